From an optimization exercise on the open Yosys and OpenROAD flow, aimed at small area; shortcuts taken in it are not production practice.
The RTL was checked by simulation tests, not by an equivalence proof against the original design.
The runs stand in the order in which they began. Some may have run side by side, so a run need not build on the results above it, and the first need not be the original design.
The series may have gaps, and a smaller design here may also do less where the tests do not look.
The flow treats the clock pin as an ideal source, which a real chip does not have.
No activity file was given, so power comes from the tool's default toggle rates.

==> design/flow/config.mk <==
export PLATFORM = sky130hd
export DESIGN_NAME = top_level
export DESIGN_NICKNAME = top_level
export VERILOG_FILES = /design/flow/design.v
export SDC_FILE = /design/flow/constraint.sdc
export NUM_CORES = 4
export LEC_CHECK = 0
export CAP_MARGIN = 20
export CORE_MARGIN = 2
export CORE_UTILIZATION = 40
export SLEW_MARGIN = 20
==> design/flow/run.sh <==
#!/bin/bash
# synth_recipe.tcl (not shown) runs the flow's synth.tcl, then flattens the netlist and writes it again
# the make line also repeats each setting of config.mk as NAME=value (left out here)
make -C /OpenROAD-flow-scripts/flow DESIGN_CONFIG=/design/flow/config.mk WORK_HOME=/design/flow/orfs CLKGATE_MAP_FILE= SYNTH_SCRIPT=/design/flow/synth_recipe.tcl finish
==> design/flow/design.v <==
`timescale 1ns / 10ps
module flex_counter #(
    parameter SIZE = 4
) (
    input logic clk,
    input logic n_rst,
    input logic clear,
    input logic count_enable,
    input logic [SIZE-1:0]rollover_val,
    output logic [SIZE-1:0]count_out,
    output logic rollover_flag
);
    logic [SIZE-1:0]curr_count;
    logic [SIZE-1:0]next_count;
    logic next_rollover_flag;
    always_ff @( posedge clk or negedge n_rst ) begin
        if(!n_rst) begin
            curr_count <= 0;
            rollover_flag <= 0;
        end else begin
            curr_count <= next_count;
            rollover_flag <= next_rollover_flag;
        end
    end
    always_comb begin
        next_count = curr_count;
        if(clear) begin
            next_count = 0;
        end else if(count_enable) begin
            if(curr_count >= rollover_val) begin
                next_count = 1;
            end else begin
                next_count = curr_count+1;
            end
        end
        next_rollover_flag = (next_count == rollover_val);
    end
    assign count_out = curr_count;
endmodule
`timescale 1ns / 10ps
module flex_sr #(
    parameter SIZE = 8,
    parameter MSB_FIRST = 0
) (
    input logic clk,
    input logic n_rst,
    input logic shift_enable,
    input logic load_enable,
    input logic serial_in,
    input logic [SIZE-1:0]parallel_in,
    output logic serial_out,
    output logic [SIZE-1:0]parallel_out
);
    logic [SIZE-1:0]sr_temp;
    logic [SIZE-1:0]sr_next;
    always_ff @(posedge clk, negedge n_rst) begin
        if(!n_rst) begin
            sr_temp <= {SIZE{1'b1}};
        end else begin
            sr_temp <= sr_next;
        end
    end
    always_comb begin
        if(load_enable) begin
            sr_next = parallel_in;
        end else if(shift_enable) begin
            if(MSB_FIRST) begin
                sr_next = {sr_temp[SIZE-2:0], serial_in};
            end else if(!MSB_FIRST) begin
                sr_next = {serial_in, sr_temp[SIZE-1:1]};
            end
        end else begin
            sr_next = sr_temp;
        end
    end
    assign serial_out = MSB_FIRST ? sr_temp[SIZE-1] : sr_temp[0];
    assign parallel_out = sr_temp;
endmodule
`timescale 1ns / 10ps
module bit_pd_counter (
    input clk, n_rst,
    input logic enable,
    input logic clear,
    output logic flag,
    output logic [3:0] count_out
);
  logic [1:0] cycle_ctr, next_cycle_ctr;
  logic [3:0] period_cnt, next_period_cnt;
  logic curr_flag, next_flag;
  logic [3:0] max_cnt;
  always @(posedge clk, negedge n_rst) begin
    if (!n_rst) begin
      cycle_ctr  <= 2'd0;
      period_cnt <= 4'd0;
      curr_flag     <= 1'b0;
    end
    else begin
      cycle_ctr  <= next_cycle_ctr;
      period_cnt <= next_period_cnt;
      curr_flag <= next_flag;
    end
  end
  always_comb begin
    next_cycle_ctr = cycle_ctr;
    next_period_cnt = period_cnt;
    max_cnt = (cycle_ctr == 2) ? 4'd8 : 4'd7;
    if(clear) begin
        next_cycle_ctr = 0;
        next_period_cnt = 0;
    end else if(enable) begin
        if(period_cnt == max_cnt) begin
            next_period_cnt = 4'h0;
            if(cycle_ctr == 2) begin
                next_cycle_ctr = 2'h0;
            end else begin
                next_cycle_ctr = cycle_ctr + 1;
            end
        end else begin
            next_period_cnt = period_cnt + 1;
        end
    end
    next_flag = (next_period_cnt == max_cnt);
  end
  assign count_out = period_cnt;
  assign flag = curr_flag;
endmodule
`timescale 1ns / 10ps
module encoder #(
) (
    input clk, n_rst,
    input logic serial_in,
    input logic shift_strobe,
    input logic send_eop,
    input logic [4:0]curr_state,
    output logic dp_out,
    output logic dm_out
);
    logic d_out, next_d, d_inv, next_d_inv;
    always_ff @(posedge clk, negedge n_rst) begin
        if(!n_rst) begin
            d_out <= 1'b1;
            d_inv <= 1'b0;
        end else begin
            d_out <= next_d;
            d_inv <= next_d_inv;
        end
    end
    always_comb begin
        next_d = d_out;
        next_d_inv = d_inv;
        if (shift_strobe && (curr_state==5'h9 || curr_state==5'd10 || curr_state==5'd11)) begin
            next_d = 1'b0;
            next_d_inv = 1'b0;
        end else if(shift_strobe) begin
            next_d = serial_in ? d_out : ~d_out;
            next_d_inv = ~next_d;
        end
    end
    assign dp_out = d_out;
    assign dm_out = d_inv;
endmodule
`timescale 1ns / 10ps
module tx_timer (
    input clk, n_rst,
    input logic timer_en, timer_clr,
    output logic byte_done,
    output logic bit_done,
    output logic shift_strobe,
    output logic [3:0] pd_count, bit_count
);
    logic flag1, flag2;
    logic [3:0]count1, count2;
    bit_pd_counter bit_pd(
        .clk(clk), 
        .n_rst(n_rst),
        .enable(timer_en),
        .clear(timer_clr),
        .flag(flag1),
        .count_out(count1)
    );
    flex_counter #(
        .SIZE(4)
    ) bit_counter(
        .clk(clk),
        .n_rst(n_rst),
        .clear(timer_clr),
        .count_enable(flag1),
        .rollover_val(4'h8),
        .rollover_flag(flag2),
        .count_out(count2)
    );
    assign byte_done = (count1==4'h6) ? flag2 : 1'b0;
    assign shift_strobe = flag1;
    assign bit_done = flag1;
    assign pd_count = count1;
    assign bit_count = count2;
endmodule
`timescale 1ns / 10ps
module txcu #(
) (
    input clk, n_rst,
    input logic [7:0] tx_packet_data,
    input logic [6:0] buffer_occupancy,
    input logic [2:0] tx_packet,
    input logic byte_done,  bit_done,
    input logic [3:0]pd_count, bit_count,
    output logic [7:0] data_to_send,
    output logic timer_en, timer_clr,
    output logic load_en,
    output logic send_eop,
    output logic tx_transfer_active,
    output logic get_tx_packet_data,
    output logic tx_error,
    output logic [4:0]curr_state
);
typedef enum logic [4:0] {IDLE, EIDLE, LOAD_SYNC, SEND_SYNC, LOAD_PID, SEND_PID, FETCH_TX_DATA, LOAD_TX_DATA, SEND_TX_DATA, WAIT_EOP, SEND_EOP1, SEND_EOP2, END_TX, LOAD_CRC1, SEND_CRC1, LOAD_CRC2, SEND_CRC2} state_t;
typedef enum logic [2:0] {OUT, IN, DATA0, DATA1, ACK, NAK, STALL} tx_packet_type;
state_t state, next_state;
localparam [7:0]SYNC_DATA = 8'b00000001;
localparam [7:0]DATA0_PID = 8'b11000011;
localparam [7:0]DATA1_PID = 8'b01001011;
localparam [7:0]ACK_PID = 8'b11010010;
localparam [7:0]NAK_PID = 8'b01011010;
localparam [7:0]STALL_PID = 8'b00011110;
always_ff @(posedge clk, negedge n_rst) begin : state_logic
    if(!n_rst) begin
        state <= IDLE;
        tx_transfer_active <= 0;
    end else begin
        state <= next_state;
        tx_transfer_active <= (next_state!=IDLE && next_state!=EIDLE && next_state!=END_TX);
    end
end
always_comb begin : next_state_logic
    next_state = state;
    case (state)
        IDLE: begin
            if((tx_packet == DATA0 || tx_packet == DATA1) && buffer_occupancy == 7'h0) begin
                next_state = EIDLE;
            end else if(((tx_packet == DATA0 || tx_packet == DATA1) && buffer_occupancy != 7'h0) || tx_packet == ACK || tx_packet == NAK || tx_packet == STALL)begin
                next_state = LOAD_SYNC;
            end else begin
                next_state = IDLE;
            end
        end
        LOAD_SYNC: next_state = SEND_SYNC;
        SEND_SYNC: next_state = byte_done ? LOAD_PID : SEND_SYNC;
        LOAD_PID: next_state = SEND_PID;
        SEND_PID: begin
            if(pd_count==4'h4 && bit_count==4'h8) begin
                next_state = (tx_packet==DATA0 || tx_packet==DATA1) ? FETCH_TX_DATA : SEND_PID;
            end else if (byte_done) begin
                next_state = WAIT_EOP;
            end else begin
                next_state = SEND_PID;
            end
        end
        FETCH_TX_DATA: next_state = LOAD_TX_DATA;
        LOAD_TX_DATA: next_state = SEND_TX_DATA;
        SEND_TX_DATA: begin
            if(buffer_occupancy != 0) begin
                next_state = (pd_count==4'h4 && bit_count==4'h8) ? FETCH_TX_DATA : SEND_TX_DATA;
            end else begin
                next_state = (pd_count==4'h5 && bit_count==4'h8) ? LOAD_CRC1 : SEND_TX_DATA;
            end
        end
        LOAD_CRC1: next_state = SEND_CRC1;
        SEND_CRC1: next_state = (pd_count==4'h5 && bit_count==4'h8) ? LOAD_CRC2 : SEND_CRC1;
        LOAD_CRC2: next_state = SEND_CRC2;
        SEND_CRC2: next_state = byte_done ? WAIT_EOP : SEND_CRC2;
        WAIT_EOP: next_state = bit_done ? SEND_EOP1 : WAIT_EOP;
        SEND_EOP1: next_state = bit_done ? SEND_EOP2 : SEND_EOP1;
        SEND_EOP2: next_state = bit_done ? END_TX : SEND_EOP2;
        END_TX: next_state = tx_packet==3'h7 ? IDLE : END_TX;
        EIDLE: begin
            if((tx_packet == DATA0 || tx_packet == DATA1) && buffer_occupancy == 7'h0) begin
                next_state = EIDLE;
            end else if (((tx_packet == DATA0 || tx_packet == DATA1) && buffer_occupancy != 7'h0) || tx_packet == ACK || tx_packet == NAK || tx_packet == STALL) begin
                next_state = LOAD_SYNC;
            end else begin
                next_state = EIDLE;
            end
        end
        default: next_state = state;
    endcase
end
always_comb begin : output_block
    data_to_send = 8'h1;
    timer_en = 0;
    timer_clr = 0;
    load_en = 0;
    send_eop = 0;
    case(state)
        IDLE: begin
            data_to_send = 8'h1;
            timer_en = 0;
            load_en = 0;
            send_eop = 0;
            timer_clr = 1'b1;
        end
        LOAD_SYNC: begin
            data_to_send = SYNC_DATA;
            timer_en = 1'b1;
            timer_clr = 1'b0;
            load_en = 1'b1;
        end
        SEND_SYNC: begin
            load_en = 1'b0;
            timer_en = 1'b1;
        end
        LOAD_PID: begin
            load_en = 1'b1;
            timer_en = 1'b1;
            case(tx_packet)
                DATA0: data_to_send = DATA0_PID;
                DATA1: data_to_send = DATA1_PID;
                ACK: data_to_send = ACK_PID;
                NAK: data_to_send = NAK_PID;
                STALL: data_to_send = STALL_PID;
                default: data_to_send = 8'b11111111;
            endcase
        end
        SEND_PID:  begin
            load_en = 1'b0;
            timer_en = 1'b1;
            case(tx_packet)
                DATA0: data_to_send = DATA0_PID;
                ACK: data_to_send = ACK_PID;
                NAK: data_to_send = NAK_PID;
                STALL: data_to_send = STALL_PID;
                default: data_to_send = 8'b11111111;
            endcase
        end
        FETCH_TX_DATA:  begin
            timer_en = 1'b1;
        end
        LOAD_TX_DATA:  begin
            load_en = 1'b1;
            data_to_send = tx_packet_data;
            timer_en = 1'b1;
        end
        SEND_TX_DATA:  begin
            load_en = 1'b0;
            data_to_send = tx_packet_data;
            timer_en = 1'b1;
        end
        LOAD_CRC1:  begin
            load_en = 1'b1;
            data_to_send = 8'h55;
            timer_en = 1'b1;
        end
        SEND_CRC1:  begin
            load_en = 1'b0;
            data_to_send = 8'h55;
            timer_en = 1'b1;
        end
        LOAD_CRC2:  begin
            load_en = 1'b1;
            data_to_send = 8'h55;
            timer_en = 1'b1;
        end
        SEND_CRC2:  begin
            load_en = 1'b0;
            data_to_send = 8'h55;
            timer_en = 1'b1;
        end
        WAIT_EOP:  begin
            load_en = 1'b0;
            send_eop = 1'b0;
            timer_en = 1'b1;
        end
        SEND_EOP1:  begin
            load_en = 1'b0;
            send_eop = 1'b1;
            timer_en = 1'b1;
        end
        SEND_EOP2:  begin
            load_en = 1'b0;
            send_eop = 1'b1;
            timer_en = 1'b1;
        end
        END_TX: begin
            data_to_send = 8'h1;
            timer_en = 0;
            load_en = 0;
            send_eop = 0;
            timer_clr = 1'b1;
        end
        EIDLE:  begin
            data_to_send = 8'h1;
            timer_en = 0;
            load_en = 0;
            send_eop = 0;
        end
        default: begin
            data_to_send = 8'hFF;
            timer_en = 0;
            load_en = 0;
            send_eop = 0;
            timer_clr = 0;
        end
    endcase
end
assign curr_state = state;
assign get_tx_packet_data = state==FETCH_TX_DATA;
assign tx_error = state==EIDLE;
endmodule
`timescale 1ns / 10ps
module usb_tx (
    input clk, n_rst,
    input logic [7:0] tx_packet_data,
    input logic [6:0] buffer_occupancy,
    input logic [2:0] tx_packet,
    output logic dp_out, dm_out,
    output logic tx_transfer_active, tx_error, get_tx_packet_data
);
    logic byte_done, timer_en, timer_clr, load_en, send_eop, shift_strobe, sr_to_stuffer, bit_done; 
    logic [7:0]data_to_send;
    logic [4:0]curr_state;
    logic [3:0]pd_count, bit_count;
    txcu fsm_ctrl(
        .clk(clk),
        .n_rst(n_rst),
        .tx_packet_data(tx_packet_data),
        .buffer_occupancy(buffer_occupancy),
        .tx_packet(tx_packet),
        .byte_done(byte_done),
        .bit_done(bit_done),
        .pd_count(pd_count),
        .bit_count(bit_count),
        .data_to_send(data_to_send),
        .timer_en(timer_en), 
        .timer_clr(timer_clr),
        .load_en(load_en),
        .send_eop(send_eop),
        .tx_transfer_active(tx_transfer_active),
        .get_tx_packet_data(get_tx_packet_data),
        .tx_error(tx_error),
        .curr_state(curr_state)
    );
    tx_timer timer(
        .clk(clk), 
        .n_rst(n_rst),
        .timer_en(timer_en), 
        .timer_clr(timer_clr),
        .byte_done(byte_done),
        .bit_done(bit_done),
        .shift_strobe(shift_strobe),
        .pd_count(pd_count),
        .bit_count(bit_count)
    );
    flex_sr #(
        .SIZE(8),
        .MSB_FIRST(0)
    ) pts_register (
        .clk(clk),
        .n_rst(n_rst),
        .shift_enable(shift_strobe),
        .load_enable(load_en),
        .serial_in(1'b1),
        .parallel_in(data_to_send),
        .serial_out(sr_to_stuffer),
        .parallel_out()
    );
    encoder encoder_module(
        .clk(clk), 
        .n_rst(n_rst),
        .serial_in(sr_to_stuffer),
        .shift_strobe(shift_strobe),
        .curr_state(curr_state),
        .send_eop(send_eop),
        .dp_out(dp_out),
        .dm_out(dm_out)
    );
endmodule
`timescale 1ns / 10ps
module bit_pd_counter_rx (
    input clk, n_rst,
    input logic enable,
    input logic clear, restart,
    output logic flag,
    output logic [3:0] count_out
);
  logic [1:0] cycle_ctr, next_cycle_ctr;
  logic [3:0] period_cnt, next_period_cnt;
  logic curr_flag, next_flag;
  logic [3:0] max_cnt;
  always @(posedge clk, negedge n_rst) begin
    if (!n_rst) begin
      cycle_ctr  <= 2'd0;
      period_cnt <= 4'd0;
      curr_flag     <= 1'b0;
    end else if (restart) begin
      cycle_ctr  <= 2'd0;
      period_cnt <= 4'd0;
      curr_flag     <= 1'b0;
    end
    else begin
      cycle_ctr  <= next_cycle_ctr;
      period_cnt <= next_period_cnt;
      curr_flag <= next_flag;
    end
  end
  always_comb begin
    next_cycle_ctr = cycle_ctr;
    next_period_cnt = period_cnt;
    max_cnt = (cycle_ctr == 2) ? 4'd8 : 4'd7;
    if(clear) begin
        next_cycle_ctr = 0;
        next_period_cnt = 0;
    end else if(enable) begin
        if(period_cnt == max_cnt) begin
            next_period_cnt = 4'h0;
            if(cycle_ctr == 2) begin
                next_cycle_ctr = 2'h0;
            end else begin
                next_cycle_ctr = cycle_ctr + 1;
            end
        end else begin
            next_period_cnt = period_cnt + 1;
        end
    end
    next_flag = (next_period_cnt == max_cnt);
  end
  assign count_out = period_cnt;
  assign flag = curr_flag;
endmodule
`timescale 1ns / 10ps
module decoder #(
) (
    input clk, n_rst,
    input logic dp_in, dm_in,
    input logic sample_en, restart,
    output logic d_orig, error, end_packet
);
    logic prev_dp, prev_dm, next_d_orig;
    always_ff @(posedge clk, negedge n_rst) begin
        if (!n_rst) begin
            prev_dp <= 1;
            prev_dm <= 0;
            d_orig <= 0;
        end else if (restart) begin
            prev_dp <= 1;
            prev_dm <= 0;
            d_orig <= 0;
        end else if (sample_en) begin
            prev_dp <= dp_in;
            prev_dm <= dm_in;
            d_orig <= next_d_orig;
        end
    end
    always_comb begin
        next_d_orig = d_orig;
        end_packet = 0;
        error = 0;
        if (sample_en) begin
        if (dp_in == !dm_in) begin
            next_d_orig = (dp_in == prev_dp) ? 1 : 0;
        end else if ((dp_in == dm_in) && (dp_in == 0)) begin
            if ((dp_in == prev_dp) && (dp_in == prev_dm)) 
                end_packet = 1;
            else if (prev_dp == prev_dm)
                error = 1;
        end
        end
    end
endmodule
`timescale 1ns / 10ps
module flex_counter_rx #(
    parameter SIZE = 4
) (
    input logic clk,
    input logic n_rst,
    input logic clear,
    input logic count_enable, restart,
    input logic [SIZE-1:0]rollover_val,
    output logic [SIZE-1:0]count_out,
    output logic rollover_flag
);
    logic [SIZE-1:0]curr_count;
    logic [SIZE-1:0]next_count;
    logic next_rollover_flag;
    always_ff @( posedge clk or negedge n_rst ) begin
        if(!n_rst) begin
            curr_count <= 0;
            rollover_flag <= 0;
        end else if (restart) begin
            curr_count <= 0;
            rollover_flag <= 0;
        end else begin
            curr_count <= next_count;
            rollover_flag <= next_rollover_flag;
        end
    end
    always_comb begin
        next_count = curr_count;
        if(clear) begin
            next_count = 0;
        end else if(count_enable) begin
            if(curr_count >= rollover_val) begin
                next_count = 1;
            end else begin
                next_count = curr_count+1;
            end
        end
        next_rollover_flag = (next_count == rollover_val);
    end
    assign count_out = curr_count;
endmodule
`timescale 1ns / 10ps
module flex_sr_rx #(
    parameter SIZE = 8,
    parameter MSB_FIRST = 0
) (
    input logic clk,
    input logic n_rst,
    input logic shift_enable,
    input logic load_enable,
    input logic serial_in, restart,
    input logic [SIZE-1:0]parallel_in,
    output logic serial_out,
    output logic [SIZE-1:0]parallel_out
);
    logic [SIZE-1:0]sr_temp;
    logic [SIZE-1:0]sr_next;
    always_ff @(posedge clk, negedge n_rst) begin
        if(!n_rst) begin
            sr_temp <= {SIZE{1'b0}};
        end else if (restart) begin
            sr_temp <= {SIZE{1'b0}};
        end else begin
            sr_temp <= sr_next;
        end
    end
    always_comb begin
        if(load_enable) begin
            sr_next = parallel_in;
        end else if(shift_enable) begin
            if(MSB_FIRST) begin
                sr_next = {sr_temp[SIZE-2:0], serial_in};
            end else if(!MSB_FIRST) begin
                sr_next = {serial_in, sr_temp[SIZE-1:1]};
            end
        end else begin
            sr_next = sr_temp;
        end
    end
    assign serial_out = MSB_FIRST ? sr_temp[SIZE-1] : sr_temp[0];
    assign parallel_out = sr_temp;
endmodule
`timescale 1ns / 10ps
module rx_cu #(
) (
    input clk, n_rst,
    input logic [7:0] byte_reg,
    input logic end_packet, error,
    input logic valid_byte,
    input logic shift_strobe,
    input logic [6:0] buffer_occupancy,
    output logic start_count, restart,
    output logic [7:0] rx_packet_data,
    output logic rx_transfer_active, rx_error, rx_store_packet_data,
    output logic rx_data_ready, flush,
    output logic [2:0] rx_packet
);
    typedef enum logic [4:0] { IDLE, PID, DATA, WAIT, TOKEN, ACK, ERROR, EOP, WAIT1, WAIT2, WAIT3, WAIT4, WAIT5,WAITB,EIDLE, WAITA, WAITC, WAITD, WAITE, WAITF } states;
    states state, next_state;
    logic prev_valid, nxt_valid, prev_prev_valid, nxt_prev_valid, prev_prev_prev_valid;
    logic [1:0] token_byte_cnt;
    logic err, n_err, prev_end_packet, next_rx_data_ready;
    logic [2:0] next_rx_packet;
    always_ff @(posedge clk, negedge n_rst) begin
        if (!n_rst) begin
            state <= IDLE;
            prev_valid <= '0;
            prev_prev_valid <= 0;
            prev_prev_prev_valid <= 0;
            prev_end_packet <= 0;
            rx_packet <= 3'd7;
            rx_data_ready <= 0;
            err <= 0;
        end else if (restart) begin
            state <=  IDLE;
            prev_valid <= '0;
            prev_prev_valid <= 0;
            prev_prev_prev_valid <= 0;
            prev_end_packet <= 0;
            rx_packet <= 3'd7;
            rx_data_ready <= 0;
            err <= n_err;
        end else begin
            state <= next_state;
            prev_valid <= nxt_valid;
            prev_prev_valid <= nxt_prev_valid;
            prev_prev_prev_valid <= prev_prev_valid;
            prev_end_packet <= end_packet;
            rx_packet <= next_rx_packet;
            rx_data_ready <= next_rx_data_ready;
            err <= n_err;
        end
    end
    always_comb begin: valid
        nxt_valid = prev_valid;
        nxt_prev_valid = prev_prev_valid;
        if (shift_strobe) begin
            nxt_valid = valid_byte;
            nxt_prev_valid = prev_valid;
        end 
        if (prev_prev_valid == 1)
            nxt_prev_valid = 0;
    end
    always_comb begin : next_state_logic
        next_state = state;
        case(state) 
            EIDLE: begin
                if (prev_prev_prev_valid) begin
                    if (byte_reg == 8'h01) 
                        next_state = PID;
                end else 
                    next_state = EIDLE;
            end
            IDLE: begin
                if (byte_reg == 8'hc0) begin
                    next_state = ERROR;
                end
                if (prev_prev_prev_valid) begin
                    if (byte_reg == 8'h01) begin
                        next_state = PID;
                    end
                end else 
                    next_state = IDLE;
            end
            PID: begin
                if (end_packet)
                    next_state = ERROR;
                else begin
                    if (prev_prev_valid) begin
                        if (byte_reg[3:0] == 4'd3 || byte_reg[3:0] == 4'd11) begin
                            next_state = DATA;
                        end else if (byte_reg[3:0] == 4'd1 || byte_reg[3:0] == 4'd2 || byte_reg[3:0] == 4'd4) begin
                            next_state = TOKEN;
                        end else begin
                            next_state = ERROR;
                        end
                    end else begin
                        next_state = PID;
                end
                end
            end
            TOKEN: begin
                if (end_packet)
                    next_state = EOP;
                else
                    next_state = TOKEN;
            end
            ACK: begin
                if (end_packet)
                    next_state = EOP;
                else
                    next_state = TOKEN;
            end
            DATA: begin
                if (!prev_end_packet) begin
                    if (prev_prev_valid) begin
                        if (buffer_occupancy == 7'd64) begin
                            next_state = ERROR;
                        end else begin
                            next_state = WAIT;
                        end
                    end else begin
                        next_state = DATA;
                    end
                end else begin
                    next_state = EOP;
                end
            end
            WAIT: begin
                if (prev_end_packet || end_packet) begin
                    next_state = EOP;
                end else if (buffer_occupancy == 7'd64) begin
                    next_state = WAITA;
                end else
                    next_state = DATA;
            end
            WAITA: begin
                    next_state = WAITB;
            end
            WAITB: begin
                next_state = WAITC;
            end
            WAITC: begin
                next_state = WAITD;
            end
            WAITD: begin
                next_state =WAITE;
            end
            WAITE: begin
                next_state = WAITF;
            end
            WAITF: begin
                if (!end_packet && buffer_occupancy == 7'd64) 
                    next_state = ERROR;
                else
                    next_state = WAIT;
            end
            EOP: begin
                next_state = WAIT1;
            end
            ERROR: begin
                next_state = WAIT1;
            end
            WAIT1: next_state = WAIT2;
            WAIT2: next_state = WAIT3;
            WAIT3: next_state = WAIT4;
            WAIT4: next_state = WAIT5;
            WAIT5: next_state = IDLE;
            default: begin
                next_state = IDLE;
            end
        endcase
    end
    always_comb begin : output_logic
        next_rx_packet = rx_packet;
        rx_packet_data = 0;
        rx_store_packet_data = 0;
        flush = 0;
        next_rx_data_ready = rx_data_ready;
        start_count = 0;
        rx_transfer_active = 0;
        rx_error = 0;
        restart = 0;
        n_err = err;
        case(state)
            EIDLE: begin
                if (prev_prev_prev_valid) begin
                    if (byte_reg == 8'h01) begin
                        start_count = 1;
                        n_err = 0;
                    end
                end
                else begin
                    start_count = 0;
                end
            end
            IDLE: begin
                n_err = 0;
                if (prev_prev_prev_valid) begin
                    if (byte_reg == 8'h01) begin
                        start_count = 1;
                    end
                end
                else begin
                    start_count = 0;
                end
            end
            PID: begin
                if (prev_prev_valid) begin
                    rx_transfer_active = 1;
                    case (byte_reg ) 
                        8'b11100001: next_rx_packet = 3'd0;
                        8'b11010011: next_rx_packet = 3'd1;
                        8'b11000011: next_rx_packet = 3'd2;
                        8'b01001011: next_rx_packet = 3'd3;
                        8'b11010010: next_rx_packet = 3'd4;
                        default: begin 
                            next_rx_packet = 3'd7;
                        end
                    endcase
                    if (byte_reg[3:0] == 4'd3 || byte_reg[3:0] == 4'd11) begin
                        flush = 1;
                    end else begin
                        flush = 0;
                    end
                end else begin
                    rx_transfer_active = 0;
                end
            end
            TOKEN: begin
                rx_transfer_active = 1;
            end
            DATA: begin
                flush = 0;
                rx_transfer_active = 1;
                if (!prev_end_packet) begin
                    if (prev_prev_valid) begin
                        if (buffer_occupancy < 7'd64) begin
                            rx_store_packet_data = 1;
                            rx_packet_data = byte_reg;
                        end
                    end
                end
            end
            WAIT: begin
                rx_transfer_active = 1;
                rx_store_packet_data = 0;
            end
            WAITA: begin
                rx_transfer_active = 1;
            end
            WAITB: begin
                rx_transfer_active = 1;
            end
            WAITC: begin
                rx_transfer_active = 1;
            end
            WAITD: begin
                rx_transfer_active = 1;
            end
            WAITE: begin
                rx_transfer_active = 1;
            end
            WAITF: begin
                rx_transfer_active = 1;
            end
            ERROR:  begin rx_error = 1;
                    n_err = 1;
                    rx_transfer_active = 0;
            end
            EOP: begin
                next_rx_data_ready = 1;
                rx_transfer_active = 0;
            end
            WAIT5: restart = 1;
            default: begin
            end
        endcase
    end
endmodule
`timescale 1ns / 10ps
module rx_timer #(
) (
    input clk, n_rst,
    input logic timer_en, timer_clr, restart,
    output logic byte_done, shift_strobe, bit_done,
    output logic [3:0] pd_count, bit_count
);
    logic flag1, flag2;
    logic [3:0] count1, count2;
    bit_pd_counter_rx pd (
        .clk(clk),
        .n_rst(n_rst),
        .restart(restart),
        .enable(timer_en),
        .clear(timer_clr),
        .flag(flag1),
        .count_out(count1)
    );
    flex_counter_rx count (
        .clk(clk),
        .n_rst(n_rst),
        .restart(restart),
        .clear(timer_clr),
        .count_enable(flag1),
        .rollover_val(4'h8),
        .rollover_flag(flag2),
        .count_out(count2)
    );
    assign shift_strobe = flag1;
    assign bit_done = flag1;
    assign byte_done = flag2;
    assign pd_count = count1;
    assign bit_count = count2;
endmodule
`timescale 1ns / 10ps
module usb_rx #(
) (
    input clk, n_rst,
    input logic dp_in, dm_in,
    input logic [6:0] buffer_occupancy,
    output logic flush,
    output logic rx_data_ready, rx_transfer_active, rx_error, rx_store_packet_data,
    output logic [7:0] rx_packet_data, 
    output logic [2:0] rx_packet
);
    logic d_orig, error, end_packet;
    logic [7:0] input_data, byte_reg;
    logic unused, serial_out;
    logic shift_enable;
    logic valid_byte, start_count;
    logic bit_done, unused3;
    logic [3:0] pd_count, bit_count, unused1, unused2;
    logic restart;
    decoder nrzi (
        .clk(clk),
        .n_rst(n_rst),
        .restart(restart),
        .dp_in(dp_in),
        .dm_in(dm_in),
        .sample_en(shift_enable),
        .d_orig(d_orig),
        .error(error),
        .end_packet(end_packet)
    );
    flex_sr_rx #(.MSB_FIRST(0)) bit_shift (
        .clk(clk),
        .n_rst(n_rst),
        .restart(restart),
        .shift_enable(shift_enable),
        .load_enable(1'b0),
        .serial_in(d_orig),
        .parallel_in(8'b0),
        .serial_out(serial_out),
        .parallel_out(input_data)
    );
    assign unused = serial_out;
    always_ff @(posedge clk, negedge n_rst) begin
        if (!n_rst)
            byte_reg <= 8'b0;
        else if (restart)
            byte_reg <= 8'b0;
        else    
            byte_reg <= input_data;
    end
    rx_cu rcu (
        .clk(clk),
        .n_rst(n_rst),
        .restart(restart),
        .byte_reg(byte_reg),
        .end_packet(end_packet),
        .error(error),
        .valid_byte(valid_byte),
        .shift_strobe(shift_enable),
        .buffer_occupancy(buffer_occupancy),
        .start_count(start_count),
        .rx_packet_data(rx_packet_data),
        .rx_transfer_active(rx_transfer_active),
        .rx_error(rx_error),
        .rx_store_packet_data(rx_store_packet_data),
        .rx_data_ready(rx_data_ready),
        .flush(flush),
        .rx_packet(rx_packet)
    );
    logic temp;
    assign temp = error || start_count;
    rx_timer timer (
        .clk(clk),
        .n_rst(n_rst),
        .restart(restart),
        .timer_en(1'b1),
        .timer_clr(temp),
        .bit_done(bit_done),
        .shift_strobe(shift_enable),
        .byte_done(valid_byte),
        .pd_count(pd_count),
        .bit_count(bit_count)
    );
    assign unused1 = pd_count;
    assign unused2 = bit_count;
    assign unused3 = bit_done;
endmodule
`timescale 1ns / 10ps
module data_buffer #(
) (
    input clk, n_rst,
    input logic flush, clear,
    input logic get_rx_data, get_tx_packet_data,
    input logic store_tx_data, store_rx_packet_data,
    input logic [7:0] tx_data, rx_packet_data,
    output logic [6:0] buffer_occupancy,
    output logic [7:0] tx_packet_data, rx_data
);
    logic [63:0][7:0] curr_reg;
    logic [63:0][7:0] next_reg;
    logic [5:0] curr_read_ptr, curr_write_ptr, next_read_ptr, next_write_ptr;
    logic [6:0]curr_occupancy, next_occupancy;
    logic [7:0] curr_tx_packet_data, next_tx_packet_data, curr_rx_data, next_rx_data;
    always_ff @(posedge clk, negedge n_rst) begin
        if(!n_rst) begin
            curr_reg <= '0;
            curr_write_ptr <= 6'h0;
            curr_read_ptr <= 6'h0;
            curr_occupancy <= 7'h0;
            curr_tx_packet_data <= 8'd0;
            curr_rx_data <= 8'd0;
        end else begin
            curr_reg <= next_reg;
            curr_write_ptr <= next_write_ptr;
            curr_read_ptr <= next_read_ptr;
            curr_occupancy <= next_occupancy;
            curr_tx_packet_data <= next_tx_packet_data;
            curr_rx_data <= next_rx_data;
        end
    end
    always_comb begin : _WRITE
        next_reg = curr_reg;
        next_write_ptr = curr_write_ptr;
        if(clear || flush) begin
            next_write_ptr = 6'h0;
        end else if(curr_occupancy < 7'd64) begin
            if(store_tx_data) begin
                next_reg[curr_write_ptr] = tx_data;
                next_write_ptr = curr_write_ptr == 6'd63 ? 6'd0 : curr_write_ptr + 1;
            end else if(store_rx_packet_data) begin
                next_reg[curr_write_ptr] = rx_packet_data;
                next_write_ptr = curr_write_ptr == 6'd63 ? 6'd0 : curr_write_ptr + 1;
            end
        end
    end
    always_comb begin : _OCCUPANCY
        next_occupancy = curr_occupancy;
        if (clear || flush) begin
            next_occupancy = 7'd0;
        end else begin
            if ((store_tx_data||store_rx_packet_data) && !(get_tx_packet_data||get_rx_data)) begin
                next_occupancy = (curr_occupancy<7'd64) ? curr_occupancy+7'd1 : 7'd64;
            end else if ((get_tx_packet_data||get_rx_data) && !(store_tx_data||store_rx_packet_data)) begin
                next_occupancy = (curr_occupancy>0) ? curr_occupancy-7'd1 : 7'd0;
            end
        end
    end
    always_comb begin : _READ
        next_tx_packet_data = curr_tx_packet_data;
        next_rx_data = curr_rx_data;
        next_read_ptr = curr_read_ptr;
        if(clear || flush) begin
            next_read_ptr = 6'd0;
        end else if(get_tx_packet_data) begin
            next_tx_packet_data = curr_reg[curr_read_ptr];
            next_read_ptr = curr_read_ptr == 6'd63 ? 6'd0 : curr_read_ptr + 1;
        end else if(get_rx_data) begin
            next_rx_data = curr_reg[curr_read_ptr];
            next_read_ptr = curr_read_ptr == 6'd63 ? 6'd0 : curr_read_ptr + 1;
        end
    end
    assign tx_packet_data = curr_tx_packet_data;
    assign rx_data = curr_rx_data;
    assign buffer_occupancy = curr_occupancy;
endmodule
`timescale 1ns / 10ps
module hready_controller (
    input logic clk, 
    input logic n_rst,
    output logic hready,
    output logic hresp,
    output logic [3:0] regadd,
    output logic write_tx,
    output logic store_tx_data,
    output logic get_rx_data,
    input logic hwrite,
    input logic [3:0] haddr,
    input logic [1:0] hsize,
    input logic hsel,
    input logic [3:0] curr_addr,
    input logic [1:0] htrans
);
    typedef enum logic [5:0] {
        IDLE, EIDLE1, EIDLE2, WRITE0_DATA, WRITE1_DATA, WRITE1_MEM, WRITE1_NEXTTX, WRITE1_TX,
        WRITE2_DATA, WRITE2_MEM, WRITE2_NEXTTX1, WRITE2_NEXTTX2, WRITE2_TX,
        WRITE4_DATA, WRITE4_MEM, WRITE4_NEXTTX1, WRITE4_NEXTTX2, WRITE4_NEXTTX3, WRITE4_NEXTTX4, WRITE4_TX,
        READ0_DATA, READ1_DATA, READ1_NEXTMEM, READ1_MEM, READ1_HRDATA, 
        READ2_DATA, READ2_NEXTMEM1, READ2_NEXTMEM2, READ2_MEM, READ2_HRDATA,
        READ4_DATA, READ4_NEXTMEM1, READ4_NEXTMEM2, READ4_NEXTMEM3, READ4_NEXTMEM4, READ4_MEM, READ4_HRDATA
    } state_t;
    logic next_hready, next_hresp, next_get_rx_data, next_store_tx_data;
    state_t state, next_state;
    always_ff @( posedge clk, negedge n_rst ) begin : hready_state
        if(!n_rst) begin
            state <= IDLE;
            hready <= 1'b1;
            hresp <= 1'b0;
            get_rx_data <= 1'b0;
            store_tx_data <= 1'b0;
        end else begin
            state <= hsel ? next_state : IDLE;
            get_rx_data <= hsel ? next_get_rx_data : 1'b0;
            store_tx_data <= hsel ? next_store_tx_data : 1'b0;
            hready <= hsel ? next_hready : 1'b1;
            hresp <= hsel ? next_hresp : 1'b0;
        end        
    end
    always_comb begin : state_logic
        next_state = state;
        regadd = 4'h9;
        next_hready = 1'b0;
        next_hresp = 1'b0;
        next_store_tx_data = 1'b0;
        next_get_rx_data = 1'b0;
        write_tx = 1'b0;
        case (state)
            IDLE: begin
                next_hready = 1'b1;
                if((haddr == 4'd9 | haddr == 4'd10 | haddr == 4'd11 | haddr == 4'd14 | haddr == 4'd15) | 
                    (hwrite & ~(haddr == 4'b0 | haddr == 4'b1 | haddr == 4'd2 | haddr == 4'd3 | haddr == 4'd12 | haddr == 4'd13)) | 
                    (hwrite & haddr == 4'hC & hsize == 2'b10)) begin
                        next_state = EIDLE1;
                        next_hresp = 1'b1;
                        next_hready = 1'b0;
                end
                else if(!hwrite && haddr > 4'h3) begin 
                    next_state = IDLE;
                    next_hready = 1'b1;
                end
                else if(!hwrite && hsize == 2'b0 && haddr < 4'h4) begin
                    next_state = READ1_DATA;
                    next_get_rx_data = 1'b1;
                    next_hready = 1'b0;
                end
                else if(!hwrite && hsize == 2'b1 && (haddr == 4'b0 || haddr == 4'h2)) begin
                    next_state = READ2_DATA;
                    next_get_rx_data = 1'b1;
                    next_hready = 1'b0;
                end
                else if(!hwrite && hsize == 2'b10 && haddr == 4'b0) begin
                    next_state = READ4_DATA;
                    next_get_rx_data = 1'b1;
                    next_hready = 1'b0;
                end
                else if(hwrite && haddr > 4'h3) begin
                    next_state = WRITE0_DATA;
                    next_hready = 1'b0;
                end
                else if(hwrite && hsize == 2'b0 && haddr < 4'h4) begin
                    next_state = WRITE1_DATA;
                    next_hready = 1'b0;
                end
                else if(hwrite && hsize == 2'b1 && (haddr == 4'b0 || haddr == 4'h2)) begin
                    next_state = WRITE2_DATA;
                    next_hready = 1'b0;
                end
                else if(hwrite && hsize == 2'b10 && haddr == 4'b0) begin
                    next_state = WRITE4_DATA;
                    next_hready = 1'b0;
                end
                if(!hsel || htrans == 2'b0) begin
                    next_hready = 1'b1;
                    next_state = IDLE;
                    next_get_rx_data = 1'b0;
                    next_store_tx_data = 1'b0;
                    next_hresp = 1'b0;
                end
            end
            EIDLE1: begin
                next_hresp = 1'b1;
                next_hready = 1'b1;
                next_state = EIDLE2;
            end
            EIDLE2: begin
                next_hready = 1'b1;
                next_hresp = 1'b0;
                next_state = IDLE;
            end
            READ0_DATA: begin
                next_hready = 1'b1;
                next_state = IDLE;
            end
            READ1_DATA: begin
                next_get_rx_data = 1'b0;
                next_state = READ1_NEXTMEM;
            end
            READ1_NEXTMEM: begin
                regadd = curr_addr;
                next_state = READ1_MEM;
            end
            READ1_MEM: begin
                next_state = READ1_HRDATA;
            end
            READ1_HRDATA: begin 
                next_hready = 1'b1;
                next_state = IDLE;
            end
            READ2_DATA: begin
                next_get_rx_data = 1'b1;
                next_state = READ2_NEXTMEM1;
            end
            READ2_NEXTMEM1: begin
                next_get_rx_data = 1'b0;
                regadd = curr_addr;
                next_state = READ2_NEXTMEM2;
            end
            READ2_NEXTMEM2: begin
                regadd = curr_addr+4'b1;
                next_state = READ2_MEM;
            end
            READ2_MEM: next_state = READ2_HRDATA;
            READ2_HRDATA: begin 
                next_hready = 1'b1;
                next_state = IDLE;
            end
            READ4_DATA: begin
                next_get_rx_data = 1'b1;
                next_state = READ4_NEXTMEM1;
            end
            READ4_NEXTMEM1: begin
                next_get_rx_data = 1'b1;
                next_state = READ4_NEXTMEM2;
                regadd = curr_addr;
            end
            READ4_NEXTMEM2: begin
                next_get_rx_data = 1'b1;
                next_state = READ4_NEXTMEM3;
                regadd = curr_addr + 4'b1;
            end
            READ4_NEXTMEM3: begin
                next_get_rx_data = 1'b0;
                next_state = READ4_NEXTMEM4;
                regadd = curr_addr + 4'b10;
            end
            READ4_NEXTMEM4: begin
                regadd = curr_addr + 4'b11;
                next_state = READ4_MEM;
            end
            READ4_MEM: next_state = READ4_HRDATA;
            READ4_HRDATA: begin 
                next_hready = 1'b1;
                next_state = IDLE;
            end
            WRITE0_DATA: begin 
                next_hready = 1'b1;
                next_state = IDLE;
            end
            WRITE1_DATA: begin
                next_state = WRITE1_MEM;
            end
            WRITE1_MEM: next_state = WRITE1_NEXTTX;
            WRITE1_NEXTTX: begin
                regadd = curr_addr;
                write_tx = 1'b1;
                next_state = WRITE1_TX;
                next_store_tx_data = 1'b1;
            end
            WRITE1_TX: begin
                next_store_tx_data = 1'b0;
                next_hready = 1'b1;
                next_state = IDLE;
            end
            WRITE2_DATA: next_state = WRITE2_MEM;
            WRITE2_MEM: next_state = WRITE2_NEXTTX1;
            WRITE2_NEXTTX1: begin
                regadd = curr_addr;
                write_tx = 1'b1;
                next_state = WRITE2_NEXTTX2;
                next_store_tx_data = 1'b1;
            end
            WRITE2_NEXTTX2: begin
                regadd = curr_addr + 4'b1;
                next_state = WRITE2_TX;
                write_tx = 1'b1;
                next_store_tx_data = 1'b1;
            end
            WRITE2_TX: begin
                next_store_tx_data = 1'b0;
                next_state = IDLE;
                next_hready = 1'b1;
            end
            WRITE4_DATA: next_state = WRITE4_MEM;
            WRITE4_MEM: next_state = WRITE4_NEXTTX1;
            WRITE4_NEXTTX1: begin
                regadd = curr_addr;
                write_tx = 1'b1;
                next_state = WRITE4_NEXTTX2;
                next_store_tx_data = 1'b1;
            end
            WRITE4_NEXTTX2: begin
                regadd = curr_addr + 4'b1;
                write_tx = 1'b1;
                next_store_tx_data = 1'b1;
                next_state = WRITE4_NEXTTX3;
            end
            WRITE4_NEXTTX3: begin
                regadd = curr_addr + 4'h2;
                write_tx = 1'b1;
                next_store_tx_data = 1'b1;
                next_state = WRITE4_NEXTTX4;
            end
            WRITE4_NEXTTX4: begin
                regadd = curr_addr + 4'h3;
                write_tx = 1'b1;
                next_store_tx_data = 1'b1;
                next_state = WRITE4_TX;
            end
            WRITE4_TX: begin
                next_store_tx_data = 1'b0;
                next_hready = 1'b1;
                next_state = IDLE;
            end
            default: next_state = IDLE;
        endcase
    end
endmodule
`timescale 1ns / 10ps
module ahb_subordinate_lite (
    input logic clk,
    input logic n_rst,
    input logic hsel,
    input logic [3:0] haddr,
    input logic [1:0] hsize,
    input logic [1:0] htrans,
    input logic hwrite,
    input logic [31:0] hwdata,
    output logic [31:0] hrdata,
    output logic hresp,
    output logic hready,
    input logic [2:0] rx_packet,
    input logic rx_data_ready,
    input logic rx_transfer_active,
    input logic rx_error,
    output logic d_mode,
    input logic [6:0] buffer_occupancy,
    input logic [7:0] rx_data,
    output logic get_rx_data,
    output logic store_tx_data,
    output logic [7:0] tx_data,
    output logic clear,
    output logic [2:0] tx_packet,
    input logic tx_transfer_active,
    input logic tx_error,
    input logic [2:0] hburst
    );
    logic [3:0] txreg;
    /*verilator lint_off UNUSEDSIGNAL*/
    logic [15:0][7:0] mem,next_mem;
    logic write_tx;
    /*verilator lint_on UNUSEDSIGNAL*/
    logic [3:0] prev_addr, curr_addr;
    logic [1:0] prev_size, curr_size;
    hready_controller hrcu(.clk(clk), .n_rst(n_rst), .hready(hready), .hresp(hresp), 
                            .regadd(txreg), .write_tx(write_tx), .store_tx_data(store_tx_data), .hsel(hsel), .htrans(htrans),
                            .get_rx_data(get_rx_data), .hwrite(hwrite), .haddr(haddr), .curr_addr(prev_addr), .hsize(hsize));
    logic [31:0] next_hrdata;
    logic [7:0] next_tx_data;
    logic prev_hwrite, prev_write, curr_write;
    logic [3:0] prev_write_addr, write_addr;
    logic [1:0] prev_write_size, write_size;
    logic prev_tx_active, prev_get_rx_data;
    assign d_mode = tx_transfer_active;
    assign clear = mem[13][0];
    always_comb begin
        case (mem[12])
            8'd1: tx_packet = 3'd2;
            8'd2: tx_packet = 3'd3;
            8'd3: tx_packet = 3'd4;
            8'd4: tx_packet = 3'd5;
            8'd5: tx_packet = 3'd6; 
            default: tx_packet = 3'd7;
        endcase
        next_tx_data = 8'b0;
        curr_addr = prev_addr;
        curr_size = prev_size;
        curr_write = prev_write;
        if(txreg < 4'h4) next_tx_data = mem[txreg][7:0];
        if(hsel && hready) begin
            curr_addr = haddr;
            curr_size = hsize;
            curr_write = hwrite;
        end
    end
    always_ff @( posedge clk, negedge n_rst ) begin : ready_stuff
        if(!n_rst) begin
            prev_addr <= 4'h9;
            prev_size <= 2'b0;
            prev_write <= 1'b0;
        end else begin
            prev_write <= curr_write;
            prev_addr <= curr_addr;
            prev_size <= curr_size;
        end
    end
    always_comb begin : read_logic
        next_hrdata = hrdata;
        if(hsel) begin
            next_hrdata = 32'b0;
            if(hready) begin
                if(!hwrite && !(hresp)) begin  
                    next_hrdata[31:0] = 32'b0;
                    if(hsize == 2'b0) begin
                        next_hrdata[haddr[1:0]*8 +: 8] = mem[haddr];
                    end
                    if(hsize == 2'b1) begin
                        next_hrdata[haddr[1:0]*8 +: 16] = {mem[haddr+4'b1], mem[haddr]};
                    end
                    if(hsize == 2'b10 && haddr <= 4'd12) begin
                        next_hrdata[31:0] = {mem[haddr+4'b11], mem[haddr+4'b10], mem[haddr+4'b1], mem[haddr]};
                    end
                end
            end
            if(~hready) begin
                if(!prev_write && !hresp) begin
                    if(prev_size == 2'b0) begin
                        next_hrdata[prev_addr[1:0]*8 +: 8] = mem[prev_addr];
                    end
                    if(prev_size == 2'b1) begin
                        next_hrdata[prev_addr[1:0]*8 +: 16] = {mem[prev_addr+4'b1], mem[prev_addr]};
                    end
                    if(prev_size == 2'b10 && prev_addr <= 4'd12) begin
                        next_hrdata[31:0] = {mem[prev_addr+4'b11], mem[prev_addr+4'b10], mem[prev_addr+4'b1], mem[prev_addr]};
                    end
                end
            end
        end
    end
    always_comb begin : write_logic
        next_mem = mem;
        if((tx_transfer_active == 1'b0 && prev_tx_active == 1'b1) || tx_error == 1'b1) next_mem[12] = 8'b0;
        if(hsel) begin
            if(prev_hwrite && (prev_write_addr < 4'd4 || prev_write_addr == 4'd12 || prev_write_addr == 4'd13)) begin
                if(prev_write_size == 2'b0) begin
                    next_mem[prev_write_addr] = hwdata[prev_write_addr[1:0]*8 +: 8];
                end
                if(prev_write_size == 2'b1) begin
                    next_mem[prev_write_addr] = hwdata[prev_write_addr[1:0]*8 +: 8];
                    next_mem[prev_write_addr+4'b1] = hwdata[prev_write_addr[1:0]*8+8 +: 8];
                end
                if(prev_write_size == 2'b10) begin
                    next_mem[prev_write_addr] = hwdata[7:0];
                    next_mem[prev_write_addr+4'b1] = hwdata[15:8];
                    next_mem[prev_write_addr+4'b10] = hwdata[23:16];
                    next_mem[prev_write_addr+4'b11] = hwdata[31:24];
                end
                if(prev_write_addr == 4'd13 || (prev_write_addr == 4'd12 && prev_write_size!=0)) begin
                end
            end
        end
        write_addr = 4'h9;
        write_size = 2'b0;
        if(hsel && htrans != 0 && hwrite) begin
            write_addr = haddr;
            write_size = hsize;
        end
        else if(hsel && htrans != 0 && hwrite == 1'b0) begin
            write_addr = 4'hF;
        end
        if(prev_get_rx_data) begin
            next_mem[txreg] = rx_data;
        end
        if(mem[13][0] == 1'b1) begin
            next_mem[13] = 8'b0;
        end
    end
    always_ff @(posedge clk, negedge n_rst) begin : write_ff
        if(!n_rst) begin
            prev_write_addr <= 4'b0;
            prev_hwrite <= 1'b0;
            prev_write_size <= 2'b0;
            prev_tx_active <= 1'b0;
            prev_get_rx_data <= 1'b0;
        end
        else begin
            prev_tx_active <= tx_transfer_active;
            prev_get_rx_data <= get_rx_data;
            prev_write_addr <= (hready == 1'b0) ? prev_write_addr : write_addr;
            prev_write_size <= (hready == 1'b0) ? prev_write_size : write_size;
            prev_hwrite <= (hready == 1'b0) ? prev_hwrite : hwrite;
        end
    end
    always_ff @( posedge clk, negedge n_rst ) begin : registers_ff
        if(!n_rst) begin
            mem <= '0;
            hrdata <= 32'b0;
            tx_data <= 8'b0;
        end
        else begin
            hrdata <= next_hrdata;
            tx_data <= next_tx_data;
            mem[0] <= next_mem[0];
            mem[1] <= next_mem[1];
            mem[2] <= next_mem[2];
            mem[3] <= next_mem[3];
            mem[4][0] <= rx_data_ready;
            mem[4][1] <= rx_packet == 3'b1;  
            mem[4][2] <= rx_packet == 3'b0;  
            mem[4][3] <= rx_packet == 3'd4;  
            mem[4][4] <= rx_packet == 3'd2;  
            mem[4][5] <= rx_packet == 3'd3;  
            mem[4][7:6] <= 2'b0;
            mem[5] <= {6'b0, tx_transfer_active, rx_transfer_active};
            mem[6] <= {7'b0, rx_error};
            mem[7] <= {7'b0, tx_error};
            mem[8] <= {1'b0, buffer_occupancy};
            mem[9] <= 8'b0;  
            mem[10] <= 8'b0;  
            mem[11] <= 8'b0;  
            mem[12] <= next_mem[12];  
            mem[13] <= next_mem[13];  
            mem[14] <= 8'b0;  
            mem[15] <= 8'b0;  
        end
    end
endmodule
`timescale 1ns / 10ps
module top_level #(
) (
    input logic clk,
    input logic n_rst,
    input logic hsel,
    input logic [3:0] haddr,
    input logic [1:0] hsize,
    input logic [1:0] htrans,
    input logic hwrite,
    input logic [31:0] hwdata,
    output logic [31:0] hrdata,
    output logic hresp,
    output logic hready,
    input logic dp_in,
    input logic dm_in,
    output logic d_mode,
    output logic dp_out,
    output logic dm_out
);
    logic [6:0] occupancy;
    logic rx_transfer_active, rx_data_ready, rx_error;
    logic [2:0] rx_packet, tx_packet;
    logic flush;
    logic [7:0] rx_data, tx_data;
    logic get_rx_data, store_tx_data;
    logic clear;
    logic [7:0] tx_packet_data, rx_packet_data;
    logic store_rx_packet_data, get_tx_packet_data;
    logic tx_transfer_active, tx_error;
    ahb_subordinate_lite ahb(
        .clk(clk),
        .n_rst(n_rst),
        .hsel(hsel),
        .haddr(haddr),
        .hsize(hsize),
        .htrans(htrans),
        .hwrite(hwrite),
        .hwdata(hwdata),
        .hrdata(hrdata),
        .hready(hready),
        .hresp(hresp),
        .rx_packet(rx_packet),
        .rx_data_ready(rx_data_ready),
        .rx_transfer_active(rx_transfer_active),
        .rx_error(rx_error),
        .d_mode(d_mode),
        .buffer_occupancy(occupancy),
        .rx_data(rx_data),
        .get_rx_data(get_rx_data),
        .store_tx_data(store_tx_data),
        .tx_data(tx_data),
        .clear(clear),
        .tx_packet(tx_packet),
        .tx_transfer_active(tx_transfer_active),
        .tx_error(tx_error),
        .hburst(3'b000)
    );
    data_buffer buffer(
        .clk(clk),
        .n_rst(n_rst),
        .flush(flush),
        .clear(clear),
        .get_rx_data(get_rx_data),
        .get_tx_packet_data(get_tx_packet_data),
        .store_tx_data(store_tx_data),
        .store_rx_packet_data(store_rx_packet_data),
        .tx_data(tx_data),
        .rx_packet_data(rx_packet_data),
        .buffer_occupancy(occupancy),
        .tx_packet_data(tx_packet_data),
        .rx_data(rx_data)
    );
    usb_tx transmitter(
        .clk(clk),
        .n_rst(n_rst),
        .tx_packet_data(tx_packet_data),
        .buffer_occupancy(occupancy),
        .tx_packet(tx_packet),
        .dp_out(dp_out),
        .dm_out(dm_out),
        .tx_transfer_active(tx_transfer_active),
        .tx_error(tx_error),
        .get_tx_packet_data(get_tx_packet_data)
    );
    usb_rx rx (
        .clk(clk),
        .n_rst(n_rst),
        .dp_in(dp_in),
        .dm_in(dm_in),
        .buffer_occupancy(occupancy),
        .flush(flush),
        .rx_data_ready(rx_data_ready),
        .rx_error(rx_error),
        .rx_store_packet_data(store_rx_packet_data),
        .rx_packet(rx_packet),
        .rx_packet_data(rx_packet_data),
        .rx_transfer_active(rx_transfer_active)
    );
endmodule
==> design/flow/constraint.sdc <==
create_clock -name core_clock -period 10.0 [get_ports {clk}]
set_input_delay 2.0000 -clock core_clock [delete_from_list [all_inputs] [get_ports {clk}]]
set_output_delay 2.0000 -clock core_clock [all_outputs]
set_load 0.01 [all_outputs]
==> results.txt, run 1 <==
outcome complete, no violations; Final setup viols 0; Final HPWL DP 118 mm; Worst-Skew Late Latency 0.68 ns; CP max-delay cell dfrtp_1; register area share after synthesis 40.3%; CTS Buf Count 83; vias in the first global route 39600; leakage power figure 20.7 nW; initial drt markers 4810; gp weighted congestion 1.01; critical setup path kind register to register; Register Area 0.0188 mm^2; first-pass GRT wire length 258 mm; max cap viols 0; H-tree depth 3; Most common cell on crit path inv_1; # diodes 0; most frequent cells in the layout nand2_1 (766), dfrtp_1 (729), o21ai_0 (637); final worst path period share 51.3%; Remaining DRCs 0; flop2flop setup slack 4.87 ns; Peak supply drop 146 uV; site row count 125; Layout Nets 5001; GRT Residual Overflow 0; share of cells above drive strength 1 14.4%; XOR/XNOR Fraction of Synth Area 0.683%; r2r endpoint ahb.mem[30]$_DFF_PN0_; Synth Area in Adders 1.17%; Final ANT Viol Nets 0; Hold Path Stages 0; multiplexer share of the synthesized area 15.7%; Port Buffers 82; per-cell routed wire length 26.0 um; Hold Slack 0.416 ns; Min-Delay Path Class register to register; Avg Inst Size Synth 9.15 um^2; Critical Path End Type register; initial antenna violation count 3; Synth Register Bits 749; RSZ-0062 raised after global routing no; Post-Synth Simple-Gate Area 17.0%; HP Start rx.rcu.rx_data_ready$_DFFE_PN0P_; Area contributors post-synth dfrtp_1 (39%), mux4_2 (8.4%), o21ai_0 (6.9%); met1 GRT Util 37.9%; Tmin final 5.13 ns; largest net degree at the start of global routing 172; Crit. Startpoint ahb.hrcu.state[1]$_DFFE_PN0P_; PwrDens 201 mW/mm^2; Fin. Hold Viols 0; multi-input logic area 0.0258 mm^2; total number of vias 41100; number of primary I/O pins 83; GRT Overall Usage 27.9%; Worst Tran Pin Value 1.12 ns; main combinational cell family by area after synthesis compound AO/OA/AOI/OAI gates; total wire length 169 mm; Max Fclk 0.195 GHz; Slew HR 23.7%; CP Max Fanout 26; Root Driver clkbuf_16; ys flop type dfrtp_1; crit-path max cell delay 0.83 ns; busiest grt layer met2; setup_tns 0 ns; Startpoint Class register; Slew Limit Fails 0; number of synthesized flops with an enable pin 0; clock tree buffer depth 3; Worst-path clk slew 0.06 ns; max FFs per register 512; FF-to-FF Start ahb.hrcu.state[1]$_DFFE_PN0P_; Cells after Synth 5082; met3 usage 4.38%; worst clock skew 0.0324 ns; CP arrival 5.71 ns; post-synthesis cell area 0.0465 mm^2; core outline area 0.116 mm^2; most common cell after layout, fill and taps aside nand2_1; CTS hold repair buffers 0; Post-CTS Setup Bufs 0; Min-Delay Endpoint ahb.mem[32]$_DFF_PN0_; Die Y 345 um; syn_nets 5171; via/cell ratio 6.31; CTS resizes 0; initial core utilization 40.2%; post-synth top area cell dfrtp_1; P&R area growth vs syn 9.88%; Compound-Gate Fraction of Synth Area 20.8%; # fillers 11300; yosys warns 14; GR met2 Demand/Resource 43.9%; die width 345 um; router iterations before antenna repair 8; area of the die 0.119 mm^2; Synth top area share 39.4%; Critical Path RT 10.59 ns; clk sink count 749; Synth cell types 103; critical path, cell by cell inv_1, nor2_1, and3_1, inv_1, fa_1, o221ai_1, buf_4, clkinv_1, ha_1, or3_1, a211oi_1, and2_1, mux2_2, o21ai_0; fin util 44.2%; Async SR Flop Fraction 100%; TritonCTS clock tree done; path depth of the worst reg2reg path 14
## worst max path at each step
stage                                            end  slack (ns)  cells after the start
after floorplan           ahb.hrdata[25]$_DFFE_PN0P_        5.59                     11
after global placement    ahb.hrdata[14]$_DFFE_PN0P_        4.45                     10
after detailed placement  ahb.hrdata[14]$_DFFE_PN0P_        4.37                     10
after CTS                      ahb.mem[30]$_DFF_PN0_        5.00                     14
after global routing           ahb.mem[19]$_DFF_PN0_        4.49                     14
final                          ahb.mem[30]$_DFF_PN0_        4.87                     14
## where the power goes
| part | total, mW | switching, mW | internal, mW |
|---|---|---|---|
| registers | 3.86 | 0.607 | 3.26 |
| logic | 3.21 | 2.03 | 1.18 |
| clock network | 3.20 | 1.33 | 1.87 |
| total | 10.3 | 3.97 | 6.31 |
## Yosys cell counts (12+ instances only)
cell,instances
nor2_1,338
buf_2,65
inv_1,72
nand2b_1,24
and2_1,58
and3_1,33
xnor2_1,18
a22o_1,32
o221ai_1,34
o21a_1,15
nand2_1,766
nor3b_1,13
nor2b_1,46
nor3_1,85
a311oi_1,16
nand4_1,39
clkbuf_1,311
a221oi_1,33
mux2_2,198
or2_2,22
nor4_1,15
ha_1,42
dfrtp_1,733
a221o_1,15
a21o_1,18
o211ai_1,30
a211oi_1,49
mux2i_1,115
a22oi_1,79
nand2_2,16
or3_1,28
dfstp_2,16
mux4_2,174
a32oi_1,24
nand3_1,131
a211o_1,12
a21oi_1,274
o21ai_0,639
o22ai_1,97
a31oi_1,76
buf_1,39
## layer usage
layer  routed length, um  share of wire [%]  vias up
met5                   0                  0        -
met4                9080                5.4        0
met3               12500                7.4      453
met2               77300                 46     1863
met1               70400                 42    20400
li1                    -                  -    18400
## final cells by class
class,count,share of cell area [%]
inverter,78,0.573
sequential,749,36.7
tap,1524,3.73
clock inverter,27,0.815
clock buffer,127,4.76
multi-input combinational,3831,50.5
timing repair buffer,169,2.92
## critical path, delay by kind of cell (launching register included)
family / cells / cell delay [ns]
compound gates: 3 / 0.74
simple gates: 4 / 1.42
mux: 1 / 0.38
flops: 1 / 0.83
fa+ha+maj: 2 / 0.84
buf+inv: 4 / 0.83
## cells by family (layout without fill, tap and decap cells)
family                   Yosys count  after routing
XOR/XNOR                          32             32
AO/OA/AOI/OAI                   1567           1567
adder cells (fa/ha/maj)           43             43
flip-flops                       749            749
AND/OR/NAND/NOR                 1702           1702
multiplexers                     487            487
buffers and inverters            502            401
## metrics by stage
step | setup slack, ns | cells | cell area [um^2] | power [mW]
after floorplan | 5.59 | 5082 | 46500 | 5.80
after global placement | 4.45 | 6349 | 48200 | 6.98
after detailed placement | 4.37 | 6349 | 48200 | 6.99
after CTS | 5.00 | 6503 | 51100 | 10.2
after global routing | 4.49 | 6505 | 51100 | 10.7
final | 4.87 | 6505 | 51100 | 10.3
==> run 2: changes to the inputs <==
==> design/flow/design.v (replaced) <==
`timescale 1ns / 10ps
`timescale 1ns / 10ps
`timescale 1ns / 10ps
`timescale 1ns / 10ps
`timescale 1ns / 10ps
`timescale 1ns / 10ps
`timescale 1ns / 10ps
module usb_tx (
    input clk, n_rst,
    input logic [7:0] tx_packet_data,
    input logic [6:0] buffer_occupancy,
    input logic [7:0] tx_req,
    output logic dp_out, dm_out,
    output logic tx_transfer_active, tx_error, get_tx_packet_data,
    output logic tx_req_clr
);
    typedef enum logic [4:0] {
        IDLE = 5'd0, EIDLE = 5'd1, END1 = 5'd2, END_TX = 5'd3,
        WAIT_EOP = 5'd8, SEND_EOP1 = 5'd9, SEND_EOP2 = 5'd10,
        LOAD_SYNC = 5'd16, SEND_SYNC = 5'd17, LOAD_PID = 5'd18, SEND_PID = 5'd19,
        FETCH_TX_DATA = 5'd20, LOAD_TX_DATA = 5'd21, SEND_TX_DATA = 5'd22,
        LOAD_CRC1 = 5'd24, SEND_CRC1 = 5'd25, LOAD_CRC2 = 5'd26, SEND_CRC2 = 5'd27
    } state_t;
    state_t state, next_state;
    logic [3:0] pd, bc;
    logic [1:0] cyc;
    logic [7:0] sr;
    logic d_out, d_inv;
    logic is_data, is_hand, is_none, occ0;
    assign is_data = tx_req == 8'd1 || tx_req == 8'd2;
    assign is_hand = tx_req == 8'd3 || tx_req == 8'd4 || tx_req == 8'd5;
    assign is_none = !is_data && !is_hand;
    assign occ0 = buffer_occupancy == 7'd0;
    logic active, eop, strobe, bc8, byte_done;
    assign active = state[4] | state[3];
    assign eop = state[4:3] == 2'b01;
    assign strobe = pd == ((cyc == 2'd2) ? 4'd8 : 4'd7);
    assign bc8 = bc == 4'd8;
    assign byte_done = bc8 && pd == 4'd6;
    always_comb begin
        next_state = state;
        case (state)
            IDLE, EIDLE: begin
                if (is_data && occ0) next_state = EIDLE;
                else if (!is_none) next_state = LOAD_SYNC;
            end
            LOAD_SYNC: next_state = SEND_SYNC;
            SEND_SYNC: if (byte_done) next_state = LOAD_PID;
            LOAD_PID: next_state = SEND_PID;
            SEND_PID: begin
                if (bc8 && pd == 4'd4) begin
                    if (is_data) next_state = FETCH_TX_DATA;
                end else if (byte_done) next_state = WAIT_EOP;
            end
            FETCH_TX_DATA: next_state = LOAD_TX_DATA;
            LOAD_TX_DATA: next_state = SEND_TX_DATA;
            SEND_TX_DATA: begin
                if (!occ0) begin
                    if (bc8 && pd == 4'd4) next_state = FETCH_TX_DATA;
                end else if (bc8 && pd == 4'd5) next_state = LOAD_CRC1;
            end
            LOAD_CRC1: next_state = SEND_CRC1;
            SEND_CRC1: if (bc8 && pd == 4'd5) next_state = LOAD_CRC2;
            LOAD_CRC2: next_state = SEND_CRC2;
            SEND_CRC2: if (byte_done) next_state = WAIT_EOP;
            WAIT_EOP: if (strobe) next_state = SEND_EOP1;
            SEND_EOP1: if (strobe) next_state = SEND_EOP2;
            SEND_EOP2: if (strobe) next_state = END1;
            END1, END_TX: next_state = is_none ? IDLE : END_TX;
            default: next_state = state;
        endcase
    end
    logic load;
    logic [7:0] ld;
    assign load = state == LOAD_SYNC || state == LOAD_PID || state == LOAD_TX_DATA ||
                  state == LOAD_CRC1 || state == LOAD_CRC2;
    always_comb begin
        case (state)
            LOAD_SYNC: ld = 8'h01;
            LOAD_PID: begin
                case (tx_req)
                    8'd1: ld = 8'b11000011;
                    8'd2: ld = 8'b01001011;
                    8'd3: ld = 8'b11010010;
                    8'd4: ld = 8'b01011010;
                    8'd5: ld = 8'b00011110;
                    default: ld = 8'hff;
                endcase
            end
            LOAD_TX_DATA: ld = tx_packet_data;
            default: ld = 8'h55;
        endcase
    end
    always_ff @(posedge clk, negedge n_rst) begin
        if (!n_rst) begin
            state <= IDLE;
            pd <= '0;
            cyc <= '0;
            bc <= '0;
            sr <= 8'hff;
            d_out <= 1'b1;
            d_inv <= 1'b0;
        end else begin
            state <= next_state;
            if (!active) begin
                pd <= '0;
                cyc <= '0;
                bc <= '0;
            end else begin
                if (strobe) begin
                    pd <= '0;
                    cyc <= (cyc == 2'd2) ? 2'd0 : cyc + 2'd1;
                    bc <= bc8 ? 4'd1 : bc + 4'd1;
                end else pd <= pd + 4'd1;
            end
            if (load) sr <= ld;
            else if (strobe) sr <= {1'b1, sr[7:1]};
            if (strobe) begin
                if (eop) begin
                    d_out <= 1'b0;
                    d_inv <= 1'b0;
                end else begin
                    d_out <= sr[0] ? d_out : ~d_out;
                    d_inv <= sr[0] ? ~d_out : d_out;
                end
            end
        end
    end
    assign dp_out = d_out;
    assign dm_out = d_inv;
    assign tx_transfer_active = active;
    assign tx_error = state == EIDLE;
    assign get_tx_packet_data = state == FETCH_TX_DATA;
    assign tx_req_clr = state == END1 || state == EIDLE;
endmodule
`timescale 1ns / 10ps
`timescale 1ns / 10ps
`timescale 1ns / 10ps
`timescale 1ns / 10ps
`timescale 1ns / 10ps
`timescale 1ns / 10ps
`timescale 1ns / 10ps
module usb_rx #(
) (
    input clk, n_rst,
    input logic dp_in, dm_in,
    input logic [6:0] buffer_occupancy,
    output logic flush,
    output logic rx_data_ready, rx_transfer_active, rx_error, rx_store_packet_data,
    output logic [7:0] rx_packet_data,
    output logic [2:0] rx_packet
);
    typedef enum logic [4:0] {
        IDLE = 5'd0, PID = 5'd1, ERROR = 5'd2, EOP = 5'd3,
        WAIT1 = 5'd4, WAIT2 = 5'd5, WAIT3 = 5'd6, WAIT4 = 5'd7, WAIT5 = 5'd8,
        TOKEN = 5'd16, DATA = 5'd17, WAIT = 5'd18,
        WAITA = 5'd19, WAITB = 5'd20, WAITC = 5'd21, WAITD = 5'd22, WAITE = 5'd23, WAITF = 5'd24
    } state_t;
    state_t state, next_state;
    logic prev_dp, prev_dm, d_orig;
    logic [3:0] pd, bc;
    logic [1:0] cyc;
    logic [7:0] sr, byte_reg;
    logic pv, ppv, pppv, pep;
    logic [2:0] next_rx_packet;
    logic restart, strobe, se0, end_packet, error, start_count, tclr, full;
    assign restart = state == WAIT5;
    assign strobe = pd == ((cyc == 2'd2) ? 4'd8 : 4'd7);
    assign se0 = !dp_in && !dm_in;
    assign end_packet = strobe && se0 && !prev_dp && !prev_dm;
    assign error = strobe && se0 && prev_dp && prev_dm;
    assign start_count = state == IDLE && pppv && byte_reg == 8'h01;
    assign tclr = error || start_count;
    assign full = buffer_occupancy == 7'd64;
    always_comb begin
        next_state = state;
        case (state)
            IDLE: if (pppv) begin
                if (byte_reg == 8'h01) next_state = PID;
                else if (byte_reg == 8'hc0) next_state = ERROR;
            end
            PID: begin
                if (end_packet) next_state = ERROR;
                else if (ppv) begin
                    if (byte_reg[2:0] == 3'd3) next_state = DATA;
                    else if (byte_reg[3:0] == 4'd1 || byte_reg[3:0] == 4'd2 || byte_reg[3:0] == 4'd4)
                        next_state = TOKEN;
                    else next_state = ERROR;
                end
            end
            TOKEN: if (end_packet) next_state = EOP;
            DATA: begin
                if (pep) next_state = EOP;
                else if (ppv) next_state = full ? ERROR : WAIT;
            end
            WAIT: begin
                if (pep || end_packet) next_state = EOP;
                else if (full) next_state = WAITA;
                else next_state = DATA;
            end
            WAITA: next_state = WAITB;
            WAITB: next_state = WAITC;
            WAITC: next_state = WAITD;
            WAITD: next_state = WAITE;
            WAITE: next_state = WAITF;
            WAITF: next_state = (!end_packet && full) ? ERROR : WAIT;
            EOP, ERROR: next_state = WAIT1;
            WAIT1: next_state = WAIT2;
            WAIT2: next_state = WAIT3;
            WAIT3: next_state = WAIT4;
            WAIT4: next_state = WAIT5;
            default: next_state = IDLE;
        endcase
    end
    always_comb begin
        case (byte_reg)
            8'b11100001: next_rx_packet = 3'd0;
            8'b11010011: next_rx_packet = 3'd1;
            8'b11000011: next_rx_packet = 3'd2;
            8'b01001011: next_rx_packet = 3'd3;
            8'b11010010: next_rx_packet = 3'd4;
            default: next_rx_packet = 3'd7;
        endcase
    end
    always_ff @(posedge clk, negedge n_rst) begin
        if (!n_rst) begin
            state <= IDLE;
            prev_dp <= 1'b1;
            prev_dm <= 1'b0;
            d_orig <= 1'b0;
            pd <= '0;
            cyc <= '0;
            bc <= '0;
            sr <= '0;
            byte_reg <= '0;
            pv <= 1'b0;
            ppv <= 1'b0;
            pppv <= 1'b0;
            pep <= 1'b0;
            rx_packet <= 3'd7;
            rx_data_ready <= 1'b0;
        end else if (restart) begin
            state <= IDLE;
            prev_dp <= 1'b1;
            prev_dm <= 1'b0;
            d_orig <= 1'b0;
            pd <= '0;
            cyc <= '0;
            bc <= '0;
            sr <= '0;
            byte_reg <= '0;
            pv <= 1'b0;
            ppv <= 1'b0;
            pppv <= 1'b0;
            pep <= 1'b0;
            rx_packet <= 3'd7;
            rx_data_ready <= 1'b0;
        end else begin
            state <= next_state;
            if (strobe) begin
                prev_dp <= dp_in;
                prev_dm <= dm_in;
                if (dp_in != dm_in) d_orig <= dp_in == prev_dp;
                sr <= {d_orig, sr[7:1]};
            end
            if (tclr) begin
                pd <= '0;
                cyc <= '0;
                bc <= '0;
            end else if (strobe) begin
                pd <= '0;
                cyc <= (cyc == 2'd2) ? 2'd0 : cyc + 2'd1;
                bc <= (bc == 4'd8) ? 4'd1 : bc + 4'd1;
            end else pd <= pd + 4'd1;
            byte_reg <= sr;
            if (strobe) pv <= bc == 4'd8;
            ppv <= !ppv && strobe && pv;
            pppv <= ppv;
            pep <= end_packet;
            if (state == PID && ppv) rx_packet <= next_rx_packet;
            if (state == EOP) rx_data_ready <= 1'b1;
        end
    end
    assign flush = state == PID && ppv && byte_reg[2:0] == 3'd3;
    assign rx_transfer_active = state[4] || (state == PID && ppv);
    assign rx_error = state == ERROR;
    assign rx_store_packet_data = state == DATA && !pep && ppv && !full;
    assign rx_packet_data = byte_reg;
endmodule
`timescale 1ns / 10ps
module data_buffer #(
) (
    input clk, n_rst,
    input logic flush, clear,
    input logic get_rx_data, get_tx_packet_data,
    input logic store_tx_data, store_rx_packet_data,
    input logic [7:0] tx_data, rx_packet_data,
    output logic [6:0] buffer_occupancy,
    output logic [7:0] tx_packet_data, rx_data
);
    logic [7:0] mem [0:63];
    logic [5:0] wptr, rptr;
    logic [6:0] occ, hwm;
    logic [7:0] txd, rxd;
    logic clr, st, gt, wen;
    logic [7:0] wdata, rdata;
    assign clr = clear | flush;
    assign st = store_tx_data | store_rx_packet_data;
    assign gt = get_tx_packet_data | get_rx_data;
    assign wen = !clr && !occ[6] && st;
    assign wdata = store_tx_data ? tx_data : rx_packet_data;
    assign rdata = (hwm > {1'b0, rptr}) ? mem[rptr] : 8'h00;
    always_ff @(posedge clk) begin
        if (wen) mem[wptr] <= wdata;
    end
    always_ff @(posedge clk, negedge n_rst) begin
        if (!n_rst) begin
            wptr <= '0;
            rptr <= '0;
            occ <= '0;
            hwm <= '0;
            txd <= '0;
            rxd <= '0;
        end else begin
            if (wen && {1'b0, wptr} == hwm) hwm <= hwm + 7'd1;
            if (clr) wptr <= '0;
            else if (wen) wptr <= wptr + 6'd1;
            if (clr) rptr <= '0;
            else if (gt) rptr <= rptr + 6'd1;
            if (clr) occ <= '0;
            else if (st && !gt && !occ[6]) occ <= occ + 7'd1;
            else if (gt && !st && occ != 7'd0) occ <= occ - 7'd1;
            if (!clr && get_tx_packet_data) txd <= rdata;
            if (!clr && !get_tx_packet_data && get_rx_data) rxd <= rdata;
        end
    end
    assign tx_packet_data = txd;
    assign rx_data = rxd;
    assign buffer_occupancy = occ;
endmodule
`timescale 1ns / 10ps
`timescale 1ns / 10ps
module ahb_subordinate_lite (
    input logic clk,
    input logic n_rst,
    input logic hsel,
    input logic [3:0] haddr,
    input logic [1:0] hsize,
    input logic [1:0] htrans,
    input logic hwrite,
    input logic [31:0] hwdata,
    output logic [31:0] hrdata,
    output logic hresp,
    output logic hready,
    input logic [2:0] rx_packet,
    input logic rx_data_ready,
    input logic rx_transfer_active,
    input logic rx_error,
    input logic [6:0] buffer_occupancy,
    input logic [7:0] rx_data,
    output logic get_rx_data,
    output logic store_tx_data,
    output logic [7:0] tx_data,
    output logic clear,
    output logic [7:0] tx_req,
    input logic tx_transfer_active,
    input logic tx_error,
    input logic tx_req_clr
);
    localparam logic [2:0] M_IDLE = 3'b000, M_ERR2 = 3'b001, M_ERR1 = 3'b011,
                           M_W0 = 3'b100, M_SEQ = 3'b110;
    logic [2:0] mode, next_mode;
    logic [2:0] step;
    logic rd;
    logic [3:0] paddr;
    logic [1:0] psize;
    logic wv;
    logic [7:0] win [0:3];
    logic [7:0] r12, r13;
    logic [2:0] rxp_d;
    logic rdy_d, rxa_d, txa_d, rxe_d, txe_d;
    logic [6:0] occ_d;
    assign hready = !mode[2] && !mode[1];
    assign hresp = mode[0];
    logic seq, err, last;
    assign seq = (mode == M_SEQ);
    always_comb begin
        case (psize)
            2'd0: last = (step == 3'd3);
            2'd1: last = (step == 3'd4);
            default: last = (step == 3'd6);
        endcase
    end
    assign err = haddr == 4'd9 || haddr == 4'd10 || haddr == 4'd11 || haddr == 4'd14 || haddr == 4'd15 ||
                 (hwrite && haddr[3:2] != 2'b00 && haddr != 4'd12 && haddr != 4'd13) ||
                 (hwrite && haddr == 4'd12 && hsize == 2'd2);
    always_comb begin
        next_mode = mode;
        if (!hsel) next_mode = M_IDLE;
        else begin
            case (mode)
                M_IDLE: if (htrans != 2'b00) begin
                    if (err) next_mode = M_ERR1;
                    else if (haddr[3:2] != 2'b00) next_mode = hwrite ? M_W0 : M_IDLE;
                    else next_mode = M_SEQ;
                end
                M_ERR1: next_mode = M_ERR2;
                M_SEQ: if (last) next_mode = M_IDLE;
                default: next_mode = M_IDLE;
            endcase
        end
    end
    always_ff @(posedge clk, negedge n_rst) begin
        if (!n_rst) mode <= M_IDLE;
        else mode <= next_mode;
    end
    always_ff @(posedge clk) begin
        step <= seq ? step + 3'd1 : 3'd0;
        if (hready) rd <= !hwrite;
    end
    logic [2:0] s1, s3;
    assign s1 = step - 3'd1;
    assign s3 = step - 3'd3;
    logic pop;
    logic [1:0] pop_idx, tx_idx;
    always_comb begin
        case (psize)
            2'd0: begin get_rx_data = step == 3'd0; pop = step == 3'd1; end
            2'd1: begin get_rx_data = step[2:1] == 2'b00; pop = s1[2:1] == 2'b00; end
            default: begin get_rx_data = !step[2]; pop = !s1[2]; end
        endcase
        get_rx_data = get_rx_data && seq && rd;
        pop = pop && seq && rd && step != 3'd0;
        store_tx_data = seq && !rd && (step >= 3'd3);
    end
    assign pop_idx = paddr[1:0] + s1[1:0];
    assign tx_idx = paddr[1:0] + s3[1:0];
    assign tx_data = win[tx_idx];
    function automatic logic lanesel(input logic [1:0] a, input logic [1:0] sz, input logic [1:0] k);
        lanesel = sz[1] || (sz[0] ? a[1] == k[1] : a == k);
    endfunction
    always_ff @(posedge clk, negedge n_rst) begin
        if (!n_rst) begin
            paddr <= 4'h9;
            psize <= 2'b0;
            wv <= 1'b0;
        end else begin
            if (hsel && hready) begin
                paddr <= haddr;
                psize <= hsize;
            end
            if (hready) wv <= hsel && htrans != 2'b00 && hwrite &&
                              (haddr[3:2] == 2'b00 || haddr == 4'd12 || haddr == 4'd13);
        end
    end
    logic bw_win, bw_reg;
    assign bw_win = hsel && wv && !paddr[3];
    assign bw_reg = hsel && wv && paddr[3];
    always_ff @(posedge clk, negedge n_rst) begin
        if (!n_rst) begin
            win[0] <= '0; win[1] <= '0; win[2] <= '0; win[3] <= '0;
            r12 <= '0;
            r13 <= '0;
            rxp_d <= 3'd7;
            rdy_d <= 1'b0; rxa_d <= 1'b0; txa_d <= 1'b0; rxe_d <= 1'b0; txe_d <= 1'b0;
            occ_d <= '0;
        end else begin
            for (int k = 0; k < 4; k++) begin
                if (pop && pop_idx == k[1:0]) win[k] <= rx_data;
                else if (bw_win && lanesel(paddr[1:0], psize, k[1:0])) win[k] <= hwdata[8*k +: 8];
            end
            if (bw_reg && lanesel(paddr[1:0], psize, 2'd0)) r12 <= hwdata[7:0];
            else if (tx_req_clr) r12 <= 8'd0;
            if (r13[0]) r13 <= 8'd0;
            else if (bw_reg && lanesel(paddr[1:0], psize, 2'd1)) r13 <= hwdata[15:8];
            rxp_d <= rx_packet;
            rdy_d <= rx_data_ready;
            rxa_d <= rx_transfer_active;
            txa_d <= tx_transfer_active;
            rxe_d <= rx_error;
            txe_d <= tx_error;
            occ_d <= buffer_occupancy;
        end
    end
    assign clear = r13[0];
    assign tx_req = r12;
    logic [3:0] ra;
    logic [1:0] rs;
    logic [31:0] rv;
    logic [7:0] st4;
    assign ra = hready ? haddr : paddr;
    assign rs = hready ? hsize : psize;
    assign st4 = {2'b00, rxp_d == 3'd3, rxp_d == 3'd2, rxp_d == 3'd4, rxp_d == 3'd0, rxp_d == 3'd1, rdy_d};
    always_comb begin
        for (int k = 0; k < 4; k++) begin
            logic [7:0] b;
            case (ra[3:2])
                2'd0: b = win[k];
                2'd1: b = (k == 0) ? st4 : (k == 1) ? {6'b0, txa_d, rxa_d} :
                          (k == 2) ? {7'b0, rxe_d} : {7'b0, txe_d};
                2'd2: b = (k == 0) ? {1'b0, occ_d} : 8'h00;
                default: b = (k == 0) ? r12 : (k == 1) ? r13 : 8'h00;
            endcase
            rv[8*k +: 8] = (lanesel(ra[1:0], rs, k[1:0]) && !hresp) ? b : 8'h00;
        end
    end
    always_ff @(posedge clk) begin
        if (hsel) hrdata <= rv;
    end
endmodule
`timescale 1ns / 10ps
module top_level #(
) (
    input logic clk,
    input logic n_rst,
    input logic hsel,
    input logic [3:0] haddr,
    input logic [1:0] hsize,
    input logic [1:0] htrans,
    input logic hwrite,
    input logic [31:0] hwdata,
    output logic [31:0] hrdata,
    output logic hresp,
    output logic hready,
    input logic dp_in,
    input logic dm_in,
    output logic d_mode,
    output logic dp_out,
    output logic dm_out
);
    logic [6:0] occupancy;
    logic rx_transfer_active, rx_data_ready, rx_error;
    logic [2:0] rx_packet;
    logic [7:0] tx_req;
    logic tx_req_clr;
    logic flush;
    logic [7:0] rx_data, tx_data;
    logic get_rx_data, store_tx_data;
    logic clear;
    logic [7:0] tx_packet_data, rx_packet_data;
    logic store_rx_packet_data, get_tx_packet_data;
    logic tx_transfer_active, tx_error;
    assign d_mode = tx_transfer_active;
    ahb_subordinate_lite ahb(
        .clk(clk),
        .n_rst(n_rst),
        .hsel(hsel),
        .haddr(haddr),
        .hsize(hsize),
        .htrans(htrans),
        .hwrite(hwrite),
        .hwdata(hwdata),
        .hrdata(hrdata),
        .hready(hready),
        .hresp(hresp),
        .rx_packet(rx_packet),
        .rx_data_ready(rx_data_ready),
        .rx_transfer_active(rx_transfer_active),
        .rx_error(rx_error),
        .buffer_occupancy(occupancy),
        .rx_data(rx_data),
        .get_rx_data(get_rx_data),
        .store_tx_data(store_tx_data),
        .tx_data(tx_data),
        .clear(clear),
        .tx_req(tx_req),
        .tx_transfer_active(tx_transfer_active),
        .tx_error(tx_error),
        .tx_req_clr(tx_req_clr)
    );
    data_buffer buffer(
        .clk(clk),
        .n_rst(n_rst),
        .flush(flush),
        .clear(clear),
        .get_rx_data(get_rx_data),
        .get_tx_packet_data(get_tx_packet_data),
        .store_tx_data(store_tx_data),
        .store_rx_packet_data(store_rx_packet_data),
        .tx_data(tx_data),
        .rx_packet_data(rx_packet_data),
        .buffer_occupancy(occupancy),
        .tx_packet_data(tx_packet_data),
        .rx_data(rx_data)
    );
    usb_tx transmitter(
        .clk(clk),
        .n_rst(n_rst),
        .tx_packet_data(tx_packet_data),
        .buffer_occupancy(occupancy),
        .tx_req(tx_req),
        .dp_out(dp_out),
        .dm_out(dm_out),
        .tx_transfer_active(tx_transfer_active),
        .tx_error(tx_error),
        .get_tx_packet_data(get_tx_packet_data),
        .tx_req_clr(tx_req_clr)
    );
    usb_rx rx (
        .clk(clk),
        .n_rst(n_rst),
        .dp_in(dp_in),
        .dm_in(dm_in),
        .buffer_occupancy(occupancy),
        .flush(flush),
        .rx_data_ready(rx_data_ready),
        .rx_error(rx_error),
        .rx_store_packet_data(store_rx_packet_data),
        .rx_packet(rx_packet),
        .rx_packet_data(rx_packet_data),
        .rx_transfer_active(rx_transfer_active)
    );
endmodule
==> run 2 against run 1 <==
  * Combinational power shrank 52%
  * First-iteration DRC count shrank 63%
  * Final area shrank 30%
  * Sequential power grew 3%
  * Non-clock buffer count shrank 63
  * Hold slack lost 0.046 ns
  * Routed wire length shrank 53%
  * Die area shrank 32%
  * Clock power shrank 14%
  * Area after synthesis shrank 32%
  * Largest power group unchanged
==> results.txt, run 2 <==
outcome complete, no violations; Slew HR 23.8%; initial core utilization 40.1%; Synth Register Bits 730; number of synthesized flops with an enable pin 545; max FFs per register 512; Max Fclk 0.226 GHz; RSZ-0062 raised after global routing no; CP Max Fanout 18; TritonCTS clock tree done; Avg Inst Size Synth 14.8 um^2; Min-Delay Endpoint ahb.rxp_d[0]$_DFF_PN1_; critical path, cell by cell nor2_1, inv_1, clkdlybuf4s50_1; core outline area 0.0786 mm^2; fin util 45.5%; syn_nets 2219; Final setup viols 0; Post-CTS Setup Bufs 0; FF-to-FF Start buffer.rptr[1]$_DFFE_PN0P_; ys flop type edfxtp_1; Peak supply drop 161 uV; GRT Overall Usage 19.2%; CTS Buf Count 76; clock tree buffer depth 3; path depth of the worst reg2reg path 8; area of the die 0.0812 mm^2; register area share after synthesis 66.5%; number of primary I/O pins 83; total number of vias 18900; Critical Path End Type output port; critical setup path kind register to output port; Routed met2 length 37.9 mm; via/cell ratio 5.67; CP max-delay cell dfrtp_1; initial drt markers 1797; leakage power figure 12.6 nW; max cap viols 0; CTS hold repair buffers 0; gp weighted congestion 0.851; total wire length 78.7 mm; Area contributors post-synth edfxtp_1 (52%), dfrtp_1 (13%), mux4_2 (7.3%); vias in the first global route 18500; Die Y 285 um; Tmin final 4.42 ns; HP Start rx.rx_packet[0]$_DFFE_PN1P_; clk sink count 730; die width 285 um; first-pass GRT wire length 118 mm; Hold Path Stages 0; most frequent cells in the layout edfxtp_1 (545), nor2_1 (223), dfrtp_1 (161); r2r endpoint buffer.txd[5]$_DFFE_PN0P_; site row count 103; post-synth top area cell edfxtp_1; share of cells above drive strength 1 13.6%; Worst Tran Pin Value 1.14 ns; Async SR Flop Fraction 24.9%; largest net degree at the start of global routing 108; Slew Limit Fails 0; met3 wire len 4.88 mm; final worst path period share 44.2%; Fin. Hold Viols 0; GRT Residual Overflow 0; Max Used Layer met5; worst clock skew 0.0207 ns; H-tree depth 3; Synth cell types 84; Final HPWL DP 50.4 mm; initial antenna violation count 1; met1 WL 33.9 mm; count leader, synth edfxtp_1; Min-Delay Path Class register to register; crit-path max cell delay 0.57 ns; setup_tns 0 ns; CTS resizes 0; yosys warns 5; Cells after Synth 2139; Final ANT Viol Nets 0; PwrDens 231 mW/mm^2; Layout Nets 2298; router iterations before antenna repair 6; CP arrival 2.42 ns; Worst-path clk slew 0.06 ns; Startpoint Class register; Root Driver clkbuf_16; per-cell routed wire length 23.7 um; flop2flop setup slack 5.65 ns; Remaining DRCs 0; Critical Path RT 8.00 ns; # diodes 0; post-synthesis cell area 0.0316 mm^2; P&R area growth vs syn 13.4%; Worst-Skew Late Latency 0.64 ns; Synth top area share 51.9%; most common cell after layout, fill and taps aside edfxtp_1; Port Buffers 82; Commonest cells post-synth edfxtp_1 (545), nor2_1 (223), dfrtp_1 (164)
## run 2: cell types whose count changed after synthesis, sizes merged, moves of 66 or more
| cell | before | now |
|---|---|---|
| a21oi | 274 | 112 |
| dfrtp | 733 | 164 |
| edfxtp | 0 | 545 |
| o21ai | 647 | 62 |
| nand2 | 783 | 127 |
| mux2 | 198 | 28 |
| clkbuf | 314 | 54 |
| nand3 | 132 | 26 |
| a31oi | 76 | 10 |
| nor2 | 343 | 223 |
| mux4 | 174 | 103 |
| o22ai | 97 | 11 |
## run 2: cells by family (layout without fill, tap and decap cells)
family / Yosys count / count (layout) / share of synthesized area [%]
multiplexers: 276 / 276 / 13.0
buffers and inverters: 142 / 280 / 2.07
AND/OR/NAND/NOR: 570 / 570 / 8.82
adder cells (fa/ha/maj): 34 / 34 / 1.37
flip-flops: 730 / 730 / 66.5
XOR/XNOR: 37 / 37 / 1.03
AO/OA/AOI/OAI: 350 / 350 / 7.21
## run 2: layout make-up
cell class                 count  area (um^2)
tap                         1050         1310
sequential                   730        21000
clock buffer                 106         2110
inverter                      37          139
multi-input combinational   1267         9920
clock inverter                31          303
fill                        6865        42800
timing repair buffer         106         1000
## run 2: how the worst max path moves through the flow
stage,from,end,slack [ns],cells past startpoint
5_1_grt,transmitter.state[3]$_DFFE_PN0P_,d_mode,5.41,3
3_3_place_gp,haddr[2],ahb.hrdata[0]$_SDFFCE_PN0P_,5.59,4
4_1_cts,transmitter.state[3]$_DFFE_PN0P_,d_mode,5.52,3
2_1_floorplan,haddr[3],ahb.hrdata[2]$_SDFFCE_PN0P_,6.41,4
6_report,transmitter.state[3]$_DFFE_PN0P_,d_mode,5.58,3
3_5_place_dp,haddr[2],ahb.hrdata[0]$_SDFFCE_PN0P_,5.53,4
## run 2: per-layer routing
layer	vias to the layer above	GRT usage, %
li1	8335	-
met3	139	3.31
met4	2	6.02
met5	-	0
met2	676	31.3
met1	9701	26.3
## run 2: where the power goes
group,leakage (nW),switching (mW),internal (mW)
logic,4.07,0.897,0.636
clock network,1.17,1.20,1.57
registers,7.40,0.311,3.68
## run 2: per-stage QoR
step           hold slack (ns)  power [mW]  cell area (um^2)  std cells  setup WS, ns
2_1_floorplan            0.354        5.01             31600       2139          6.41
3_3_place_gp             0.362        5.52             33400       3189          5.59
3_5_place_dp             0.363        5.58             33400       3189          5.53
4_1_cts                  0.371        8.33             35800       3326          5.52
5_1_grt                  0.374        8.63             35800       3327          5.41
6_report                 0.370        8.28             35800       3327          5.58
## run 2: critical path: cells and delay by family (launching register included)
family | cells | cell delay, ns
DFF | 1 | 0.57
and+or+nand+nor | 1 | 0.44
buffers and inverters | 2 | 0.78
==> run 3: changes to the inputs <==
--- a/design/flow/config.mk
+++ b/design/flow/config.mk
@@ -7,5 +7,7 @@
 export LEC_CHECK = 0
 export CAP_MARGIN = 20
 export CORE_MARGIN = 2
-export CORE_UTILIZATION = 40
+export CORE_UTILIZATION = 60
+export CTS_BUF_LIST = sky130_fd_sc_hd__clkbuf_4
+export CTS_CLUSTER_SIZE = 30
 export SLEW_MARGIN = 20
==> run 3 against run 2 <==
  * Utilization increased by 22 points
  * Sequential share of layout area increased by 0.76 points
  * Clock-buffer cell count increased by 168
  * Die area decreased by 33%
  * Hold slack got worse by 0.0033 ns
  * First-iteration DRC count increased by 14%
  * Largest power group unchanged
  * Flip-flop and latch count unchanged
  * Clock skew increased by 0.037 ns
  * Global-route usage increased by 9.8 points
  * Final area decreased by 1.3%
  * Routed wire length decreased by 3.2%
==> results.txt, run 3 <==
Startpoint Class register; router iterations before antenna repair 5; Critical Path RT 8.00 ns; Synth cell types 84; Worst Tran Pin Value 1.15 ns; Hold Slack 0.366 ns; Port Buffers 82; Final HPWL DP 48.1 mm; most common cell after layout, fill and taps aside edfxtp_1; initial antenna violation count 1; main combinational cell family by area after synthesis multiplexers; core outline area 0.0522 mm^2; CP max-delay cell dfrtp_1; die width 233 um; Psw 2.39 mW; multiplexer share of the synthesized area 13.0%; Tmin final 4.84 ns; Die Y 233 um; Fin. Hold Viols 0; clk sink count 730; GRT Residual Overflow 0; site row count 84; TritonCTS clock tree done; Worst-path clk slew 0.06 ns; critical path, cell by cell nor2_1, inv_1, clkdlybuf4s50_1; PwrDens 227 mW/mm^2; vias in the first global route 19500; Root Driver clkbuf_4; Synth Register Bits 730; CP Max Fanout 18; per-cell routed wire length 24.1 um; yosys warns 5; delay-heaviest family, CP buffers and inverters; initial drt markers 2040; Commonest cells post-synth edfxtp_1 (545), nor2_1 (223), dfrtp_1 (164); share of cells above drive strength 1 20.0%; largest net degree at the start of global routing 69; max FFs per register 512; Synth top area share 51.9%; CTS resizes 0; Layout Nets 2407; gp weighted congestion 0.876; Cells after Synth 2139; Clock Power Share 31.7%; Max Fclk 0.206 GHz; Final setup viols 0; Post-CTS Setup Bufs 0; GRT Overall Usage 29.0%; setup_tns 0 ns; count leader, synth edfxtp_1; Tot Pwr 8.03 mW; total number of vias 19300; Cell Int Power 5.64 mW; syn_nets 2219; Min-Delay Path Class register to register; number of primary I/O pins 83; via/cell ratio 6.11; total wire length 76.2 mm; Comb power frac 19.1%; Post-Synth Simple-Gate Area 8.82%; met1 GRT Util 39.1%; CTS hold repair buffers 0; critical setup path kind register to output port; ys flop type edfxtp_1; CTS Buf Count 186; register area share after synthesis 66.5%; outcome complete, no violations; GR met2 Demand/Resource 45.9%; clock tree buffer depth 3; Compound-Gate Fraction of Synth Area 7.21%; # fillers 3762; Slew Limit Fails 0; Peak supply drop 142 uV; post-synth top area cell edfxtp_1; most frequent cells in the layout edfxtp_1 (545), clkbuf_4 (274), nor2_1 (223); busiest grt layer met2; max cap viols 0; area of the die 0.0545 mm^2; first-pass GRT wire length 116 mm; Avg Inst Size Synth 14.8 um^2; Async SR Flop Fraction 24.9%; initial core utilization 60.4%; critical path buffer and inverter count 2; RSZ-0062 raised after global routing no; H-tree depth 4; Final ANT Viol Nets 0; Critical Path End Type output port; post-synthesis cell area 0.0316 mm^2; Slew HR 23.5%; Sw Ratio 29.7%; XOR/XNOR Fraction of Synth Area 1.03%; fin util 67.7%; P&R area growth vs syn 12.0%; Area contributors post-synth edfxtp_1 (52%), dfrtp_1 (13%), mux4_2 (7.3%); number of synthesized flops with an enable pin 545; Worst-Skew Late Latency 1.02 ns; Remaining DRCs 0; CP arrival 2.84 ns; Seq pwr share 49.2%; crit-path max cell delay 0.58 ns; leakage power figure 12.9 nW; worst clock skew 0.0575 ns; final worst path period share 48.4%; Synth Area in Adders 1.37%; met3 usage 6.80%
-- run 3: cell counts after synthesis --
No cell type changed its count.
-- run 3: area by class of cell --
| cell class | count | area (um^2) | share of cell area, % |
|---|---|---|---|
| Tap cell | 688 | 861 | 2.44 |
| Sequential cell | 730 | 21000 | 59.5 |
| Antenna cell | 2 | 5.00 | 0.0142 |
| Clock buffer | 274 | 2060 | 5.82 |
| Timing Repair Buffer | 105 | 995 | 2.81 |
| Clock inverter | 59 | 347 | 0.981 |
| Multi-Input combinational cell | 1267 | 9920 | 28.1 |
| Inverter | 37 | 139 | 0.393 |
-- run 3: metrics by stage --
step | worst slack (ns) | cells | instance area (um^2)
2_1_floorplan | 6.41 | 2139 | 31600
5_1_grt | 4.90 | 3162 | 35300
6_report | 5.16 | 3162 | 35300
3_5_place_dp | 5.20 | 2826 | 32900
4_1_cts | 5.03 | 3159 | 35300
3_3_place_gp | 5.30 | 2826 | 32900
-- run 3: path summary, 6_finish.rpt --
path / slack [ns] / from / cells past startpoint / end
max: 5.16 / transmitter.state[3]$_DFFE_PN0P_ / 3 / d_mode
min in group asynchronous: 0.99 / n_rst / 1 / transmitter.bc[3]$_DFFE_PN0P_
min: 0.37 / rx.rx_packet[0]$_DFFE_PN1P_ / 0 / ahb.rxp_d[0]$_DFF_PN1_
max reg2reg: 5.89 / buffer.rptr[1]$_DFFE_PN0P_ / 8 / buffer.rxd[1]$_DFFE_PN0P_
max in group asynchronous: 7.69 / n_rst / 2 / buffer.rptr[0]$_DFFE_PN0P_
min reg2reg: 0.37 / rx.rx_packet[0]$_DFFE_PN1P_ / 0 / ahb.rxp_d[0]$_DFF_PN1_
-- run 3: cells by family (layout without fill, tap and decap cells) --
family,count (synthesis),count (layout)
flops,730,730
buf+inv,142,475
mux,276,276
fa+ha+maj,34,34
other cells,0,2
xor+xnor,37,37
simple gates,570,570
compound gates,350,350
-- run 3: metal layers --
layer | part of all wire, % | up-vias
li1 | - | 8686
met1 | 40 | 9626
met2 | 48 | 836
met3 | 8.1 | 163
met4 | 3.4 | 0
met5 | 0 | -
-- run 3: power groups by stage --
stage                     logic, mW  registers (mW)  clock network [mW]
after CTS                      1.53            3.95                2.60
final                          1.53            3.95                2.55
after detailed placement       1.52            4.01                   0
after floorplan                1.14            3.87                   0
after global placement         1.48            4.01                   0
after global routing           1.68            3.99                2.76
==> run 4: changes to the inputs <==
--- a/design/flow/design.v
+++ b/design/flow/design.v
@@ -34,7 +34,7 @@
     logic active, eop, strobe, bc8, byte_done;
     assign active = state[4] | state[3];
     assign eop = state[4:3] == 2'b01;
-    assign strobe = pd == ((cyc == 2'd2) ? 4'd8 : 4'd7);
+    assign strobe = active && pd == ((cyc == 2'd2) ? 4'd8 : 4'd7);
     assign bc8 = bc == 4'd8;
     assign byte_done = bc8 && pd == 4'd6;
     always_comb begin
@@ -94,14 +94,22 @@
     always_ff @(posedge clk, negedge n_rst) begin
         if (!n_rst) begin
             state <= IDLE;
-            pd <= '0;
-            cyc <= '0;
-            bc <= '0;
-            sr <= 8'hff;
             d_out <= 1'b1;
             d_inv <= 1'b0;
         end else begin
             state <= next_state;
+            if (strobe) begin
+                if (eop) begin
+                    d_out <= 1'b0;
+                    d_inv <= 1'b0;
+                end else begin
+                    d_out <= sr[0] ? d_out : ~d_out;
+                    d_inv <= sr[0] ? ~d_out : d_out;
+                end
+            end
+        end
+    end
+    always_ff @(posedge clk) begin
             if (!active) begin
                 pd <= '0;
                 cyc <= '0;
@@ -115,16 +123,6 @@
             end
             if (load) sr <= ld;
             else if (strobe) sr <= {1'b1, sr[7:1]};
-            if (strobe) begin
-                if (eop) begin
-                    d_out <= 1'b0;
-                    d_inv <= 1'b0;
-                end else begin
-                    d_out <= sr[0] ? d_out : ~d_out;
-                    d_inv <= sr[0] ? ~d_out : d_out;
-                end
-            end
-        end
     end
     assign dp_out = d_out;
     assign dm_out = d_inv;
@@ -160,7 +158,8 @@
     logic prev_dp, prev_dm, d_orig;
     logic [3:0] pd, bc;
     logic [1:0] cyc;
-    logic [7:0] sr, byte_reg;
+    logic [8:0] sr;
+    logic [7:0] cur_byte, prev_byte;
     logic pv, ppv, pppv, pep;
     logic [2:0] next_rx_packet;
     logic restart, strobe, se0, end_packet, error, start_count, tclr, full;
@@ -169,21 +168,23 @@
     assign se0 = !dp_in && !dm_in;
     assign end_packet = strobe && se0 && !prev_dp && !prev_dm;
     assign error = strobe && se0 && prev_dp && prev_dm;
-    assign start_count = state == IDLE && pppv && byte_reg == 8'h01;
+    assign cur_byte = sr[8:1];
+    assign prev_byte = sr[7:0];
+    assign start_count = state == IDLE && pppv && cur_byte == 8'h01;
     assign tclr = error || start_count;
     assign full = buffer_occupancy == 7'd64;
     always_comb begin
         next_state = state;
         case (state)
             IDLE: if (pppv) begin
-                if (byte_reg == 8'h01) next_state = PID;
-                else if (byte_reg == 8'hc0) next_state = ERROR;
+                if (cur_byte == 8'h01) next_state = PID;
+                else if (cur_byte == 8'hc0) next_state = ERROR;
             end
             PID: begin
                 if (end_packet) next_state = ERROR;
                 else if (ppv) begin
-                    if (byte_reg[2:0] == 3'd3) next_state = DATA;
-                    else if (byte_reg[3:0] == 4'd1 || byte_reg[3:0] == 4'd2 || byte_reg[3:0] == 4'd4)
+                    if (prev_byte[2:0] == 3'd3) next_state = DATA;
+                    else if (prev_byte[3:0] == 4'd1 || prev_byte[3:0] == 4'd2 || prev_byte[3:0] == 4'd4)
                         next_state = TOKEN;
                     else next_state = ERROR;
                 end
@@ -213,7 +214,7 @@
         endcase
     end
     always_comb begin
-        case (byte_reg)
+        case (prev_byte)
             8'b11100001: next_rx_packet = 3'd0;
             8'b11010011: next_rx_packet = 3'd1;
             8'b11000011: next_rx_packet = 3'd2;
@@ -232,7 +233,6 @@
             cyc <= '0;
             bc <= '0;
             sr <= '0;
-            byte_reg <= '0;
             pv <= 1'b0;
             ppv <= 1'b0;
             pppv <= 1'b0;
@@ -248,7 +248,6 @@
             cyc <= '0;
             bc <= '0;
             sr <= '0;
-            byte_reg <= '0;
             pv <= 1'b0;
             ppv <= 1'b0;
             pppv <= 1'b0;
@@ -261,7 +260,7 @@
                 prev_dp <= dp_in;
                 prev_dm <= dm_in;
                 if (dp_in != dm_in) d_orig <= dp_in == prev_dp;
-                sr <= {d_orig, sr[7:1]};
+                sr <= {d_orig, sr[8:1]};
             end
             if (tclr) begin
                 pd <= '0;
@@ -272,7 +271,6 @@
                 cyc <= (cyc == 2'd2) ? 2'd0 : cyc + 2'd1;
                 bc <= (bc == 4'd8) ? 4'd1 : bc + 4'd1;
             end else pd <= pd + 4'd1;
-            byte_reg <= sr;
             if (strobe) pv <= bc == 4'd8;
             ppv <= !ppv && strobe && pv;
             pppv <= ppv;
@@ -281,11 +279,11 @@
             if (state == EOP) rx_data_ready <= 1'b1;
         end
     end
-    assign flush = state == PID && ppv && byte_reg[2:0] == 3'd3;
+    assign flush = state == PID && ppv && prev_byte[2:0] == 3'd3;
     assign rx_transfer_active = state[4] || (state == PID && ppv);
     assign rx_error = state == ERROR;
     assign rx_store_packet_data = state == DATA && !pep && ppv && !full;
-    assign rx_packet_data = byte_reg;
+    assign rx_packet_data = prev_byte;
 endmodule
 `timescale 1ns / 10ps
 module data_buffer #(
@@ -309,7 +307,25 @@
     assign gt = get_tx_packet_data | get_rx_data;
     assign wen = !clr && !occ[6] && st;
     assign wdata = store_tx_data ? tx_data : rx_packet_data;
-    assign rdata = (hwm > {1'b0, rptr}) ? mem[rptr] : 8'h00;
+    logic valid;
+    logic [63:0] rsel;
+    assign valid = hwm > {1'b0, rptr};
+    always_comb begin
+        rsel = '0;
+        rsel[rptr] = valid;
+    end
+    genvar b, g;
+    generate
+        for (b = 0; b < 8; b++) begin : rbit
+            logic [21:0] t;
+            for (g = 0; g < 21; g++) begin : grp
+                rd_aoi3 u (.d({mem[3*g+2][b], mem[3*g+1][b], mem[3*g][b]}),
+                           .s(rsel[3*g+2:3*g]), .y(t[g]));
+            end
+            assign t[21] = !(mem[63][b] && rsel[63]);
+            assign rdata[b] = !(&t);
+        end
+    endgenerate
     always_ff @(posedge clk) begin
         if (wen) mem[wptr] <= wdata;
     end
@@ -338,6 +354,13 @@
     assign rx_data = rxd;
     assign buffer_occupancy = occ;
 endmodule
+module rd_aoi3 (
+    input logic [2:0] d,
+    input logic [2:0] s,
+    output logic y
+);
+    assign y = !((d[0] && s[0]) || (d[1] && s[1]) || (d[2] && s[2]));
+endmodule
 `timescale 1ns / 10ps
 `timescale 1ns / 10ps
 module ahb_subordinate_lite (
@@ -415,6 +438,10 @@
         else mode <= next_mode;
     end
     always_ff @(posedge clk) begin
+        if (hsel && hready) begin
+            paddr <= haddr;
+            psize <= hsize;
+        end
         step <= seq ? step + 3'd1 : 3'd0;
         if (hready) rd <= !hwrite;
     end
@@ -441,14 +468,8 @@
     endfunction
     always_ff @(posedge clk, negedge n_rst) begin
         if (!n_rst) begin
-            paddr <= 4'h9;
-            psize <= 2'b0;
             wv <= 1'b0;
         end else begin
-            if (hsel && hready) begin
-                paddr <= haddr;
-                psize <= hsize;
-            end
             if (hready) wv <= hsel && htrans != 2'b00 && hwrite &&
                               (haddr[3:2] == 2'b00 || haddr == 4'd12 || haddr == 4'd13);
         end
==> design/flow/flow/run.sh (new file) <==
#!/bin/bash
# Standard layout with two changes: port buffers use the smallest buffer cell,
# and clock tree synthesis uses small clock buffers without dummy loads.
set -euo pipefail
bash standard.sh \
  "BUFFER_PORTS_ARGS=-buffer_cell sky130_fd_sc_hd__buf_1" \
  "CTS_ARGS=-sink_clustering_enable -repair_clock_nets -dont_use_dummy_load -buf_list sky130_fd_sc_hd__clkbuf_8 -sink_clustering_size 20 -sink_clustering_max_diameter 50" \
  finish > orfs_make.log 2>&1
==> design/flow/standard.sh (new file) <==
#!/bin/bash
# synth_recipe.tcl (not shown) runs the flow's synth.tcl, then flattens the netlist and writes it again
# the make line also repeats each setting of config.mk as NAME=value (left out here)
make -C /OpenROAD-flow-scripts/flow DESIGN_CONFIG=/design/flow/config.mk WORK_HOME=/design/flow/orfs CLKGATE_MAP_FILE= SYNTH_SCRIPT=/design/flow/synth_recipe.tcl "${@:-finish}"
--- a/design/flow/config.mk
+++ b/design/flow/config.mk
@@ -8,6 +8,6 @@
 export CAP_MARGIN = 20
 export CORE_MARGIN = 2
 export CORE_UTILIZATION = 60
-export CTS_BUF_LIST = sky130_fd_sc_hd__clkbuf_4
-export CTS_CLUSTER_SIZE = 30
 export SLEW_MARGIN = 20
+export SYNTH_HIERARCHICAL = 1
+export SYNTH_MINIMUM_KEEP_SIZE = 0
removed: design/flow/run.sh
==> run 4 against run 3 <==
  * Highest routed layer unchanged
  * Register-to-register slack worse by 0.57 ns
  * Critical endpoint is now buffer.rxd[4]$_DFFE_PN0P_
  * Combinational power down 19%
  * Area after synthesis down 4.7%
  * Still clean on timing, DRC and antenna
==> results.txt, run 4 <==
Synth Area in Adders 1.43%; largest net degree at the start of global routing 78; max FFs per register 512; count leader, synth edfxtp_1; post-synth top area cell edfxtp_1; Critical Path End Type register; Compound-Gate Fraction of Synth Area 11.6%; critical setup path kind register to register; GRT Overall Usage 30.8%; fin worst setup slack 5.32 ns; Remaining DRCs 0; multiplexer share of the synthesized area 2.61%; leakage power figure 11.3 nW; CP Max Fanout 31; CTS resizes 0; register area share after synthesis 69.3%; via/cell ratio 6.77; Psw 1.99 mW; share of cells above drive strength 1 9.09%; router iterations before antenna repair 14; gp weighted congestion 1.06; total wire length 80.0 mm; Worst Tran Pin Value 1.19 ns; DP Cell Count 2834; vias in the first global route 18800; Async SR Flop Fraction 20.9%; initial core utilization 60.3%; fin util 64.2%; initial drt markers 2892; Sw Ratio 30.8%; Port Buffers 82; clk sink count 723; Synth Register Bits 723; CTS hold repair buffers 0; yosys warns 11; H-tree depth 2; Slew HR 20.0%; TritonCTS clock tree done; Register Area 0.0208 mm^2; Root Driver clkbuf_8; clock tree buffer depth 3; Clock Power Share 22.2%; max cap viols 0; # diodes 0; Fin. Hold Viols 0; initial antenna violation count 0; number of primary I/O pins 83; Synth top area share 55.8%; Peak supply drop 158 uV; Comb power frac 19.1%; RSZ-0062 raised after global routing no; site row count 82; Die Y 228 um; PwrDens 202 mW/mm^2; GRT Residual Overflow 0; outcome complete, no violations; Post-Synth Simple-Gate Area 11.8%; Post-CTS Setup Bufs 0; Cell Int Power 4.48 mW; final worst path period share 46.8%; multi-input logic area 0.00877 mm^2; core outline area 0.0499 mm^2; XOR/XNOR Fraction of Synth Area 1.22%; most frequent cells in the layout edfxtp_1 (559), nor2_1 (212), a222oi_1 (169); Startpoint Class register; # fillers 3801; syn_nets 2199; CTS Buf Count 60; pre-CTS WS 5.45 ns; Layout Nets 2303; ys flop type edfxtp_1; Worst-path clk slew 0.09 ns; Synth cell types 104; Slew Limit Fails 0; area of the die 0.0519 mm^2; worst clock skew 0.0970 ns; setup_tns 0 ns; first-pass GRT wire length 121 mm; per-cell routed wire length 27.6 um; Final setup viols 0; die width 228 um; total number of vias 19600; number of synthesized flops with an enable pin 559; Min-Delay Path Class register to register; most common cell after layout, fill and taps aside edfxtp_1; Cells after Synth 2120; main combinational cell family by area after synthesis simple AND/OR/NAND/NOR gates; post-synthesis cell area 0.0301 mm^2; Tmin final 4.68 ns; Area contributors post-synth edfxtp_1 (56%), dfrtp_1 (12%), a222oi_1 (5.6%); CP arrival 5.30 ns; Final ANT Viol Nets 0; Max Fclk 0.214 GHz; Commonest cells post-synth edfxtp_1 (559), nor2_1 (212), a222oi_1 (169); Final HPWL DP 54.2 mm; Layout Cells excl Fill 2894; P&R area growth vs syn 6.43%; Critical Path RT 10.62 ns; Avg Inst Size Synth 14.2 um^2; Seq pwr share 58.7%; Worst-Skew Late Latency 0.75 ns
==> run 4: changes by cell type after synthesis, sizes merged, moves of 28 or more <==
cell	delta
a222oi	+169
mux2i	-107
mux4	-94
nand4	+42
nor4	+38
nor3	+33
nand2	+28
==> run 4: through the flow <==
step	hold WS (ns)	total power, mW	instance area, um^2
floorplan	0.352	4.61	30100
global placement	0.361	5.02	31000
detailed placement	0.358	5.08	31100
CTS	0.370	6.47	32000
global route	0.377	6.74	32000
finish	0.368	6.48	32000
==> run 4: worst paths after layout <==
check,startpoint,end,slack (ns),cells after the start
setup / recovery,buffer.rptr[4]$_DFFE_PN0P_,buffer.rxd[4]$_DFFE_PN0P_,5.32,14
hold / removal,rx.rx_packet[2]$_DFFE_PN1P_,ahb.rxp_d[2]$_DFF_PN1_,0.37,0
setup reg to reg,buffer.rptr[4]$_DFFE_PN0P_,buffer.rxd[4]$_DFFE_PN0P_,5.32,14
hold reg to reg,rx.rx_packet[2]$_DFFE_PN1P_,ahb.rxp_d[2]$_DFF_PN1_,0.37,0
max in group asynchronous,n_rst,transmitter.state[1]$_DFFE_PN0P_,6.69,3
min in group asynchronous,n_rst,ahb.win[3][7]$_DFFE_PN0P_,1.17,1
==> run 4: per-layer routing <==
layer / global-route usage, % / up-vias / wire length (um)
li1: - / 8643 / -
met1: 44.6 / 9679 / 32200
met2: 48.4 / 1118 / 37200
met3: 4.48 / 163 / 7580
met4: 11.1 / 0 / 2920
met5: 0 / - / 0
==> run 4: kinds of logic (layout without fill, tap and decap cells) <==
| logic type | Yosys count | count (layout) |
|---|---|---|
| buf+inv | 120 | 222 |
| compound gates | 445 | 445 |
| xor+xnor | 42 | 42 |
| fa+ha+maj | 34 | 34 |
| simple gates | 691 | 691 |
| flops | 723 | 723 |
| mux | 65 | 65 |
==> run 4: area by class of cell <==
cell class / count / area share, %
multi-input cells: 1277 / 27.4
flip-flops and latches: 723 / 65.1
repair buffers: 115 / 1.74
clock buffers: 60 / 2.58
inverters: 47 / 0.559
well taps: 672 / 2.63
==> run 4: power groups by stage <==
stage | clock (mW) | combinational, mW | sequential, mW
final | 1.43 | 1.24 | 3.80
after floorplan | 0 | 0.866 | 3.75
after global placement | 0 | 1.16 | 3.86
after global routing | 1.56 | 1.35 | 3.83
after detailed placement | 0 | 1.21 | 3.87
after CTS | 1.45 | 1.22 | 3.80
==> run 4: worst max-delay path, cell delays in order, from the launching register on <==
cell      delay (ns)
dfrtp_1         0.46
clkinv_1        0.30
ha_1            0.40
a21o_1          0.17
a211oi_1        0.24
a21oi_1         0.28
nand3_1         0.17
buf_4           0.46
nor3_1          0.30
a222oi_1        0.59
nand4_1         0.18
nor4_1          0.62
nand2_1         0.17
nor2_1          0.15
a21oi_1         0.09
==> run 4: modules after synthesis (local to each module, per instance), excerpt <==
module                cells  copies in the design
data_buffer            1056                     1
ahb_subordinate_lite    446                     1
usb_rx                  247                     1
usb_tx                  203                     1
rd_aoi3                   1                   168
==> run 5: changes to the inputs <==
==> design/flow/flow/run.sh (replaced) <==
#!/bin/bash
# Standard layout with two changes: port buffers use the smallest buffer cell,
# and clock tree synthesis uses small clock buffers without dummy loads.
set -euo pipefail
bash standard.sh \
  "BUFFER_PORTS_ARGS=-buffer_cell sky130_fd_sc_hd__buf_1" \
  "CTS_ARGS=-sink_clustering_enable -repair_clock_nets -dont_use_dummy_load -buf_list sky130_fd_sc_hd__clkbuf_4 -sink_clustering_size 10 -sink_clustering_max_diameter 40" \
  finish > orfs_make.log 2>&1
==> run 5 against run 4 <==
  * Non-clock buffer count unchanged
  * Clock-buffer cell count grew 41
  * Register-to-register slack better by 0.04 ns
  * Die area stayed put
  * Via count up 0.79%
  * First-iteration DRC count grew 6.1%
  * Setup slack better by 0.037 ns
  * Utilization is 0.11 points lower
  * Synthesized cell count did not move
  * Routed wire length up 0.25%
  * Final cell count increased by 1.6%
  * Hold slack got worse by 0.0048 ns
  * Critical path type unchanged
==> results.txt, run 5 <==
Startpoint Class register; Placed Area 0.0311 mm^2; fin area 0.0320 mm^2; Slew Limit Fails 0; area of the die 0.0519 mm^2; CP arrival 5.45 ns; Layout Cells excl Fill 2939; worst clock skew 0.137 ns; Die Y 228 um; Commonest cells post-synth edfxtp_1 (559), nor2_1 (212), a222oi_1 (169); leakage power figure 11.3 nW; GRT Overall Usage 31.0%; fin worst setup slack 5.36 ns; syn_nets 2199; Cells after Synth 2120; Synth cell types 104; critical setup path kind register to register; total wire length 80.2 mm; Synth Register Bits 723; count leader, synth edfxtp_1; Final ANT Viol Nets 0; initial drt markers 3069; vias in the first global route 19000; crit-path max cell delay 0.99 ns; P&R area growth vs syn 6.26%; Worst-Skew Late Latency 0.93 ns; outcome complete, no violations; CP max-delay cell nor3_1; Max Fclk 0.216 GHz; number of synthesized flops with an enable pin 559; Avg Inst Size Synth 14.2 um^2; max FFs per register 512; final worst path period share 46.4%; Port Buffers 82; clock tree buffer depth 3; register area share after synthesis 69.3%; Tmin final 4.64 ns; Remaining DRCs 0; first-pass GRT wire length 121 mm; Worst-path clk slew 0.11 ns; initial core utilization 60.3%; CTS Buf Count 101; core outline area 0.0499 mm^2; Synth top area share 55.8%; ys flop type edfxtp_1; DP Cell Count 2834; share of cells above drive strength 1 10.8%; Worst Tran Pin Value 1.17 ns; max cap viols 0; setup_tns 0 ns; CP Max Fanout 31; total number of vias 19800; most frequent cells in the layout edfxtp_1 (559), nor2_1 (212), a222oi_1 (169); Critical Path RT 10.81 ns; most common cell after layout, fill and taps aside edfxtp_1; largest net degree at the start of global routing 78; yosys warns 11; Peak supply drop 127 uV; Area contributors post-synth edfxtp_1 (56%), dfrtp_1 (12%), a222oi_1 (5.6%); Slew HR 21.2%; Async SR Flop Fraction 20.9%; RSZ-0062 raised after global routing no; Layout Nets 2344; Min-Delay Path Class register to register; PwrDens 200 mW/mm^2; Final setup viols 0; per-cell routed wire length 27.3 um; TritonCTS clock tree done; clk sink count 723; site row count 82; H-tree depth 3; Fin. Hold Viols 0; GRT Residual Overflow 0; via/cell ratio 6.72; post-synthesis cell area 0.0301 mm^2; pre-CTS WS 5.45 ns; number of primary I/O pins 83; CTS hold repair buffers 0; Post-CTS Setup Bufs 0; router iterations before antenna repair 14; Root Driver clkbuf_4; # fillers 3841; CTS resizes 0; initial antenna violation count 1; Critical Path End Type register; critical path, cell by cell clkinv_1, ha_1, nand4b_1, a21o_1, a21oi_1, nand2_1, buf_4, nor3_1, a222oi_1, nand3_1, nor2_1, nand2_1, nor2_1, a21oi_1; Final HPWL DP 54.2 mm; gp weighted congestion 1.06; post-synth top area cell edfxtp_1; die width 228 um
-- run 5: changes by cell type in the layout (fill, tap and decap cells not counted) --
| cell | change |
|---|---|
| clkbuf_4 | +101 |
| clkbuf_8 | -60 |
| diode_2 | +4 |
| nor3_1 | -1 |
| nor3_2 | +1 |
-- run 5: worst paths after layout --
path,startpoint,depth (start not counted),to,slack [ns]
min in group asynchronous,n_rst,1,ahb.mode[2]$_DFFE_PN0P_,1.02
worst max-delay path,buffer.rptr[4]$_DFFE_PN0P_,14,buffer.rxd[3]$_DFFE_PN0P_,5.36
worst min register to register,rx.rx_packet[0]$_DFFE_PN1P_,0,ahb.rxp_d[0]$_DFF_PN1_,0.36
worst min-delay path,rx.rx_packet[0]$_DFFE_PN1P_,0,ahb.rxp_d[0]$_DFF_PN1_,0.36
max in group asynchronous,n_rst,3,rx.bc[1]$_DFFE_PN0P_,6.88
worst max register to register,buffer.rptr[4]$_DFFE_PN0P_,14,buffer.rxd[3]$_DFFE_PN0P_,5.36
-- run 5: layout make-up --
cell class | count | area [um^2] | share of cell area [%]
diodes | 4 | 10.0 | 0.0313
clock buffers | 101 | 758 | 2.37
inverters | 47 | 179 | 0.560
multi-input cells | 1277 | 8770 | 27.5
flip-flops and latches | 723 | 20800 | 65.2
well taps | 672 | 841 | 2.63
repair buffers | 115 | 556 | 1.74
-- run 5: power by group --
group / switching, mW / total, mW / internal, mW / leakage, nW
Clock: 0.902 / 1.36 / 0.461 / 0.465
Combinational: 0.832 / 1.24 / 0.406 / 3.27
Sequential: 0.260 / 3.80 / 3.54 / 7.57
Total: 1.99 / 6.41 / 4.41 / 11.3
-- run 5: per-layer routing --
| layer | up-vias | GRT usage, % | routed length [um] |
|---|---|---|---|
| met4 | 0 | 9.58 | 2710 |
| met3 | 189 | 5.66 | 7260 |
| met2 | 1059 | 48.8 | 37800 |
| li1 | 8762 | - | - |
| met1 | 9748 | 44.4 | 32400 |
| met5 | - | 0 | 0 |
-- run 5: per-module statistics from Yosys (local to each module, per instance), a selection --
module / cells / area, um^2 / times used / flops+latches
rd_aoi3: 1 / 10.0 / 168 / 0
data_buffer: 1056 / 19300 / 1 / 554
usb_rx: 247 / 2130 / 1 / 35
ahb_subordinate_lite: 446 / 5190 / 1 / 109
usb_tx: 203 / 1730 / 1 / 25
-- run 5: stage by stage --
| stage | utilization (%) | hold slack, ns | power (mW) |
|---|---|---|---|
| final | 64.1 | 0.363 | 6.41 |
| after global routing | 64.1 | 0.373 | 6.69 |
| after CTS | 64.0 | 0.367 | 6.41 |
| after detailed placement | 62.5 | 0.358 | 5.08 |
| after global placement | 62.2 | 0.361 | 5.02 |
| after floorplan | - | 0.352 | 4.61 |
-- run 5: kinds of logic after synthesis --
family,Yosys count,share of synthesized area [%]
AO/OA/AOI/OAI,445,11.6
AND/OR/NAND/NOR,691,11.8
adder cells (fa/ha/maj),34,1.43
flip-flops,723,69.3
buffers and inverters,120,2.04
multiplexers,65,2.61
XOR/XNOR,42,1.22
-- run 5: worst max-delay path, delay by kind of cell (launching register included) --
kind | cells | cell delay [ns]
flops | 1 | 0.48
simple gates | 7 | 1.76
compound gates | 4 | 1.33
buf+inv | 2 | 0.63
fa+ha+maj | 1 | 0.41
==> run 6: changes to the inputs <==
==> design/flow/design.v (replaced) <==
`timescale 1ns / 10ps
`timescale 1ns / 10ps
`timescale 1ns / 10ps
`timescale 1ns / 10ps
`timescale 1ns / 10ps
`timescale 1ns / 10ps
`timescale 1ns / 10ps
`timescale 1ns / 10ps
`timescale 1ns / 10ps
`timescale 1ns / 10ps
`timescale 1ns / 10ps
`timescale 1ns / 10ps
`timescale 1ns / 10ps
`timescale 1ns / 10ps
`timescale 1ns / 10ps
`timescale 1ns / 10ps
`timescale 1ns / 10ps
`timescale 1ns / 10ps
module top_level #(
) (
    input logic clk,
    input logic n_rst,
    input logic hsel,
    input logic [3:0] haddr,
    input logic [1:0] hsize,
    input logic [1:0] htrans,
    input logic hwrite,
    input logic [31:0] hwdata,
    output logic [31:0] hrdata,
    output logic hresp,
    output logic hready,
    input logic dp_in,
    input logic dm_in,
    output logic d_mode,
    output logic dp_out,
    output logic dm_out
);
    logic get_rx_data, store_tx_data, clear;
    logic [7:0] tx_data;
    logic [7:0] tx_req;
    logic tx_active, tx_error, tx_req_clr, get_tx_data;
    logic [6:0] occ;
    logic [7:0] txd, rxd;
    logic flush, rx_ready, rx_active, rx_error, store_rx_data;
    logic [7:0] rx_byte;
    logic [2:0] rx_packet;
    localparam logic [2:0] M_IDLE = 3'b000, M_ERR2 = 3'b001, M_ERR1 = 3'b011,
                           M_W0 = 3'b100, M_SEQ = 3'b110;
    logic [2:0] mode, next_mode;
    logic [2:0] step;
    logic rd;
    logic [3:0] paddr;
    logic [1:0] psize;
    logic wv;
    logic [7:0] win [0:3];
    logic [7:0] r12, r13;
    logic [2:0] rxp_d;
    logic rdy_d, rxa_d, txa_d, rxe_d, txe_d;
    logic [6:0] occ_d;
    function automatic logic lanesel(input logic [1:0] a, input logic [1:0] sz, input logic [1:0] k);
        lanesel = sz[1] || (sz[0] ? a[1] == k[1] : a == k);
    endfunction
    assign hready = !mode[2] && !mode[1];
    assign hresp = mode[0];
    logic seq, err, last;
    assign seq = (mode == M_SEQ);
    always_comb begin
        case (psize)
            2'd0: last = (step == 3'd3);
            2'd1: last = (step == 3'd4);
            default: last = (step == 3'd6);
        endcase
    end
    assign err = haddr == 4'd9 || haddr == 4'd10 || haddr == 4'd11 || haddr == 4'd14 || haddr == 4'd15 ||
                 (hwrite && haddr[3:2] != 2'b00 && haddr != 4'd12 && haddr != 4'd13) ||
                 (hwrite && haddr == 4'd12 && hsize == 2'd2);
    always_comb begin
        next_mode = mode;
        if (!hsel) next_mode = M_IDLE;
        else begin
            case (mode)
                M_IDLE: if (htrans != 2'b00) begin
                    if (err) next_mode = M_ERR1;
                    else if (haddr[3:2] != 2'b00) next_mode = hwrite ? M_W0 : M_IDLE;
                    else next_mode = M_SEQ;
                end
                M_ERR1: next_mode = M_ERR2;
                M_SEQ: if (last) next_mode = M_IDLE;
                default: next_mode = M_IDLE;
            endcase
        end
    end
    always_ff @(posedge clk, negedge n_rst) begin
        if (!n_rst) mode <= M_IDLE;
        else mode <= next_mode;
    end
    always_ff @(posedge clk) begin
        if (hsel && hready) begin
            paddr <= haddr;
            psize <= hsize;
        end
        step <= seq ? step + 3'd1 : 3'd0;
        if (hready) rd <= !hwrite;
    end
    logic [2:0] s1, s3;
    assign s1 = step - 3'd1;
    assign s3 = step - 3'd3;
    logic pop;
    logic [1:0] pop_idx, tx_idx;
    always_comb begin
        case (psize)
            2'd0: begin get_rx_data = step == 3'd0; pop = step == 3'd1; end
            2'd1: begin get_rx_data = step[2:1] == 2'b00; pop = s1[2:1] == 2'b00; end
            default: begin get_rx_data = !step[2]; pop = !s1[2]; end
        endcase
        get_rx_data = get_rx_data && seq && rd;
        pop = pop && seq && rd && step != 3'd0;
        store_tx_data = seq && !rd && (step >= 3'd3);
    end
    assign pop_idx = paddr[1:0] + s1[1:0];
    assign tx_idx = paddr[1:0] + s3[1:0];
    assign tx_data = win[tx_idx];
    always_ff @(posedge clk, negedge n_rst) begin
        if (!n_rst) begin
            wv <= 1'b0;
        end else begin
            if (hready) wv <= hsel && htrans != 2'b00 && hwrite &&
                              (haddr[3:2] == 2'b00 || haddr == 4'd12 || haddr == 4'd13);
        end
    end
    logic bw_win, bw_reg;
    assign bw_win = hsel && wv && !paddr[3];
    assign bw_reg = hsel && wv && paddr[3];
    always_ff @(posedge clk, negedge n_rst) begin
        if (!n_rst) begin
            win[0] <= '0; win[1] <= '0; win[2] <= '0; win[3] <= '0;
            r12 <= '0;
            r13 <= '0;
            rxp_d <= 3'd7;
            rdy_d <= 1'b0; rxa_d <= 1'b0; txa_d <= 1'b0; rxe_d <= 1'b0; txe_d <= 1'b0;
            occ_d <= '0;
        end else begin
            for (int k = 0; k < 4; k++) begin
                if (pop && pop_idx == k[1:0]) win[k] <= rxd;
                else if (bw_win && lanesel(paddr[1:0], psize, k[1:0])) win[k] <= hwdata[8*k +: 8];
            end
            if (bw_reg && lanesel(paddr[1:0], psize, 2'd0)) r12 <= hwdata[7:0];
            else if (tx_req_clr) r12 <= 8'd0;
            if (r13[0]) r13 <= 8'd0;
            else if (bw_reg && lanesel(paddr[1:0], psize, 2'd1)) r13 <= hwdata[15:8];
            rxp_d <= rx_packet;
            rdy_d <= rx_ready;
            rxa_d <= rx_active;
            txa_d <= tx_active;
            rxe_d <= rx_error;
            txe_d <= tx_error;
            occ_d <= occ;
        end
    end
    assign clear = r13[0];
    assign tx_req = r12;
    logic [3:0] ra;
    logic [1:0] rs;
    logic [31:0] rv;
    logic [7:0] st4;
    assign ra = hready ? haddr : paddr;
    assign rs = hready ? hsize : psize;
    assign st4 = {2'b00, rxp_d == 3'd3, rxp_d == 3'd2, rxp_d == 3'd4, rxp_d == 3'd0, rxp_d == 3'd1, rdy_d};
    always_comb begin
        for (int k = 0; k < 4; k++) begin
            logic [7:0] b;
            case (ra[3:2])
                2'd0: b = win[k];
                2'd1: b = (k == 0) ? st4 : (k == 1) ? {6'b0, txa_d, rxa_d} :
                          (k == 2) ? {7'b0, rxe_d} : {7'b0, txe_d};
                2'd2: b = (k == 0) ? {1'b0, occ_d} : 8'h00;
                default: b = (k == 0) ? r12 : (k == 1) ? r13 : 8'h00;
            endcase
            rv[8*k +: 8] = (lanesel(ra[1:0], rs, k[1:0]) && !hresp) ? b : 8'h00;
        end
    end
    always_ff @(posedge clk) begin
        if (hsel) hrdata <= rv;
    end
    logic [7:0] mem [0:63];
    logic [5:0] wptr, rptr;
    logic [6:0] hwm;
    logic clr, st, gt, wen;
    logic [7:0] wdata, rdata;
    assign clr = clear | flush;
    assign st = store_tx_data | store_rx_data;
    assign gt = get_tx_data | get_rx_data;
    assign wen = !clr && !occ[6] && st;
    assign wdata = store_tx_data ? tx_data : rx_byte;
    logic valid;
    logic [63:0] rsel;
    assign valid = hwm > {1'b0, rptr};
    always_comb begin
        rsel = '0;
        rsel[rptr] = valid;
    end
    genvar gb, gg;
    generate
        for (gb = 0; gb < 8; gb++) begin : rbit
            logic [21:0] t;
            for (gg = 0; gg < 21; gg++) begin : grp
                rd_aoi3 u (.d({mem[3*gg+2][gb], mem[3*gg+1][gb], mem[3*gg][gb]}),
                           .s(rsel[3*gg+2:3*gg]), .y(t[gg]));
            end
            assign t[21] = !(mem[63][gb] && rsel[63]);
            assign rdata[gb] = !(&t);
        end
    endgenerate
    always_ff @(posedge clk) begin
        if (wen) mem[wptr] <= wdata;
    end
    always_ff @(posedge clk, negedge n_rst) begin
        if (!n_rst) begin
            wptr <= '0;
            rptr <= '0;
            occ <= '0;
            hwm <= '0;
            txd <= '0;
            rxd <= '0;
        end else begin
            if (wen && {1'b0, wptr} == hwm) hwm <= hwm + 7'd1;
            if (clr) wptr <= '0;
            else if (wen) wptr <= wptr + 6'd1;
            if (clr) rptr <= '0;
            else if (gt) rptr <= rptr + 6'd1;
            if (clr) occ <= '0;
            else if (st && !gt && !occ[6]) occ <= occ + 7'd1;
            else if (gt && !st && occ != 7'd0) occ <= occ - 7'd1;
            if (!clr && get_tx_data) txd <= rdata;
            if (!clr && !get_tx_data && get_rx_data) rxd <= rdata;
        end
    end
    localparam logic [4:0]
        T_IDLE = 5'd0, T_EIDLE = 5'd1, T_END1 = 5'd2, T_END = 5'd3,
        T_WAIT_EOP = 5'd8, T_EOP1 = 5'd9, T_EOP2 = 5'd10,
        T_LOAD_SYNC = 5'd16, T_SEND_SYNC = 5'd17, T_LOAD_PID = 5'd18, T_SEND_PID = 5'd19,
        T_FETCH = 5'd20, T_LOAD_DATA = 5'd21, T_SEND_DATA = 5'd22,
        T_LOAD_CRC1 = 5'd24, T_SEND_CRC1 = 5'd25, T_LOAD_CRC2 = 5'd26, T_SEND_CRC2 = 5'd27;
    logic [4:0] t_state, t_next;
    logic [3:0] t_pd, t_bc;
    logic [1:0] t_cyc;
    logic [7:0] t_sr;
    logic t_dout, t_dinv;
    logic t_is_data, t_is_none, t_occ0;
    assign t_is_data = tx_req == 8'd1 || tx_req == 8'd2;
    assign t_is_none = !(tx_req == 8'd1 || tx_req == 8'd2 || tx_req == 8'd3 ||
                         tx_req == 8'd4 || tx_req == 8'd5);
    assign t_occ0 = occ == 7'd0;
    logic t_eop, t_strobe, t_bc8, t_byte_done;
    assign tx_active = t_state[4] | t_state[3];
    assign t_eop = t_state[4:3] == 2'b01;
    assign t_strobe = tx_active && t_pd == ((t_cyc == 2'd2) ? 4'd8 : 4'd7);
    assign t_bc8 = t_bc == 4'd8;
    assign t_byte_done = t_bc8 && t_pd == 4'd6;
    always_comb begin
        t_next = t_state;
        case (t_state)
            T_IDLE, T_EIDLE: begin
                if (t_is_data && t_occ0) t_next = T_EIDLE;
                else if (!t_is_none) t_next = T_LOAD_SYNC;
            end
            T_LOAD_SYNC: t_next = T_SEND_SYNC;
            T_SEND_SYNC: if (t_byte_done) t_next = T_LOAD_PID;
            T_LOAD_PID: t_next = T_SEND_PID;
            T_SEND_PID: begin
                if (t_bc8 && t_pd == 4'd4) begin
                    if (t_is_data) t_next = T_FETCH;
                end else if (t_byte_done) t_next = T_WAIT_EOP;
            end
            T_FETCH: t_next = T_LOAD_DATA;
            T_LOAD_DATA: t_next = T_SEND_DATA;
            T_SEND_DATA: begin
                if (!t_occ0) begin
                    if (t_bc8 && t_pd == 4'd4) t_next = T_FETCH;
                end else if (t_bc8 && t_pd == 4'd5) t_next = T_LOAD_CRC1;
            end
            T_LOAD_CRC1: t_next = T_SEND_CRC1;
            T_SEND_CRC1: if (t_bc8 && t_pd == 4'd5) t_next = T_LOAD_CRC2;
            T_LOAD_CRC2: t_next = T_SEND_CRC2;
            T_SEND_CRC2: if (t_byte_done) t_next = T_WAIT_EOP;
            T_WAIT_EOP: if (t_strobe) t_next = T_EOP1;
            T_EOP1: if (t_strobe) t_next = T_EOP2;
            T_EOP2: if (t_strobe) t_next = T_END1;
            T_END1, T_END: t_next = t_is_none ? T_IDLE : T_END;
            default: t_next = t_state;
        endcase
    end
    logic t_load;
    logic [7:0] t_ld;
    assign t_load = t_state == T_LOAD_SYNC || t_state == T_LOAD_PID || t_state == T_LOAD_DATA ||
                    t_state == T_LOAD_CRC1 || t_state == T_LOAD_CRC2;
    always_comb begin
        case (t_state)
            T_LOAD_SYNC: t_ld = 8'h01;
            T_LOAD_PID: begin
                case (tx_req)
                    8'd1: t_ld = 8'b11000011;
                    8'd2: t_ld = 8'b01001011;
                    8'd3: t_ld = 8'b11010010;
                    8'd4: t_ld = 8'b01011010;
                    8'd5: t_ld = 8'b00011110;
                    default: t_ld = 8'hff;
                endcase
            end
            T_LOAD_DATA: t_ld = txd;
            default: t_ld = 8'h55;
        endcase
    end
    always_ff @(posedge clk, negedge n_rst) begin
        if (!n_rst) begin
            t_state <= T_IDLE;
            t_dout <= 1'b1;
            t_dinv <= 1'b0;
        end else begin
            t_state <= t_next;
            if (t_strobe) begin
                if (t_eop) begin
                    t_dout <= 1'b0;
                    t_dinv <= 1'b0;
                end else begin
                    t_dout <= t_sr[0] ? t_dout : ~t_dout;
                    t_dinv <= t_sr[0] ? ~t_dout : t_dout;
                end
            end
        end
    end
    always_ff @(posedge clk) begin
        if (!tx_active) begin
            t_pd <= '0;
            t_cyc <= '0;
            t_bc <= '0;
        end else if (t_strobe) begin
            t_pd <= '0;
            t_cyc <= (t_cyc == 2'd2) ? 2'd0 : t_cyc + 2'd1;
            t_bc <= t_bc8 ? 4'd1 : t_bc + 4'd1;
        end else t_pd <= t_pd + 4'd1;
        if (t_load) t_sr <= t_ld;
        else if (t_strobe) t_sr <= {1'b1, t_sr[7:1]};
    end
    assign dp_out = t_dout;
    assign dm_out = t_dinv;
    assign d_mode = tx_active;
    assign tx_error = t_state == T_EIDLE;
    assign get_tx_data = t_state == T_FETCH;
    assign tx_req_clr = t_state == T_END1 || t_state == T_EIDLE;
    localparam logic [4:0]
        R_IDLE = 5'd0, R_PID = 5'd1, R_ERROR = 5'd2, R_EOP = 5'd3,
        R_WAIT1 = 5'd4, R_WAIT2 = 5'd5, R_WAIT3 = 5'd6, R_WAIT4 = 5'd7, R_WAIT5 = 5'd8,
        R_TOKEN = 5'd16, R_DATA = 5'd17, R_WAIT = 5'd18,
        R_WAITA = 5'd19, R_WAITB = 5'd20, R_WAITC = 5'd21, R_WAITD = 5'd22, R_WAITE = 5'd23,
        R_WAITF = 5'd24;
    logic [4:0] r_state, r_next;
    logic r_prev_dp, r_prev_dm, r_d_orig;
    logic [3:0] r_pd, r_bc;
    logic [1:0] r_cyc;
    logic [8:0] r_sr;
    logic [7:0] r_cur, r_prev;
    logic r_pv, r_ppv, r_pppv, r_pep;
    logic [2:0] r_next_packet;
    logic r_restart, r_strobe, r_se0, r_end_packet, r_error_bit, r_start, r_tclr, r_full;
    assign r_cur = r_sr[8:1];
    assign r_prev = r_sr[7:0];
    assign r_restart = r_state == R_WAIT5;
    assign r_strobe = r_pd == ((r_cyc == 2'd2) ? 4'd8 : 4'd7);
    assign r_se0 = !dp_in && !dm_in;
    assign r_end_packet = r_strobe && r_se0 && !r_prev_dp && !r_prev_dm;
    assign r_error_bit = r_strobe && r_se0 && r_prev_dp && r_prev_dm;
    assign r_start = r_state == R_IDLE && r_pppv && r_cur == 8'h01;
    assign r_tclr = r_error_bit || r_start;
    assign r_full = occ == 7'd64;
    always_comb begin
        r_next = r_state;
        case (r_state)
            R_IDLE: if (r_pppv) begin
                if (r_cur == 8'h01) r_next = R_PID;
                else if (r_cur == 8'hc0) r_next = R_ERROR;
            end
            R_PID: begin
                if (r_end_packet) r_next = R_ERROR;
                else if (r_ppv) begin
                    if (r_prev[2:0] == 3'd3) r_next = R_DATA;
                    else if (r_prev[3:0] == 4'd1 || r_prev[3:0] == 4'd2 || r_prev[3:0] == 4'd4)
                        r_next = R_TOKEN;
                    else r_next = R_ERROR;
                end
            end
            R_TOKEN: if (r_end_packet) r_next = R_EOP;
            R_DATA: begin
                if (r_pep) r_next = R_EOP;
                else if (r_ppv) r_next = r_full ? R_ERROR : R_WAIT;
            end
            R_WAIT: begin
                if (r_pep || r_end_packet) r_next = R_EOP;
                else if (r_full) r_next = R_WAITA;
                else r_next = R_DATA;
            end
            R_WAITA: r_next = R_WAITB;
            R_WAITB: r_next = R_WAITC;
            R_WAITC: r_next = R_WAITD;
            R_WAITD: r_next = R_WAITE;
            R_WAITE: r_next = R_WAITF;
            R_WAITF: r_next = (!r_end_packet && r_full) ? R_ERROR : R_WAIT;
            R_EOP, R_ERROR: r_next = R_WAIT1;
            R_WAIT1: r_next = R_WAIT2;
            R_WAIT2: r_next = R_WAIT3;
            R_WAIT3: r_next = R_WAIT4;
            R_WAIT4: r_next = R_WAIT5;
            default: r_next = R_IDLE;
        endcase
    end
    always_comb begin
        case (r_prev)
            8'b11100001: r_next_packet = 3'd0;
            8'b11010011: r_next_packet = 3'd1;
            8'b11000011: r_next_packet = 3'd2;
            8'b01001011: r_next_packet = 3'd3;
            8'b11010010: r_next_packet = 3'd4;
            default: r_next_packet = 3'd7;
        endcase
    end
    always_ff @(posedge clk, negedge n_rst) begin
        if (!n_rst) begin
            r_state <= R_IDLE;
            r_prev_dp <= 1'b1;
            r_prev_dm <= 1'b0;
            r_d_orig <= 1'b0;
            r_pd <= '0;
            r_cyc <= '0;
            r_bc <= '0;
            r_sr <= '0;
            r_pv <= 1'b0;
            r_ppv <= 1'b0;
            r_pppv <= 1'b0;
            r_pep <= 1'b0;
            rx_packet <= 3'd7;
            rx_ready <= 1'b0;
        end else if (r_restart) begin
            r_state <= R_IDLE;
            r_prev_dp <= 1'b1;
            r_prev_dm <= 1'b0;
            r_d_orig <= 1'b0;
            r_pd <= '0;
            r_cyc <= '0;
            r_bc <= '0;
            r_sr <= '0;
            r_pv <= 1'b0;
            r_ppv <= 1'b0;
            r_pppv <= 1'b0;
            r_pep <= 1'b0;
            rx_packet <= 3'd7;
            rx_ready <= 1'b0;
        end else begin
            r_state <= r_next;
            if (r_strobe) begin
                r_prev_dp <= dp_in;
                r_prev_dm <= dm_in;
                if (dp_in != dm_in) r_d_orig <= dp_in == r_prev_dp;
                r_sr <= {r_d_orig, r_sr[8:1]};
            end
            if (r_tclr) begin
                r_pd <= '0;
                r_cyc <= '0;
                r_bc <= '0;
            end else if (r_strobe) begin
                r_pd <= '0;
                r_cyc <= (r_cyc == 2'd2) ? 2'd0 : r_cyc + 2'd1;
                r_bc <= (r_bc == 4'd8) ? 4'd1 : r_bc + 4'd1;
            end else r_pd <= r_pd + 4'd1;
            if (r_strobe) r_pv <= r_bc == 4'd8;
            r_ppv <= !r_ppv && r_strobe && r_pv;
            r_pppv <= r_ppv;
            r_pep <= r_end_packet;
            if (r_state == R_PID && r_ppv) rx_packet <= r_next_packet;
            if (r_state == R_EOP) rx_ready <= 1'b1;
        end
    end
    assign flush = r_state == R_PID && r_ppv && r_prev[2:0] == 3'd3;
    assign rx_active = r_state[4] || (r_state == R_PID && r_ppv);
    assign rx_error = r_state == R_ERROR;
    assign store_rx_data = r_state == R_DATA && !r_pep && r_ppv && !r_full;
    assign rx_byte = r_prev;
endmodule
module rd_aoi3 (
    input logic [2:0] d,
    input logic [2:0] s,
    output logic y
);
    assign y = !((d[0] && s[0]) || (d[1] && s[1]) || (d[2] && s[2]));
endmodule
==> design/flow/flow/run.sh (replaced) <==
#!/bin/bash
# The standard layout (standard.sh, unchanged synthesis) with three changes:
#  - port buffers use the smallest buffer cell (sky130_fd_sc_hd__buf_1);
#  - clock tree synthesis uses clkbuf_4 sink clusters and no dummy loads;
#  - after CTS, repair_timing -recover_power downsizes cells with spare slack.
# ORFS's full output goes to orfs_make.log in this folder.
set -euo pipefail
bash standard.sh \
  "BUFFER_PORTS_ARGS=-buffer_cell sky130_fd_sc_hd__buf_1" \
  "CTS_ARGS=-sink_clustering_enable -repair_clock_nets -dont_use_dummy_load -buf_list sky130_fd_sc_hd__clkbuf_4 -sink_clustering_size 10 -sink_clustering_max_diameter 40" \
  "POST_CTS_TCL=$PWD/flow/post_cts.tcl" \
  finish > orfs_make.log 2>&1
==> design/flow/flow/post_cts.tcl (new file) <==
# After clock tree synthesis: trade unused setup slack for smaller cells.
estimate_parasitics -placement
repair_timing -recover_power 100
==> run 6 against run 5 <==
  * Critical endpoint is now txd[3]$_DFFE_PN0P_
  * Setup slack lost 0.17 ns
  * Sequential share of layout area rose by 0.27 points
  * Die area down 1.1%
  * Hold slack about the same
  * Global-route usage about the same
==> results.txt, run 6 <==
syn_nets 2179; Tot Pwr 6.41 mW; Avg Inst Size Synth 14.2 um^2; Synth cell types 92; final worst path period share 48.1%; Slew Limit Fails 0; gp weighted congestion 0.976; Startpoint Class register; total number of vias 19500; share of cells above drive strength 1 8.96%; most frequent cells in the layout edfxtp_1 (559), nor2_1 (247), a222oi_1 (168); TritonCTS clock tree done; Cells after Synth 2099; area of the die 0.0513 mm^2; Async SR Flop Fraction 20.9%; post-synthesis cell area 0.0297 mm^2; initial drt markers 3064; Synth Register Bits 723; Worst Tran Pin Value 1.27 ns; Worst-Skew Late Latency 0.92 ns; first-pass GRT wire length 116 mm; Min-Delay Path Class register to register; leakage power figure 11.4 nW; Tmin final 4.81 ns; Synth top area share 56.5%; critical setup path kind register to register; Final HPWL DP 52.2 mm; router iterations before antenna repair 12; CP arrival 5.55 ns; vias in the first global route 18700; worst clock skew 0.120 ns; Area contributors post-synth edfxtp_1 (56%), dfrtp_1 (12%), a222oi_1 (5.7%); site row count 81; outcome complete, no violations; Max Fclk 0.208 GHz; max cap viols 0; Hold Slack 0.363 ns; number of synthesized flops with an enable pin 559; initial core utilization 60.7%; P&R area growth vs syn 7.03%; Final setup viols 0; Remaining DRCs 0; max FFs per register 512; # fillers 3683; Critical Path End Type register; per-cell routed wire length 26.8 um; RSZ-0062 raised after global routing no; PwrDens 201 mW/mm^2; via/cell ratio 6.66; count leader, synth edfxtp_1; register area share after synthesis 70.1%; setup_tns 0 ns; core outline area 0.0490 mm^2; multi-input logic area 0.00846 mm^2; largest net degree at the start of global routing 66; Critical Path RT 10.74 ns; number of primary I/O pins 83; initial antenna violation count 3; Peak supply drop 123 uV; clk sink count 723; Slew HR 14.8%; CP Max Fanout 13; post-synth top area cell edfxtp_1; ys flop type edfxtp_1; Port Buffers 82; Layout Nets 2336; GRT Residual Overflow 0; Final ANT Viol Nets 0; Die Y 227 um; GRT Overall Usage 30.9%; Register Area 0.0208 mm^2; most common cell after layout, fill and taps aside edfxtp_1; Fin. Hold Viols 0; Commonest cells post-synth edfxtp_1 (559), nor2_1 (240), a222oi_1 (168); yosys warns 8; die width 227 um; Worst-path clk slew 0.09 ns; total wire length 78.3 mm
## run 6: layout make-up
class / instances / share of cell area [%]
flip-flops and latches: 723 / 65.5
well taps: 664 / 2.61
diodes: 3 / 0.0236
inverters: 39 / 0.460
multi-input cells: 1268 / 26.6
clock buffers: 106 / 2.50
repair buffers: 118 / 2.34
## run 6: per-stage QoR
step           instance area, um^2  std cells  utilization (%)  setup slack (ns)
3_3_place_gp                 30800       2800             63.0              5.45
3_5_place_dp                 30800       2801             63.0              5.51
5_1_grt                      31800       2921             65.0              4.96
6_report                     31800       2921             65.0              5.19
2_1_floorplan                29700       2099                -              6.44
## run 6: logic make-up after synthesis
group           Yosys count  synth area share, %
compound gates          415                 11.0
xor+xnor                 41                 1.21
fa+ha+maj                35                 1.49
buf+inv                 108                 1.45
flops                   723                 70.1
mux                      82                 3.40
simple gates            695                 11.4
## run 6: report_power, final
| part | internal, mW | total, mW | switching [mW] |
|---|---|---|---|
| registers | 3.57 | 3.84 | 0.265 |
| logic | 0.422 | 1.16 | 0.738 |
| clock network | 0.482 | 1.41 | 0.927 |
## run 6: path summary, 6_finish.rpt
path	slack, ns	depth (start not counted)	from	endpoint
max	5.19	11	rptr[0]$_DFFE_PN0P_	txd[3]$_DFFE_PN0P_
min	0.36	0	rx_packet[2]$_DFFE_PN1P_	rxp_d[2]$_DFF_PN1_
max reg2reg	5.19	11	rptr[0]$_DFFE_PN0P_	txd[3]$_DFFE_PN0P_
min reg2reg	0.36	0	rx_packet[2]$_DFFE_PN1P_	rxp_d[2]$_DFF_PN1_
max in group asynchronous	7.06	5	n_rst	r13[1]$_DFFE_PN0P_
min in group asynchronous	0.91	1	n_rst	wv$_DFFE_PN0P_
## run 6: per-module statistics from Yosys (local to each module, per instance)
| module | flops+latches | times used | cells |
|---|---|---|---|
| rd_aoi3 | 0 | 168 | 1 |
| top_level | 723 | 1 | 1931 |
## run 6: per-layer routing
metal | share of wire, % | vias to the layer above | wire [um] | track usage (%)
met3 | 8.1 | 200 | 6330 | 6.13
li1 | - | 8628 | - | -
met2 | 47 | 990 | 37200 | 49.8
met1 | 40 | 9632 | 31500 | 41.8
met4 | 4.3 | 2 | 3350 | 12.3
met5 | 0.017 | - | 13 | 0
## run 6: critical path, cell delays in order (launching register included)
cell and delay, ns:
dfrtp_1 0.62, inv_1 0.17, ha_1 0.52, nand2b_1 0.37
or2_0 0.69, nor3_1 0.36, a222oi_1 0.52, nand4_1 0.33
nor4_1 0.66, nand2_1 0.15, nor2_1 0.13, a21oi_1 0.09
==> run 7: changes to the inputs <==
--- a/design/flow/flow/run.sh
+++ b/design/flow/flow/run.sh
@@ -7,6 +7,6 @@
 set -euo pipefail
 bash standard.sh \
   "BUFFER_PORTS_ARGS=-buffer_cell sky130_fd_sc_hd__buf_1" \
-  "CTS_ARGS=-sink_clustering_enable -repair_clock_nets -dont_use_dummy_load -buf_list sky130_fd_sc_hd__clkbuf_4 -sink_clustering_size 10 -sink_clustering_max_diameter 40" \
+  "CTS_ARGS=-sink_clustering_enable -repair_clock_nets -dont_use_dummy_load -buf_list sky130_fd_sc_hd__clkbuf_4 -sink_clustering_size 8 -sink_clustering_max_diameter 35" \
   "POST_CTS_TCL=$PWD/flow/post_cts.tcl" \
   finish > orfs_make.log 2>&1
--- a/design/flow/config.mk
+++ b/design/flow/config.mk
@@ -5,9 +5,9 @@
 export SDC_FILE = /design/flow/constraint.sdc
 export NUM_CORES = 4
 export LEC_CHECK = 0
-export CAP_MARGIN = 20
+export CAP_MARGIN = 10
 export CORE_MARGIN = 2
 export CORE_UTILIZATION = 60
-export SLEW_MARGIN = 20
+export SLEW_MARGIN = 10
 export SYNTH_HIERARCHICAL = 1
 export SYNTH_MINIMUM_KEEP_SIZE = 0
==> run 7 against run 6 <==
  * Still clean
  * Utilization is essentially flat
  * Total power rose by 2.0%
  * Register-to-register slack improved by 0.07 ns
  * Routed wire length down 0.29%
  * Setup slack better by 0.067 ns
  * Critical path type unchanged
  * Critical endpoint unchanged
  * Largest power group unchanged
==> results.txt, run 7 <==
Routed met2 length 36.8 mm; DP Cell Count 2800; worst clock skew 0.0917 ns; total wire length 78.1 mm; ys flop type edfxtp_1; CP max-delay cell or2_0; Synth cell types 92; critical path, cell by cell inv_1, ha_1, nand2b_1, or2_0, nor3_1, a222oi_1, nand4_1, nor4_1, nand2_1, nor2_1, a21oi_1; post-synth top area cell edfxtp_1; Async SR Flop Fraction 20.9%; initial drt markers 2671; HP Start rx_packet[2]$_DFFE_PN1P_; Tmin final 4.74 ns; count leader, synth edfxtp_1; met1 WL 31.4 mm; gp weighted congestion 0.976; Tot Pwr 6.54 mW; path depth of the worst reg2reg path 11; syn_nets 2179; Cell Int Power 4.59 mW; post-synthesis cell area 0.0297 mm^2; Slew HR 13.4%; crit-path max cell delay 0.68 ns; met3 wire len 6.37 mm; number of primary I/O pins 83; CP Max Fanout 13; Die Y 227 um; Cells after Synth 2099; final worst path period share 47.4%; die width 227 um; GRT Overall Usage 31.3%; fin util 65.0%; max FFs per register 512; Clock Power Share 23.9%; Avg Inst Size Synth 14.2 um^2; FF-to-FF Start rptr[0]$_DFFE_PN0P_; Layout Nets 2354; Seq pwr share 58.8%; most common cell after layout, fill and taps aside edfxtp_1; Layout Cells excl Fill 2947; initial core utilization 60.7%; Max Used Layer met5; PwrDens 205 mW/mm^2; Synth top area share 56.5%; via/cell ratio 6.66; number of synthesized flops with an enable pin 559; flop2flop setup slack 5.26 ns; P&R area growth vs syn 7.01%; most frequent cells in the layout edfxtp_1 (559), nor2_1 (247), a222oi_1 (168); Worst-path clk slew 0.08 ns; Final setup viols 0; Worst-Skew Late Latency 1.03 ns; initial antenna violation count 3; Hold Slack 0.364 ns; setup_tns 0 ns; Area contributors post-synth edfxtp_1 (56%), dfrtp_1 (12%), a222oi_1 (5.7%); CP arrival 5.61 ns; Critical Path RT 10.87 ns; max cap viols 0; Fin. Hold Viols 0; Min-Delay Path Class register to register; register area share after synthesis 70.1%; TritonCTS clock tree done; Critical Path End Type register; largest net degree at the start of global routing 66; router iterations before antenna repair 14; yosys warns 8; Hold Path Stages 0; Synth Register Bits 723; fin area 0.0318 mm^2; Placed Area 0.0308 mm^2; Slew Limit Fails 0; leakage power figure 11.4 nW; Peak supply drop 126 uV; site row count 81; critical setup path kind register to register; Startpoint Class register; fin worst setup slack 5.26 ns; GRT Residual Overflow 0; area of the die 0.0513 mm^2; share of cells above drive strength 1 9.42%; per-cell routed wire length 26.5 um; Final HPWL DP 52.1 mm; Worst Tran Pin Value 1.29 ns; Psw 1.95 mW; Final ANT Viol Nets 0; RSZ-0062 raised after global routing no; Comb power frac 17.2%; Min-Delay Endpoint rxp_d[2]$_DFF_PN1_; vias in the first global route 18900; Port Buffers 82; first-pass GRT wire length 117 mm; outcome complete, no violations; Commonest cells post-synth edfxtp_1 (559), nor2_1 (240), a222oi_1 (168); clk sink count 723; Sw Ratio 29.8%; core outline area 0.0490 mm^2; total number of vias 19600; pre-CTS WS 5.44 ns; Remaining DRCs 0; Max Fclk 0.211 GHz; r2r endpoint txd[3]$_DFFE_PN0P_
run 7: power groups by stage:
| stage | logic (mW) | registers [mW] | clock network, mW |
|---|---|---|---|
| after detailed placement | 1.12 | 3.91 | 0 |
| after global routing | 1.24 | 3.87 | 1.73 |
| final | 1.13 | 3.85 | 1.56 |
| after floorplan | 0.828 | 3.78 | 0 |
| after global placement | 1.10 | 3.90 | 0 |
run 7: worst max-delay path by stage:
| stage | startpoint | cells past startpoint | end |
|---|---|---|---|
| after floorplan | haddr[2] | 4 | hrdata[3]$_SDFFCE_PN0P_ |
| after global placement | rptr[0]$_DFFE_PN0P_ | 11 | txd[3]$_DFFE_PN0P_ |
| after detailed placement | rptr[0]$_DFFE_PN0P_ | 11 | txd[3]$_DFFE_PN0P_ |
| after global routing | rptr[0]$_DFFE_PN0P_ | 11 | rxd[3]$_DFFE_PN0P_ |
| final | rptr[0]$_DFFE_PN0P_ | 11 | txd[3]$_DFFE_PN0P_ |
run 7: per-layer routing:
metal / GRT usage [%] / vias to the layer above
met2: 49.6 / 1018
li1: - / 8694
met3: 6.98 / 209
met1: 41.8 / 9715
met4: 14.3 / 2
met5: 0 / -
run 7: area by class of cell:
cell class                      instances  area (um^2)
Antenna cell                           11         27.5
Clock buffer                          132          991
Fill cell                            3712        17100
Inverter                               39          146
Multi-Input combinational cell       1268         8420
Sequential cell                       723        20800
Tap cell                              664          831
Timing Repair Buffer                  110          563
run 7: cell families after synthesis:
family / count (synthesis) / share of synthesized area [%]
flops: 723 / 70.1
xor+xnor: 41 / 1.21
buf+inv: 108 / 1.45
mux: 82 / 3.40
fa+ha+maj: 35 / 1.49
simple gates: 695 / 11.4
compound gates: 415 / 11.0
run 7: critical path, delay by kind of cell (launching register included):
kind | cells | cell delay [ns]
compound gates | 2 | 0.64
fa+ha+maj | 1 | 0.54
buf+inv | 1 | 0.17
flops | 1 | 0.62
simple gates | 7 | 2.64
run 7: per-module statistics from Yosys (local to each module, per instance):
module     cell area [um^2]  flops+latches
rd_aoi3                10.0              0
top_level             28000            723
==> run 8: changes to the inputs <==
--- a/design/flow/flow/run.sh
+++ b/design/flow/flow/run.sh
@@ -7,6 +7,6 @@
 set -euo pipefail
 bash standard.sh \
   "BUFFER_PORTS_ARGS=-buffer_cell sky130_fd_sc_hd__buf_1" \
-  "CTS_ARGS=-sink_clustering_enable -repair_clock_nets -dont_use_dummy_load -buf_list sky130_fd_sc_hd__clkbuf_4 -sink_clustering_size 8 -sink_clustering_max_diameter 35" \
+  "CTS_ARGS=-sink_clustering_enable -repair_clock_nets -dont_use_dummy_load -buf_list sky130_fd_sc_hd__clkbuf_4 -sink_clustering_size 9 -sink_clustering_max_diameter 40" \
   "POST_CTS_TCL=$PWD/flow/post_cts.tcl" \
   finish > orfs_make.log 2>&1
--- a/design/flow/config.mk
+++ b/design/flow/config.mk
@@ -5,9 +5,9 @@
 export SDC_FILE = /design/flow/constraint.sdc
 export NUM_CORES = 4
 export LEC_CHECK = 0
-export CAP_MARGIN = 10
+export CAP_MARGIN = 0
 export CORE_MARGIN = 2
 export CORE_UTILIZATION = 60
-export SLEW_MARGIN = 10
+export SLEW_MARGIN = 0
 export SYNTH_HIERARCHICAL = 1
 export SYNTH_MINIMUM_KEEP_SIZE = 0
==> run 8 against run 7 <==
  * Still clean
  * Via count shrank 0.95%
  * Non-clock buffer count grew 5
  * Sequential share of layout area grew 0.28 points
  * Critical endpoint unchanged
==> results.txt, run 8 <==
Worst-path clk slew 0.10 ns; Synth top area share 56.5%; Async SR Flop Fraction 20.9%; RSZ-0062 raised after global routing no; via/cell ratio 6.67; total wire length 77.9 mm; main combinational cell family by area after synthesis simple AND/OR/NAND/NOR gates; Commonest cells post-synth edfxtp_1 (559), nor2_1 (240), a222oi_1 (168); largest net degree at the start of global routing 66; Worst Tran Pin Value 1.28 ns; Tmin final 4.90 ns; Die Y 227 um; per-cell routed wire length 26.7 um; area of the die 0.0513 mm^2; Area contributors post-synth edfxtp_1 (56%), dfrtp_1 (12%), a222oi_1 (5.7%); fin area 0.0317 mm^2; Critical Path RT 10.74 ns; site row count 81; Startpoint Class register; XOR/XNOR Fraction of Synth Area 1.21%; # fillers 3708; Max Fclk 0.204 GHz; number of primary I/O pins 83; GRT Overall Usage 31.0%; CP Max Fanout 13; share of cells above drive strength 1 8.61%; Synth Area in Adders 1.49%; Critical Path End Type register; max cap viols 0; max FFs per register 512; Final ANT Viol Nets 0; TritonCTS clock tree done; Port Buffers 82; Layout Cells excl Fill 2917; Final setup viols 0; initial drt markers 3109; initial antenna violation count 2; multi-input logic area 0.00842 mm^2; register area share after synthesis 70.1%; Remaining DRCs 0; die width 227 um; initial core utilization 60.7%; most common cell after layout, fill and taps aside edfxtp_1; clk sink count 723; gp weighted congestion 0.976; Peak supply drop 115 uV; ys flop type edfxtp_1; multiplexer share of the synthesized area 3.40%; Post-Synth Simple-Gate Area 11.4%; Slew Limit Fails 0; critical setup path kind register to register; Layout Nets 2334; fin worst setup slack 5.10 ns; pre-CTS WS 5.44 ns; Slew HR 14.3%; P&R area growth vs syn 6.54%; Min-Delay Path Class register to register; count leader, synth edfxtp_1; DP Cell Count 2800; total number of vias 19500; leakage power figure 11.3 nW; post-synthesis cell area 0.0297 mm^2; GRT Residual Overflow 0; most frequent cells in the layout edfxtp_1 (559), nor2_1 (247), a222oi_1 (168); Final HPWL DP 52.1 mm; outcome complete, no violations; core outline area 0.0490 mm^2; first-pass GRT wire length 117 mm; CP arrival 5.64 ns; Fin. Hold Viols 0; Avg Inst Size Synth 14.2 um^2; setup_tns 0 ns; number of synthesized flops with an enable pin 559; Synth Register Bits 723; final worst path period share 49.0%; Compound-Gate Fraction of Synth Area 11.0%; Register Area 0.0208 mm^2; syn_nets 2179; Placed Area 0.0308 mm^2; Synth cell types 92; Worst-Skew Late Latency 0.91 ns; yosys warns 8; router iterations before antenna repair 14; Cells after Synth 2099; PwrDens 202 mW/mm^2; post-synth top area cell edfxtp_1; worst clock skew 0.104 ns; vias in the first global route 18700
[run 8: cell counts after synthesis]
Identical to the previous run, type by type.
[run 8: worst max-delay path: stages, from the launching register on]
cell,delay (ns)
dfrtp_1,0.63
inv_1,0.17
ha_1,0.55
nand2b_1,0.39
or2_0,0.69
nor3_1,0.35
a222oi_1,0.58
nand4_1,0.33
nor4_1,0.67
nand2_1,0.16
nor2_1,0.13
a21oi_1,0.09
[run 8: area by class of cell]
cell class                      instances  share of cell area (%)
Clock buffer                          107                    2.54
Antenna cell                            1                 0.00790
Inverter                               39                   0.462
Multi-Input combinational cell       1268                    26.6
Sequential cell                       723                    65.8
Tap cell                              664                    2.62
Timing Repair Buffer                  115                    2.01
[run 8: kinds of logic (layout without fill, tap and decap cells)]
kind of cell / count (synthesis) / in the layout
buffers and inverters: 108 / 261
adder cells (fa/ha/maj): 35 / 35
AO/OA/AOI/OAI: 415 / 415
multiplexers: 82 / 82
other: 0 / 1
flip-flops: 723 / 723
AND/OR/NAND/NOR: 695 / 695
XOR/XNOR: 41 / 41
[run 8: per-layer routing]
metal	track usage (%)	part of all wire, %	routed length [um]
met5	0	0.014	11
met4	12.8	4.3	3370
met3	5.96	8.2	6350
met2	49.7	47	36700
met1	42.0	40	31400
[run 8: path summary, 6_finish.rpt]
check	from	endpoint	slack (ns)	depth (start not counted)
max	rptr[0]$_DFFE_PN0P_	txd[3]$_DFFE_PN0P_	5.10	11
min	rx_packet[1]$_DFFE_PN1P_	rxp_d[1]$_DFF_PN1_	0.37	0
max reg2reg	rptr[0]$_DFFE_PN0P_	txd[3]$_DFFE_PN0P_	5.10	11
min reg2reg	rx_packet[1]$_DFFE_PN1P_	rxp_d[1]$_DFF_PN1_	0.37	0
max in group asynchronous	n_rst	t_state[1]$_DFFE_PN0P_	6.46	3
min in group asynchronous	n_rst	r_bc[1]$_DFFE_PN0P_	1.18	1
[run 8: power by group]
part | leakage [nW] | switching, mW | internal [mW]
Sequential | 7.26 | 0.265 | 3.57
Combinational | 3.60 | 0.730 | 0.419
Clock | 0.492 | 0.929 | 0.487
Total | 11.3 | 1.92 | 4.48
[run 8: per-stage QoR]
| step | power, mW | utilization (%) | hold WS (ns) |
|---|---|---|---|
| finish | 6.40 | 64.7 | 0.373 |
| global route | 6.70 | 64.7 | 0.380 |
| detailed placement | 5.03 | 63.0 | 0.360 |
| global placement | 5.00 | 63.0 | 0.364 |
| floorplan | 4.61 | - | 0.352 |
[run 8: per-module statistics from Yosys (local to each module, per instance)]
module,times used,flip-flops and latches
top_level,1,723
rd_aoi3,168,0
==> run 9: changes to the inputs <==
--- a/design/flow/config.mk
+++ b/design/flow/config.mk
@@ -7,7 +7,7 @@
 export LEC_CHECK = 0
 export CAP_MARGIN = 0
 export CORE_MARGIN = 2
-export CORE_UTILIZATION = 60
+export CORE_UTILIZATION = 70
 export SLEW_MARGIN = 0
 export SYNTH_HIERARCHICAL = 1
 export SYNTH_MINIMUM_KEEP_SIZE = 0
==> run 9 against run 8 <==
  * Final area down 0.54%
  * Area after synthesis unchanged
  * Critical path type unchanged
  * Register-to-register slack got worse by 0.26 ns
  * Combinational power about the same
  * Largest power group unchanged
  * Largest cell class unchanged
  * Still clean on timing, DRC and antenna
==> results.txt, run 9 <==
outcome complete, no violations; PwrDens 201 mW/mm^2; Layout Nets 2330; post-synth top area cell edfxtp_1; TritonCTS clock tree done; via/cell ratio 7.06; critical setup path kind register to register; RSZ-0062 raised after global routing no; leakage power figure 11.3 nW; Sw Ratio 29.7%; Startpoint Class register; Hold Slack 0.376 ns; final worst path period share 51.6%; delay-heaviest family, CP simple AND/OR/NAND/NOR gates; fin util 75.1%; Final ANT Viol Nets 0; total wire length 74.2 mm; Remaining DRCs 0; syn_nets 2179; Worst Tran Pin Value 1.28 ns; Final HPWL DP 49.8 mm; number of synthesized flops with an enable pin 559; site row count 75; Cell Int Power 4.45 mW; Async SR Flop Fraction 20.9%; worst clock skew 0.131 ns; Max Fclk 0.194 GHz; Min-Delay Path Class register to register; Synth top area share 56.5%; Die Y 210 um; initial antenna violation count 2; Register Area 0.0208 mm^2; Commonest cells post-synth edfxtp_1 (559), nor2_1 (240), a222oi_1 (168); Port Buffers 82; vias in the first global route 19100; GRT Overall Usage 34.1%; Tmin final 5.16 ns; Seq pwr share 60.7%; core outline area 0.0419 mm^2; die width 210 um; Critical Path RT 10.76 ns; max cap viols 0; P&R area growth vs syn 5.97%; max FFs per register 512; number of primary I/O pins 83; Comb power frac 18.0%; Fin. Hold Viols 0; CP max-delay cell or2_0; share of cells above drive strength 1 8.54%; multi-input logic area 0.00842 mm^2; setup_tns 0 ns; Worst-path clk slew 0.10 ns; Area contributors post-synth edfxtp_1 (56%), dfrtp_1 (12%), a222oi_1 (5.7%); Clock Power Share 21.3%; ys flop type edfxtp_1; CP arrival 5.92 ns; router iterations before antenna repair 14; GRT Residual Overflow 0; per-cell routed wire length 26.6 um; gp weighted congestion 0.966; crit-path max cell delay 0.76 ns; # fillers 2722; Psw 1.88 mW; clk sink count 723; Slew Limit Fails 0; Synth Register Bits 723; yosys warns 8; Cells after Synth 2099; count leader, synth edfxtp_1; Critical Path End Type register; post-synthesis cell area 0.0297 mm^2; Worst-Skew Late Latency 0.92 ns; largest net degree at the start of global routing 65; critical path buffer and inverter count 1; initial core utilization 70.9%; CP Max Fanout 13; initial drt markers 2959; register area share after synthesis 70.1%; most frequent cells in the layout edfxtp_1 (559), nor2_1 (247), a222oi_1 (168); Final setup viols 0; total number of vias 19700; Synth cell types 92; Peak supply drop 138 uV; critical path, cell by cell inv_1, ha_1, nand2b_1, or2_0, nor2_1, a222oi_1, nand4_1, nor4_1, nand2_1, nor2_1, a21oi_1; Avg Inst Size Synth 14.2 um^2; first-pass GRT wire length 112 mm; Most common cell on crit path nor2_1; area of the die 0.0441 mm^2; Slew HR 13.9%; most common cell after layout, fill and taps aside edfxtp_1
==> run 9: changes by cell type in the layout (fill, tap and decap cells not counted), moves of 2 or more <==
| cell | delta |
|---|---|
| buf_4 | +2 |
| and2_1 | +3 |
| diode_2 | +4 |
| and2_0 | -3 |
| clkbuf_4 | -8 |
| nor4_1 | +2 |
| nor4_2 | -2 |
==> run 9: layout make-up <==
cell class,count,share of cell area (%)
well taps,539,2.14
diodes,5,0.0397
inverters,39,0.465
repair buffers,118,2.11
clock buffers,100,2.38
flip-flops and latches,723,66.1
multi-input cells,1268,26.7
==> run 9: metal layers <==
layer | vias to the layer above | GRT usage [%] | part of all wire, %
li1 | 8603 | - | -
met1 | 9607 | 45.3 | 38
met2 | 1298 | 55.8 | 48
met3 | 205 | 6.63 | 9.2
met4 | 0 | 15.0 | 4.8
met5 | - | 0 | 0
==> run 9: final timing paths <==
kind	from	slack, ns	to	cells past startpoint
worst max-delay path	rptr[0]$_DFFE_PN0P_	4.84	txd[7]$_DFFE_PN0P_	11
worst min-delay path	rx_packet[1]$_DFFE_PN1P_	0.38	rxp_d[1]$_DFF_PN1_	0
worst max register to register	rptr[0]$_DFFE_PN0P_	4.84	txd[7]$_DFFE_PN0P_	11
worst min register to register	rx_packet[1]$_DFFE_PN1P_	0.38	rxp_d[1]$_DFF_PN1_	0
max in group asynchronous	n_rst	6.49	t_state[1]$_DFFE_PN0P_	3
min in group asynchronous	n_rst	1.22	rx_ready$_DFFE_PN0P_	1
==> run 9: cells by family after synthesis <==
kind of cell	share of synthesized area (%)
flops	70.1
simple gates	11.4
compound gates	11.0
buf+inv	1.45
mux	3.40
xor+xnor	1.21
fa+ha+maj	1.49
==> run 9: Yosys stat by module (local to each module, per instance) <==
module	times used	cell area, um^2
top_level	1	28000
rd_aoi3	168	10.0
==> run 9: power groups by stage <==
stage | logic [mW] | clock network [mW] | registers, mW
global placement | 1.08 | 0 | 3.89
finish | 1.14 | 1.35 | 3.84
detailed placement | 1.11 | 0 | 3.90
floorplan | 0.828 | 0 | 3.78
global route | 1.25 | 1.49 | 3.87
==> run 9: metrics by stage <==
stage / worst slack [ns] / power (mW) / instances / instance area (um^2)
6_report: 4.84 / 6.33 / 2792 / 31500
3_5_place_dp: 5.15 / 5.01 / 2675 / 30600
2_1_floorplan: 6.44 / 4.61 / 2099 / 29700
5_1_grt: 4.79 / 6.61 / 2792 / 31500
3_3_place_gp: 5.31 / 4.97 / 2675 / 30600
==> run 10: changes to the inputs <==
==> design/flow/flow/run.sh (replaced) <==
#!/bin/bash
# The standard layout (standard.sh, unchanged synthesis) with three changes:
#  - port buffers use the smallest buffer cell (sky130_fd_sc_hd__buf_1);
#  - clock tree synthesis uses clkbuf_4 sink clusters and no dummy loads;
#  - after CTS and after global routing, repair_timing -recover_power
#    downsizes cells with spare slack (RECOVER_POWER in the global route step).
# ORFS's full output goes to orfs_make.log in this folder.
set -euo pipefail
bash standard.sh \
  "BUFFER_PORTS_ARGS=-buffer_cell sky130_fd_sc_hd__buf_1" \
  "CTS_ARGS=-sink_clustering_enable -repair_clock_nets -dont_use_dummy_load -buf_list sky130_fd_sc_hd__clkbuf_4 -sink_clustering_size 9 -sink_clustering_max_diameter 40" \
  "POST_CTS_TCL=$PWD/flow/post_cts.tcl" \
  "RECOVER_POWER=100" \
  finish > orfs_make.log 2>&1
--- a/design/flow/config.mk
+++ b/design/flow/config.mk
@@ -7,7 +7,7 @@
 export LEC_CHECK = 0
 export CAP_MARGIN = 0
 export CORE_MARGIN = 2
-export CORE_UTILIZATION = 70
+export CORE_UTILIZATION = 60
 export SLEW_MARGIN = 0
 export SYNTH_HIERARCHICAL = 1
 export SYNTH_MINIMUM_KEEP_SIZE = 0
==> run 10 against run 9 <==
  * Now fails the layout checks on max-capacitance violations, max-slew violations
  * Utilization decreased by 11 points
  * Clock power rose by 4%
  * Final cell count is 4.5% higher
  * Critical endpoint is now t_state[2]$_DFFE_PN0P_
  * Register-to-register slack lost 0.33 ns
  * Hold slack worse by 0.0026 ns
  * Via count decreased by 1.4%
  * Clock-buffer cell count rose by 7
  * Fmax fell by 13%
  * Routed wire length rose by 5.0%
  * Clock skew down 0.028 ns
  * Sequential power about the same
==> results.txt, run 10 <==
via/cell ratio 6.66; met1 WL 31.5 mm; area of the die 0.0513 mm^2; Final ANT Viol Nets 0; most common cell after layout, fill and taps aside edfxtp_1; Worst-path clk slew 0.09 ns; P&R area growth vs syn 5.96%; number of primary I/O pins 83; initial drt markers 2880; Worst-Skew Late Latency 0.92 ns; Critical Path RT 10.83 ns; most frequent cells in the layout edfxtp_1 (559), nor2_1 (248), a222oi_1 (168); Final HPWL DP 52.1 mm; Remaining DRCs 0; Tot Pwr 6.38 mW; GRT Residual Overflow 0; initial antenna violation count 2; final worst path period share 59.3%; worst clock skew 0.103 ns; Critical Path End Type asynchronous set/reset pin; clk sink count 723; max FFs per register 512; Avg Inst Size Synth 14.2 um^2; PwrDens 203 mW/mm^2; Die Y 227 um; HP Start rx_packet[1]$_DFFE_PN1P_; site row count 81; Final setup viols 0; Synth cell types 92; Layout Nets 2334; critical setup path kind input pin to asynchronous set/reset pin; Worst Tran Pin Value 3.43 ns; pre-CTS WS 5.44 ns; total number of vias 19400; syn_nets 2179; DP Cell Count 2800; Max Used Layer met5; Levels on crit path 3; Failed Checks max-capacitance violations, max-slew violations; Commonest cells post-synth edfxtp_1 (559), nor2_1 (240), a222oi_1 (168); post-synthesis cell area 0.0297 mm^2; Hold Slack 0.373 ns; max cap viols 13; largest net degree at the start of global routing 66; register area share after synthesis 70.1%; met3 wire len 6.24 mm; fin worst setup slack 4.07 ns; die width 227 um; critical path, cell by cell clkbuf_1, clkbuf_1, buf_4; FF-to-FF Start step[0]$_SDFF_PP0_; Synth top area share 56.5%; RSZ-0062 raised after global routing no; router iterations before antenna repair 9; core outline area 0.0490 mm^2; Cells after Synth 2099; post-synth top area cell edfxtp_1; gp weighted congestion 0.976; Most common cell on crit path clkbuf_1; Placed Area 0.0308 mm^2; Port Buffers 82; Synth Register Bits 723; Fin. Hold Viols 0; GRT Overall Usage 31.0%; setup_tns 0 ns; TritonCTS clock tree done; initial core utilization 60.7%; outcome failed layout checks; per-cell routed wire length 26.7 um; first-pass GRT wire length 117 mm; Tmin final 5.93 ns; # fillers 3742; Max Fclk 0.169 GHz; share of cells above drive strength 1 7.64%; Slew HR -129%; ys flop type edfxtp_1; path depth of the worst reg2reg path 8; Slew Limit Fails 546; leakage power figure 11.2 nW; number of synthesized flops with an enable pin 559; Startpoint Class input pin; vias in the first global route 18700; Async SR Flop Fraction 20.9%; delay-heaviest family, CP buffers and inverters; fin util 64.4%; r2r endpoint mem[44][5]$_DFFE_PP_; count leader, synth edfxtp_1; Routed met2 length 36.9 mm; crit-path max cell delay 2.48 ns; Area contributors post-synth edfxtp_1 (56%), dfrtp_1 (12%), a222oi_1 (5.7%); Peak supply drop 115 uV; fin area 0.0315 mm^2; Layout Cells excl Fill 2917; critical path buffer and inverter count 3; flop2flop setup slack 4.51 ns; total wire length 77.9 mm; Min-Delay Path Class register to register; CP arrival 6.76 ns; Hold Path Stages 0; Min-Delay Endpoint rxp_d[1]$_DFF_PN1_; CP Max Fanout 65; yosys warns 8; CP max-delay cell clkbuf_1
run 10: final cells by class:
class / count / area [um^2] / area share, %
inverters: 39 / 146 / 0.465
multi-input cells: 1268 / 8410 / 26.7
clock buffers: 107 / 803 / 2.55
flip-flops and latches: 723 / 20800 / 66.1
diodes: 1 / 2.50 / 0.00794
repair buffers: 115 / 478 / 1.52
well taps: 664 / 831 / 2.64
run 10: power breakdown:
group / switching, mW / internal [mW] / total [mW]
combinational: 0.725 / 0.390 / 1.11
sequential: 0.266 / 3.59 / 3.85
clock: 0.928 / 0.487 / 1.41
total: 1.92 / 4.46 / 6.38
run 10: logic make-up after synthesis:
logic type | Yosys count | synth area share, %
buf+inv | 108 | 1.45
xor+xnor | 41 | 1.21
mux | 82 | 3.40
compound gates | 415 | 11.0
simple gates | 695 | 11.4
fa+ha+maj | 35 | 1.49
flops | 723 | 70.1
run 10: Yosys stat by module (local to each module, per instance):
module / cell area, um^2 / flops+latches / times used / cells inside
rd_aoi3: 10.0 / 0 / 168 / 1
top_level: 28000 / 723 / 1 / 1931
run 10: metal layers:
metal / global-route usage [%] / vias to the layer above
met4: 12.8 / 2
li1: - / 8626
met3: 5.96 / 195
met2: 49.7 / 982
met1: 42.0 / 9636
met5: 0 / -
run 10: worst register-to-register path, delay by kind of cell, from the launching register on:
kind | cells | cell delay, ns
xor gates and xnor gates | 2 | 1.01
muxes | 1 | 0.42
adders and majority gates | 1 | 0.23
DFF | 1 | 0.44
and+or+nand+nor | 2 | 0.12
buffers and inverters | 2 | 2.53
run 10: how the worst max path moves through the flow:
stage,from,to,slack (ns)
detailed placement,rptr[0]$_DFFE_PN0P_,txd[3]$_DFFE_PN0P_,5.44
global route,n_rst,r13[1]$_DFFE_PN0P_,3.25
floorplan,haddr[2],hrdata[3]$_SDFFCE_PN0P_,6.44
global placement,rptr[0]$_DFFE_PN0P_,txd[3]$_DFFE_PN0P_,5.45
finish,n_rst,t_state[2]$_DFFE_PN0P_,4.07
==> run 11: changes to the inputs <==
==> design/flow/flow/run.sh (replaced) <==
#!/bin/bash
# The standard layout (standard.sh, unchanged synthesis) with three changes:
#  - port buffers use the smallest buffer cell (sky130_fd_sc_hd__buf_1);
#  - clock tree synthesis uses clkbuf_4 sink clusters and no dummy loads;
#  - after CTS, repair_timing -recover_power downsizes cells with spare slack.
# ORFS's full output goes to orfs_make.log in this folder.
set -euo pipefail
bash standard.sh \
  "BUFFER_PORTS_ARGS=-buffer_cell sky130_fd_sc_hd__buf_1" \
  "CTS_ARGS=-sink_clustering_enable -repair_clock_nets -dont_use_dummy_load -buf_list sky130_fd_sc_hd__clkbuf_4 -sink_clustering_size 9 -sink_clustering_max_diameter 40" \
  "POST_CTS_TCL=$PWD/flow/post_cts.tcl" \
  finish > orfs_make.log 2>&1
--- a/design/flow/config.mk
+++ b/design/flow/config.mk
@@ -7,7 +7,7 @@
 export LEC_CHECK = 0
 export CAP_MARGIN = 0
 export CORE_MARGIN = 2
-export CORE_UTILIZATION = 60
+export CORE_UTILIZATION = 65
 export SLEW_MARGIN = 0
 export SYNTH_HIERARCHICAL = 1
 export SYNTH_MINIMUM_KEEP_SIZE = 0
==> run 11 against run 10 <==
  * Now clean on timing, DRC and antenna
  * Final area increased by 0.26%
  * Fmax rose by 12%
  * Via count is essentially flat
  * Area after synthesis unchanged
  * Largest power group unchanged
  * Highest routed layer is now met4
==> results.txt, run 11 <==
Synth top area share 56.5%; yosys warns 8; post-synth top area cell edfxtp_1; Max Fclk 0.189 GHz; max FFs per register 512; syn_nets 2179; count leader, synth edfxtp_1; PwrDens 201 mW/mm^2; critical path, cell by cell inv_1, ha_1, nand2b_1, or2_0, or2_2, nor2_1, a222oi_1, nand4_1, nor4_1, nand2_1, nor2_1, a21oi_1; CP Max Fanout 13; Most common cell on crit path nor2_1; Synth cell types 92; Worst-Skew Late Latency 0.91 ns; delay-heaviest family, CP simple AND/OR/NAND/NOR gates; Final setup viols 0; area of the die 0.0475 mm^2; router iterations before antenna repair 11; GR met2 Demand/Resource 52.0%; number of primary I/O pins 83; critical setup path kind register to register; initial antenna violation count 1; Layout Nets 2330; Hold Slack 0.372 ns; Final ANT Viol Nets 0; Synth Register Bits 723; die width 218 um; Die Y 218 um; Min-Delay Endpoint rxp_d[1]$_DFF_PN1_; Tmin final 5.28 ns; Commonest cells post-synth edfxtp_1 (559), nor2_1 (240), a222oi_1 (168); CP arrival 6.00 ns; # fillers 3201; gp weighted congestion 0.900; setup_tns 0 ns; first-pass GRT wire length 113 mm; flop2flop setup slack 4.72 ns; CP max-delay cell dfrtp_1; site row count 78; initial drt markers 2713; Avg Inst Size Synth 14.2 um^2; via/cell ratio 6.82; Slew Limit Fails 0; ys flop type edfxtp_1; Final HPWL DP 49.7 mm; r2r endpoint txd[2]$_DFFE_PN0P_; Peak supply drop 132 uV; Worst-path clk slew 0.09 ns; met1 GRT Util 43.0%; most frequent cells in the layout edfxtp_1 (559), nor2_1 (247), a222oi_1 (168); path depth of the worst reg2reg path 12; met3 usage 6.05%; final worst path period share 52.8%; core outline area 0.0453 mm^2; share of cells above drive strength 1 8.41%; GRT Residual Overflow 0; Fin. Hold Viols 0; Worst Tran Pin Value 1.26 ns; Cells after Synth 2099; register area share after synthesis 70.1%; fin worst setup slack 4.72 ns; Critical Path RT 10.72 ns; Min-Delay Path Class register to register; TritonCTS clock tree done; Startpoint Class register; post-synthesis cell area 0.0297 mm^2; Async SR Flop Fraction 20.9%; Critical Path End Type register; leakage power figure 11.3 nW; P&R area growth vs syn 6.24%; Area contributors post-synth edfxtp_1 (56%), dfrtp_1 (12%), a222oi_1 (5.7%); per-cell routed wire length 26.3 um; Hold Path Stages 0; number of synthesized flops with an enable pin 559; vias in the first global route 18900; worst clock skew 0.132 ns; most common cell after layout, fill and taps aside edfxtp_1; crit-path max cell delay 0.77 ns; clk sink count 723; GRT Overall Usage 32.1%; Slew HR 15.6%; Port Buffers 82; total number of vias 19400; outcome complete, no violations; RSZ-0062 raised after global routing no; max cap viols 0; pre-CTS WS 5.14 ns; critical path buffer and inverter count 1; HP Start rx_packet[1]$_DFFE_PN1P_; busiest grt layer met2; largest net degree at the start of global routing 71; total wire length 75.0 mm; initial core utilization 65.7%; FF-to-FF Start rptr[0]$_DFFE_PN0P_; Remaining DRCs 0
-- run 11: cell counts after synthesis --
No cell type changed its count.
-- run 11: cell type report --
| cell class | instances | area, um^2 | area share (%) |
|---|---|---|---|
| sequential | 723 | 20800 | 66.0 |
| clock buffer | 100 | 751 | 2.38 |
| multi-input combinational | 1268 | 8420 | 26.7 |
| tap | 600 | 751 | 2.38 |
| antenna | 3 | 7.51 | 0.0238 |
| timing repair buffer | 118 | 677 | 2.14 |
| inverter | 39 | 146 | 0.463 |
-- run 11: worst max-delay path by stage --
stage / cells past startpoint / startpoint / endpoint / slack (ns)
after detailed placement: 12 / rptr[0]$_DFFE_PN0P_ / txd[2]$_DFFE_PN0P_ / 5.14
after global placement: 12 / rptr[0]$_DFFE_PN0P_ / txd[2]$_DFFE_PN0P_ / 5.13
after floorplan: 4 / haddr[2] / hrdata[3]$_SDFFCE_PN0P_ / 6.44
final: 12 / rptr[0]$_DFFE_PN0P_ / txd[2]$_DFFE_PN0P_ / 4.72
after global routing: 12 / rptr[0]$_DFFE_PN0P_ / txd[2]$_DFFE_PN0P_ / 4.79
-- run 11: through the flow --
stage                     util (%)  power, mW  std cells  instance area, um^2
after global routing          69.7       6.62       2849                31600
after floorplan                  -       4.61       2099                29700
final                         69.8       6.35       2851                31600
after detailed placement      67.9       5.02       2737                30700
after global placement        67.9       4.98       2737                30700
-- run 11: logic make-up (layout without fill, tap and decap cells) --
logic type      Yosys count  in the layout  share of synthesized area [%]
mux                      82             82                           3.40
buf+inv                 108            257                           1.45
other cells               0              3                              0
fa+ha+maj                35             35                           1.49
xor+xnor                 41             41                           1.21
simple gates            695            695                           11.4
compound gates          415            415                           11.0
flops                   723            723                           70.1
-- run 11: report_power, final --
group	total (mW)	switching [mW]	internal, mW
Combinational	1.14	0.725	0.420
Clock	1.35	0.897	0.457
Sequential	3.85	0.275	3.57
-- run 11: modules after synthesis, one instance, submodules excluded --
module     flops+latches  cells inside  times used  cell area (um^2)
rd_aoi3                0             1         168              10.0
top_level            723          1931           1             28000
-- run 11: layer usage --
metal  part of all wire, %  vias to the layer above  routed length (um)
met2                    48                     1124               36000
met4                   4.3                        0                3230
met3                   9.3                      166                6940
li1                      -                     8624                   -
met5                     0                        -                   0
met1                    38                     9532               28800

## re-timing with driven ports
In the flow no input, the clock included, has a driving cell. The finished layouts below were timed again as built, in two steps.
Step 1 sets driving cells, clkbuf_16 on the clock port and buf_2 on the other inputs (assumed; they add their load-dependent delay and slew).
Step 2, shift: input delay + t, output delay - t, t = (earliest + latest rising clock arrival at the registers) / 2. This alone moves slack from input paths to output paths.
Slacks: no drivers / after step 1 / after step 2; pairs: no drivers / after step 1.
| run | t, ns | slack for setup (ns) | latest minus earliest clock arrival (ns) | cell pins on the clock port's net |
|---|---|---|---|---|
| run 1 | 0.730 | 4.875 / 4.875 / 4.322 | 0.033 / 0.033 | 1 |
| run 2 | 0.689 | 5.580 / 5.516 / 5.583 | 0.020 / 0.021 | 1 |
| run 3 | 1.051 | 5.155 / 5.100 / 5.210 | 0.058 / 0.058 | 1 |
| run 4 | 0.761 | 5.324 / 5.324 / 5.324 | 0.098 / 0.098 | 1 |
| run 5 | 0.923 | 5.360 / 5.360 / 5.360 | 0.141 / 0.140 | 1 |
| run 6 | 0.919 | 5.190 / 5.190 / 5.190 | 0.128 / 0.127 | 1 |
| run 7 | 1.037 | 5.257 / 5.257 / 5.257 | 0.092 / 0.092 | 1 |
| run 8 | 0.910 | 5.095 / 5.095 / 5.095 | 0.104 / 0.104 | 1 |
| run 9 | 0.906 | 4.837 / 4.837 / 4.837 | 0.132 / 0.131 | 1 |
| run 10 | 0.916 | 4.074 / 4.086 / 3.170 | 0.103 / 0.102 | 1 |
| run 11 | 0.903 | 4.715 / 4.715 / 4.715 | 0.133 / 0.133 | 1 |
The setup slack of run 10, which loses most, moves by +0.012 ns with the drivers and by -0.904 ns with both steps. The worst setup slack also covers recovery checks on asynchronous resets.
